Context: an optimization exercise on an open-source flow, tuned for small area. The choices shown serve that exercise and are no tape-out recipe. Where RTL was checked, it was by simulation tests only, not by an equivalence proof against the original. Order is by start time. A run may have started before the one above it ended, and the first run may already hold edits. Some runs may be left out. An edit can pass the tests and still lose a function that they never use. Only the layout flow was run in runs 10, 11 and 14; the RTL was not checked for function there. In runs 8 to 15 the design's own scripts or RTL, not TritonCTS, make the clock network. The clock input has no modelled driver; a real chip could not lean on it and would need a root buffer or a full tree. Power and IR drop assume default switching activity.

## flow/design.v

```verilog
`timescale 1ns / 1ps
module ultrasonic(clk, rst, start, trigger, echo, distance_raw, new_measure, timeout);
	input clk, rst, start, echo;
	output trigger, new_measure, timeout;
	output reg [20:0] distance_raw;
	parameter 	CLK_MHZ = 50,			 
			TRIGGER_PULSE_US = 12,  	 
			TIMEOUT_MS = 25;		 
	localparam	COUNT_TRIGGER_PULSE = CLK_MHZ * TRIGGER_PULSE_US;
	localparam  	COUNT_TIMEOUT = CLK_MHZ * TIMEOUT_MS * 1000;
	reg [20:0] counter;
	reg[2:0]  state, state_next;
	localparam 	IDLE 		= 0,
			TRIG 		= 1,
			WAIT_ECHO_UP 	= 2,
			MEASUREMENT 	= 3,
			MEASURE_OK 	= 4;
	always @(posedge clk) state <= rst ? IDLE : state_next;
	wire measurement;
	assign measurement = (state == MEASUREMENT);
	assign new_measure = (state == MEASURE_OK);
	wire counter_timeout;
	assign counter_timeout = (counter >= COUNT_TIMEOUT);
	assign timeout = new_measure && counter_timeout;
	assign trigger = (state == TRIG);
	wire enable_counter;
	assign enable_counter = trigger || echo;	
	always @(posedge clk) begin
		if (rst)
			counter <= 21'b0;
		else if (enable_counter)
			counter <=  counter + 21'b1;
		else
			counter <= 21'b0;  
	end	
	always @(posedge clk) begin
		if (rst)
			distance_raw <= 21'b0;
		else if (enable_counter && measurement)
			distance_raw <= counter;
	end
	always @(*) begin
		state_next <= state;  
		case (state)
			IDLE: begin  
				if (start) state_next <= TRIG;
			end
			TRIG: begin  
				if (counter >= COUNT_TRIGGER_PULSE) state_next <= WAIT_ECHO_UP;
			end
			WAIT_ECHO_UP: begin
				if (echo) state_next <= MEASUREMENT;
			end
			MEASUREMENT: begin  
				if (counter_timeout || (~echo)) state_next <= MEASURE_OK;
			end
			MEASURE_OK: begin
				state_next <= IDLE;			
			end
			default: begin
				state_next <= IDLE;
			end	
		endcase
	end
endmodule
`timescale 1ns / 1ps
module vga(
    input clk_50,    
    input reset,         
    output video_on,     
    output hsync,        
    output vsync,        
    output p_tick,       
    output [9:0] x,      
    output [9:0] y       
    );
    parameter HD = 640;              
    parameter HF = 48;               
    parameter HB = 16;               
    parameter HR = 96;               
    parameter HMAX = HD+HF+HB+HR-1;  
    parameter VD = 480;              
    parameter VF = 10;               
    parameter VB = 33;               
    parameter VR = 2;                
    parameter VMAX = VD+VF+VB+VR-1;  
    reg clk_25;
	 always@(posedge clk_50)
    begin
    if(reset)
        clk_25<=1'b0;
    else
        clk_25<=~clk_25;  
    end
    reg [9:0] h_count_reg, h_count_next;
    reg [9:0] v_count_reg, v_count_next;
    reg v_sync_reg, h_sync_reg;
    wire v_sync_next, h_sync_next;
    always @(posedge clk_50)
        if(reset) begin
            v_count_reg <= 0;
            h_count_reg <= 0;
            v_sync_reg  <= 1'b0;
            h_sync_reg  <= 1'b0;
        end
        else begin
            v_count_reg <= v_count_next;
            h_count_reg <= h_count_next;
            v_sync_reg  <= v_sync_next;
            h_sync_reg  <= h_sync_next;
        end
    always @(posedge clk_50)       
        if(reset)
            h_count_next <= 0;
        else if(~clk_25)
            if(h_count_reg == HMAX)                  
                h_count_next <= 0;
            else
                h_count_next <= h_count_reg + 1;         
    always @(posedge clk_50)
        if(reset)
            v_count_next <= 0;
        else if(~clk_25)
            if(h_count_reg == HMAX)                  
                if((v_count_reg == VMAX))            
                    v_count_next <= 0;
                else
                    v_count_next <= v_count_reg + 1;
    assign h_sync_next = ~(h_count_reg >= (HD+HB) && h_count_reg <= (HD+HB+HR-1));
    assign v_sync_next = ~(v_count_reg >= (VD+VB) && v_count_reg <= (VD+VB+VR-1));
    assign video_on = (h_count_reg < HD) && (v_count_reg < VD);  
    assign hsync  = h_sync_reg;
    assign vsync  = v_sync_reg;
    assign x      = h_count_reg;
    assign y      = v_count_reg;
    assign p_tick = clk_25;
endmodule
`timescale 1ns / 1ps
`timescale 1ns / 1ps
module pixel_generation(
    input video_on,
    input [9:0] x, y,
    output reg [11:0] rgb
    );
    parameter RED    = 12'h00F;
    parameter GREEN  = 12'h0F0;
    parameter BLUE   = 12'hF00;
    parameter YELLOW = 12'h0FF;      
    parameter AQUA   = 12'hFF0;      
    parameter VIOLET = 12'hF0F;      
    parameter WHITE  = 12'hFFF;      
    parameter BLACK  = 12'h000;      
    parameter GRAY   = 12'hAAA;      
    wire u_white_on, u_yellow_on, u_aqua_on, u_green_on, u_violet_on, u_red_on, u_blue_on;
    wire l_blue_on, l_black1_on, l_violet_on, l_gray_on, l_aqua_on, l_black2_on, l_white_on;
    assign u_white_on  = ((x >= 0)   && (x < 91)   &&  (y >= 0) && (y < 412));
    assign u_yellow_on = ((x >= 91)  && (x < 182)  &&  (y >= 0) && (y < 412));
    assign u_aqua_on   = ((x >= 182) && (x < 273)  &&  (y >= 0) && (y < 412));
    assign u_green_on  = ((x >= 273) && (x < 364)  &&  (y >= 0) && (y < 412));
    assign u_violet_on = ((x >= 364) && (x < 455)  &&  (y >= 0) && (y < 412));
    assign u_red_on    = ((x >= 455) && (x < 546)  &&  (y >= 0) && (y < 412));
    assign u_blue_on   = ((x >= 546) && (x < 640)  &&  (y >= 0) && (y < 412));
    assign l_blue_on   = ((x >= 0)   && (x < 91)   &&  (y >= 412) && (y < 480));
    assign l_black1_on = ((x >= 91)  && (x < 182)  &&  (y >= 412) && (y < 480));
    assign l_violet_on = ((x >= 182) && (x < 273)  &&  (y >= 412) && (y < 480));
    assign l_gray_on   = ((x >= 273) && (x < 364)  &&  (y >= 412) && (y < 480));
    assign l_aqua_on   = ((x >= 364) && (x < 455)  &&  (y >= 412) && (y < 480));
    assign l_black2_on = ((x >= 455) && (x < 546)  &&  (y >= 412) && (y < 480));
    assign l_white_on  = ((x >= 546) && (x < 640)  &&  (y >= 412) && (y < 480));
    always @*
        if(~video_on)
            rgb = BLACK;
        else
            if(u_white_on)
                rgb = WHITE;
            else if(u_yellow_on)
                rgb = YELLOW;
            else if(u_aqua_on)
                rgb = AQUA;
            else if(u_green_on)
                rgb = GREEN;
            else if(u_violet_on)
                rgb = VIOLET;
            else if(u_red_on)
                rgb = RED;
            else if(u_blue_on)
                rgb = BLUE;
            else if(l_blue_on)
                rgb = BLUE;
            else if(l_black1_on)
                rgb = BLACK;
            else if(l_violet_on)
                rgb = VIOLET;
            else if(l_gray_on)
                rgb = GRAY;
            else if(l_aqua_on)
                rgb = AQUA;
            else if(l_black2_on)
                rgb = BLACK;
            else if(l_white_on)
                rgb = WHITE;
            else
                rgb = BLACK;
endmodule
`timescale 1ns / 1ps
`timescale 1ns / 1ps
module vga_top(
    input clk_50,        
    input rst,               
    input reset,             
    output hsync,            
    output vsync,            
    output [11:0] rgb        
    );
    wire w_video_on, w_p_tick;
    wire [9:0] w_x, w_y;
    reg [11:0] rgb_reg;
    wire [11:0] rgb_next;
    vga vc(.clk_50(clk_50), .reset(rst | reset), .video_on(w_video_on), 
                      .hsync(hsync), .vsync(vsync), .p_tick(w_p_tick), .x(w_x), .y(w_y));
    pixel_generation pg(.video_on(w_video_on), .x(w_x), .y(w_y), .rgb(rgb_next));
    always @(posedge clk_50)
        if(rst)
            rgb_reg <= 12'h000;
        else if(w_p_tick)
            rgb_reg <= rgb_next;
    assign rgb = rgb_reg;
endmodule
`timescale 1ns / 1ps
module top(CLOCK_50,rst,rgb,vsync,hsync, TRIG, ECHO, LED);
	input 		 CLOCK_50;
	input 		 rst;      
	output [11:0] rgb;
	output hsync,vsync;
	output 		 TRIG;
	input		 ECHO;   
	output [7:0] 	 LED;
	wire start, new_measure, timeout;
	wire [20:0] distance_raw;
	reg [24:0] counter_ping;
	localparam CLK_MHZ = 1;	  
	localparam PERIOD_PING_MS = 60;   
	localparam COUNTER_MAX_PING = CLK_MHZ * PERIOD_PING_MS * 1000;
	localparam D = 58 * CLK_MHZ;
	ultrasonic #(	.CLK_MHZ(CLK_MHZ), 
			.TRIGGER_PULSE_US(12), 
			.TIMEOUT_MS(3)
					) U1
						(	.clk(CLOCK_50),
							.trigger(TRIG),
							.echo(ECHO),
							.rst(rst),
							.start(start),
							.new_measure(new_measure),
							.timeout(timeout),
							.distance_raw(distance_raw)
						);
	reg reset;
	vga_top vgau(
    .clk_50(CLOCK_50),        
    .rst(rst),
    .reset(reset),             
    .hsync(hsync),            
    .vsync(vsync),            
    .rgb(rgb)        
    );
	reg [31:0] timer;
    localparam integer TEN_SECONDS = 32'd1000000;  
    always @(posedge CLOCK_50) begin
        if (rst) begin
            timer <= 0;
            reset <= 0;
        end else if (distance_raw < 50 * D) begin
            if (timer < TEN_SECONDS)
                timer <= timer + 1;
            else
                reset <= 1;
        end else begin
            timer <= 0;
            reset <= 0;
        end
    end    
	assign LED[6] = (distance_raw > 40*D);  
	assign LED[5] = (distance_raw > 30*D);
	assign LED[4] = (distance_raw > 25*D);
	assign LED[3] = (distance_raw > 20*D);
	assign LED[2] = (distance_raw > 15*D);
	assign LED[1] = (distance_raw > 10*D);
	assign LED[0] = (distance_raw >  5*D);  
	assign LED[7] = timeout;	 
	assign start = (counter_ping == COUNTER_MAX_PING - 1);
	always @(posedge CLOCK_50) begin
		if (rst || counter_ping == COUNTER_MAX_PING - 1)
			counter_ping <= 25'd0;
		else begin	
			counter_ping <= counter_ping + 25'd1;
		end
	end
endmodule
```

## flow/run.sh

```bash
#!/bin/bash
# synth_recipe.tcl (not shown) runs the flow's synth.tcl, then flattens the netlist and writes it again
# the make line also repeats each setting of config.mk as NAME=value (left out here)
make -C /OpenROAD-flow-scripts/flow DESIGN_CONFIG=/design/flow/config.mk WORK_HOME=/design/flow/orfs CLKGATE_MAP_FILE= SYNTH_SCRIPT=/design/flow/synth_recipe.tcl finish
```

## flow/config.mk

```make
export PLATFORM = sky130hd
export DESIGN_NAME = top
export DESIGN_NICKNAME = top
export VERILOG_FILES = /design/flow/design.v
export SDC_FILE = /design/flow/constraint.sdc
export NUM_CORES = 4
export LEC_CHECK = 0
export CAP_MARGIN = 20
export CORE_MARGIN = 2
export CORE_UTILIZATION = 40
export SLEW_MARGIN = 20
```

## flow/constraint.sdc

```tcl
create_clock -name core_clock -period 20.0 [get_ports {CLOCK_50}]
set_input_delay 4.0000 -clock core_clock [delete_from_list [all_inputs] [get_ports {CLOCK_50}]]
set_output_delay 4.0000 -clock core_clock [all_outputs]
set_load 0.01 [all_outputs]
```

==> run_results.csv, run 1 <==
group,metric,value,unit
run_status,outcome,"no timing/DRC/antenna violations",
yosys,yosysWarnings,5,
timing,setup_tns,0,ns
yosys,synth_seq_cells,152,
layout,area_delta_synth_final,12.7,%
hold_path,min_to,"vgau.vc.v_count_reg[2]$_SDFF_PP0_",
worst_setup_path,reg2reg_to,"vgau.vc.v_count_next[0]$_SDFFE_PP0P_",
run,cap_violations,0,
clock_network,postCtsHoldBufs,0,
clock_network,clock_sinks,152,
worst_setup_path,reg2reg_depth,7,
clock_network,cts_root_buf,"clkbuf_16",
power,power_density,79.5,mW/mm2
layout,final_util,45.7,%
yosys,async_flop_share,0,%
yosys,synthMuxAreaShare,0.691,%
timing,period_share,33.2,%
timing,max_freq,0.150,GHz
yosys,synth_compound_area_share,14.2,%
drt,viasPerCell,5.32,
layout,largestRegisters,"timer (32), counter_ping (25)",
timing,rsz0062_at_grt,"no",
drt,dr.pass1.iters,5,
worst_setup_path,cp_max_fo,10,
worst_setup_path,reg2reg_from,"vgau.vc.h_count_reg[1]$_SDFF_PP0_",
hold_path,whs_path_depth,2,
hold_path,hp-start,"vgau.vc.v_count_next[2]$_SDFFE_PP0P_",
worst_setup_path,crit_type,"register to output port",
clock_network,clock_path_buffers,2,
drt,wl_per_cell,13.2,um
yosys,synth-xor-area-share,8.47,%
yosys,yosysSeqAreaShare,42.0,%
worst_setup_path,arrival,2.65,ns
yosys,synth_area,0.00724,mm2
drt,drc,0,
worst_setup_path,critPathLaunchType,"register",
grt,grt_pass1_wl,24900,um
timing,clock_skew,0.0108,ns
timing,finalHoldViolCount,0,
worst_setup_path,r2r_setup_slack,17.76,ns
drt,drt_wl_total,14400,um
clock_network,tritoncts,"done",
yosys,synth_ff_type,"dfxtp_1",
power,max-vdd-ir-drop,69.5,uV
yosys,syn_avg_cell_area,8.50,um2
yosys,synth_cells,852,
yosys,synth_top_family_by_area,"simple AND/OR/NAND/NOR gates",
yosys,synth-edff-count,0,
hold_path,min_path_type,"register to register",
yosys,yosys.area.top_type,"dfxtp_1",
layout,drive_above_1_share,7.93,%
layout,final_nets,860,
floorplanning,num_io_pins,26,
grt,grt_max_degree,40,
worst_setup_path,worstSetupEndpointType,"output port",
placed_design,gp_congestion,0.845,
placed_design,io_buffer_count,25,
grt,grt_overflow_total,0,
clock_network,clk_pin_slew_worst_paths,0.06,ns
power,power_leakage,0.00284,uW
grt,antenna_found_initial,0,
yosys,synth_fa_ha_area_share,2.07,%
grt,grt_usage,15.4,%
floorplanning,start_util,40.6,%
timing,setup_viol,0,
yosys,synthTopCellsByArea,"dfxtp_1 42%, xnor2_1 5.9%, nor2_1 4.5%",
worst_setup_path,crit_required,16.00,ns
layout,antenna_cells,0,
clock_network,worstSkewPairLatency,0.42,ns
floorplanning,fp.dieW,139,um
clock_network,cts-resized-gates,0,
timing,maxSlewHeadroom,42.2,%
layout,largest_register_ffs,32,
floorplanning,fp.coreArea,0.0178,mm2
clock_network,postCtsSetupBuffers,0,
drt,via_count,5778,
timing,tightest_slew,0.860,ns
power,power,648,uW
timing,min_period,6.65,ns
timing,slew_violations,0,
yosys,yosysUniqueCellTypes,71,
yosys,synth.top_cell.area_share,42.0,%
yosys,syn_nets,867,
drt,final_antenna_net_count,0,
drt,drtIter0Drc,409,
yosys,synthSimpleGateAreaFrac,27.0,%
grt,grt_pass1_vias,5138,
floorplanning,num_rows,49,
layout,regMostFlops,"timer",
floorplanning,die_y,139,um
clock_network,cts_buffers,17,
clock_network,htreeDepth,4,
floorplanning,die_area,0.0192,mm2
placed_design,dp_hpwl,9570,um
-- worst max-delay path by stage --
stage          depth (start not counted)                             from  slack, ns     end
3_3_place_gp                           6  U1.distance_raw[8]$_SDFFE_PP0P_      13.76  LED[0]
2_1_floorplan                          6  U1.distance_raw[3]$_SDFFE_PP0P_      14.34  LED[2]
3_5_place_dp                           6  U1.distance_raw[8]$_SDFFE_PP0P_      13.80  LED[0]
4_1_cts                                6  U1.distance_raw[8]$_SDFFE_PP0P_      13.35  LED[0]
6_report                               6  U1.distance_raw[8]$_SDFFE_PP0P_      13.35  LED[0]
5_1_grt                                6  U1.distance_raw[8]$_SDFFE_PP0P_      13.12  LED[0]
-- routing by layer --
layer / vias up / wire length (um) / track usage (%)
met5: - / 0 / 0
li1: 2984 / - / -
met1: 2708 / 7660 / 21.7
met3: 10 / 421 / 4.61
met2: 76 / 6170 / 23.1
met4: 0 / 99 / 3.54
-- cell usage after synthesis, drive strengths merged (3+ instances only) --
cell type,count
nand4,18
a31oi,7
clkbuf,35
and2,28
o31ai,5
o41a,3
o32ai,3
a41oi,3
a211o,3
or3,9
o211ai,3
o21a,3
o22ai,12
ha,12
a211oi,12
nand3,40
and4,6
xor2,21
a21o,4
inv,39
nor4b,5
o2111ai,4
or4b,5
and3,14
or4,6
nor2b,3
or2,7
o2111a,3
nor3,22
o21ai,14
o21bai,3
xnor2,49
nand3b,3
buf,20
o2bb2ai,6
a2111oi,4
dfxtp,152
a21oi,49
nand2,86
nor2,88
mux2i,5
nor4,24
-- stage by stage --
| stage | std cells | instance area (um2) | hold WS (ns) | setup slack [ns] |
|---|---|---|---|---|
| CTS | 1087 | 8160 | 0.435 | 13.35 |
| global route | 1087 | 8160 | 0.454 | 13.12 |
| floorplan | 852 | 7240 | 0.404 | 14.34 |
| detailed placement | 1055 | 7560 | 0.421 | 13.80 |
| global placement | 1055 | 7560 | 0.408 | 13.76 |
| finish | 1087 | 8160 | 0.431 | 13.35 |
-- cells by family after synthesis --
family	after synthesis
simple gates	368
flops	152
compound gates	150
buf+inv	95
xor+xnor	70
fa+ha+maj	12
mux	5
-- cell type report --
class                   count  area (um2)
clock buffers              21         480
clock inverters            11         113
fillers                  1752        9690
inverters                  40         150
multi-input cells         605        3800
flip-flops and latches    152        3040
well taps                 229         287
repair buffers             29         280
-- worst max-delay path, stage by stage, from the launching register on --
cell and delay (ns):
dfxtp_1 0.51, inv_1 0.11, nor4b_1 0.40, nand3_1 0.16, o2111a_1 0.27, a31oi_1 0.19
clkdlybuf4s50_1 0.58
-- cells in the final DEF (no fill, tap or decap), types with 15 or more instances in the layout --
cell | Yosys | layout
nand4_1 | 15 | 15
dfxtp_1 | 152 | 152
nand3_1 | 39 | 39
inv_1 | 39 | 39
and2_1 | 28 | 28
nand2_1 | 86 | 86
nor4_1 | 18 | 17
clkdlybuf4s50_1 | 0 | 25
a21oi_1 | 49 | 49
xor2_1 | 21 | 21
nor2_1 | 87 | 87
clkbuf_16 | 0 | 17
xnor2_1 | 49 | 49
nor3_1 | 22 | 22
-- power breakdown --
part           total (uW)  internal, uW  switching (uW)
clock network         316           186             130
registers             311           307            4.38
logic                21.5          9.69            11.8
total                 648           502             146
==> run 2, diff against run 1 <==
==> flow/design.v (replaced) <==
module ultrasonic(clk, rst, start, echo, trigger, timeout, led, far);
    input        clk, rst, start, echo;
    output       trigger, timeout;
    output [6:0] led;    
    output       far;    
    reg t, a, b;
    wire idle = ~t & ~a & ~b;
    wire wt   = ~a & b;
    wire meas = a & b;
    wire ok   = a & ~b;
    reg [20:0] counter;
    wire en      = t | echo;
    wire ge12    = (counter >= 21'd12);
    wire ge3000  = (counter >= 21'd3000);
    always @(posedge clk) begin
        if (rst | ~en) counter <= 21'd0;
        else           counter <= counter + 21'd1;
        t <= ~rst & ((idle & start) | (t & ~ge12));
        a <= ~rst & ((wt & echo) | meas);
        b <= ~rst & ((t & ge12) | wt | (meas & echo & ~ge3000));
    end
    assign trigger = t;
    assign timeout = ok & ge3000;
    wire [3:0] cls = (counter >= 21'd2900) ? 4'd8 :
                     (counter >  21'd2320) ? 4'd7 :
                     (counter >  21'd1740) ? 4'd6 :
                     (counter >  21'd1450) ? 4'd5 :
                     (counter >  21'd1160) ? 4'd4 :
                     (counter >  21'd870)  ? 4'd3 :
                     (counter >  21'd580)  ? 4'd2 :
                     (counter >  21'd290)  ? 4'd1 : 4'd0;
    reg [3:0] d;
    always @(posedge clk)
        if (rst)               d <= 4'd0;
        else if (meas & echo)  d <= cls;
    assign led[6] = (d > 4'd6);
    assign led[5] = (d > 4'd5);
    assign led[4] = (d > 4'd4);
    assign led[3] = (d > 4'd3);
    assign led[2] = (d > 4'd2);
    assign led[1] = (d > 4'd1);
    assign led[0] = (d > 4'd0);
    assign far    = d[3];
endmodule
module vga(
    input clk,
    input reset,
    output video_on,
    output upper,        
    output [2:0] col,    
    output hsync,
    output vsync,
    output p_tick
    );
    reg       ck;
    reg [9:0] h, v;
    reg       hs, vs;
    wire hend = (h == 10'd799);
    always @(posedge clk) begin
        ck <= ~reset & ~ck;
        if (reset)   h <= 10'd0;
        else if (ck) h <= hend ? 10'd0 : h + 10'd1;
        if (reset)   v <= 10'd0;
        else if (ck & hend) v <= (v == 10'd524) ? 10'd0 : v + 10'd1;
        hs <= ~reset & ~(h >= 10'd656 && h <= 10'd751);
        vs <= ~reset & ~(v >= 10'd513 && v <= 10'd514);
    end
    assign video_on = (h < 10'd640) && (v < 10'd480);
    assign upper = (v < 10'd412);
    assign col = (h < 10'd91)  ? 3'd0 :
                 (h < 10'd182) ? 3'd1 :
                 (h < 10'd273) ? 3'd2 :
                 (h < 10'd364) ? 3'd3 :
                 (h < 10'd455) ? 3'd4 :
                 (h < 10'd546) ? 3'd5 : 3'd6;
    assign hsync = hs;
    assign vsync = vs;
    assign p_tick = ck;
endmodule
module pixel_generation(
    input video_on,
    input upper,
    input [2:0] col,
    output [3:0] px
    );
    wire b2 = ~col[0];
    wire b1 = upper ? ~col[2] : (col[2] & ~col[0]);
    wire b0 = upper ? ~col[1] : (col[1] & ~col[0]);
    wire g  = ~upper & (col == 3'd3);
    assign px = video_on ? {b2, b1, b0, g} : 4'd0;
endmodule
module vga_top(
    input clk,
    input rst,
    input off,
    output hsync,
    output vsync,
    output [11:0] rgb
    );
    wire       ptick, video_on, upper;
    wire [2:0] col;
    vga vc(.clk(clk), .reset(rst | off), .video_on(video_on), .upper(upper),
           .col(col), .hsync(hsync), .vsync(vsync), .p_tick(ptick));
    wire [3:0] px;
    pixel_generation pg(.video_on(video_on), .upper(upper), .col(col), .px(px));
    reg [3:0] q;    
    always @(posedge clk)
        if (rst)        q <= 4'd0;
        else if (ptick) q <= px;
    wire a2 = q[3] | q[0], a1 = q[2] | q[0], a0 = q[1] | q[0];
    assign rgb = {a2, q[3], a2, q[3], a1, q[2], a1, q[2], a0, q[1], a0, q[1]};
endmodule
module top(CLOCK_50, rst, rgb, vsync, hsync, TRIG, ECHO, LED);
    input         CLOCK_50;
    input         rst;       
    output [11:0] rgb;
    output        hsync, vsync;
    output        TRIG;
    input         ECHO;
    output [7:0]  LED;
    localparam [15:0] PING_END = 16'hb4d2;
    reg  [15:0] ping;
    wire        start = (ping == PING_END);
    wire        ping_clr = rst | start;
    always @(posedge CLOCK_50) begin
        ping[0]    <= ~(ping_clr | (ping[15] ^ ping[13] ^ ping[12] ^ ping[10]));
        ping[15:1] <= ~({15{ping_clr}} | ping[14:0]);
    end
    wire far;
    ultrasonic U1(.clk(CLOCK_50), .rst(rst), .start(start), .echo(ECHO),
                  .trigger(TRIG), .timeout(LED[7]), .led(LED[6:0]), .far(far));
    localparam [19:0] TIMER_HIT = 20'hfa6b3;
    reg  [19:0] timer;
    reg         off;
    wire        timer_clr = rst | far;
    always @(posedge CLOCK_50) begin
        timer[0]    <= ~(timer_clr | ~(timer[19] ^ timer[16]));
        timer[19:1] <= ~({19{timer_clr}} | timer[18:0]);
        off         <= ~timer_clr & (off | (timer == TIMER_HIT));
    end
    vga_top vgau(.clk(CLOCK_50), .rst(rst), .off(off),
                 .hsync(hsync), .vsync(vsync), .rgb(rgb));
endmodule
--- a/flow/config.mk
+++ b/flow/config.mk
@@ -6,4 +6,5 @@
 export NUM_CORES = 4
 export LEC_CHECK = 0
+export ABC_AREA = 1
 export CAP_MARGIN = 20
 export CORE_MARGIN = 2
==> run 2 against run 1 <==
Net effect:
- critical path type unchanged
- worst setup slack better by 0.091 ns
- die area is 34% lower
- maximum frequency increased by 1.4%
- combinational power shrank 14%
- sequential share of layout area fell by 2.3 points
- clock power is 47% lower
- worst hold slack worse by 0.022 ns
==> run_results.csv, run 2 <==
group,metric,value,unit
yosys,yosysUniqueCellTypes,44,
grt,grt_pass1_vias,4033,
timing,min_period,6.55,ns
worst_setup_path,crit_chain,"nor2_1 -> nand2_1 -> nor2_2 -> nand4_1 -> nand2_1 -> a21oi_1 -> nor3_1 -> clkdlybuf4s50_1",
clock_network,htreeDepth,3,
grt,antenna_found_initial,0,
yosys,synth_fa_ha_area_share,2.64,%
yosys,synth-edff-count,0,
worst_setup_path,cp_num_buf_inv,1,
yosys,synth_compound_area_share,10.9,%
yosys,synth_commonest_cells,"127 x nand2_1, 111 x nor2_1, 92 x dfxtp_1",
floorplanning,start_util,41.3,%
drt,drtIter0Drc,283,
placed_design,gp_congestion,0.929,
timing,max_freq,0.153,GHz
hold_path,min_path_type,"register to register",
layout,largest_register_ffs,21,
yosys,syn_nets,695,
layout,layout.cells.non_filler,834,
yosys,yosysSeqAreaShare,38.9,%
floorplanning,num_rows,39,
worst_setup_path,critPathLaunchType,"register",
drt,via_count,4322,
power,max-vdd-ir-drop,53.4,uV
placed_design,io_buffer_count,25,
run,cap_violations,0,
yosys,synth-xor-area-share,1.29,%
clock_network,tritoncts,"done",
power,comb_power_share,4.8,%
drt,viasPerCell,5.18,
yosys,synth_area,0.00474,mm2
timing,clock_skew,0.00455,ns
yosys,yosysWarnings,4,
clock_network,cts_root_buf,"clkbuf_16",
yosys,synth_cells,682,
drt,final_antenna_net_count,0,
clock_network,clock_path_buffers,2,
yosys,yosys.area.top_type,"dfxtp_1",
yosys,syn_avg_cell_area,6.95,um2
worst_setup_path,cp_slowest_cell,"clkdlybuf4s50_1",
clock_network,postCtsSetupBuffers,0,
placed_design,placed_cells_incl_taps,818,
floorplanning,fp.coreArea,0.0115,mm2
layout,mostFrequentLayoutCells,"127 x nand2_1, 111 x nor2_1, 92 x dfxtp_1",
yosys,synth.most_common_cell,"nand2_1",
yosys,synth_ff_type,"dfxtp_1",
floorplanning,die_area,0.0127,mm2
worst_setup_path,cp_max_fo,13,
floorplanning,die_y,113,um
grt,grt_usage,17.9,%
power,p_int,286,uW
clock_network,cts_buffers,9,
power,pwr-share-clk,43.9,%
timing,setup_tns,0,ns
timing,slew_violations,0,
placed_design,dp_hpwl,8330,um
drt,wl_per_cell,13.0,um
clock_network,cts-resized-gates,0,
drt,drc,0,
clock_network,worstSkewPairLatency,0.35,ns
layout,area_delta_synth_final,11.2,%
clock_network,clock_sinks,92,
layout,drive_above_1_share,7.67,%
timing,maxSlewHeadroom,51.5,%
timing,period_share,32.8,%
grt,grt_overflow_total,0,
power,sw_frac_of_total,24.6,%
layout,largestRegisters,"U1.counter (21), timer (20), ping (16)",
floorplanning,fp.dieW,113,um
yosys,synth_seq_cells,92,
timing,finalHoldViolCount,0,
worst_setup_path,arrival,2.55,ns
timing,setup_viol,0,
yosys,async_flop_share,0,%
grt,grt_max_degree,22,
run_status,outcome,"no timing/DRC/antenna violations",
worst_setup_path,crit_family,"simple AND/OR/NAND/NOR gates",
drt,drt_wl_total,10900,um
yosys,synthMuxAreaShare,0,%
worst_setup_path,crit_type,"register to output port",
worst_setup_path,worstSetupEndpointType,"output port",
clock_network,postCtsHoldBufs,0,
layout,regMostFlops,"U1.counter",
worst_setup_path,crit_top_cell,"nand2_1",
timing,rsz0062_at_grt,"no",
timing,tightest_slew,0.721,ns
layout,final_common_cell,"nand2_1",
yosys,synthSimpleGateAreaFrac,35.0,%
power,power_switching,93.7,uW
power,power_density,72.2,mW/mm2
yosys,synth.top_cell.area_share,38.9,%
worst_setup_path,crit_required,16.00,ns
drt,dr.pass1.iters,5,
worst_setup_path,critPathMaxStageDelay,0.59,ns
yosys,synthTopCellsByArea,"dfxtp_1 39%, nand2_1 10%, nor2_1 8.8%",
yosys,synth_top_family_by_area,"simple AND/OR/NAND/NOR gates",
floorplanning,num_io_pins,26,
layout,antenna_cells,0,
grt,grt_pass1_wl,18600,um
power,sequentialPowerShare,51.2,%
layout,final_nets,699,
clock_network,clk_pin_slew_worst_paths,0.07,ns
power,power_leakage,0.00222,uW
-- run 2: power groups by stage --
stage          registers [uW]  logic [uW]  clock network (uW)
2_1_floorplan             198        13.9                   0
3_5_place_dp              199        18.5                   0
5_1_grt                   196        20.7                 181
6_report                  195        18.4                 167
4_1_cts                   195        18.6                 174
3_3_place_gp              199        18.4                   0
-- run 2: cell families after synthesis --
group | Yosys count
buffers and inverters | 122
xor gates and xnor gates | 7
and+or+nand+nor | 359
adders and majority gates | 10
AOI/OAI and AO/OA | 92
DFF | 92
-- run 2: cell type report --
class                           count  area [um2]
Multi-Input combinational cell    468        2360
Inverter                           89         334
Timing Repair Buffer               26         258
Sequential cell                    92        1840
Tap cell                          143         179
Clock inverter                      7        70.1
Clock buffer                        9         225
Fill cell                        1141        6200
-- run 2: path summary, 6_finish.rpt --
path         slack [ns]                   end  cells past startpoint                       from
max               13.45                LED[7]                      8  U1.counter[16]$_SDFF_PP0_
min                0.41      timer[6]$_DFF_P_                      1           timer[5]$_DFF_P_
max reg2reg       17.90  U1.d[0]$_SDFFE_PP0P_                      9  U1.counter[16]$_SDFF_PP0_
min reg2reg        0.41      timer[6]$_DFF_P_                      1           timer[5]$_DFF_P_
-- run 2: worst reg2reg max path: cells and delay by family (launching register included) --
kind,cells,cell delay [ns]
AO/OA/AOI/OAI,2,0.58
AND/OR/NAND/NOR,7,1.11
flip-flops,1,0.34
-- run 2: per-stage QoR --
stage / hold slack [ns] / total power, uW / utilization (%) / setup slack (ns) / instance area [um2]
3_5_place_dp: 0.400 / 218 / 43.3 / 13.80 / 4970
3_3_place_gp: 0.394 / 217 / 43.3 / 13.82 / 4970
6_report: 0.408 / 380 / 45.9 / 13.45 / 5270
5_1_grt: 0.428 / 398 / 45.9 / 13.25 / 5270
4_1_cts: 0.410 / 387 / 45.9 / 13.40 / 5270
2_1_floorplan: 0.392 / 212 / - / 14.70 / 4740
-- run 2: metal layers --
layer,global-route usage (%),share of wire [%]
met5,0,0
met3,4.07,5.0
met4,8.37,3.2
met1,23.6,47
met2,28.0,45
==> run 3, diff against run 2 <==
--- a/flow/config.mk
+++ b/flow/config.mk
@@ -6,5 +6,4 @@
 export NUM_CORES = 4
 export LEC_CHECK = 0
-export ABC_AREA = 1
 export CAP_MARGIN = 20
 export CORE_MARGIN = 2
==> run 3 against run 2 <==
Net effect:
- sequential share of layout area increased by 3.7 points
- clock skew increased by 0.0069 ns
- maximum frequency is 0.72% higher
- cell area down 9.5%
- still clean on timing, DRC and antenna
- register-to-register slack got worse by 0.23 ns
- wire length shrank 22%
- sequential power is essentially flat
- clock-buffer cell count unchanged
- via count is 21% lower
- synthesized cell count down 25%
- clock power fell by about 20%
- cell count shrank 22%
- critical endpoint unchanged
==> run_results.csv, run 3 <==
group,metric,value,unit
yosys,async_flop_share,0,%
yosys,synth.most_common_cell,"nor2_1",
drt,drc,0,
drt,dr.pass1.iters,5,
clock_network,cts_buffers,9,
clock_network,postCtsHoldBufs,0,
timing,maxSlewHeadroom,40.8,%
power,power_density,72.9,mW/mm2
placed_design,dp_hpwl,5810,um
floorplanning,start_util,40.5,%
timing,clock_skew,0.0114,ns
layout,drive_above_1_share,5.29,%
drt,viasPerCell,5.23,
power,sequentialPowerShare,56.3,%
clock_network,clk_pin_slew_worst_paths,0.10,ns
placed_design,io_buffer_count,25,
timing,period_share,32.5,%
power,power_switching,87.0,uW
timing,rsz0062_at_grt,"no",
power,power_leakage,0.00178,uW
layout,largest_register_ffs,21,
drt,wl_per_cell,13.0,um
worst_setup_path,arrival,2.51,ns
timing,setup_viol,0,
yosys,yosys.area.top_type,"dfxtp_1",
placed_design,placed_cells_incl_taps,634,
clock_network,htreeDepth,3,
timing,max_freq,0.154,GHz
timing,hold_slack,0.410,ns
layout,final_util,44.5,%
placed_design,gp_congestion,0.882,
floorplanning,die_y,108,um
clock_network,clock_path_buffers,2,
run_status,outcome,"no timing/DRC/antenna violations",
grt,grt_overflow_total,0,
clock_network,tritoncts,"done",
layout,ff_latch_area,0.00184,mm2
yosys,synth-edff-count,0,
drt,drtIter0Drc,197,
layout,largestRegisters,"U1.counter (21), timer (20), ping (16)",
yosys,synth.top_cell.area_share,42.5,%
timing,min_period,6.51,ns
timing,tightest_slew,0.888,ns
power,pwr-share-clk,38.6,%
worst_setup_path,crit_type,"register to output port",
hold_path,min_path_type,"register to register",
yosys,syn_avg_cell_area,8.47,um2
clock_network,worstSkewPairLatency,0.37,ns
layout,final_common_cell,"nor2_1",
yosys,synthTopCellsByArea,"dfxtp_1 42%, nor2_1 8.8%, xor2_1 4.6%",
grt,antenna_found_initial,0,
clock_network,cts-resized-gates,0,
timing,finalHoldViolCount,0,
yosys,yosysWarnings,4,
floorplanning,fp.dieW,108,um
clock_network,postCtsSetupBuffers,0,
run,cap_violations,0,
timing,setup_tns,0,ns
worst_setup_path,critPathLaunchType,"register",
timing,slew_violations,0,
worst_setup_path,cp_max_fo,5,
layout,fillers,1055,
clock_network,cts_root_buf,"clkbuf_8",
floorplanning,num_io_pins,26,
placed_design,placed_cell_area,0.00455,mm2
layout,area_delta_synth_final,9.90,%
power,p_int,260,uW
grt,grt_pass1_wl,14500,um
grt,grt_usage,15.4,%
layout,antenna_cells,0,
yosys,syn_nets,525,
worst_setup_path,r2r_setup_slack,17.67,ns
drt,via_count,3401,
layout,layout.cells.non_filler,650,
layout,regMostFlops,"U1.counter",
layout,fin_area,0.00477,mm2
floorplanning,num_rows,38,
floorplanning,fp.coreArea,0.0107,mm2
worst_setup_path,worstSetupEndpointType,"output port",
yosys,yosysSeqAreaShare,42.5,%
yosys,synth_commonest_cells,"102 x nor2_1, 92 x dfxtp_1, 32 x nand2_1",
power,comb_power_share,5.1,%
grt,grt_max_degree,22,
grt,grt_pass1_vias,3108,
layout,mostFrequentLayoutCells,"102 x nor2_1, 92 x dfxtp_1, 32 x nand2_1",
floorplanning,die_area,0.0117,mm2
power,sw_frac_of_total,25.0,%
layout,multiInputGateArea,0.00225,mm2
power,max-vdd-ir-drop,32.8,uV
drt,final_antenna_net_count,0,
yosys,synth_ff_type,"dfxtp_1",
layout,final_nets,518,
yosys,synth_area,0.00434,mm2
yosys,synth_seq_cells,92,
clock_network,clock_sinks,92,
yosys,synth_cells,512,
worst_setup_path,crit_required,16.00,ns
yosys,yosysUniqueCellTypes,64,
drt,drt_wl_total,8480,um
==> run 3: cell count changes after synthesis, sizes merged, moves of 20 or more <==
cell	before	now
clkbuf	5	27
inv	88	9
nand2	132	32
nand3	37	13
o21ai	35	8
xor2	3	23
==> run 3: cell type report <==
cell class / instances / share of cell area [%]
timing repair buffer: 25 / 5.25
multi-input combinational: 368 / 47.3
clock buffer: 9 / 2.60
tap: 140 / 3.68
clock inverter: 7 / 1.86
inverter: 9 / 0.709
sequential: 92 / 38.6
==> run 3: metrics by stage <==
step / power, uW / worst slack (ns)
global route: 362 / 13.42
global placement: 217 / 14.01
detailed placement: 218 / 13.98
finish: 347 / 13.49
CTS: 353 / 13.52
floorplan: 212 / 14.53
==> run 3: cells by family after synthesis <==
group | synth area share, %
mux | 0.462
fa+ha+maj | 2.89
simple gates | 27.5
flops | 42.5
buf+inv | 5.71
xor+xnor | 8.48
compound gates | 12.5
==> run 3: per-layer routing <==
metal,global-route usage [%],vias up,part of all wire (%)
met5,0,-,0
met1,20.8,1591,50
met4,7.51,0,1.4
met2,23.4,62,44
met3,3.19,11,4.3
li1,-,1737,-
==> run 3: critical path: stages, from the launching register on <==
cell             delay, ns
dfxtp_1               0.36
nor4_1                0.53
nand2_1               0.23
or2_0                 0.27
a21oi_1               0.18
nor3b_1               0.08
clkdlybuf4s50_1       0.48
==> run 3: power by group through the flow <==
stage | logic, uW | registers (uW) | clock network [uW]
after detailed placement | 17.9 | 200 | 0
after global routing | 20.1 | 197 | 145
after floorplan | 14.5 | 198 | 0
after global placement | 17.5 | 200 | 0
after CTS | 18.1 | 196 | 139
final | 17.7 | 195 | 134
==> run 3: worst paths after layout <==
path	from	to	cells after the start
worst max-delay path	U1.counter[13]$_SDFF_PP0_	LED[7]	6
worst min-delay path	timer[15]$_DFF_P_	timer[16]$_DFF_P_	1
worst max register to register	U1.counter[8]$_SDFF_PP0_	U1.counter[18]$_SDFF_PP0_	6
worst min register to register	timer[15]$_DFF_P_	timer[16]$_DFF_P_	1
==> run 4, diff against run 3 <==
==> flow/flow/run.sh (new file) <==
#!/bin/bash
# Layout flow: the standard ORFS flow (standard.sh) with three changes
#  - port buffers use the smallest buffer (buf_1) instead of clkdlybuf4s50_1,
#  - the clock tree uses clkbuf_8 with larger sink clusters and no dummy loads,
#  - power recovery (downsizing on paths with slack) after global routing.
# The whole make output goes to flow_make.log in the work folder.
set -euo pipefail
bash standard.sh \
  "BUFFER_PORTS_ARGS=-buffer_cell sky130_fd_sc_hd__buf_1" \
  "CTS_ARGS=-sink_clustering_enable -repair_clock_nets -buf_list sky130_fd_sc_hd__clkbuf_8 -sink_clustering_size 30 -dont_use_dummy_load" \
  "RECOVER_POWER=100" \
  finish > flow_make.log 2>&1
==> flow/standard.sh (new file) <==
#!/bin/bash
# synth_recipe.tcl (not shown) runs the flow's synth.tcl, then flattens the netlist and writes it again
# the make line also repeats each setting of config.mk as NAME=value (left out here)
make -C /OpenROAD-flow-scripts/flow DESIGN_CONFIG=/design/flow/config.mk WORK_HOME=/design/flow/orfs CLKGATE_MAP_FILE= SYNTH_SCRIPT=/design/flow/synth_recipe.tcl "${@:-finish}"
removed: flow/run.sh
==> run 4 against run 3 <==
Net effect:
- now fails the layout checks on max-capacitance violations, max-slew violations
- sequential cell count is the same
- largest cell class unchanged
- die area is the same
- critical endpoint unchanged
- via count grew 1.1%
==> run_results.csv, run 4 <==
group,metric,value,unit
run_status,outcome,"complete, but fails checks",
run_status,so_faults,"max-capacitance violations, max-slew violations",
worst_setup_path,crit_chain,"nor4_1 -> nand2_1 -> or2_0 -> a21oi_1 -> nor3b_1 -> buf_1",
clock_network,postCtsSetupBuffers,0,
layout,layout.cells.non_filler,643,
clock_network,clk_pin_slew_worst_paths,0.09,ns
layout,mostFrequentLayoutCells,"102 x nor2_1, 92 x dfxtp_1, 32 x nand2_1",
clock_network,cts-resized-gates,0,
drt,viasPerCell,5.35,
yosys,synth_fa_ha_area_share,2.89,%
layout,antenna_cells,0,
power,sequentialPowerShare,63.9,%
timing,rsz0062_at_grt,"no",
timing,hold_slack,0.406,ns
worst_setup_path,arrival,2.06,ns
yosys,synth_cells,512,
worst_setup_path,cp_max_fo,4,
timing,setup_tns,0,ns
power,power,306,uW
yosys,yosysUniqueCellTypes,64,
grt,grt_usage,15.5,%
yosys,synth_top_family_by_area,"simple AND/OR/NAND/NOR gates",
yosys,yosys.area.top_type,"dfxtp_1",
drt,final_antenna_net_count,0,
placed_design,io_buffer_count,25,
clock_network,tritoncts,"done",
placed_design,dp_hpwl,5890,um
worst_setup_path,critPathMaxStageDelay,0.49,ns
drt,drtIter0Drc,204,
yosys,synth_seq_cells,92,
yosys,synth.top_cell.area_share,42.5,%
timing,min_period,6.06,ns
yosys,synth-edff-count,0,
power,sw_frac_of_total,22.6,%
yosys,yosysWarnings,4,
clock_network,htreeDepth,3,
placed_design,placed_cells_incl_taps,634,
timing,slew_violations,22,
clock_network,cts_root_buf,"clkbuf_8",
grt,grt_overflow_total,0,
power,power_leakage,0.00167,uW
timing,tightest_slew,1.54,ns
placed_design,placed_cell_area,0.00440,mm2
hold_path,hp-start,"timer[3]$_DFF_P_",
drt,via_count,3438,
yosys,synth_commonest_cells,"102 x nor2_1, 92 x dfxtp_1, 32 x nand2_1",
floorplanning,die_area,0.0117,mm2
clock_network,worstSkewPairLatency,0.35,ns
timing,finalHoldViolCount,0,
power,max-vdd-ir-drop,27.8,uV
worst_setup_path,cp_num_buf_inv,1,
yosys,syn_avg_cell_area,8.47,um2
timing,setup_viol,0,
yosys,synthSimpleGateAreaFrac,27.5,%
grt,grt_pass1_vias,3065,
power,power_switching,69.3,uW
drt,dr.pass1.iters,4,
worst_setup_path,crit_type,"register to output port",
layout,largest_register_ffs,21,
layout,largestRegisters,"U1.counter (21), timer (20), ping (16)",
grt,antenna_found_initial,0,
drt,wl_per_cell,13.3,um
yosys,synthTopCellsByArea,"dfxtp_1 42%, nor2_1 8.8%, xor2_1 4.6%",
floorplanning,num_rows,38,
grt,grt_pass1_wl,14600,um
layout,fillers,1078,
worst_setup_path,crit_start,"U1.counter[14]$_SDFF_PP0_",
worst_setup_path,reg2reg_from,"U1.counter[6]$_SDFF_PP0_",
yosys,yosysSeqAreaShare,42.5,%
clock_network,cts_buffers,9,
placed_design,gp_congestion,0.877,
hold_path,min_path_type,"register to register",
layout,fin_area,0.00451,mm2
clock_network,postCtsHoldBufs,0,
yosys,synthMuxAreaShare,0.462,%
layout,final_common_cell,"nor2_1",
power,pwr-share-clk,31.2,%
yosys,synth_ff_type,"dfxtp_1",
yosys,synth.most_common_cell,"nor2_1",
worst_setup_path,worstSetupEndpointType,"output port",
drt,drc,0,
floorplanning,start_util,40.5,%
layout,regMostFlops,"U1.counter",
layout,drive_above_1_share,3.58,%
floorplanning,fp.coreArea,0.0107,mm2
yosys,synth-xor-area-share,8.48,%
worst_setup_path,crit_family,"simple AND/OR/NAND/NOR gates",
yosys,async_flop_share,0,%
clock_network,clock_path_buffers,2,
power,power_density,67.9,mW/mm2
worst_setup_path,crit_required,16.00,ns
worst_setup_path,cp_slowest_cell,"nor4_1",
drt,drt_wl_total,8580,um
power,comb_power_share,4.9,%
worst_setup_path,critPathLaunchType,"register",
yosys,syn_nets,525,
timing,period_share,30.3,%
floorplanning,num_io_pins,26,
layout,final_nets,518,
floorplanning,fp.dieW,108,um
grt,grt_max_degree,22,
power,p_int,237,uW
floorplanning,die_y,108,um
timing,max_freq,0.165,GHz
yosys,synth_compound_area_share,12.5,%
clock_network,clock_sinks,92,
yosys,synth_area,0.00434,mm2
layout,area_delta_synth_final,3.98,%
timing,maxSlewHeadroom,-2.84,%
run,cap_violations,1,
timing,clock_skew,0.0202,ns
-- run 4: cell count changes in the layout (fill, tap and decap cells not counted), sizes merged --
cell,change
clkdlybuf4s50,-25
buf,+23
inv,-4
clkbuf,+2
bufinv,-1
clkinv,-1
clkinvlp,-1
-- run 4: final cells by class --
| cell class | instances | area, um2 | share of cell area, % |
|---|---|---|---|
| Sequential cell | 92 | 1840 | 40.8 |
| Timing Repair Buffer | 25 | 93.8 | 2.08 |
| Tap cell | 140 | 175 | 3.88 |
| Clock buffer | 9 | 124 | 2.75 |
| Inverter | 9 | 33.8 | 0.749 |
| Multi-Input combinational cell | 368 | 2240 | 49.7 |
-- run 4: through the flow --
step | worst slack [ns] | utilization [%]
final | 13.94 | 42.2
after global routing | 13.73 | 42.2
after CTS | 13.91 | 42.2
after detailed placement | 14.31 | 41.1
after global placement | 14.36 | 41.1
after floorplan | 14.53 | -
-- run 4: worst paths after layout --
check | depth (start not counted) | slack (ns) | endpoint
worst max-delay path | 6 | 13.94 | LED[7]
worst min-delay path | 1 | 0.41 | timer[4]$_DFF_P_
worst max register to register | 6 | 17.61 | U1.counter[20]$_SDFF_PP0_
worst min register to register | 1 | 0.41 | timer[4]$_DFF_P_
-- run 4: kinds of logic (layout without fill, tap and decap cells) --
family                     count (synthesis)  in the layout
and+or+nand+nor                          236            236
adders and majority gates                 10             10
AOI/OAI and AO/OA                         78             78
muxes                                      2              2
DFF                                       92             92
xor gates and xnor gates                  42             42
buffers and inverters                     52             43
-- run 4: power groups by stage --
stage                     Combinational [uW]  Sequential [uW]  Clock (uW)
after floorplan                         14.5              198           0
after global placement                  14.9              200           0
after detailed placement                15.2              200           0
after CTS                               15.3              195         101
after global routing                    17.4              197         106
final                                   15.0              195        95.6
-- run 4: worst register-to-register path, stage by stage, from the launching register on --
cell,delay [ns]
dfxtp_1,0.68
nand4_1,0.26
or3_1,0.49
nor3_1,0.42
nand3_1,0.16
xor2_1,0.16
nor2_1,0.05
-- run 4: layer usage --
metal / vias up / routed length, um / global-route usage (%)
met2: 74 / 3610 / 22.5
met5: - / 0 / 0
met1: 1608 / 4430 / 22.1
met4: 0 / 171 / 7.60
li1: 1742 / - / -
met3: 14 / 367 / 2.71
==> run 5, diff against run 4 <==
==> flow/flow/run.sh (replaced) <==
#!/bin/bash
# Layout flow: the standard ORFS flow (standard.sh) with two changes
#  - port buffers use the smallest buffer (buf_1) instead of clkdlybuf4s50_1,
#  - the clock tree uses clkbuf_8 with larger sink clusters and no dummy loads,

# The whole make output goes to flow_make.log in the work folder.
set -euo pipefail
bash standard.sh \
  "BUFFER_PORTS_ARGS=-buffer_cell sky130_fd_sc_hd__buf_1" \
  "CTS_ARGS=-sink_clustering_enable -repair_clock_nets -buf_list sky130_fd_sc_hd__clkbuf_8 -sink_clustering_size 30 -dont_use_dummy_load" \
  finish > flow_make.log 2>&1
==> run 5 against run 4 <==
Net effect:
- now clean on timing, DRC and antenna
- largest power group unchanged
- critical path depth did not move
- synthesized cell count did not move
- global-route usage did not move
- clock power rose by 0.6%
- highest routed layer unchanged
- clock-buffer cell count did not move
- via count rose by 0.17%
==> run_results.csv, run 5 <==
group,metric,value,unit
timing,rsz0062_at_grt,"no",
floorplanning,start_util,40.5,%
drt,wl_per_cell,13.4,um
power,power_leakage,0.00167,uW
timing,period_share,30.5,%
floorplanning,die_area,0.0117,mm2
run_status,outcome,"no timing/DRC/antenna violations",
yosys,synth_ff_type,"dfxtp_1",
drt,viasPerCell,5.36,
yosys,syn_nets,525,
yosys,synth_fa_ha_area_share,2.89,%
drt,via_count,3444,
power,power_density,67.9,mW/mm2
worst_setup_path,cp_slowest_cell,"nor4_1",
yosys,yosys.area.top_type,"dfxtp_1",
clock_network,postCtsSetupBuffers,0,
yosys,async_flop_share,0,%
yosys,synthSimpleGateAreaFrac,27.5,%
worst_setup_path,critPathLaunchType,"register",
timing,maxSlewHeadroom,28.4,%
yosys,synth_top_family_by_area,"simple AND/OR/NAND/NOR gates",
placed_design,placed_cell_area,0.00440,mm2
timing,min_period,6.09,ns
layout,area_delta_synth_final,4.21,%
worst_setup_path,crit_type,"register to output port",
layout,layout.cells.non_filler,643,
yosys,synth_commonest_cells,"102 x nor2_1, 92 x dfxtp_1, 32 x nand2_1",
worst_setup_path,crit_required,16.00,ns
drt,drt_wl_total,8590,um
run,cap_violations,0,
yosys,synthMuxAreaShare,0.462,%
yosys,synth_compound_area_share,12.5,%
yosys,synth_area,0.00434,mm2
layout,fin_area,0.00452,mm2
grt,grt_overflow_total,0,
drt,dr.pass1.iters,4,
clock_network,clk_pin_slew_worst_paths,0.09,ns
placed_design,gp_congestion,0.877,
yosys,synth.most_common_cell,"nor2_1",
floorplanning,num_rows,38,
clock_network,postCtsHoldBufs,0,
layout,antenna_cells,0,
yosys,synth-xor-area-share,8.48,%
clock_network,cts-resized-gates,0,
yosys,synth_cells,512,
layout,regMostFlops,"U1.counter",
yosys,synth-edff-count,0,
worst_setup_path,worstSetupEndpointType,"output port",
timing,clock_skew,0.0200,ns
floorplanning,die_y,108,um
clock_network,cts_buffers,9,
floorplanning,num_io_pins,26,
hold_path,min_path_type,"register to register",
drt,final_antenna_net_count,0,
placed_design,io_buffer_count,25,
yosys,synthTopCellsByArea,"dfxtp_1 42%, nor2_1 8.8%, xor2_1 4.6%",
worst_setup_path,crit_chain,"nor4_1 -> nand2_1 -> or2_0 -> a21oi_1 -> nor3b_1 -> buf_1",
layout,largest_register_ffs,21,
placed_design,dp_hpwl,5890,um
clock_network,tritoncts,"done",
timing,setup_viol,0,
grt,grt_pass1_wl,14600,um
worst_setup_path,cp_max_fo,4,
power,max-vdd-ir-drop,27.8,uV
timing,setup_tns,0,ns
floorplanning,fp.coreArea,0.0107,mm2
layout,drive_above_1_share,3.98,%
layout,mostFrequentLayoutCells,"102 x nor2_1, 92 x dfxtp_1, 32 x nand2_1",
worst_setup_path,critPathMaxStageDelay,0.49,ns
clock_network,htreeDepth,3,
layout,final_util,42.2,%
worst_setup_path,cp_num_buf_inv,1,
clock_network,clock_sinks,92,
layout,fillers,1074,
timing,slew_violations,0,
power,power,307,uW
grt,antenna_found_initial,0,
layout,largestRegisters,"U1.counter (21), timer (20), ping (16)",
clock_network,worstSkewPairLatency,0.35,ns
layout,final_common_cell,"nor2_1",
placed_design,placed_cells_incl_taps,634,
yosys,synth_seq_cells,92,
clock_network,cts_root_buf,"clkbuf_8",
yosys,synth.top_cell.area_share,42.5,%
yosys,yosysUniqueCellTypes,64,
timing,tightest_slew,1.05,ns
grt,grt_max_degree,22,
floorplanning,fp.dieW,108,um
worst_setup_path,crit_family,"simple AND/OR/NAND/NOR gates",
timing,max_freq,0.164,GHz
drt,drc,0,
timing,finalHoldViolCount,0,
layout,final_nets,518,
yosys,syn_avg_cell_area,8.47,um2
yosys,yosysSeqAreaShare,42.5,%
worst_setup_path,arrival,2.09,ns
drt,drtIter0Drc,214,
grt,grt_pass1_vias,3065,
grt,grt_usage,15.5,%
clock_network,clock_path_buffers,2,
yosys,yosysWarnings,4,
==> run 5: cell count changes in the layout (fill, tap and decap cells not counted), sizes merged <==
cell	change
buf	+2
clkbuf	-2
==> run 5: where the power goes <==
group | leakage (uW) | switching (uW) | total [uW] | internal, uW
combinational | 0.000854 | 8.91 | 15.1 | 6.17
clock | 0.0000647 | 55.8 | 96.2 | 40.4
sequential | 0.000755 | 5.12 | 195 | 190
total | 0.00167 | 69.9 | 307 | 237
==> run 5: per-stage QoR <==
step	setup WS, ns	hold WS, ns
2_1_floorplan	14.53	0.383
3_3_place_gp	14.36	0.393
3_5_place_dp	14.31	0.396
4_1_cts	13.91	0.401
5_1_grt	13.71	0.419
6_report	13.91	0.406
==> run 5: layer usage <==
layer / global-route usage [%] / part of all wire, %
met1: 22.1 / 52
met2: 22.5 / 42
met3: 2.71 / 4.1
met4: 7.60 / 2.0
met5: 0 / 0
==> run 5: final timing paths <==
kind,depth (start not counted),from,endpoint,slack (ns)
max reg2reg,6,U1.counter[6]$_SDFF_PP0_,U1.counter[20]$_SDFF_PP0_,17.65
min,1,timer[3]$_DFF_P_,timer[4]$_DFF_P_,0.41
min reg2reg,1,timer[3]$_DFF_P_,timer[4]$_DFF_P_,0.41
max,6,U1.counter[14]$_SDFF_PP0_,LED[7],13.91
==> run 5: area by class of cell <==
class | instances | area (um2) | share of cell area, %
clock buffers | 9 | 124 | 2.74
well taps | 140 | 175 | 3.88
inverters | 9 | 33.8 | 0.748
repair buffers | 25 | 93.8 | 2.08
multi-input cells | 368 | 2250 | 49.8
flip-flops and latches | 92 | 1840 | 40.8
==> run 5: cells by family after synthesis <==
kind of cell	after synthesis
fa+ha+maj	10
flops	92
simple gates	236
xor+xnor	42
buf+inv	52
mux	2
compound gates	78
==> run 6, diff against run 5 <==
--- a/flow/design.v
+++ b/flow/design.v
@@ -4,4 +4,28 @@
     output [6:0] led;    
     output       far;    
+    function ge12c;
+        input [11:0] x;
+        input [11:0] k;
+        integer i;
+        reg r;
+        begin
+            r = 1'b1;
+            for (i = 0; i < 12; i = i + 1)
+                r = k[i] ? (x[i] & r) : (x[i] | r);
+            ge12c = r;
+        end
+    endfunction
+    function gt12c;
+        input [11:0] x;
+        input [11:0] k;
+        integer i;
+        reg r;
+        begin
+            r = 1'b0;
+            for (i = 0; i < 12; i = i + 1)
+                r = k[i] ? (x[i] & r) : (x[i] | r);
+            gt12c = r;
+        end
+    endfunction
     reg t, a, b;
     wire idle = ~t & ~a & ~b;
@@ -9,11 +33,23 @@
     wire meas = a & b;
     wire ok   = a & ~b;
-    reg [20:0] counter;
+    reg  [20:0] counter;
+    wire [11:0] lo = counter[11:0];
+    wire        hi = |counter[20:12];
     wire en      = t | echo;
-    wire ge12    = (counter >= 21'd12);
-    wire ge3000  = (counter >= 21'd3000);
+    wire ge12    = hi | ge12c(lo, 12'd12);
+    wire ge3000  = hi | ge12c(lo, 12'd3000);
+    reg [20:0] counter_inc;
+    reg        cy;
+    integer    i;
+    always @(*) begin
+        cy = 1'b1;
+        for (i = 0; i < 21; i = i + 1) begin
+            counter_inc[i] = counter[i] ^ cy;
+            cy = cy & counter[i];
+        end
+    end
     always @(posedge clk) begin
         if (rst | ~en) counter <= 21'd0;
-        else           counter <= counter + 21'd1;
+        else           counter <= counter_inc;
         t <= ~rst & ((idle & start) | (t & ~ge12));
         a <= ~rst & ((wt & echo) | meas);
@@ -22,23 +58,24 @@
     assign trigger = t;
     assign timeout = ok & ge3000;
-    wire [3:0] cls = (counter >= 21'd2900) ? 4'd8 :
-                     (counter >  21'd2320) ? 4'd7 :
-                     (counter >  21'd1740) ? 4'd6 :
-                     (counter >  21'd1450) ? 4'd5 :
-                     (counter >  21'd1160) ? 4'd4 :
-                     (counter >  21'd870)  ? 4'd3 :
-                     (counter >  21'd580)  ? 4'd2 :
-                     (counter >  21'd290)  ? 4'd1 : 4'd0;
+    wire [3:0] cls = ge3000 ? 4'd8 :
+                     (lo[11] & lo[9] & lo[8] & ge12c({4'd0, lo[7:0]}, 12'h54)) ? 4'd8 :
+                     gt12c(lo, 12'd2320) ? 4'd7 :
+                     gt12c(lo, 12'd1740) ? 4'd6 :
+                     gt12c(lo, 12'd1450) ? 4'd5 :
+                     gt12c(lo, 12'd1160) ? 4'd4 :
+                     gt12c(lo, 12'd870)  ? 4'd3 :
+                     gt12c(lo, 12'd580)  ? 4'd2 :
+                     gt12c(lo, 12'd290)  ? 4'd1 : 4'd0;
     reg [3:0] d;
     always @(posedge clk)
         if (rst)               d <= 4'd0;
         else if (meas & echo)  d <= cls;
-    assign led[6] = (d > 4'd6);
-    assign led[5] = (d > 4'd5);
-    assign led[4] = (d > 4'd4);
-    assign led[3] = (d > 4'd3);
-    assign led[2] = (d > 4'd2);
-    assign led[1] = (d > 4'd1);
-    assign led[0] = (d > 4'd0);
+    assign led[6] = (d == 4'd7) | d[3];
+    assign led[5] = (d[2] & d[1]) | d[3];
+    assign led[4] = (d[2] & (d[1] | d[0])) | d[3];
+    assign led[3] = d[2] | d[3];
+    assign led[2] = d[2] | (d[1] & d[0]) | d[3];
+    assign led[1] = d[2] | d[1] | d[3];
+    assign led[0] = (d != 4'd0);
     assign far    = d[3];
 endmodule
@@ -53,28 +90,64 @@
     output p_tick
     );
-    reg       ck;
-    reg [9:0] h, v;
+    function ge10c;
+        input [9:0] x;
+        input [9:0] k;
+        integer i;
+        reg r;
+        begin
+            r = 1'b1;
+            for (i = 0; i < 10; i = i + 1)
+                r = k[i] ? (x[i] & r) : (x[i] | r);
+            ge10c = r;
+        end
+    endfunction
+    reg [2:0] c;
+    reg [8:0] o;
+    reg [9:0] v;
     reg       hs, vs;
-    wire hend = (h == 10'd799);
+    wire [7:0] p = o[8:1];    
+    wire cend = o[0] & ((c != 3'd7) ? ((c == 3'd6) ? (p[6] & p[4] & p[3] & p[2] & p[0])
+                                                   : (p[6] & p[4] & p[3] & p[1]))
+                                    : (p[7] & p[4] & p[3] & p[2] & p[1] & p[0]));
+    wire hend = (c == 3'd7) & cend;
+    wire vend = v[9] & v[3] & v[2];    
+    reg [8:0] o_inc;
+    reg [2:0] c_inc;
+    reg [9:0] v_inc;
+    reg       cy;
+    integer   i;
+    always @(*) begin
+        cy = 1'b1;
+        for (i = 0; i < 9; i = i + 1) begin
+            o_inc[i] = o[i] ^ cy;
+            cy = cy & o[i];
+        end
+        cy = cend;
+        for (i = 0; i < 3; i = i + 1) begin
+            c_inc[i] = c[i] ^ cy;
+            cy = cy & c[i];
+        end
+        cy = hend;
+        for (i = 0; i < 10; i = i + 1) begin
+            v_inc[i] = v[i] ^ cy;
+            cy = cy & v[i];
+        end
+    end
     always @(posedge clk) begin
-        ck <= ~reset & ~ck;
-        if (reset)   h <= 10'd0;
-        else if (ck) h <= hend ? 10'd0 : h + 10'd1;
-        if (reset)   v <= 10'd0;
-        else if (ck & hend) v <= (v == 10'd524) ? 10'd0 : v + 10'd1;
-        hs <= ~reset & ~(h >= 10'd656 && h <= 10'd751);
-        vs <= ~reset & ~(v >= 10'd513 && v <= 10'd514);
-    end
-    assign video_on = (h < 10'd640) && (v < 10'd480);
-    assign upper = (v < 10'd412);
-    assign col = (h < 10'd91)  ? 3'd0 :
-                 (h < 10'd182) ? 3'd1 :
-                 (h < 10'd273) ? 3'd2 :
-                 (h < 10'd364) ? 3'd3 :
-                 (h < 10'd455) ? 3'd4 :
-                 (h < 10'd546) ? 3'd5 : 3'd6;
+        if (reset | cend) o <= 9'd0;
+        else              o <= o_inc;
+        if (reset) c <= 3'd0;
+        else       c <= c_inc;
+        if (reset | (hend & vend)) v <= 10'd0;
+        else                       v <= v_inc;
+        hs <= ~reset & ~((c == 3'd7) & ge10c({2'b0, p}, 10'd16) & ~ge10c({2'b0, p}, 10'd112));
+        vs <= ~reset & ~(ge10c(v, 10'd513) & ~ge10c(v, 10'd515));
+    end
+    assign video_on = (c != 3'd7) & ~ge10c(v, 10'd480);
+    assign upper = ~ge10c(v, 10'd412);
+    assign col = c;
     assign hsync = hs;
     assign vsync = vs;
-    assign p_tick = ck;
+    assign p_tick = o[0];
 endmodule
 module pixel_generation(
==> flow/run.sh (new file) <==
#!/bin/bash
# synth_recipe.tcl (not shown) runs the flow's synth.tcl, then flattens the netlist and writes it again
# the make line also repeats each setting of config.mk as NAME=value (left out here)
make -C /OpenROAD-flow-scripts/flow DESIGN_CONFIG=/design/flow/config.mk WORK_HOME=/design/flow/orfs CLKGATE_MAP_FILE= SYNTH_SCRIPT=/design/flow/synth_recipe.tcl finish
removed: flow/flow/run.sh
removed: flow/standard.sh
==> run 6 against run 5 <==
Net effect:
- critical path type unchanged
- wire length decreased by 18%
- largest power group unchanged
- still clean
- worst setup slack got worse by 0.29 ns
- clock power increased by 26%
- via count decreased by 20%
- worst hold slack got worse by 0.00052 ns
- clock-buffer cell count increased by 1
- clock skew decreased by 0.0079 ns
==> run_results.csv, run 6 <==
group,metric,value,unit
worst_setup_path,critPathLaunchType,"register",
yosys,yosysWarnings,4,
hold_path,min_to,"timer[9]$_DFF_P_",
floorplanning,die_area,0.0107,mm2
layout,area_delta_synth_final,11.7,%
worst_setup_path,cp_num_buf_inv,1,
timing,finalHoldViolCount,0,
worst_setup_path,reg2reg_to,"U1.counter[20]$_SDFF_PP0_",
hold_path,min_path_type,"register to register",
placed_design,io_buffer_count,25,
timing,maxSlewHeadroom,34.0,%
worst_setup_path,crit_start,"U1.counter[8]$_SDFF_PP0_",
layout,final_nets,459,
clock_network,cts-resized-gates,0,
floorplanning,num_io_pins,26,
worst_setup_path,cp_num_cells,5,
power,power_leakage,0.00196,uW
timing,slew_violations,0,
clock_network,htreeDepth,3,
layout,antenna_cells,0,
worst_setup_path,crit_chain,"nand3_1 -> nor3b_1 -> nor2_1 -> nor3_1 -> clkdlybuf4s50_1",
yosys,syn_avg_cell_area,9.71,um2
worst_setup_path,reg2reg_depth,21,
yosys,synth.most_common_cell,"dfxtp_1",
power,max-vdd-ir-drop,35.0,uV
grt,grt_overflow_total,0,
drt,drtIter0Drc,85,
grt,grt_max_degree,22,
worst_setup_path,crit_type,"register to output port",
yosys,synth_seq_cells,93,
run_status,outcome,"no timing/DRC/antenna violations",
floorplanning,fp.coreArea,0.00968,mm2
placed_design,gp_congestion,0.776,
floorplanning,start_util,40.8,%
drt,drc,0,
yosys,syn_nets,450,
yosys,synth.top_cell.area_share,47.1,%
yosys,async_flop_share,0,%
layout,largest_register_ffs,21,
clock_network,postCtsHoldBufs,0,
grt,grt_usage,14.7,%
layout,final_common_cell,"dfxtp_1",
yosys,synth-edff-count,0,
floorplanning,num_rows,36,
layout,regMostFlops,"U1.counter",
placed_design,dp_hpwl,5140,um
timing,clock_skew,0.0121,ns
layout,largestRegisters,"U1.counter (21), timer (20), ping (16)",
yosys,synth_area,0.00395,mm2
timing,setup_viol,0,
yosys,yosysUniqueCellTypes,55,
grt,grt_pass1_wl,12200,um
yosys,yosysSeqAreaShare,47.1,%
clock_network,worstSkewPairLatency,0.37,ns
yosys,synthTopCellsByArea,"dfxtp_1 47%, ha_1 13%, and2_1 5.7%",
clock_network,cts_buffers,9,
layout,mostFrequentLayoutCells,"93 x dfxtp_1, 53 x nor2_1, 40 x ha_1",
worst_setup_path,arrival,2.38,ns
yosys,synth_ff_type,"dfxtp_1",
yosys,synth_commonest_cells,"93 x dfxtp_1, 53 x nor2_1, 40 x ha_1",
grt,antenna_found_initial,0,
layout,drive_above_1_share,7.13,%
clock_network,postCtsSetupBuffers,0,
drt,final_antenna_net_count,0,
drt,via_count,2741,
timing,period_share,31.9,%
yosys,synth_cells,407,
layout,fillers,947,
power,power_density,75.7,mW/mm2
clock_network,clk_pin_slew_worst_paths,0.09,ns
yosys,yosys.area.top_type,"dfxtp_1",
layout,final_util,45.6,%
worst_setup_path,cp_max_fo,13,
timing,rsz0062_at_grt,"no",
worst_setup_path,reg2reg_from,"U1.counter[0]$_SDFF_PP0_",
timing,max_freq,0.157,GHz
grt,grt_pass1_vias,2649,
floorplanning,die_y,103,um
hold_path,hp-start,"timer[8]$_DFF_P_",
worst_setup_path,cp_slowest_cell,"dfxtp_1",
run,cap_violations,0,
drt,dr.pass1.iters,4,
worst_setup_path,crit_required,16.00,ns
timing,setup_tns,0,ns
worst_setup_path,r2r_setup_slack,15.50,ns
drt,wl_per_cell,12.7,um
drt,drt_wl_total,7050,um
clock_network,clock_path_buffers,2,
worst_setup_path,critPathMaxStageDelay,0.58,ns
hold_path,whs_path_depth,1,
timing,min_period,6.38,ns
clock_network,tritoncts,"done",
clock_network,cts_root_buf,"clkbuf_8",
drt,viasPerCell,4.95,
worst_setup_path,worstSetupEndpointType,"output port",
floorplanning,fp.dieW,103,um
worst_setup_path,crit_family,"simple AND/OR/NAND/NOR gates",
clock_network,clock_sinks,93,
timing,tightest_slew,0.989,ns
run 6: layout make-up:
class / count / area, um2 / area share [%]
tap: 133 / 166 / 3.77
multi-input combinational: 272 / 1880 / 42.6
clock inverter: 6 / 58.8 / 1.33
timing repair buffer: 26 / 258 / 5.84
clock buffer: 10 / 138 / 3.12
sequential: 93 / 1860 / 42.2
inverter: 14 / 52.6 / 1.19
run 6: how the worst max path moves through the flow:
stage	endpoint	slack (ns)
2_1_floorplan	LED[7]	14.64
3_3_place_gp	vgau.vc.v[9]$_SDFF_PP0_	13.94
3_5_place_dp	vgau.vc.v[6]$_SDFF_PP0_	13.87
4_1_cts	LED[7]	13.57
5_1_grt	LED[7]	13.37
6_report	LED[7]	13.62
run 6: power by group:
part | switching (uW) | internal, uW
combinational | 8.08 | 8.37
sequential | 4.22 | 192
clock | 70.6 | 50.7
run 6: kinds of logic after synthesis:
group / synth area share [%]
muxes: 0.253
buffers and inverters: 5.29
adders and majority gates: 12.7
xor gates and xnor gates: 1.99
and+or+nand+nor: 22.7
DFF: 47.1
AOI/OAI and AO/OA: 10.0
run 6: per-stage QoR:
step | worst slack [ns] | hold slack, ns | total power, uW | area (um2) | instances
3_5_place_dp | 13.87 | 0.396 | 217 | 4210 | 537
3_3_place_gp | 13.94 | 0.390 | 217 | 4210 | 537
5_1_grt | 13.37 | 0.409 | 352 | 4420 | 554
6_report | 13.62 | 0.406 | 334 | 4420 | 554
2_1_floorplan | 14.64 | 0.383 | 212 | 3950 | 407
4_1_cts | 13.57 | 0.408 | 339 | 4410 | 553
run 6: routing by layer:
layer	part of all wire, %	global-route usage, %	up-vias	wire, um
met4	1.6	6.68	0	110
met3	4.3	3.83	8	303
met1	48	19.0	1271	3390
met5	0	0	-	0
li1	-	-	1415	-
met2	46	23.2	47	3240
==> run 7, diff against run 6 <==
==> flow/flow/run.sh (new file) <==
#!/bin/bash
# Layout flow: the standard ORFS flow (standard.sh) with these changes
#  - synthesis maps the logic with an area-oriented ABC script
#    (flow/abc_area.script, used in place of ORFS's abc_speed.script in a
#    copy of ORFS's scripts folder) and without ORFS's half/full-adder
#    extraction; everything else in synthesis is the standard script,
#  - port buffers use the smallest buffer (buf_1) instead of clkdlybuf4s50_1,
#  - the clock tree uses clkbuf_8 with larger sink clusters and no dummy loads.
# Each make run writes its whole output to its own log in the work folder.
set -euo pipefail
W=$(pwd)
rm -rf "$W/scripts_area"
cp -r "$FLOW_HOME/scripts" "$W/scripts_area"
cp "$W/flow/abc_area.script" "$W/scripts_area/abc_speed.script"
bash standard.sh "SCRIPTS_DIR=$W/scripts_area" "ADDER_MAP_FILE=" synth > synth_make.log 2>&1
bash standard.sh \
  "BUFFER_PORTS_ARGS=-buffer_cell sky130_fd_sc_hd__buf_1" \
  "CTS_ARGS=-sink_clustering_enable -repair_clock_nets -buf_list sky130_fd_sc_hd__clkbuf_8 -sink_clustering_size 30 -dont_use_dummy_load" \
  finish > layout_make.log 2>&1
==> flow/flow/abc_area.script (new file) <==
&get -n
&st
&deepsyn -T 20
&st
&dch -f
&nf -R 1000 -p -a -F 10 -A 10
&put
topo
stime -c
==> flow/standard.sh (new file) <==
#!/bin/bash
# synth_recipe.tcl (not shown) runs the flow's synth.tcl, then flattens the netlist and writes it again
# the make line also repeats each setting of config.mk as NAME=value (left out here)
make -C /OpenROAD-flow-scripts/flow DESIGN_CONFIG=/design/flow/config.mk WORK_HOME=/design/flow/orfs CLKGATE_MAP_FILE= SYNTH_SCRIPT=/design/flow/synth_recipe.tcl "${@:-finish}"
removed: flow/run.sh
==> run 7 against run 6 <==
Net effect:
- global-route usage decreased by 0.86 points
- combinational power down about 20%
- die area shrank 11%
- clock power fell by 22%
- synthesized cell count shrank 2.9%
- critical endpoint unchanged
- highest routed layer unchanged
- non-clock buffer count did not move
- register-to-register slack improved by 1.1 ns
- via count decreased by 0.44%
- sequential cell count is the same
- sequential share of layout area rose by 7.4 points
==> run_results.csv, run 7 <==
group,metric,value,unit
run_status,outcome,"no timing/DRC/antenna violations",
clock_network,postCtsHoldBufs,0,
drt,drc,0,
drt,wl_per_cell,11.9,um
timing,hold_slack,0.393,ns
timing,setup_tns,0,ns
drt,dr.pass1.iters,4,
worst_setup_path,arrival,1.91,ns
timing,slew_violations,0,
yosys,syn_nets,398,
clock_network,clock_path_buffers,2,
floorplanning,fp.dieW,97.5,um
yosys,yosysUniqueCellTypes,41,
yosys,synth_commonest_cells,"93 x dfxtp_1, 79 x nor2_1, 35 x a21oi_1",
grt,grt_usage,13.9,%
drt,viasPerCell,5.20,
clock_network,clk_pin_slew_worst_paths,0.08,ns
layout,area_delta_synth_final,7.45,%
timing,min_period,5.90,ns
layout,regMostFlops,"U1.counter",
yosys,async_flop_share,0,%
yosys,yosysSeqAreaShare,53.3,%
grt,grt_util_met3,5.54,%
grt,grt_overflow_total,0,
grt,grt_pass1_wl,10800,um
worst_setup_path,critPathLaunchType,"register",
floorplanning,die_y,97.5,um
yosys,yosysWarnings,4,
drt,via_count,2729,
clock_network,cts-resized-gates,0,
worst_setup_path,crit_required,16.00,ns
power,max-vdd-ir-drop,37.3,uV
yosys,synth_area,0.00349,mm2
layout,largest_register_ffs,21,
yosys,synth_top_family_by_area,"simple AND/OR/NAND/NOR gates",
yosys,synth-edff-count,0,
yosys,synth_fa_ha_area_share,0,%
yosys,synth_seq_cells,93,
hold_path,min_path_type,"register to register",
layout,drive_above_1_share,2.40,%
layout,mostFrequentLayoutCells,"93 x dfxtp_1, 79 x nor2_1, 35 x a21oi_1",
yosys,synthSimpleGateAreaFrac,26.7,%
floorplanning,fp.coreArea,0.00859,mm2
drt,drtIter0Drc,131,
clock_network,postCtsSetupBuffers,0,
placed_design,io_buffer_count,25,
yosys,syn_avg_cell_area,8.85,um2
clock_network,clock_sinks,93,
worst_setup_path,worstSetupEndpointType,"output port",
timing,setup_viol,0,
floorplanning,num_rows,34,
yosys,synth.most_common_cell,"dfxtp_1",
layout,fillers,889,
grt,antenna_found_initial,0,
timing,tightest_slew,1.02,ns
grt,grt.met2_usage,20.6,%
worst_setup_path,crit_type,"register to output port",
yosys,synth_cells,395,
floorplanning,num_io_pins,26,
drt,drt_wl_total,6270,um
floorplanning,start_util,40.7,%
grt,globalRouteMet1Util,18.3,%
clock_network,tritoncts,"done",
layout,largestRegisters,"U1.counter (21), timer (20), ping (16)",
run,cap_violations,0,
yosys,synthMuxAreaShare,0,%
clock_network,cts_root_buf,"clkbuf_8",
yosys,synth-xor-area-share,2.26,%
yosys,synthTopCellsByArea,"dfxtp_1 53%, nor2_1 8.5%, a21oi_1 5.0%",
timing,clock_skew,0.0254,ns
grt,grt_max_degree,22,
layout,antenna_cells,0,
drt,final_antenna_net_count,0,
power,power_density,81.1,mW/mm2
yosys,synth_compound_area_share,14.5,%
floorplanning,die_area,0.00950,mm2
yosys,yosys.area.top_type,"dfxtp_1",
placed_design,gp_congestion,0.794,
layout,final_nets,422,
grt,grt_pass1_vias,2481,
power,power_leakage,0.00144,uW
layout,layout.cells.non_filler,525,
power,power,304,uW
placed_design,dp_hpwl,4390,um
grt,top_usage_layer,"met2",
placed_design,placed_cells_incl_taps,515,
yosys,synth_ff_type,"dfxtp_1",
clock_network,worstSkewPairLatency,0.35,ns
timing,max_freq,0.169,GHz
layout,final_common_cell,"dfxtp_1",
clock_network,cts_buffers,9,
timing,finalHoldViolCount,0,
yosys,synth.top_cell.area_share,53.3,%
timing,rsz0062_at_grt,"no",
timing,maxSlewHeadroom,31.7,%
worst_setup_path,cp_max_fo,5,
clock_network,htreeDepth,3,
timing,period_share,29.5,%
-- run 7: critical path: stages, from the launching register on --
cell	delay, ns
dfxtp_1	0.35
nor4_1	0.28
nand3_1	0.14
a221oi_1	0.48
nor3_1	0.16
buf_1	0.16
-- run 7: cell families (layout without fill, tap and decap cells) --
logic type,Yosys count,in the layout
buffers and inverters,17,39
AOI/OAI and AO/OA,86,86
DFF,93,93
and+or+nand+nor,190,190
xor gates and xnor gates,9,9
-- run 7: worst paths after layout --
| check | from | endpoint | slack (ns) | depth (start not counted) |
|---|---|---|---|---|
| setup / recovery | U1.counter[15]$_SDFF_PP0_ | LED[7] | 14.10 | 5 |
| hold / removal | ping[0]$_DFF_P_ | ping[1]$_DFF_P_ | 0.39 | 1 |
| setup reg to reg | U1.counter[3]$_SDFF_PP0_ | U1.counter[20]$_SDFF_PP0_ | 16.61 | 12 |
| hold reg to reg | ping[0]$_DFF_P_ | ping[1]$_DFF_P_ | 0.39 | 1 |
-- run 7: where the power goes --
part,switching [uW],total [uW],internal [uW]
logic,8.04,13.2,5.18
registers,4.35,197,192
clock network,54.1,94.5,40.4
total,66.5,304,238
-- run 7: metrics by stage --
step,utilization (%),setup WS (ns),cell area (um2)
after global placement,42.2,14.33,3630
final,43.7,14.10,3750
after CTS,43.6,14.06,3750
after global routing,43.7,13.89,3750
after floorplan,-,14.74,3490
after detailed placement,42.2,14.28,3630
-- run 7: cell type report --
class | instances | area [um2] | share of cell area [%]
repair buffers | 26 | 98.8 | 2.63
clock buffers | 9 | 124 | 3.30
inverters | 4 | 15.0 | 0.400
multi-input cells | 285 | 1520 | 40.5
flip-flops and latches | 93 | 1860 | 49.6
well taps | 108 | 135 | 3.60
-- run 7: layer usage --
| metal | wire length, um | part of all wire (%) | up-vias |
|---|---|---|---|
| li1 | - | - | 1437 |
| met1 | 3240 | 52 | 1245 |
| met2 | 2690 | 43 | 42 |
| met3 | 282 | 4.5 | 5 |
| met4 | 61 | 0.97 | 0 |
| met5 | 0 | 0 | - |
==> run 8, diff against run 7 <==
--- a/flow/flow/run.sh
+++ b/flow/flow/run.sh
@@ -6,5 +6,6 @@
 #    extraction; everything else in synthesis is the standard script,
 #  - port buffers use the smallest buffer (buf_1) instead of clkdlybuf4s50_1,
-#  - the clock tree uses clkbuf_8 with larger sink clusters and no dummy loads.
+#  - the clock tree is one level of four buffers, one per cluster of
+#    registers (flow/cts_manual.tcl, in place of TritonCTS's H-tree).
 # Each make run writes its whole output to its own log in the work folder.
 set -euo pipefail
@@ -16,4 +17,4 @@
 bash standard.sh \
   "BUFFER_PORTS_ARGS=-buffer_cell sky130_fd_sc_hd__buf_1" \
-  "CTS_ARGS=-sink_clustering_enable -repair_clock_nets -buf_list sky130_fd_sc_hd__clkbuf_8 -sink_clustering_size 30 -dont_use_dummy_load" \
+  "PRE_CTS_TCL=$W/flow/cts_manual.tcl" \
   finish > layout_make.log 2>&1
==> flow/flow/cts_manual.tcl (new file) <==
# Sourced by ORFS's cts.tcl (PRE_CTS_TCL) just before it calls
# clock_tree_synthesis. Replaces that command for this small design: the
# clock sinks are split into four clusters (k-means on their placed
# positions) and each cluster gets one buffer at its centre, driven by the
# clock port. One buffer level for every register, so the clock arrives at
# all registers through the same kind of path.
proc clock_tree_synthesis { args } {
  set K 4
  set bufcell sky130_fd_sc_hd__buf_12
  set block [ord::get_db_block]
  set clknet [$block findNet CLOCK_50]
  set pins {}
  set xs {}
  set ys {}
  foreach it [$clknet getITerms] {
    set inst [$it getInst]
    set bb [$inst getBBox]
    lappend pins [get_pins "[$inst getName]/[[$it getMTerm] getName]"]
    lappend xs [expr {([$bb xMin] + [$bb xMax]) / 2000.0}]
    lappend ys [expr {([$bb yMin] + [$bb yMax]) / 2000.0}]
  }
  set n [llength $pins]
  set cx 0.0
  set cy 0.0
  foreach x $xs y $ys {
    set cx [expr {$cx + $x}]
    set cy [expr {$cy + $y}]
  }
  set cx [expr {$cx / $n}]
  set cy [expr {$cy / $n}]
  set mx {}
  set my {}
  for {set k 0} {$k < $K} {incr k} {
    set a [expr {2 * 3.14159265 * ($k + 0.5) / $K}]
    lappend mx [expr {$cx + 20 * cos($a)}]
    lappend my [expr {$cy + 20 * sin($a)}]
  }
  for {set it 0} {$it < 50} {incr it} {
    set asg {}
    foreach x $xs y $ys {
      set best 0
      set bd 1e18
      for {set k 0} {$k < $K} {incr k} {
        set d [expr {abs($x - [lindex $mx $k]) + abs($y - [lindex $my $k])}]
        if {$d < $bd} {
          set bd $d
          set best $k
        }
      }
      lappend asg $best
    }
    set nmx {}
    set nmy {}
    for {set k 0} {$k < $K} {incr k} {
      set sx 0.0
      set sy 0.0
      set c 0
      foreach x $xs y $ys a $asg {
        if {$a == $k} {
          set sx [expr {$sx + $x}]
          set sy [expr {$sy + $y}]
          incr c
        }
      }
      if {$c > 0} {
        lappend nmx [expr {$sx / $c}]
        lappend nmy [expr {$sy / $c}]
      } else {
        lappend nmx [lindex $mx $k]
        lappend nmy [lindex $my $k]
      }
    }
    set mx $nmx
    set my $nmy
  }
  for {set k 0} {$k < $K} {incr k} {
    set lp {}
    foreach p $pins a $asg {
      if {$a == $k} { lappend lp $p }
    }
    if {[llength $lp] == 0} { continue }
    puts "clock cluster $k: [llength $lp] sinks, buffer at [lindex $mx $k] [lindex $my $k]"
    insert_buffer -buffer_cell $bufcell -net CLOCK_50 -load_pins $lp \
      -location [list [lindex $mx $k] [lindex $my $k]] \
      -buffer_name clkbuf_leaf_$k -net_name clk_leaf_$k
    set nt [$block findNet clk_leaf_$k]
    if {$nt ne "NULL"} { $nt setSigType CLOCK }
  }
  set_propagated_clock [all_clocks]
}
==> run 8 against run 7 <==
Net effect:
- combinational power hardly changed
- via count shrank 2.9%
- sequential power barely moved
- synthesized area decreased by 0.18%
- largest cell class unchanged
- highest routed layer unchanged
- first-iteration DRC count fell by 40%
- critical path depth down 1
- utilization fell by 0.55 points
- critical path type is now primary input to register
- sequential cell count unchanged
- clock power is about 20% lower
==> run_results.csv, run 8 <==
group,metric,value,unit
power,sequentialPowerShare,68.8,%
drt,drt_wl_total,6030,um
worst_setup_path,r2r_setup_slack,16.74,ns
yosys,synth_commonest_cells,"93 x dfxtp_1, 88 x nor2_1, 30 x nor3_1",
worst_setup_path,critPathMaxStageDelay,0.82,ns
layout,mostFrequentLayoutCells,"93 x dfxtp_1, 88 x nor2_1, 30 x nor3_1",
grt,antenna_found_initial,0,
layout,final_nets,415,
placed_design,placed_cell_area,0.00363,mm2
layout,drive_above_1_share,1.22,%
yosys,yosysWarnings,4,
power,max-vdd-ir-drop,35.4,uV
timing,max_freq,0.177,GHz
grt,grt_overflow_total,0,
power,comb_power_share,4.6,%
timing,clock_skew,0.0224,ns
floorplanning,die_area,0.00948,mm2
floorplanning,die_y,97.4,um
layout,area_delta_synth_final,6.28,%
worst_setup_path,arrival,5.69,ns
placed_design,io_buffer_count,25,
layout,fillers,865,
hold_path,min_path_type,"register to register",
layout,largest_register_ffs,21,
drt,wl_per_cell,11.6,um
power,power_density,77.2,mW/mm2
worst_setup_path,critPathLaunchType,"primary input",
drt,drtIter0Drc,78,
yosys,async_flop_share,0,%
clock_network,postCtsSetupBuffers,0,
timing,setup_viol,0,
power,power_leakage,0.00140,uW
yosys,syn_avg_cell_area,8.88,um2
timing,slew_violations,0,
floorplanning,start_util,40.6,%
drt,dr.pass1.iters,4,
power,p_int,230,uW
power,sw_frac_of_total,19.5,%
worst_setup_path,crit_required,20.04,ns
yosys,synth.top_cell.area_share,53.4,%
yosys,synth.most_common_cell,"dfxtp_1",
yosys,synth_cells,393,
timing,min_period,5.65,ns
power,power_switching,55.7,uW
grt,grt_pass1_vias,2406,
yosys,syn_nets,396,
drt,drc,0,
layout,largestRegisters,"U1.counter (21), timer (20), ping (16)",
timing,tightest_slew,0.976,ns
timing,setup_tns,0,ns
layout,final_util,43.1,%
layout,fin_area,0.00371,mm2
yosys,synth_area,0.00349,mm2
grt,grt_pass1_wl,10600,um
yosys,synth_ff_type,"dfxtp_1",
worst_setup_path,cp_max_fo,20,
layout,final_common_cell,"dfxtp_1",
timing,period_share,28.3,%
worst_setup_path,cp_slowest_cell,"or2_0",
timing,maxSlewHeadroom,34.9,%
drt,final_antenna_net_count,0,
layout,antenna_cells,0,
placed_design,dp_hpwl,4310,um
clock_network,clk_pin_slew_worst_paths,0.11,ns
yosys,yosysSeqAreaShare,53.4,%
drt,viasPerCell,5.11,
placed_design,gp_congestion,0.838,
run,cap_violations,0,
grt,grt_usage,12.4,%
layout,regMostFlops,"U1.counter",
floorplanning,fp.coreArea,0.00859,mm2
yosys,yosys.area.top_type,"dfxtp_1",
timing,finalHoldViolCount,0,
timing,rsz0062_at_grt,"no",
worst_setup_path,crit_chain,"buf_1 -> or2_0 -> nor2_1 -> a32o_1",
clock_network,postCtsHoldBufs,0,
worst_setup_path,worstSetupEndpointType,"register",
grt,top_usage_layer,"met2",
power,pwr-share-clk,26.6,%
floorplanning,num_rows,34,
floorplanning,num_io_pins,26,
grt,grt_max_degree,32,
yosys,synthTopCellsByArea,"dfxtp_1 53%, nor2_1 9.5%, nor3_1 4.3%",
worst_setup_path,crit_type,"primary input to register",
floorplanning,fp.dieW,97.4,um
grt,globalRouteMet1Util,18.3,%
yosys,synth-edff-count,0,
yosys,yosysUniqueCellTypes,40,
clock_network,cts-resized-gates,0,
yosys,synth_seq_cells,93,
drt,via_count,2649,
run_status,outcome,"no timing/DRC/antenna violations",
clock_network,worstSkewPairLatency,0.14,ns
grt,grt_util_met3,0.791,%
grt,grt.met2_usage,20.6,%
## run 8: cell types whose count changed after synthesis, moves of 3 or more
cell and delta:
and3_1 +6, o21ai_0 -8, clkinv_1 -3, a21oi_1 -10, nor3_1 +6, o21a_1 +3, nor2_1 +9
## run 8: kinds of logic (layout without fill, tap and decap cells)
family / after synthesis / after routing / synth area share, %
AOI/OAI and AO/OA: 71 / 71 / 12.8
xor gates and xnor gates: 11 / 11 / 2.76
buffers and inverters: 14 / 31 / 2.91
DFF: 93 / 93 / 53.4
and+or+nand+nor: 204 / 204 / 28.2
## run 8: power groups by stage
stage          Sequential [uW]  Combinational [uW]  Clock, uW
2_1_floorplan              200                12.2          0
3_5_place_dp               201                13.4          0
5_1_grt                    198                15.4       85.6
6_report                   197                13.2       75.9
4_1_cts                    197                13.5       79.4
3_3_place_gp               201                13.1          0
## run 8: final timing paths
| kind | cells after the start | endpoint | from |
|---|---|---|---|
| min reg2reg | 1 | ping[6]$_DFF_P_ | ping[5]$_DFF_P_ |
| min | 1 | ping[6]$_DFF_P_ | ping[5]$_DFF_P_ |
| max | 4 | off$_DFF_P_ | rst |
| max reg2reg | 13 | U1.counter[20]$_SDFF_PP0_ | U1.counter[0]$_SDFF_PP0_ |
## run 8: critical path: cells and delay by family
kind	cells	cell delay (ns)
buffers and inverters	1	0.49
and+or+nand+nor	2	0.94
AOI/OAI and AO/OA	1	0.26
## run 8: cell type report, clock buffers not listed
cell class	instances	area [um2]	area share [%]
tap	108	135	3.64
sequential	93	1860	50.2
timing repair buffer	26	101	2.73
multi-input combinational	286	1530	41.1
inverter	1	3.75	0.101
## run 8: metrics by stage
step / hold slack (ns) / instances / setup WS, ns / power [uW]
global placement: 0.384 / 514 / 14.23 / 214
global route: 0.394 / 518 / 14.16 / 299
detailed placement: 0.385 / 514 / 14.16 / 214
finish: 0.379 / 518 / 14.35 / 286
CTS: 0.384 / 518 / 14.33 / 290
floorplan: 0.380 / 393 / 14.77 / 212
## run 8: routing by layer
layer	vias up	part of all wire [%]
met3	6	4.7
met4	0	1.6
li1	1413	-
met2	59	41
met5	-	0
met1	1171	53
==> run 9, diff against run 8 <==
--- a/flow/design.v
+++ b/flow/design.v
@@ -4,26 +4,14 @@
     output [6:0] led;    
     output       far;    
-    function ge12c;
-        input [11:0] x;
-        input [11:0] k;
+    function ge9c;
+        input [8:0] x;
+        input [8:0] k;
         integer i;
         reg r;
         begin
             r = 1'b1;
-            for (i = 0; i < 12; i = i + 1)
+            for (i = 0; i < 9; i = i + 1)
                 r = k[i] ? (x[i] & r) : (x[i] | r);
-            ge12c = r;
-        end
-    endfunction
-    function gt12c;
-        input [11:0] x;
-        input [11:0] k;
-        integer i;
-        reg r;
-        begin
-            r = 1'b0;
-            for (i = 0; i < 12; i = i + 1)
-                r = k[i] ? (x[i] & r) : (x[i] | r);
-            gt12c = r;
+            ge9c = r;
         end
     endfunction
@@ -33,23 +21,43 @@
     wire meas = a & b;
     wire ok   = a & ~b;
-    reg  [20:0] counter;
-    wire [11:0] lo = counter[11:0];
-    wire        hi = |counter[20:12];
-    wire en      = t | echo;
-    wire ge12    = hi | ge12c(lo, 12'd12);
-    wire ge3000  = hi | ge12c(lo, 12'd3000);
-    reg [20:0] counter_inc;
+    reg  [12:0] q;
+    reg  [8:0]  r;
+    wire en    = t | echo;
+    wire rwrap = r[8] & r[5] & r[0];                           
+    wire cwrap = q[12] & q[11] & q[10] & q[6] & r[7] & r[5];   
+    wire clr   = rst | ~en | cwrap;
+    reg [8:0]  r_inc;
+    reg [12:0] q_inc;
     reg        cy;
     integer    i;
     always @(*) begin
         cy = 1'b1;
-        for (i = 0; i < 21; i = i + 1) begin
-            counter_inc[i] = counter[i] ^ cy;
-            cy = cy & counter[i];
-        end
-    end
+        for (i = 0; i < 9; i = i + 1) begin
+            r_inc[i] = (r[i] ^ cy) & ~rwrap;
+            cy = cy & r[i];
+        end
+        cy = rwrap;
+        for (i = 0; i < 13; i = i + 1) begin
+            q_inc[i] = q[i] ^ cy;
+            cy = cy & q[i];
+        end
+    end
+    wire       qhi  = |q[12:4];
+    wire [3:0] ql   = q[3:0];
+    wire       q1   = ~qhi & (ql == 4'd1);
+    wire       q10  = ~qhi & (ql == 4'd10);
+    wire       q11  = ~qhi & (ql == 4'd11);
+    wire       ge12   = qhi | (ql >= 4'd2) | (q1 & ge9c(r, 9'd11));     
+    wire       ge3000 = qhi | (ql >= 4'd12) | (q11 & ge9c(r, 9'd99));  
+    wire       ge2900 = qhi | (ql >= 4'd11) | (q10 & rwrap);           
+    wire       q9     = qhi | (ql >= 4'd9);
     always @(posedge clk) begin
-        if (rst | ~en) counter <= 21'd0;
-        else           counter <= counter_inc;
+        if (clr) begin
+            q <= 13'd0;
+            r <= 9'd289;
+        end else begin
+            q <= q_inc;
+            r <= r_inc;
+        end
         t <= ~rst & ((idle & start) | (t & ~ge12));
         a <= ~rst & ((wt & echo) | meas);
@@ -58,25 +66,17 @@
     assign trigger = t;
     assign timeout = ok & ge3000;
-    wire [3:0] cls = ge3000 ? 4'd8 :
-                     (lo[11] & lo[9] & lo[8] & ge12c({4'd0, lo[7:0]}, 12'h54)) ? 4'd8 :
-                     gt12c(lo, 12'd2320) ? 4'd7 :
-                     gt12c(lo, 12'd1740) ? 4'd6 :
-                     gt12c(lo, 12'd1450) ? 4'd5 :
-                     gt12c(lo, 12'd1160) ? 4'd4 :
-                     gt12c(lo, 12'd870)  ? 4'd3 :
-                     gt12c(lo, 12'd580)  ? 4'd2 :
-                     gt12c(lo, 12'd290)  ? 4'd1 : 4'd0;
-    reg [3:0] d;
+    wire [3:0] dn = ge2900 ? 4'd10 : (q9 ? 4'd9 : ql);
+    reg  [3:0] d;
     always @(posedge clk)
         if (rst)               d <= 4'd0;
-        else if (meas & echo)  d <= cls;
-    assign led[6] = (d == 4'd7) | d[3];
-    assign led[5] = (d[2] & d[1]) | d[3];
-    assign led[4] = (d[2] & (d[1] | d[0])) | d[3];
-    assign led[3] = d[2] | d[3];
-    assign led[2] = d[2] | (d[1] & d[0]) | d[3];
-    assign led[1] = d[2] | d[1] | d[3];
-    assign led[0] = (d != 4'd0);
-    assign far    = d[3];
+        else if (meas & echo)  d <= dn;
+    assign led[6] = d[3] & (d[1] | d[0]);             
+    assign led[5] = d[3] | (d[2] & d[1] & d[0]);      
+    assign led[4] = d[3] | (d[2] & d[1]);             
+    assign led[3] = d[3] | (d[2] & (d[1] | d[0]));    
+    assign led[2] = d[3] | d[2];                      
+    assign led[1] = d[3] | d[2] | (d[1] & d[0]);      
+    assign led[0] = d[3] | d[2] | d[1];               
+    assign far    = d[3] & d[1];                      
 endmodule
 module vga(
==> run 9 against run 8 <==
Net effect:
- worst hold slack gained 0.028 ns
- first-iteration DRC count shrank 22%
- synthesized area shrank 2.7%
- global-route usage grew 0.22 points
- sequential power is essentially flat
- largest power group unchanged
- combinational power grew 15%
- critical path type is now register to output port
- wire length shrank 4.0%
- register-to-register slack gained 0.60 ns
- highest routed layer unchanged
- critical path depth grew 2
==> run_results.csv, run 9 <==
group,metric,value,unit
run_status,outcome,"no timing/DRC/antenna violations",
clock_network,worstSkewPairLatency,0.14,ns
run,cap_violations,0,
layout,largest_register_ffs,20,
drt,drt_wl_total,5790,um
clock_network,postCtsHoldBufs,0,
drt,via_count,2532,
placed_design,pre_cts_ws,14.53,ns
drt,wl_per_cell,11.6,um
clock_network,cts-resized-gates,0,
grt,grt_max_degree,28,
timing,clock_skew,0.0209,ns
timing,min_period,5.55,ns
yosys,synth_ff_type,"dfxtp_1",
timing,period_share,27.8,%
layout,area_delta_synth_final,6.12,%
worst_setup_path,crit_type,"register to output port",
yosys,synth-edff-count,0,
yosys,synth.most_common_cell,"dfxtp_1",
yosys,yosys.area.top_type,"dfxtp_1",
floorplanning,start_util,41.3,%
worst_setup_path,critPathLaunchType,"register",
timing,slew_violations,0,
drt,viasPerCell,5.07,
worst_setup_path,cp_max_fo,5,
clock_network,postCtsSetupBuffers,0,
timing,max_freq,0.180,GHz
drt,dr.pass1.iters,4,
layout,final_nets,399,
power,power,293,uW
floorplanning,num_rows,33,
timing,tightest_slew,0.819,ns
timing,maxSlewHeadroom,44.8,%
layout,ff_latch_area,0.00188,mm2
power,max-vdd-ir-drop,37.5,uV
layout,multiInputGateArea,0.00140,mm2
worst_setup_path,arrival,1.55,ns
worst_setup_path,reg2reg_depth,10,
yosys,yosysSeqAreaShare,55.4,%
layout,antenna_cells,0,
worst_setup_path,crit_required,16.00,ns
yosys,syn_avg_cell_area,8.98,um2
yosys,synth_commonest_cells,"94 x dfxtp_1, 79 x nor2_1, 28 x nor3_1",
hold_path,min_to,"ping[2]$_DFF_P_",
layout,fillers,794,
timing,finalHoldViolCount,0,
placed_design,placed_cells_incl_taps,495,
timing,setup_viol,0,
clock_network,clk_pin_slew_worst_paths,0.10,ns
hold_path,whs_path_depth,1,
yosys,yosysWarnings,4,
layout,mostFrequentLayoutCells,"94 x dfxtp_1, 79 x nor2_1, 28 x nor3_1",
layout,largestRegisters,"timer (20), ping (16), U1.q (13)",
yosys,syn_nets,381,
yosys,synth.top_cell.area_share,55.4,%
yosys,synth_seq_cells,94,
hold_path,hp-start,"ping[1]$_DFF_P_",
yosys,synthTopCellsByArea,"dfxtp_1 55%, nor2_1 8.7%, nor3_1 4.1%",
grt,grt_usage,12.6,%
yosys,async_flop_share,0,%
layout,drive_above_1_share,1.02,%
floorplanning,fp.dieW,96.1,um
drt,drtIter0Drc,61,
placed_design,io_buffer_count,25,
grt,grt_overflow_total,0,
yosys,yosysUniqueCellTypes,36,
grt,grt_pass1_wl,9860,um
worst_setup_path,reg2reg_to,"vgau.vc.v[8]$_SDFF_PP0_",
floorplanning,die_area,0.00924,mm2
timing,rsz0062_at_grt,"no",
power,power_leakage,0.00137,uW
grt,grt_pass1_vias,2277,
power,power_density,81.5,mW/mm2
timing,finalWorstSetupSlack,14.45,ns
grt,antenna_found_initial,0,
worst_setup_path,reg2reg_from,"vgau.vc.o[0]$_SDFF_PP0_",
placed_design,dp_hpwl,4250,um
floorplanning,num_io_pins,26,
placed_design,gp_congestion,0.748,
floorplanning,die_y,96.1,um
worst_setup_path,r2r_setup_slack,17.34,ns
yosys,synth_area,0.00339,mm2
timing,setup_tns,0,ns
floorplanning,fp.coreArea,0.00822,mm2
hold_path,min_path_type,"register to register",
drt,drc,0,
worst_setup_path,worstSetupEndpointType,"output port",
layout,layout.cells.non_filler,499,
yosys,synth_cells,378,
layout,final_common_cell,"dfxtp_1",
layout,regMostFlops,"timer",
drt,final_antenna_net_count,0,
-- run 9: cell types whose count changed after synthesis, moves of 3 or more --
cell,change
nor2_1,-9
o21ai_0,+6
nand2_1,+5
and3_1,-4
nor2b_1,-3
or2_0,-3
-- run 9: how the worst max path moves through the flow --
stage	start	end	cells past startpoint
after global routing	U1.r[0]$_SDFF_PP1_	LED[7]	7
after floorplan	U1.q[4]$_SDFF_PP0_	LED[7]	6
after global placement	rst	timer[0]$_DFF_P_	4
after detailed placement	rst	timer[0]$_DFF_P_	4
after CTS	U1.q[4]$_SDFF_PP0_	LED[7]	6
final	U1.q[4]$_SDFF_PP0_	LED[7]	6
-- run 9: power breakdown --
| group | leakage [uW] | total (uW) | internal, uW | switching, uW |
|---|---|---|---|---|
| clock | 0.0000376 | 78.3 | 32.6 | 45.8 |
| sequential | 0.000772 | 200 | 195 | 5.07 |
| combinational | 0.000565 | 15.2 | 5.97 | 9.26 |
| total | 0.00137 | 293 | 233 | 60.1 |
-- run 9: cell families (layout without fill, tap and decap cells) --
kind of cell    count (synthesis)  count (layout)  synth area share [%]
compound gates                 72              72                  12.6
xor+xnor                       11              11                  2.84
buf+inv                        16              32                  3.21
flops                          94              94                  55.4
simple gates                  185             185                  25.9
-- run 9: layout make-up, clock buffers not listed --
type	instances	area share (%)
sequential	94	52.2
multi-input combinational	268	39.0
tap	105	3.65
timing repair buffer	25	2.61
inverter	3	0.313
-- run 9: critical path, stage by stage (launching register included) --
cell and delay, ns:
dfxtp_1 0.35, nor4_1 0.31, nand3_1 0.15, a21o_1 0.18, o21ai_0 0.23, nor2_1 0.08
buf_1 0.13
-- run 9: through the flow --
stage               utilization [%]  instance area [um2]  hold slack, ns
finish                         43.8                 3600           0.407
global route                   43.8                 3600           0.425
CTS                            43.8                 3600           0.407
detailed placement             42.9                 3520           0.393
global placement               42.9                 3520           0.388
floorplan                         -                 3390           0.383
-- run 9: layer usage --
metal | track usage [%] | up-vias | part of all wire (%)
li1 | - | 1340 | -
met1 | 17.8 | 1161 | 52
met2 | 21.2 | 27 | 44
met4 | 1.55 | 0 | 1.0
met5 | 0 | - | 0
met3 | 1.41 | 4 | 3.7
==> run 10, diff against run 9 <==
--- a/flow/design.v
+++ b/flow/design.v
@@ -142,5 +142,5 @@
         else                       v <= v_inc;
         hs <= ~reset & ~((c == 3'd7) & ge10c({2'b0, p}, 10'd16) & ~ge10c({2'b0, p}, 10'd112));
-        vs <= ~reset & ~(ge10c(v, 10'd513) & ~ge10c(v, 10'd515));
+        vs <= ~reset & ~(v[9] & ~v[3] & ~v[2] & (v[1] ^ v[0]));    
     end
     assign video_on = (c != 3'd7) & ~ge10c(v, 10'd480);
@@ -176,9 +176,8 @@
            .col(col), .hsync(hsync), .vsync(vsync), .p_tick(ptick));
     wire [3:0] px;
-    pixel_generation pg(.video_on(video_on), .upper(upper), .col(col), .px(px));
+    pixel_generation pg(.video_on(video_on & ~rst), .upper(upper), .col(col), .px(px));
     reg [3:0] q;    
     always @(posedge clk)
-        if (rst)        q <= 4'd0;
-        else if (ptick) q <= px;
+        if (ptick | rst) q <= px;
     wire a2 = q[3] | q[0], a1 = q[2] | q[0], a0 = q[1] | q[0];
     assign rgb = {a2, q[3], a2, q[3], a1, q[2], a1, q[2], a0, q[1], a0, q[1]};
--- a/flow/config.mk
+++ b/flow/config.mk
@@ -8,4 +8,5 @@
 export CAP_MARGIN = 20
 export CORE_MARGIN = 2
-export CORE_UTILIZATION = 40
+export CORE_UTILIZATION = 70
+export PLACE_DENSITY = 0.85
 export SLEW_MARGIN = 20
==> run 10 against run 9 <==
Net effect:
- critical endpoint unchanged
- maximum frequency decreased by 0.69%
- synthesized area is 0.48% higher
- register-to-register slack worse by 0.14 ns
- clock power down 3.4%
- worst setup slack worse by 0.038 ns
- sequential share of layout area grew 1.5 points
- die area shrank 41%
- first-iteration DRC count is 100% higher
- still clean
- synthesized cell count decreased by 2.1%
- wire length decreased by 1.7%
==> run_results.csv, run 10 <==
group,metric,value,unit
run_status,outcome,"no timing/DRC/antenna violations",
yosys,async_flop_share,0,%
grt,grt_util_met3,1.78,%
drt,wl_per_cell,12.5,um
worst_setup_path,reg2reg_depth,10,
worst_setup_path,r2r_setup_slack,17.20,ns
worst_setup_path,arrival,1.59,ns
worst_setup_path,reg2reg_from,"U1.r[5]$_SDFF_PP1_",
yosys,synth.top_cell.area_share,52.8,%
timing,slew_violations,0,
yosys,yosys.area.top_type,"dfxtp_1",
grt,grt_pass1_wl,9290,um
yosys,synth-edff-count,4,
yosys,synthTopCellsByArea,"dfxtp_1 53%, nor2_1 9.2%, nor3_1 3.8%",
layout,multiInputGateArea,0.00138,mm2
yosys,synth_ff_type,"dfxtp_1",
worst_setup_path,crit_type,"register to output port",
hold_path,whs_path_depth,1,
drt,drtIter0Drc,124,
worst_setup_path,cp_max_fo,5,
drt,drc,0,
yosys,syn_nets,373,
worst_setup_path,worstSetupEndpointType,"output port",
timing,period_share,28.0,%
clock_network,cts-resized-gates,0,
grt,top_usage_layer,"met2",
grt,grt_overflow_total,0,
hold_path,min_path_type,"register to register",
timing,max_freq,0.179,GHz
grt,antenna_found_initial,0,
clock_network,postCtsSetupBuffers,0,
hold_path,min_to,"ping[6]$_DFF_P_",
grt,globalRouteMet1Util,29.3,%
layout,antenna_cells,0,
power,power_density,81.6,mW/mm2
drt,viasPerCell,5.56,
placed_design,io_buffer_count,25,
floorplanning,num_io_pins,26,
layout,largest_register_ffs,20,
timing,tightest_slew,0.853,ns
placed_design,gp_congestion,0.775,
yosys,syn_avg_cell_area,9.22,um2
yosys,synth_cells,370,
clock_network,clk_pin_slew_worst_paths,0.10,ns
timing,clock_skew,0.0258,ns
run,cap_violations,0,
yosys,yosysSeqAreaShare,56.3,%
timing,finalHoldViolCount,0,
timing,setup_viol,0,
yosys,synth_seq_cells,94,
grt,grt_max_degree,31,
layout,final_common_cell,"dfxtp_1",
layout,final_util,75.8,%
layout,regMostFlops,"timer",
worst_setup_path,critPathLaunchType,"register",
floorplanning,die_area,0.00545,mm2
layout,drive_above_1_share,1.29,%
yosys,synth_area,0.00341,mm2
timing,rsz0062_at_grt,"no",
clock_network,postCtsHoldBufs,0,
layout,ff_latch_area,0.00192,mm2
timing,setup_tns,0,ns
floorplanning,fp.coreArea,0.00472,mm2
placed_design,dp_hpwl,4140,um
power,max-vdd-ir-drop,77.1,uV
drt,via_count,2525,
clock_network,worstSkewPairLatency,0.14,ns
drt,dr.pass1.iters,4,
layout,fillers,359,
grt,grt.met2_usage,36.1,%
grt,grt_pass1_vias,2155,
yosys,synth.most_common_cell,"dfxtp_1",
hold_path,hp-start,"ping[5]$_DFF_P_",
worst_setup_path,crit_required,16.00,ns
floorplanning,num_rows,25,
drt,final_antenna_net_count,0,
worst_setup_path,reg2reg_to,"U1.q[12]$_SDFF_PP0_",
floorplanning,fp.dieW,73.8,um
timing,maxSlewHeadroom,43.1,%
floorplanning,start_util,72.2,%
yosys,yosysWarnings,4,
layout,largestRegisters,"timer (20), ping (16), U1.q (13)",
grt,grt_usage,20.7,%
floorplanning,die_y,73.8,um
layout,mostFrequentLayoutCells,"90 x dfxtp_1, 84 x nor2_1, 26 x nor3_1",
yosys,synth_commonest_cells,"90 x dfxtp_1, 84 x nor2_1, 26 x nor3_1",
power,power_leakage,0.00137,uW
yosys,yosysUniqueCellTypes,37,
layout,area_delta_synth_final,4.92,%
timing,min_period,5.59,ns
layout,final_nets,392,
drt,drt_wl_total,5690,um
[run 10: cell types whose count changed after synthesis, moves of 4 or more]
cell      before  now
o21ai_0       20   13
dfxtp_1       94   90
a311oi_1       0    4
nor2_1        79   84
a21oi_1       27   22
edfxtp_1       0    4
[run 10: area by class of cell, clock buffers not listed]
type	instances	share of cell area [%]
Tap cell	67	2.34
Sequential cell	94	53.7
Multi-Input combinational cell	261	38.7
Timing Repair Buffer	26	2.83
Inverter	2	0.210
[run 10: power by group]
part,switching [uW],internal (uW)
clock network,43.1,32.5
registers,4.93,196
logic,9.10,6.15
[run 10: worst max-delay path by stage]
stage | start | depth (start not counted) | to
after detailed placement | rst | 4 | vgau.vc.v[3]$_SDFF_PP0_
after global placement | rst | 4 | vgau.vc.v[3]$_SDFF_PP0_
after global routing | U1.q[4]$_SDFF_PP0_ | 7 | LED[7]
final | U1.q[4]$_SDFF_PP0_ | 7 | LED[7]
after floorplan | U1.q[4]$_SDFF_PP0_ | 7 | LED[7]
after CTS | U1.q[4]$_SDFF_PP0_ | 7 | LED[7]
[run 10: logic make-up (layout without fill, tap and decap cells)]
kind of cell / count (synthesis) / after routing / share of synthesized area, %
AND/OR/NAND/NOR: 185 / 185 / 25.6
buffers and inverters: 15 / 32 / 3.08
AO/OA/AOI/OAI: 63 / 63 / 11.6
flip-flops: 94 / 94 / 56.3
XOR/XNOR: 13 / 13 / 3.34
[run 10: per-layer routing]
| metal | vias up | share of wire, % |
|---|---|---|
| met1 | 1158 | 49 |
| met4 | 0 | 0.95 |
| met5 | - | 0 |
| met3 | 5 | 2.7 |
| met2 | 41 | 48 |
| li1 | 1321 | - |
[run 10: critical path, stage by stage, from the launching register on]
cell and delay [ns]:
dfxtp_1 0.34, nor4_1 0.26, nand2_1 0.08, nor3_1 0.28
nand2_1 0.08, o21ai_0 0.24, nor2_1 0.06, buf_1 0.13
[run 10: through the flow]
step	instance area [um2]	hold slack (ns)	total power, uW	setup WS (ns)	std cells
6_report	3580	0.407	292	14.41	454
5_1_grt	3580	0.428	303	14.22	454
4_1_cts	3580	0.411	294	14.38	454
3_5_place_dp	3500	0.396	221	14.43	450
3_3_place_gp	3500	0.389	220	14.52	450
2_1_floorplan	3410	0.382	218	14.70	370
==> run 11, diff against run 10 <==
--- a/flow/config.mk
+++ b/flow/config.mk
@@ -8,5 +8,4 @@
 export CAP_MARGIN = 20
 export CORE_MARGIN = 2
-export CORE_UTILIZATION = 70
-export PLACE_DENSITY = 0.85
+export CORE_UTILIZATION = 40
 export SLEW_MARGIN = 20
==> run 11 against run 10 <==
Net effect:
- still clean on timing, DRC and antenna
- combinational power hardly changed
- via count rose by 0.79%
- worst hold slack improved by 0.0014 ns
- global-route usage fell by 7.4 points
- utilization shrank 32 points
- worst setup slack lost 0.064 ns
- register-to-register slack about the same
- synthesized cell count did not move
- die area up 70%
- wire length increased by 5.0%
- sequential power about the same
- largest cell class unchanged
- largest power group unchanged
==> run_results.csv, run 11 <==
group,metric,value,unit
worst_setup_path,reg2reg_to,"U1.q[12]$_SDFF_PP0_",
yosys,yosysUniqueCellTypes,37,
layout,largest_register_ffs,20,
yosys,synth_ff_type,"dfxtp_1",
floorplanning,fp.coreArea,0.00826,mm2
grt,top_usage_layer,"met2",
yosys,synth-edff-count,4,
worst_setup_path,r2r_setup_slack,17.21,ns
drt,wl_per_cell,12.1,um
timing,maxSlewHeadroom,42.8,%
drt,drtIter0Drc,73,
yosys,synth.top_cell.area_share,52.8,%
floorplanning,die_area,0.00928,mm2
drt,drc,0,
placed_design,io_buffer_count,25,
placed_design,gp_congestion,0.790,
grt,antenna_found_initial,0,
layout,largestRegisters,"timer (20), ping (16), U1.q (13)",
timing,clock_skew,0.0190,ns
power,max-vdd-ir-drop,56.8,uV
yosys,syn_avg_cell_area,9.22,um2
layout,fillers,855,
drt,via_count,2545,
timing,min_period,5.66,ns
yosys,synthTopCellsByArea,"dfxtp_1 53%, nor2_1 9.2%, nor3_1 3.8%",
floorplanning,num_rows,33,
worst_setup_path,cp_slowest_cell,"dfxtp_1",
clock_network,postCtsHoldBufs,0,
grt,globalRouteMet1Util,19.7,%
grt,grt_max_degree,27,
worst_setup_path,reg2reg_depth,10,
clock_network,postCtsSetupBuffers,0,
layout,mostFrequentLayoutCells,"90 x dfxtp_1, 84 x nor2_1, 26 x nor3_1",
yosys,synth_area,0.00341,mm2
clock_network,worstSkewPairLatency,0.13,ns
clock_network,cts-resized-gates,0,
worst_setup_path,crit_type,"register to output port",
layout,regMostFlops,"timer",
worst_setup_path,cp_max_fo,5,
hold_path,min_path_type,"register to register",
grt,grt_pass1_vias,2343,
drt,drt_wl_total,5980,um
worst_setup_path,crit_chain,"nor4_1 -> nand2_1 -> nor3_1 -> nand2_1 -> o21ai_0 -> nor2_1 -> buf_1",
timing,setup_viol,0,
yosys,synth_seq_cells,94,
yosys,yosysSeqAreaShare,56.3,%
worst_setup_path,crit_top_cell,"nand2_1",
yosys,yosys.area.top_type,"dfxtp_1",
grt,grt_util_met3,0.705,%
run,cap_violations,0,
yosys,synth_commonest_cells,"90 x dfxtp_1, 84 x nor2_1, 26 x nor3_1",
worst_setup_path,crit_required,16.00,ns
timing,tightest_slew,0.858,ns
grt,grt.met2_usage,22.3,%
layout,final_nets,392,
timing,period_share,28.3,%
timing,max_freq,0.177,GHz
hold_path,min_to,"ping[6]$_DFF_P_",
hold_path,hp-start,"ping[5]$_DFF_P_",
layout,drive_above_1_share,1.29,%
layout,final_common_cell,"dfxtp_1",
timing,rsz0062_at_grt,"no",
floorplanning,start_util,41.3,%
yosys,async_flop_share,0,%
layout,area_delta_synth_final,6.31,%
placed_design,placed_cell_area,0.00355,mm2
floorplanning,die_y,96.3,um
clock_network,clk_pin_slew_worst_paths,0.09,ns
floorplanning,num_io_pins,26,
worst_setup_path,critPathMaxStageDelay,0.34,ns
grt,grt_overflow_total,0,
worst_setup_path,arrival,1.66,ns
drt,dr.pass1.iters,4,
floorplanning,fp.dieW,96.3,um
grt,grt_usage,13.4,%
timing,slew_violations,0,
worst_setup_path,critPathLaunchType,"register",
timing,finalHoldViolCount,0,
drt,final_antenna_net_count,0,
yosys,syn_nets,373,
run_status,outcome,"no timing/DRC/antenna violations",
worst_setup_path,crit_family,"simple AND/OR/NAND/NOR gates",
power,power_density,81.2,mW/mm2
yosys,synth_cells,370,
layout,fin_area,0.00363,mm2
worst_setup_path,worstSetupEndpointType,"output port",
grt,grt_pass1_wl,10400,um
placed_design,dp_hpwl,4380,um
layout,antenna_cells,0,
worst_setup_path,reg2reg_from,"U1.r[0]$_SDFF_PP1_",
drt,viasPerCell,5.17,
hold_path,whs_path_depth,1,
yosys,synth.most_common_cell,"dfxtp_1",
yosys,yosysWarnings,4,
power,power_leakage,0.00137,uW
timing,setup_tns,0,ns
worst_setup_path,cp_num_buf_inv,1,
[run 11: metrics by stage]
stage	utilization (%)	total power, uW	setup slack, ns	std cells	hold WS, ns
2_1_floorplan	-	218	14.70	370	0.382
3_3_place_gp	42.9	221	14.46	488	0.392
3_5_place_dp	42.9	221	14.40	488	0.400
4_1_cts	43.9	298	14.32	492	0.413
5_1_grt	43.9	307	14.07	492	0.433
6_report	43.9	295	14.34	492	0.408
[run 11: worst max path at each step]
stage          cells after the start               start  slack, ns                 endpoint
6_report                           7  U1.q[4]$_SDFF_PP0_      14.34                   LED[7]
3_5_place_dp                       4                 rst      14.40  vgau.vc.v[3]$_SDFF_PP0_
2_1_floorplan                      7  U1.q[4]$_SDFF_PP0_      14.70                   LED[7]
5_1_grt                            7  U1.q[4]$_SDFF_PP0_      14.07                   LED[7]
4_1_cts                            7  U1.q[4]$_SDFF_PP0_      14.32                   LED[7]
3_3_place_gp                       4                 rst      14.46  vgau.vc.v[8]$_SDFF_PP0_
[run 11: cell families (layout without fill, tap and decap cells)]
kind of cell / after synthesis / after routing / share of synthesized area, %
DFF: 94 / 94 / 56.3
and+or+nand+nor: 185 / 185 / 25.6
buffers and inverters: 15 / 32 / 3.08
xor gates and xnor gates: 13 / 13 / 3.34
AOI/OAI and AO/OA: 63 / 63 / 11.6
[run 11: metal layers]
metal  vias up  wire length [um]
met3         6               155
met2        29              2590
li1       1319                 -
met5         -                 0
met4         0                80
met1      1191              3150
[run 11: report_power, final]
group | internal [uW] | total [uW] | leakage, uW | switching, uW
sequential | 196 | 201 | 0.000780 | 4.92
clock | 32.6 | 77.9 | 0.0000376 | 45.4
combinational | 6.15 | 15.4 | 0.000557 | 9.21
[run 11: layout make-up, clock buffers not listed]
type	instances	area, um2	share of cell area [%]
Inverter	2	7.51	0.207
Multi-Input combinational cell	261	1380	38.2
Sequential cell	94	1920	53.0
Tap cell	105	131	3.62
Timing Repair Buffer	26	101	2.80
==> run 12, diff against run 11 <==
--- a/flow/design.v
+++ b/flow/design.v
@@ -142,5 +142,5 @@
         else                       v <= v_inc;
         hs <= ~reset & ~((c == 3'd7) & ge10c({2'b0, p}, 10'd16) & ~ge10c({2'b0, p}, 10'd112));
-        vs <= ~reset & ~(v[9] & ~v[3] & ~v[2] & (v[1] ^ v[0]));    
+        vs <= ~reset & ~(ge10c(v, 10'd513) & ~ge10c(v, 10'd515));
     end
     assign video_on = (c != 3'd7) & ~ge10c(v, 10'd480);
@@ -176,8 +176,9 @@
            .col(col), .hsync(hsync), .vsync(vsync), .p_tick(ptick));
     wire [3:0] px;
-    pixel_generation pg(.video_on(video_on & ~rst), .upper(upper), .col(col), .px(px));
+    pixel_generation pg(.video_on(video_on), .upper(upper), .col(col), .px(px));
     reg [3:0] q;    
     always @(posedge clk)
-        if (ptick | rst) q <= px;
+        if (rst)        q <= 4'd0;
+        else if (ptick) q <= px;
     wire a2 = q[3] | q[0], a1 = q[2] | q[0], a0 = q[1] | q[0];
     assign rgb = {a2, q[3], a2, q[3], a1, q[2], a1, q[2], a0, q[1], a0, q[1]};
==> flow/flow/abc_area.script (replaced) <==
&get -n
&st
&deepsyn -I 1 -J 200
&st
&dch -f
&nf -R 1000 -p -a -F 10 -A 10
&put
topo
stime -c
==> run 12 against run 11 <==
Net effect:
- still clean
- critical path depth shrank 1
- maximum frequency grew 1.8%
- sequential power is essentially flat
- first-iteration DRC count shrank 16%
- critical path type unchanged
- critical endpoint unchanged
==> run_results.csv, run 12 <==
group,metric,value,unit
drt,drt_wl_total,5790,um
yosys,synth.top_cell.area_share,55.4,%
worst_setup_path,crit_required,16.00,ns
floorplanning,num_rows,33,
floorplanning,start_util,41.3,%
timing,clock_skew,0.0209,ns
timing,rsz0062_at_grt,"no",
grt,grt_usage,12.6,%
worst_setup_path,worstSetupEndpointType,"output port",
worst_setup_path,crit_start,"U1.q[4]$_SDFF_PP0_",
hold_path,min_to,"ping[2]$_DFF_P_",
timing,setup_viol,0,
timing,max_freq,0.180,GHz
layout,layout.cells.non_filler,499,
worst_setup_path,arrival,1.55,ns
drt,wl_per_cell,11.6,um
yosys,syn_nets,381,
run,cap_violations,0,
floorplanning,die_area,0.00924,mm2
timing,finalHoldViolCount,0,
drt,drtIter0Drc,61,
grt,grt_pass1_wl,9860,um
yosys,yosysUniqueCellTypes,36,
layout,antenna_cells,0,
power,power_leakage,0.00137,uW
clock_network,cts-resized-gates,0,
worst_setup_path,crit_type,"register to output port",
yosys,syn_avg_cell_area,8.98,um2
floorplanning,die_y,96.1,um
clock_network,clk_pin_slew_worst_paths,0.10,ns
clock_network,postCtsHoldBufs,0,
yosys,synth_seq_cells,94,
yosys,async_flop_share,0,%
worst_setup_path,reg2reg_from,"vgau.vc.o[0]$_SDFF_PP0_",
yosys,synth.most_common_cell,"dfxtp_1",
layout,mostFrequentLayoutCells,"94 x dfxtp_1, 79 x nor2_1, 28 x nor3_1",
timing,tightest_slew,0.819,ns
worst_setup_path,critPathLaunchType,"register",
grt,grt_pass1_vias,2277,
floorplanning,fp.dieW,96.1,um
power,power_density,81.5,mW/mm2
yosys,yosysWarnings,4,
drt,wl_met2,2520,um
power,power,293,uW
power,max-vdd-ir-drop,37.5,uV
drt,wl_met1,2990,um
grt,grt_max_degree,28,
placed_design,gp_congestion,0.748,
grt,grt_overflow_total,0,
drt,viasPerCell,5.07,
yosys,synthTopCellsByArea,"dfxtp_1 55%, nor2_1 8.7%, nor3_1 4.1%",
yosys,synth_cells,378,
run_status,outcome,"no timing/DRC/antenna violations",
timing,setup_tns,0,ns
worst_setup_path,r2r_setup_slack,17.34,ns
worst_setup_path,reg2reg_to,"vgau.vc.v[8]$_SDFF_PP0_",
timing,hold_slack,0.407,ns
layout,largest_register_ffs,20,
drt,dr.pass1.iters,4,
layout,final_common_cell,"dfxtp_1",
layout,area_delta_synth_final,6.12,%
placed_design,placed_cells_incl_taps,495,
yosys,yosysSeqAreaShare,55.4,%
yosys,synth-edff-count,0,
hold_path,min_path_type,"register to register",
yosys,synth_commonest_cells,"94 x dfxtp_1, 79 x nor2_1, 28 x nor3_1",
clock_network,worstSkewPairLatency,0.14,ns
layout,drive_above_1_share,1.02,%
drt,final_antenna_net_count,0,
hold_path,hp-start,"ping[1]$_DFF_P_",
timing,min_period,5.55,ns
timing,maxSlewHeadroom,44.8,%
grt,antenna_found_initial,0,
yosys,synth_ff_type,"dfxtp_1",
yosys,synth_area,0.00339,mm2
placed_design,dp_hpwl,4250,um
floorplanning,fp.coreArea,0.00822,mm2
timing,period_share,27.8,%
yosys,yosys.area.top_type,"dfxtp_1",
hold_path,whs_path_depth,1,
drt,top_layer,"met4",
worst_setup_path,cp_max_fo,5,
floorplanning,num_io_pins,26,
layout,largestRegisters,"timer (20), ping (16), U1.q (13)",
drt,dr_wl_met3,217,um
clock_network,postCtsSetupBuffers,0,
timing,slew_violations,0,
drt,via_count,2532,
worst_setup_path,reg2reg_depth,10,
layout,final_nets,399,
placed_design,io_buffer_count,25,
layout,regMostFlops,"timer",
drt,drc,0,
==> run 12: cell count changes after synthesis, moves of 3 or more <==
cell,before,now
a211oi_1,4,1
a21oi_1,22,27
a311oi_1,4,0
dfxtp_1,90,94
edfxtp_1,4,0
nor2_1,84,79
o21a_1,5,8
o21ai_0,13,20
==> run 12: final cells by class, clock buffers not listed <==
class / count / area, um2
Fill cell: 794 / 4610
Sequential cell: 94 / 1880
Multi-Input combinational cell: 268 / 1400
Tap cell: 105 / 131
Timing Repair Buffer: 25 / 93.8
Inverter: 3 / 11.3
==> run 12: kinds of logic (layout without fill, tap and decap cells) <==
group / after synthesis / in the layout / share of synthesized area, %
buf+inv: 16 / 32 / 3.21
compound gates: 72 / 72 / 12.6
flops: 94 / 94 / 55.4
simple gates: 185 / 185 / 25.9
xor+xnor: 11 / 11 / 2.84
==> run 12: worst max path at each step <==
stage                             to  slack [ns]  cells past startpoint
finish                        LED[7]       14.45                      6
global route                  LED[7]       14.27                      7
CTS                           LED[7]       14.45                      6
detailed placement  timer[0]$_DFF_P_       14.53                      4
global placement    timer[0]$_DFF_P_       14.60                      4
floorplan                     LED[7]       14.77                      6
==> run 12: layer usage <==
layer / track usage [%] / vias up
met1: 17.8 / 1161
met3: 1.41 / 4
met5: 0 / -
li1: - / 1340
met2: 21.2 / 27
met4: 1.55 / 0
==> run 12: critical path, stage by stage (launching register included) <==
cell     delay [ns]
dfxtp_1        0.35
nor4_1         0.31
nand3_1        0.15
a21o_1         0.18
o21ai_0        0.23
nor2_1         0.08
buf_1          0.13
==> run 12: power breakdown <==
group          switching (uW)  total [uW]  internal, uW
combinational            9.26        15.2          5.97
sequential               5.07         200           195
clock                    45.8        78.3          32.6
total                    60.1         293           233
==> run 12: through the flow <==
| stage | area, um2 | setup WS, ns | utilization, % |
|---|---|---|---|
| 3_3_place_gp | 3520 | 14.60 | 42.9 |
| 5_1_grt | 3600 | 14.27 | 43.8 |
| 2_1_floorplan | 3390 | 14.77 | - |
| 4_1_cts | 3600 | 14.45 | 43.8 |
| 6_report | 3600 | 14.45 | 43.8 |
| 3_5_place_dp | 3520 | 14.53 | 42.9 |
==> run 13, diff against run 12 <==
--- a/flow/design.v
+++ b/flow/design.v
@@ -103,14 +103,13 @@
     endfunction
     reg [2:0] c;
-    reg [8:0] o;
+    reg [7:0] o;
     reg [9:0] v;
     reg       hs, vs;
-    wire [7:0] p = o[8:1];    
-    wire cend = o[0] & ((c != 3'd7) ? ((c == 3'd6) ? (p[6] & p[4] & p[3] & p[2] & p[0])
-                                                   : (p[6] & p[4] & p[3] & p[1]))
-                                    : (p[7] & p[4] & p[3] & p[2] & p[1] & p[0]));
+    wire s67 = c[2] & c[1];
+    wire cend = s67 ? (o[7] & o[6] & o[5] & o[4] & o[3] & o[2] & o[0])
+                    : (o[7] & o[5] & o[4] & o[2] & o[0]);
     wire hend = (c == 3'd7) & cend;
     wire vend = v[9] & v[3] & v[2];    
-    reg [8:0] o_inc;
+    reg [7:0] o_inc;
     reg [2:0] c_inc;
     reg [9:0] v_inc;
@@ -119,5 +118,5 @@
     always @(*) begin
         cy = 1'b1;
-        for (i = 0; i < 9; i = i + 1) begin
+        for (i = 0; i < 8; i = i + 1) begin
             o_inc[i] = o[i] ^ cy;
             cy = cy & o[i];
@@ -134,6 +133,8 @@
         end
     end
+    wire hsr = (c == 3'd6) ? ge10c({2'b0, o}, 10'd220)
+                           : ((c == 3'd7) & ~ge10c({2'b0, o}, 10'd158));
     always @(posedge clk) begin
-        if (reset | cend) o <= 9'd0;
+        if (reset | cend) o <= 8'd0;
         else              o <= o_inc;
         if (reset) c <= 3'd0;
@@ -141,8 +142,8 @@
         if (reset | (hend & vend)) v <= 10'd0;
         else                       v <= v_inc;
-        hs <= ~reset & ~((c == 3'd7) & ge10c({2'b0, p}, 10'd16) & ~ge10c({2'b0, p}, 10'd112));
+        hs <= ~reset & ~hsr;
         vs <= ~reset & ~(ge10c(v, 10'd513) & ~ge10c(v, 10'd515));
     end
-    assign video_on = (c != 3'd7) & ~ge10c(v, 10'd480);
+    assign video_on = (~s67 | (~c[0] & ~ge10c({2'b0, o}, 10'd188))) & ~ge10c(v, 10'd480);
     assign upper = ~ge10c(v, 10'd412);
     assign col = c;
==> run 13 against run 12 <==
Net effect:
- utilization is 0.13 points lower
- die area is 0.81% lower
- highest routed layer unchanged
- largest power group unchanged
- sequential share of layout area is 0.14 points lower
- combinational power is 3% higher
- synthesized area is 0.85% lower
==> run_results.csv, run 13 <==
group,metric,value,unit
run_status,outcome,"no timing/DRC/antenna violations",
timing,min_period,5.68,ns
yosys,syn_avg_cell_area,9.00,um2
drt,drc,0,
floorplanning,num_rows,33,
worst_setup_path,cp_slowest_cell,"dfxtp_1",
layout,multiInputGateArea,0.00140,mm2
yosys,synthTopCellsByArea,"dfxtp_1 55%, nor2_1 8.8%, a21oi_1 4.3%",
clock_network,cts-resized-gates,0,
worst_setup_path,reg2reg_from,"vgau.vc.c[1]$_SDFF_PN0_",
timing,slew_violations,0,
drt,via_count,2513,
power,power_leakage,0.00135,uW
grt,grt_overflow_total,0,
power,p_int,232,uW
yosys,syn_nets,377,
worst_setup_path,cp_num_buf_inv,1,
power,sequentialPowerShare,68.3,%
grt,grt_usage,12.9,%
grt,grt_pass1_vias,2339,
hold_path,min_path_type,"register to register",
layout,largestRegisters,"timer (20), ping (16), U1.q (13)",
timing,finalHoldViolCount,0,
yosys,synth_commonest_cells,"93 x dfxtp_1, 79 x nor2_1, 29 x a21oi_1",
placed_design,placed_cells_incl_taps,491,
floorplanning,num_io_pins,26,
yosys,synth_ff_type,"dfxtp_1",
hold_path,min_to,"ping[1]$_DFF_P_",
timing,tightest_slew,0.899,ns
placed_design,pre_cts_ws,14.18,ns
placed_design,placed_cell_area,0.00349,mm2
worst_setup_path,cp_max_fo,4,
worst_setup_path,worstSetupEndpointType,"output port",
drt,final_antenna_net_count,0,
grt,grt_pass1_wl,10100,um
layout,layout.cells.non_filler,495,
yosys,synth-edff-count,0,
yosys,synth_cells,374,
yosys,yosysUniqueCellTypes,38,
worst_setup_path,crit_chain,"nor4_1 -> nand2_1 -> nor3_1 -> nand2_1 -> o21ai_0 -> nor2_1 -> buf_1",
hold_path,hp-start,"ping[0]$_DFF_P_",
timing,finalWorstSetupSlack,14.32,ns
yosys,yosys.area.top_type,"dfxtp_1",
grt,grt_max_degree,32,
timing,period_share,28.4,%
layout,regMostFlops,"timer",
worst_setup_path,crit_top_cell,"nand2_1",
layout,fillers,807,
worst_setup_path,arrival,1.68,ns
clock_network,postCtsHoldBufs,0,
worst_setup_path,r2r_setup_slack,17.25,ns
timing,max_freq,0.176,GHz
placed_design,gp_congestion,0.819,
layout,mostFrequentLayoutCells,"93 x dfxtp_1, 79 x nor2_1, 29 x a21oi_1",
layout,largest_register_ffs,20,
floorplanning,start_util,41.2,%
timing,clock_skew,0.0291,ns
worst_setup_path,critPathLaunchType,"register",
power,power_density,81.2,mW/mm2
worst_setup_path,crit_family,"simple AND/OR/NAND/NOR gates",
yosys,synth.top_cell.area_share,55.3,%
yosys,yosysSeqAreaShare,55.3,%
placed_design,dp_hpwl,4210,um
timing,rsz0062_at_grt,"no",
layout,antenna_cells,0,
worst_setup_path,crit_type,"register to output port",
worst_setup_path,reg2reg_depth,11,
floorplanning,fp.dieW,95.7,um
drt,drt_wl_total,5750,um
yosys,synth.most_common_cell,"dfxtp_1",
worst_setup_path,critPathMaxStageDelay,0.34,ns
power,pwr-share-clk,26.3,%
yosys,yosysWarnings,4,
layout,area_delta_synth_final,6.17,%
clock_network,clk_pin_slew_worst_paths,0.11,ns
timing,setup_tns,0,ns
timing,setup_viol,0,
drt,viasPerCell,5.08,
timing,maxSlewHeadroom,39.6,%
power,sw_frac_of_total,20.1,%
power,power_switching,58.4,uW
worst_setup_path,reg2reg_to,"vgau.vc.v[8]$_SDFF_PP0_",
clock_network,postCtsSetupBuffers,0,
worst_setup_path,crit_required,16.00,ns
floorplanning,die_y,95.7,um
power,comb_power_share,5.4,%
drt,wl_per_cell,11.6,um
yosys,async_flop_share,0,%
run,cap_violations,0,
drt,drtIter0Drc,78,
clock_network,worstSkewPairLatency,0.14,ns
layout,final_nets,395,
yosys,synth_seq_cells,93,
drt,dr.pass1.iters,4,
layout,drive_above_1_share,1.03,%
power,power,290,uW
layout,fin_area,0.00357,mm2
floorplanning,die_area,0.00916,mm2
floorplanning,fp.coreArea,0.00818,mm2
yosys,synth_area,0.00337,mm2
power,max-vdd-ir-drop,38.6,uV
grt,antenna_found_initial,0,
layout,final_common_cell,"dfxtp_1",
placed_design,io_buffer_count,25,
hold_path,whs_path_depth,1,
layout,ff_latch_area,0.00186,mm2
## run 13: routing by layer
| layer | track usage, % | up-vias | part of all wire (%) |
|---|---|---|---|
| li1 | - | 1332 | - |
| met1 | 17.9 | 1138 | 51 |
| met2 | 22.7 | 40 | 43 |
| met3 | 1.49 | 3 | 5.1 |
| met4 | 0.952 | 0 | 0.80 |
| met5 | 0 | - | 0 |
## run 13: final cells by class, clock buffers not listed
type,count,area share [%]
inverter,1,0.105
multi-input combinational,267,39.3
sequential,93,52.1
tap,105,3.68
timing repair buffer,25,2.63
## run 13: worst max path at each step
stage | start | end | slack (ns) | cells after the start
2_1_floorplan | U1.q[12]$_SDFF_PP0_ | LED[7] | 14.69 | 7
3_3_place_gp | rst | U1.r[2]$_SDFF_PP0_ | 14.24 | 4
3_5_place_dp | rst | U1.r[4]$_SDFF_PP0_ | 14.18 | 4
4_1_cts | U1.q[12]$_SDFF_PP0_ | LED[7] | 14.30 | 7
5_1_grt | rst | U1.r[4]$_SDFF_PP0_ | 14.11 | 4
6_report | U1.q[12]$_SDFF_PP0_ | LED[7] | 14.32 | 7
## run 13: cell families after synthesis
kind of cell / Yosys count / synth area share [%]
and+or+nand+nor: 191 / 27.1
AOI/OAI and AO/OA: 64 / 11.5
xor gates and xnor gates: 12 / 3.12
DFF: 93 / 55.3
buffers and inverters: 14 / 3.01
## run 13: power by group through the flow
stage / registers, uW / clock network [uW] / logic, uW
3_3_place_gp: 202 / 0 / 15.6
4_1_cts: 198 / 79.3 / 16.0
3_5_place_dp: 202 / 0 / 15.9
5_1_grt: 199 / 84.4 / 18.3
2_1_floorplan: 201 / 0 / 14.3
6_report: 198 / 76.3 / 15.7
## run 13: worst register-to-register path, delay by kind of cell (launching register included)
family | cells | cell delay (ns)
compound gates | 2 | 0.15
flops | 1 | 0.37
simple gates | 9 | 2.17
## run 13: through the flow
step,util [%],hold WS [ns]
after floorplan,-,0.383
after global placement,42.7,0.394
after detailed placement,42.7,0.400
after CTS,43.7,0.381
after global routing,43.7,0.391
final,43.7,0.376
==> run 14, diff against run 13 <==
--- a/flow/design.v
+++ b/flow/design.v
@@ -51,5 +51,4 @@
     wire       ge3000 = qhi | (ql >= 4'd12) | (q11 & ge9c(r, 9'd99));  
     wire       ge2900 = qhi | (ql >= 4'd11) | (q10 & rwrap);           
-    wire       q9     = qhi | (ql >= 4'd9);
     always @(posedge clk) begin
         if (clr) begin
@@ -66,5 +65,5 @@
     assign trigger = t;
     assign timeout = ok & ge3000;
-    wire [3:0] dn = ge2900 ? 4'd10 : (q9 ? 4'd9 : ql);
+    wire [3:0] dn = ge2900 ? 4'd11 : ql;
     reg  [3:0] d;
     always @(posedge clk)
@@ -78,5 +77,5 @@
     assign led[1] = d[3] | d[2] | (d[1] & d[0]);      
     assign led[0] = d[3] | d[2] | d[1];               
-    assign far    = d[3] & d[1];                      
+    assign far    = d[3] & d[1] & d[0];               
 endmodule
 module vga(
==> run 14 against run 13 <==
Net effect:
- first-iteration DRC count fell by 37%
- sequential cell count unchanged
- critical path type unchanged
- utilization about the same
- largest cell class unchanged
- synthesized cell count fell by 1.6%
- still clean on timing, DRC and antenna
- sequential power barely moved
- worst setup slack improved by 0.16 ns
==> run_results.csv, run 14 <==
group,metric,value,unit
yosys,yosysWarnings,4,
timing,max_freq,0.181,GHz
yosys,synth_compound_area_share,13.7,%
grt,grt.met2_usage,22.3,%
yosys,yosysUniqueCellTypes,42,
floorplanning,die_y,95.9,um
floorplanning,num_rows,33,
grt,grt_max_degree,32,
power,power_density,80.3,mW/mm2
floorplanning,num_io_pins,26,
placed_design,placed_cell_area,0.00351,mm2
worst_setup_path,cp_max_fo,3,
yosys,syn_avg_cell_area,9.17,um2
grt,grt_pass1_vias,2344,
power,max-vdd-ir-drop,41.0,uV
layout,fin_area,0.00359,mm2
drt,dr.pass1.iters,5,
yosys,synth-xor-area-share,2.34,%
layout,mostFrequentLayoutCells,"93 x dfxtp_1, 76 x nor2_1, 28 x nor3_1",
layout,final_nets,390,
grt,globalRouteMet1Util,17.7,%
placed_design,gp_congestion,0.802,
drt,final_antenna_net_count,0,
power,power,288,uW
timing,tightest_slew,0.679,ns
yosys,synth_ff_type,"dfxtp_1",
yosys,synthMuxAreaShare,0,%
yosys,yosysSeqAreaShare,55.2,%
clock_network,cts-resized-gates,0,
power,power_leakage,0.00136,uW
yosys,synthSimpleGateAreaFrac,25.5,%
layout,area_delta_synth_final,6.38,%
floorplanning,fp.dieW,95.9,um
worst_setup_path,crit_chain,"a21o_1 -> o311a_1 -> nor3_1 -> o21ai_0 -> nand2_1 -> nor2_1 -> buf_1",
worst_setup_path,critPathMaxStageDelay,0.34,ns
grt,grt_overflow_total,0,
worst_setup_path,r2r_setup_slack,17.32,ns
hold_path,min_path_type,"register to register",
worst_setup_path,arrival,1.51,ns
timing,finalWorstSetupSlack,14.49,ns
worst_setup_path,crit_required,16.00,ns
yosys,synth.most_common_cell,"dfxtp_1",
clock_network,clk_pin_slew_worst_paths,0.09,ns
floorplanning,fp.coreArea,0.00822,mm2
placed_design,pre_cts_ws,14.35,ns
floorplanning,start_util,41.1,%
clock_network,worstSkewPairLatency,0.14,ns
yosys,syn_nets,371,
yosys,synth.top_cell.area_share,55.2,%
placed_design,dp_hpwl,4240,um
layout,antenna_cells,0,
grt,top_usage_layer,"met2",
layout,largest_register_ffs,20,
yosys,synth_fa_ha_area_share,0,%
clock_network,postCtsSetupBuffers,0,
yosys,synth_seq_cells,93,
timing,rsz0062_at_grt,"no",
timing,finalHoldViolCount,0,
layout,largestRegisters,"timer (20), ping (16), U1.q (13)",
timing,setup_viol,0,
yosys,synth_area,0.00337,mm2
yosys,yosys.area.top_type,"dfxtp_1",
drt,drt_wl_total,5840,um
yosys,synth_top_family_by_area,"simple AND/OR/NAND/NOR gates",
timing,maxSlewHeadroom,54.7,%
grt,antenna_found_initial,0,
timing,slew_violations,0,
grt,grt_usage,12.9,%
drt,viasPerCell,5.18,
floorplanning,die_area,0.00919,mm2
yosys,synth-edff-count,0,
timing,setup_tns,0,ns
timing,clock_skew,0.0301,ns
worst_setup_path,crit_type,"register to output port",
timing,period_share,27.6,%
yosys,synth_cells,368,
layout,regMostFlops,"timer",
yosys,synthTopCellsByArea,"dfxtp_1 55%, nor2_1 8.5%, nor3_1 4.2%",
run_status,outcome,"no timing/DRC/antenna violations",
clock_network,postCtsHoldBufs,0,
run,cap_violations,0,
worst_setup_path,worstSetupEndpointType,"output port",
grt,grt_util_met3,1.72,%
timing,min_period,5.51,ns
drt,drc,0,
yosys,synth_commonest_cells,"93 x dfxtp_1, 76 x nor2_1, 28 x nor3_1",
layout,final_common_cell,"dfxtp_1",
grt,grt_pass1_wl,10200,um
worst_setup_path,critPathLaunchType,"register",
drt,wl_per_cell,11.9,um
yosys,async_flop_share,0,%
worst_setup_path,cp_slowest_cell,"dfxtp_1",
layout,drive_above_1_share,1.30,%
placed_design,io_buffer_count,25,
drt,via_count,2540,
drt,drtIter0Drc,49,
==> run 14: worst max-delay path: cells and delay by family, from the launching register on <==
kind,cells,cell delay (ns)
AOI/OAI and AO/OA,3,0.61
DFF,1,0.34
and+or+nand+nor,3,0.31
buffers and inverters,1,0.14
==> run 14: report_power, final <==
| part | switching (uW) | internal (uW) | leakage (uW) |
|---|---|---|---|
| Combinational | 9.00 | 6.03 | 0.000556 |
| Sequential | 5.12 | 193 | 0.000764 |
| Clock | 42.7 | 32.5 | 0.0000376 |
| Total | 56.9 | 231 | 0.00136 |
==> run 14: layer usage <==
layer / vias up / part of all wire, %
li1: 1341 / -
met1: 1163 / 51
met2: 30 / 44
met3: 6 / 3.9
met4: 0 / 1.1
met5: - / 0
==> run 14: worst paths after layout <==
check | from | endpoint | cells after the start
worst max-delay path | U1.r[1]$_SDFF_PP0_ | LED[7] | 7
worst min-delay path | ping[14]$_DFF_P_ | ping[15]$_DFF_P_ | 1
worst max register to register | vgau.vc.c[1]$_SDFF_PN0_ | vgau.vc.v[8]$_SDFF_PP0_ | 10
worst min register to register | ping[14]$_DFF_P_ | ping[15]$_DFF_P_ | 1
==> run 14: per-stage QoR <==
stage | util, % | hold WS, ns | std cells
global route | 43.7 | 0.432 | 490
detailed placement | 42.7 | 0.391 | 486
floorplan | - | 0.380 | 368
finish | 43.7 | 0.410 | 490
CTS | 43.7 | 0.412 | 490
global placement | 42.7 | 0.394 | 486
==> run 14: cell families (layout without fill, tap and decap cells) <==
logic type,after synthesis,count (layout)
and+or+nand+nor,178,178
DFF,93,93
AOI/OAI and AO/OA,72,72
buffers and inverters,16,33
xor gates and xnor gates,9,9
==> run 14: area by class of cell, clock buffers not listed <==
type                       count  area, um2
fill                         809       4630
timing repair buffer          26        101
tap                          105        131
inverter                       3       11.3
multi-input combinational    259       1400
sequential                    93       1860
==> run 15, diff against run 14 <==
--- a/flow/design.v
+++ b/flow/design.v
@@ -103,14 +103,12 @@
     reg [2:0] c;
     reg [7:0] o;
-    reg [9:0] v;
+    reg [9:0] w;       
     reg       hs, vs;
-    wire s67 = c[2] & c[1];
-    wire cend = s67 ? (o[7] & o[6] & o[5] & o[4] & o[3] & o[2] & o[0])
-                    : (o[7] & o[5] & o[4] & o[2] & o[0]);
+    wire cend = &o;                          
     wire hend = (c == 3'd7) & cend;
-    wire vend = v[9] & v[3] & v[2];    
+    wire wend = ~w[9] & w[5] & w[3] & w[2];  
     reg [7:0] o_inc;
     reg [2:0] c_inc;
-    reg [9:0] v_inc;
+    reg [9:0] w_inc;
     reg       cy;
     integer   i;
@@ -128,22 +126,24 @@
         cy = hend;
         for (i = 0; i < 10; i = i + 1) begin
-            v_inc[i] = v[i] ^ cy;
-            cy = cy & v[i];
-        end
-    end
-    wire hsr = (c == 3'd6) ? ge10c({2'b0, o}, 10'd220)
-                           : ((c == 3'd7) & ~ge10c({2'b0, o}, 10'd158));
+            w_inc[i] = w[i] ^ cy;
+            cy = cy & w[i];
+        end
+    end
+    wire nshort = ~(c[2] & (c[1] ^ c[0]));        
+    wire hsr = (c == 3'd6) ? ge10c({2'b0, o}, 10'd222)
+                           : ((c == 3'd7) & ~ge10c({2'b0, o}, 10'd160));
     always @(posedge clk) begin
-        if (reset | cend) o <= 8'd0;
-        else              o <= o_inc;
+        if (reset)     o <= 8'd74;
+        else if (cend) o <= nshort ? 8'd74 : 8'd2;
+        else           o <= o_inc;
         if (reset) c <= 3'd0;
         else       c <= c_inc;
-        if (reset | (hend & vend)) v <= 10'd0;
-        else                       v <= v_inc;
+        if (reset | (hend & wend)) w <= 10'd544;
+        else                       w <= w_inc;
         hs <= ~reset & ~hsr;
-        vs <= ~reset & ~(ge10c(v, 10'd513) & ~ge10c(v, 10'd515));
-    end
-    assign video_on = (~s67 | (~c[0] & ~ge10c({2'b0, o}, 10'd188))) & ~ge10c(v, 10'd480);
-    assign upper = ~ge10c(v, 10'd412);
+        vs <= ~reset & ~(~w[9] & w[5] & ~w[3] & ~w[2] & (w[1] ^ w[0]));
+    end
+    assign video_on = (~(c[2] & c[1]) | (~c[0] & ~ge10c({2'b0, o}, 10'd190))) & w[9];
+    assign upper = w[9] & ~ge10c(w, 10'd956);
     assign col = c;
     assign hsync = hs;
==> run 15 against run 14 <==
Net effect:
- still clean on timing, DRC and antenna
- critical path depth down 2
- register-to-register slack worse by 0.12 ns
- sequential power about the same
- sequential cell count unchanged
- via count down 1.9%
- utilization down 0.15 points
- clock power up 2%
- wire length down 4.1%
- sequential share of layout area up 0.44 points
- maximum frequency down 3.0%
- global-route usage down 0.37 points
- worst setup slack worse by 0.17 ns
- largest power group unchanged
==> run_results.csv, run 15 <==
group,metric,value,unit
layout,drive_above_1_share,1.04,%
yosys,synth.most_common_cell,"dfxtp_1",
clock_network,worstSkewPairLatency,0.13,ns
timing,period_share,28.4,%
worst_setup_path,critPathLaunchType,"primary input",
yosys,synth.top_cell.area_share,55.5,%
clock_network,cts-resized-gates,0,
floorplanning,die_y,95.5,um
clock_network,postCtsSetupBuffers,0,
layout,regMostFlops,"timer",
floorplanning,num_rows,33,
drt,drtIter0Drc,61,
floorplanning,num_io_pins,26,
drt,via_count,2493,
clock_network,postCtsHoldBufs,0,
worst_setup_path,cp_max_fo,16,
timing,finalWorstSetupSlack,14.32,ns
layout,largestRegisters,"timer (20), ping (16), U1.q (13)",
worst_setup_path,arrival,5.74,ns
yosys,syn_avg_cell_area,9.08,um2
yosys,yosysUniqueCellTypes,37,
layout,layout.cells.non_filler,490,
drt,wl_per_cell,11.4,um
placed_design,pre_cts_ws,14.16,ns
layout,final_common_cell,"dfxtp_1",
timing,clock_skew,0.0207,ns
yosys,synth_cells,369,
timing,min_period,5.69,ns
placed_design,dp_hpwl,4140,um
timing,setup_viol,0,
placed_design,placed_cells_incl_taps,486,
power,max-vdd-ir-drop,62.3,uV
yosys,synth_ff_type,"dfxtp_1",
timing,slew_violations,0,
yosys,yosysSeqAreaShare,55.5,%
layout,mostFrequentLayoutCells,"93 x dfxtp_1, 75 x nor2_1, 28 x nor3_1",
worst_setup_path,worstSetupEndpointType,"register",
grt,grt_overflow_total,0,
drt,final_antenna_net_count,0,
yosys,async_flop_share,0,%
floorplanning,fp.dieW,95.5,um
layout,final_nets,390,
grt,antenna_found_initial,0,
yosys,synth-edff-count,0,
drt,viasPerCell,5.09,
yosys,synthTopCellsByArea,"dfxtp_1 56%, nor2_1 8.4%, nor3_1 4.2%",
layout,largest_register_ffs,20,
layout,fillers,816,
floorplanning,start_util,41.0,%
hold_path,min_path_type,"register to register",
layout,area_delta_synth_final,6.20,%
clock_network,clk_pin_slew_worst_paths,0.10,ns
timing,max_freq,0.176,GHz
worst_setup_path,crit_required,20.06,ns
timing,maxSlewHeadroom,41.4,%
power,power_leakage,0.00137,uW
power,power_density,81.7,mW/mm2
grt,grt_pass1_vias,2242,
floorplanning,die_area,0.00913,mm2
grt,grt_usage,12.5,%
yosys,synth_area,0.00335,mm2
floorplanning,fp.coreArea,0.00818,mm2
yosys,syn_nets,372,
yosys,synth_commonest_cells,"93 x dfxtp_1, 75 x nor2_1, 28 x nor3_1",
layout,antenna_cells,0,
yosys,yosysWarnings,4,
timing,rsz0062_at_grt,"no",
yosys,synth_seq_cells,93,
yosys,yosys.area.top_type,"dfxtp_1",
placed_design,gp_congestion,0.749,
grt,grt_max_degree,29,
drt,dr.pass1.iters,4,
timing,finalHoldViolCount,0,
drt,drc,0,
layout,ff_latch_area,0.00186,mm2
timing,tightest_slew,0.873,ns
run,cap_violations,0,
layout,multiInputGateArea,0.00138,mm2
worst_setup_path,crit_type,"primary input to register",
placed_design,io_buffer_count,25,
drt,drt_wl_total,5600,um
run_status,outcome,"no timing/DRC/antenna violations",
grt,grt_pass1_wl,9750,um
timing,setup_tns,0,ns
-- run 15: cell types whose count changed after synthesis, moves of 3 or more --
| cell | previous run | this run |
|---|---|---|
| and4_1 | 4 | 0 |
| nand3_1 | 9 | 6 |
| nand2_1 | 15 | 20 |
| nor2b_1 | 2 | 5 |
| a311oi_1 | 6 | 2 |
| o21bai_1 | 0 | 3 |
-- run 15: area by class of cell, clock buffers not listed --
| type | count | area share, % |
|---|---|---|
| timing repair buffer | 25 | 2.64 |
| inverter | 3 | 0.316 |
| sequential | 93 | 52.3 |
| tap | 105 | 3.69 |
| multi-input combinational | 260 | 38.8 |
-- run 15: power by group --
| part | switching [uW] | internal, uW | leakage, uW | total [uW] |
|---|---|---|---|---|
| registers | 5.36 | 193 | 0.000765 | 199 |
| logic | 8.90 | 6.54 | 0.000563 | 15.4 |
| clock network | 44.3 | 32.6 | 0.0000376 | 76.8 |
-- run 15: final timing paths --
path,cells after the start,from,end,slack [ns]
max,5,rst,U1.r[7]$_SDFF_PP0_,14.32
max reg2reg,10,vgau.vc.o[1]$_SDFF_PP1_,vgau.vc.w[9]$_SDFF_PP1_,17.20
min reg2reg,1,ping[1]$_DFF_P_,ping[2]$_DFF_P_,0.41
min,1,ping[1]$_DFF_P_,ping[2]$_DFF_P_,0.41
-- run 15: per-stage QoR --
stage / utilization [%] / area, um2 / hold WS (ns) / power [uW]
finish: 43.5 / 3560 / 0.408 / 291
global route: 43.5 / 3560 / 0.424 / 303
global placement: 42.6 / 3480 / 0.393 / 218
CTS: 43.5 / 3560 / 0.409 / 295
detailed placement: 42.6 / 3480 / 0.396 / 219
floorplan: - / 3350 / 0.383 / 216
-- run 15: logic make-up (layout without fill, tap and decap cells) --
| family | Yosys count | after routing | synth area share (%) |
|---|---|---|---|
| compound gates | 62 | 62 | 11.4 |
| simple gates | 188 | 188 | 27.2 |
| xor+xnor | 10 | 10 | 2.61 |
| flops | 93 | 93 | 55.5 |
| buf+inv | 16 | 32 | 3.25 |
-- run 15: worst max-delay path, stage by stage --
cell and delay (ns):
buf_1 0.30, nor3_1 0.81, nand2b_1 0.29, o21bai_1 0.23, a21oi_1 0.10
-- run 15: metal layers --
| layer | GRT usage (%) | up-vias | wire (um) |
|---|---|---|---|
| li1 | - | 1314 | - |
| met3 | 1.26 | 3 | 179 |
| met2 | 23.4 | 25 | 2690 |
| met5 | 0 | - | 0 |
| met1 | 16.1 | 1151 | 2680 |
| met4 | 1.07 | 0 | 55 |

[what the ideal ports hide]
How much do the figures lean on ideal ports? The routed layouts below were timed once more, with nothing changed but the port constraints. Step 1 assumes that a clkbuf_16 drives the clock port and a buf_2 every other input. Step 2 times the ports against the registers' clock, not the clock port: input delays grow and output delays shrink by t, the midpoint of the rising clock arrivals with the driver on. Three values: ideal, step 1, step 2; two values: the first two.
run	t, ns	slack for setup (ns)	worst setup path at the end	worst slew at a driven data input, ns	pins driven straight from the clock port
run 1	0.459	13.354 / 13.312 / 13.771	register to output	0.03	1
run 2	0.382	13.446 / 13.409 / 13.791	register to output	0.03	1
run 3	0.402	13.493 / 13.460 / 13.862	register to output	0.03	1
run 4	0.377	13.943 / 13.908 / 14.285	register to output	0.05	1
run 5	0.379	13.909 / 13.875 / 14.254	register to output	0.05	1
run 6	0.395	13.616 / 13.585 / 13.947	input to register	0.03	1
run 7	0.369	14.095 / 14.064 / 14.338	input to register	0.03	1
run 8	0.213	14.347 / 14.335 / 14.197	input to register	0.03	4
run 9	0.210	14.445 / 14.361 / 14.564	input to register	0.03	4
run 10	0.203	14.407 / 14.328 / 14.468	input to register	0.03	4
run 11	0.201	14.343 / 14.264 / 14.464	register to output	0.03	4
run 12	0.210	14.445 / 14.361 / 14.564	input to register	0.03	4
run 13	0.206	14.323 / 14.242 / 14.215	input to register	0.04	4
run 14	0.208	14.486 / 14.404 / 14.376	input to register	0.05	4
run 15	0.208	14.315 / 14.377 / 14.170	input to register	0.03	4
For run 8, which loses most, drivers alone change the setup slack by -0.012 ns; drivers and shift together by -0.150 ns.
